Background: an optimization exercise with open tools, aiming at small area and a short achievable clock period. Do not read the settings as production practice.
RTL that was checked went through simulation tests only; none was proved equivalent to the original.
Runs are listed by start time; runs that overlapped did not see each other's results, and the first one shown may already differ from the original design.
Some runs may be left out. An edit can pass the tests and still lose a function that they never use.
For run 3, only the layout was checked, not whether the RTL still works.
Power and IR drop assume default switching activity.

**flow/config.mk**
```make
export PLATFORM = sky130hd
export DESIGN_NAME = pipeline
export DESIGN_NICKNAME = pipeline
export VERILOG_FILES = /design/flow/design.v
export SDC_FILE = /design/flow/constraint.sdc
export NUM_CORES = 4
export LEC_CHECK = 0
export CAP_MARGIN = 20
export CELL_PAD_IN_SITES_DETAIL_PLACEMENT = 2
export CELL_PAD_IN_SITES_GLOBAL_PLACEMENT = 2
export CORE_MARGIN = 2
export CORE_UTILIZATION = 30
export PLACE_DENSITY = 0.35
export SLEW_MARGIN = 20
```
**flow/constraint.sdc**
```tcl
create_clock -name core_clock -period 12.0 [get_ports {clk}]
set_input_delay 2.4000 -clock core_clock [delete_from_list [all_inputs] [get_ports {clk}]]
set_output_delay 2.4000 -clock core_clock [all_outputs]
set_load 0.01 [all_outputs]
```
**flow/design.v**
```verilog
module func_unit(
  input [3:0]  FS,
  input [4:0]  SH,
  input [31:0] A,
  input [31:0] B,
  output reg V,
  output reg C,
  output reg N,
  output reg Z,
  output reg [31:0] F
);
  parameter T_A    = 4'b0000,
            A_A1   = 4'b0001,
            A_AB   = 4'b0010,
            A_AB1  = 4'b0011,
            A_ANB  = 4'b0100,
            A_ANB1 = 4'b0101,
            S_A1   = 4'b0110,
            T_A2   = 4'b0111,
            LAND   = 4'b1000,
            LOR    = 4'b1001,
            LXOR   = 4'b1010,
            T_NA   = 4'b1011,
            T_B    = 4'b1100,
            LSR    = 4'b1101,
            LSL    = 4'b1110,
            ONE    = 32'h0000_0001,
            NONE   = 32'hFFFF_FFFF;
  reg [31:0] NA;
  reg [31:0] NB;
  function overflow;
    input M_A, M_B, M_F;
    begin
      overflow = (M_A != M_B) | (M_A == M_F) ? 1'b0 : 1'b1; 
    end
  endfunction
  always @(*) begin
    V = 0;
    C = 0;
    F = 0;
    NA = ~A;  
    NB = ~B;
    case(FS)
      T_A    : begin
                 F = A;
               end
      A_A1   : begin
                 {C, F} = A + ONE; 
                 V = overflow(A[31], 1'b0, F[31]);
               end
      A_AB   : begin 
                 {C, F} = A + B;
                 V = overflow(A[31], B[31], F[31]);
               end
      A_AB1  : begin
                 {C, F} = A + B + ONE;
                 V = overflow(A[31], (B + ONE) >> 31, F[31]);
               end
      A_ANB  : begin
                 {C, F} = A + NB;
                 V = overflow(A[31], NB[31], F[31]);
               end
      A_ANB1 : begin
                 {C, F} = A + NB + 1;
                 V = overflow(A[31], (NB + ONE) >> 31, F[31]);
               end
      S_A1   : begin
                 {C, F} = A + NONE;
                 V = overflow(A[31], 1'b1, F[31]);
               end
      T_A2   : begin 
                 F = A;
               end
      LAND   : begin
                 F = A & B;
               end
      LOR    : begin
                 F = A | B;
               end
      LXOR   : begin
                 F = A ^ B;
               end
      T_NA   : begin
                 F = NA;
               end
      T_B    : begin
                 F = B;
               end
      LSR    : begin
                 F = B >> SH;
               end
      LSL    : begin
                 F = B << SH;
               end
    endcase
    Z = F ? 0 : 1;
    N = F[31];
  end
endmodule
module instruction_decoder (
    input  wire flush,
    input  wire [31:0] IR,
    output reg  [4:0]  DA,
    output reg  [4:0]  AA,
    output reg  [4:0]  BA,
    output reg         RW,
    output reg  [1:0]  MD,
    output reg  [1:0]  BS,
    output reg         PS,
    output reg         MW,
    output reg  [3:0]  FS,
    output reg         MB,
    output reg         MA,
    output reg         CS
    );
reg [6:0] opcode;
parameter NOP  = 7'b000_0000,
          MOVA = 7'b100_0000,
          ADD  = 7'b000_0010,
          SUB  = 7'b000_0101,
          AND  = 7'b000_1000,
          OR   = 7'b000_1001,
          XOR  = 7'b000_1010,
          NOT  = 7'b000_1011,
          ADI  = 7'b010_0010,
          SBI  = 7'b010_0101,
          ANI  = 7'b010_1000,
          ORI  = 7'b010_1001,
          XRI  = 7'b010_1010,
          AIU  = 7'b100_0010,
          SIU  = 7'b100_0101,
          MOVB = 7'b000_1100,
          LSR  = 7'b000_1101,
          LSL  = 7'b000_1110,
          LD   = 7'b001_0000,
          ST   = 7'b010_0000,
          JMR  = 7'b111_0000,
          SLT  = 7'b110_0101,
          BZ   = 7'b110_0000,
          BNZ  = 7'b100_1000,
          JMP  = 7'b110_1000,
          JML  = 7'b011_0000;
  always @(*) begin
    RW = 0;
    MD = 0;
    BS = 0;
    PS = 0;
    MW = 0;
    MB = 0;
    MA = 0;
    CS = 0;
    FS = 0;
    DA = 0;
    AA = 0;
    BA = 0;
    opcode = 0;
    if(!flush) begin
      DA = IR[24:20];
      AA = IR[19:15];
      BA = IR[14:10];
      opcode = IR[31:25];
      FS = IR[28:25];
      case(opcode)
        MOVA,
        MOVB,
        ADD ,
        SUB ,
        AND , 
        OR  ,
        XOR ,
        LSR ,
        LSL ,
        NOT  : RW = 1'b1;
        ADI ,
        SBI  : {RW, MB, CS} = 3'b1_1_1;
        ANI ,
        ORI ,
        XRI ,
        AIU ,
        SIU  : {RW, MB}             = 2'b1_1;
        LD   : {RW, MD}             = 3'b1_01;
        ST   : MW                   = 1'b1;
        JMR  : BS                   = 2'b10;
        SLT  : {RW, MD}             = 3'b1_10;
        BZ   : {BS, MB, CS}         = 4'b01_1_1;
        BNZ  : {BS, PS, FS, MB, CS} = 9'b01_1_0000_1_1;
        JMP  : {BS, MB, CS}         = 4'b11_1_1;
        JML  : {RW, BS, MB, MA, CS} = 6'b1_11_1_1_1;
      endcase
    end
  end
endmodule
module register_file (
  input clk,
  input rst_n,
  input RW,
  input  [4:0]  DA,
  input  [4:0]  AA,
  input  [4:0]  BA,
  input  [31:0] BUS_D,
  output reg [31:0] REG_A,
  output reg [31:0] REG_B
);
  reg [31:0] R00, R01, R02, R03, R04, R05, R06, R07, R08, R09, R10, R11, R12, R13, R14, R15,
             R16, R17, R18, R19, R20, R21, R22, R23, R24, R25, R26, R27, R28, R29, R30, R31;
  always @(posedge clk) begin
    if(!rst_n) begin
      R00 <= 0;
      R01 <= 0;
      R02 <= 0;
      R03 <= 0;
      R04 <= 0;
      R05 <= 0;
      R06 <= 0;
      R07 <= 0;
      R08 <= 0;
      R09 <= 0;
      R10 <= 0;
      R11 <= 0;
      R12 <= 0;
      R13 <= 0;
      R14 <= 0;
      R15 <= 0;
      R16 <= 0;
      R17 <= 0;
      R18 <= 0;
      R19 <= 0;
      R20 <= 0;
      R21 <= 0;
      R22 <= 0;
      R23 <= 0;
      R24 <= 0;
      R25 <= 0;
      R26 <= 0;
      R27 <= 0;
      R28 <= 0;
      R29 <= 0;
      R30 <= 0;
      R31 <= 0;
    end else begin
      if(RW) begin
        case(DA)
          5'd01 : R01 <= BUS_D;
          5'd02 : R02 <= BUS_D;
          5'd03 : R03 <= BUS_D;
          5'd04 : R04 <= BUS_D;
          5'd05 : R05 <= BUS_D;
          5'd06 : R06 <= BUS_D;
          5'd07 : R07 <= BUS_D;
          5'd08 : R08 <= BUS_D;
          5'd09 : R09 <= BUS_D;
          5'd10 : R10 <= BUS_D;
          5'd11 : R11 <= BUS_D;
          5'd12 : R12 <= BUS_D;
          5'd13 : R13 <= BUS_D;
          5'd14 : R14 <= BUS_D;
          5'd15 : R15 <= BUS_D;
          5'd16 : R16 <= BUS_D;
          5'd17 : R17 <= BUS_D;
          5'd18 : R18 <= BUS_D;
          5'd19 : R19 <= BUS_D;
          5'd20 : R20 <= BUS_D;
          5'd21 : R21 <= BUS_D;
          5'd22 : R22 <= BUS_D;
          5'd23 : R23 <= BUS_D;
          5'd24 : R24 <= BUS_D;
          5'd25 : R25 <= BUS_D;
          5'd26 : R26 <= BUS_D;
          5'd27 : R27 <= BUS_D;
          5'd28 : R28 <= BUS_D;
          5'd29 : R29 <= BUS_D;
          5'd30 : R30 <= BUS_D;
          5'd31 : R31 <= BUS_D;
        endcase
      end
    end
  end
  always @(*) begin
    case(AA)
      5'd01 : REG_A = R01;
      5'd02 : REG_A = R02;
      5'd03 : REG_A = R03;
      5'd04 : REG_A = R04;
      5'd05 : REG_A = R05;
      5'd06 : REG_A = R06;
      5'd07 : REG_A = R07;
      5'd08 : REG_A = R08;
      5'd09 : REG_A = R09;
      5'd10 : REG_A = R10;
      5'd11 : REG_A = R11;
      5'd12 : REG_A = R12;
      5'd13 : REG_A = R13;
      5'd14 : REG_A = R14;
      5'd15 : REG_A = R15;
      5'd16 : REG_A = R16;
      5'd17 : REG_A = R17;
      5'd18 : REG_A = R18;
      5'd19 : REG_A = R19;
      5'd20 : REG_A = R20;
      5'd21 : REG_A = R21;
      5'd22 : REG_A = R22;
      5'd23 : REG_A = R23;
      5'd24 : REG_A = R24;
      5'd25 : REG_A = R25;
      5'd26 : REG_A = R26;
      5'd27 : REG_A = R27;
      5'd28 : REG_A = R28;
      5'd29 : REG_A = R29;
      5'd30 : REG_A = R30;
      5'd31 : REG_A = R31;
      default:REG_A = 0;
    endcase
    case(BA)
      5'd01 : REG_B = R01;
      5'd02 : REG_B = R02;
      5'd03 : REG_B = R03;
      5'd04 : REG_B = R04;
      5'd05 : REG_B = R05;
      5'd06 : REG_B = R06;
      5'd07 : REG_B = R07;
      5'd08 : REG_B = R08;
      5'd09 : REG_B = R09;
      5'd10 : REG_B = R10;
      5'd11 : REG_B = R11;
      5'd12 : REG_B = R12;
      5'd13 : REG_B = R13;
      5'd14 : REG_B = R14;
      5'd15 : REG_B = R15;
      5'd16 : REG_B = R16;
      5'd17 : REG_B = R17;
      5'd18 : REG_B = R18;
      5'd19 : REG_B = R19;
      5'd20 : REG_B = R20;
      5'd21 : REG_B = R21;
      5'd22 : REG_B = R22;
      5'd23 : REG_B = R23;
      5'd24 : REG_B = R24;
      5'd25 : REG_B = R25;
      5'd26 : REG_B = R26;
      5'd27 : REG_B = R27;
      5'd28 : REG_B = R28;
      5'd29 : REG_B = R29;
      5'd30 : REG_B = R30;
      5'd31 : REG_B = R31;
      default:REG_B = 0;
    endcase
  end
endmodule
module pipeline(
  input  clk, rst_n,
  input  [31:0] IR ,   
  input  [31:0] D_IN,   
  output reg [31:0] D_OUT,  
  output reg [10:0] I_ADDR,
  output reg [10:0] D_ADDR, 
  output reg im_oen,
  output reg dm_oen,
  output reg dm_wen,
  output reg halt
);
reg  [31:0] BrA, RAA;
reg  [31:0] MUX_C, PC_NEXT;
reg  [31:0] PC, PC_1, PC_2;       
reg  [1:0]  C_SELECT;
reg  [1:0]  C_SELECT_NEXT;
reg  HA, HB;                      
wire MA, MB;                      
wire CS;                          
wire ID_RW, ID_PS, ID_MW;         
wire [1:0]  ID_MD, ID_BS;         
wire [3:0]  ID_FS;                
wire [4:0]  ID_DA, ID_AA, ID_BA;  
wire [31:0] RA, RB;               
reg  [31:0] BUS_A, BUS_B;         
reg  [31:0] FWD;                  
reg  [31:0] IM;                   
reg  [4:0]  ID_SH;                
reg  flush_ID;                    
wire V, C, N, Z;                  
wire [31:0]   F;                  
reg  [31:0] EX_BUSA, EX_BUSB;     
reg  EX_RW, EX_PS, EX_MW;         
reg  [1:0]  EX_MD, EX_BS;         
reg  [4:0]  EX_DA, EX_AA, EX_BA;  
reg  [3:0]  EX_FS;                
reg  [4:0]  EX_SH;                
reg WB_RW;                        
reg [1:0]  WB_MD;                 
reg [4:0]  WB_DA;                 
reg [31:0] WB_F, WB_SLT, WB_DIN;  
reg [31:0] BUS_D;          
reg WHA, WHB;
reg dm_onext, dm_wnext;
reg halt_next;
reg [31:0] instrc, instrc_next;
  always @(posedge clk) begin
    if(!rst_n) begin
      PC     <= 0;
      PC_1   <= 0;
      PC_2   <= 0;
      I_ADDR <= 0;
      im_oen <= 1'b1;
      halt   <= 1'b0;
      WB_RW  <= 0;
      WB_MD  <= 0;
      WB_DA  <= 0;
      WB_F   <= 0;
      WB_SLT <= 0;
      WB_DIN <= 0;
      EX_FS    <= 0;
      EX_RW    <= 0;
      EX_DA    <= 0;
      EX_MD    <= 0;
      EX_BS    <= 0;
      EX_PS    <= 0;
      flush_ID <= 0;
  end else begin
      im_oen <= 1'b0;
      PC_2   <= PC_1;
      PC_1   <= PC;
      PC     <= PC_NEXT;
      I_ADDR <= PC_NEXT[10:0];  
      WB_RW   <= EX_RW;
      WB_MD   <= EX_MD;
      WB_DA   <= EX_DA;
      WB_F    <= F;
      WB_SLT  <= {31'b0, N ^ V};
      WB_DIN  <= D_IN;
      EX_RW    <= ID_RW;
      EX_DA    <= ID_DA;
      EX_MD    <= ID_MD;
      EX_BS    <= ID_BS;
      EX_PS    <= ID_PS;
      EX_MW    <= ID_MW;
      EX_FS    <= ID_FS;
      EX_BUSA  <= BUS_A;
      EX_BUSB  <= BUS_B;
      EX_SH    <= ID_SH;
      flush_ID <= C_SELECT;        
      D_OUT    <= BUS_B;
      halt     <= halt_next;
    end
  end
  always @(posedge clk) begin
    if(!rst_n) begin
      instrc <= 0;
    end else begin
      instrc <= instrc_next;
    end
  end
  always @(*) begin
    instrc_next = ((C_SELECT != 2'b00) | flush_ID | !rst_n) ? 32'b0 : IR;
    halt_next = 0;
    if(&instrc_next | halt) begin 
      halt_next = 1'b1;
    end
  end
register_file       REGF (.clk(clk), .rst_n(rst_n), .RW(WB_RW),
                          .DA(WB_DA), .AA(ID_AA)   , .BA(ID_BA), .BUS_D(BUS_D),
                          .REG_A(RA), .REG_B(RB));
instruction_decoder INSDE(.flush(|C_SELECT),
                          .IR(instrc), .DA(ID_DA), .AA(ID_AA), .BA(ID_BA),
                          .RW(ID_RW) , .MD(ID_MD), .BS(ID_BS), .PS(ID_PS), 
                          .MW(ID_MW) , .FS(ID_FS), .MB(MB)   , .MA(MA)   , .CS(CS));
  always @(*) begin
    IM      = {17'h0_0000 ,instrc[14:0]};
    ID_SH   = instrc[4:0];
    if(CS & instrc[14]) begin
      IM = {17'h1_ffff, instrc[14:0]};
    end
  end
  always @(*) begin
    case({WHA, HA, MA})
      3'b000 : BUS_A = RA;
      3'b001 : BUS_A = PC_1;  
      3'b010,
      3'b110 : BUS_A = FWD;
      3'b100 : BUS_A = BUS_D;
      default: BUS_A = 0;
    endcase
  end
  always @(*) begin
    case({WHB, HB, MB})
      3'b000 : BUS_B = RB;
      3'b001 : BUS_B = IM;  
      3'b010 : BUS_B = FWD;
      3'b100 : BUS_B = BUS_D;
      default: BUS_B = 0;
    endcase
  end
  always @(posedge clk) begin
    if(!rst_n) begin
      dm_oen <= 1'b1;
      dm_wen <= 1'b1;
    end else begin
      dm_oen <= dm_onext;
      dm_wen <= dm_wnext;
    end
  end
  always @(*) begin
    dm_onext = 1'b1;
    dm_wnext = 1'b1;
    if(ID_MW)
      dm_wnext = 1'b0;
    if(ID_MD[0])
      dm_onext = 1'b0;
    if(dm_wen) begin
      D_ADDR = BUS_A;
    end else begin
      D_ADDR = EX_BUSA;
    end
  end
func_unit FUNCUNIT(.FS(EX_FS), .SH(EX_SH), .A(EX_BUSA), .B(EX_BUSB), 
                    .V(V), .C(C), .N(N), .Z(Z), .F(F));
  always @(*) begin
    HA = (EX_RW) & (|EX_DA) & ~(MA) & (EX_DA == ID_AA);
    HB = (EX_RW) & (|EX_DA) & ~(MB) & (EX_DA == ID_BA);
    WHA= (WB_RW) & (|WB_DA) & ~(MA) & (WB_DA == ID_AA);
    WHB= (WB_RW) & (|WB_DA) & ~(MB) & (WB_DA == ID_BA);
  end
  always @(*) begin
    FWD = 0;
    case(EX_MD)
      2'b00 : FWD = F;
      2'b01 : FWD = D_IN;
      2'b10 : FWD = {31'b0, N ^ V};
    endcase
  end
  always @(*) begin
    BrA = PC_2 + EX_BUSB;
    RAA = EX_BUSA;
  end
  always @(*) begin
    case(WB_MD)
      2'b00 : BUS_D = WB_F;
      2'b01 : BUS_D = WB_DIN;
      2'b10 : BUS_D = WB_SLT;
      default:BUS_D = 0;
    endcase
  end
  always @(*) begin
      PC_NEXT = PC + 1;
    case(C_SELECT)
      2'b01 : PC_NEXT = BrA;
      2'b10 : PC_NEXT = RAA;
      2'b11 : PC_NEXT = BrA;
    endcase
  end
  always @(*) begin
    if(!flush_ID)
      C_SELECT = {EX_BS[1], (((EX_PS ^ Z) | EX_BS[1]) & EX_BS[0])};
    else
      C_SELECT = 0;
  end
endmodule
```
**flow/run.sh**
```bash
#!/bin/bash
# synth_recipe.tcl (not shown) runs the flow's synth.tcl, then flattens the netlist and writes it again
# the make line also repeats each setting of config.mk as NAME=value (left out here)
make -C /OpenROAD-flow-scripts/flow DESIGN_CONFIG=/design/flow/config.mk WORK_HOME=/design/flow/orfs CLKGATE_MAP_FILE= SYNTH_SCRIPT=/design/flow/synth_recipe.tcl finish
```
==> reports/metrics.yaml, run 1 <==
synth_top_cell_by_area: "dfxtp_1"
globalRouteTotalUtil_pct: 46.7
rsz0062_at_grt: "true"
hp-start: "PC_1[16]"
cp.required_ns: 9.60
max_stage_delay_ns: 0.66
period_minus_slack_ns: 11.90
start_util_pct: 30.1
synth_seq_cells: 1282
clockBufferDepth: 3
maxCapViolCount: 0
synth_area_leaders: "dfxtp_1 32%, nand2_1 11%, a21oi_1 8.1%"
ant_nets: 0
grt_pass1_wl_mm: 811
postCtsHoldBufs: 0
nets: 10073
post-dp-hpwl_mm: 419
vias: 90893
crit_family: "simple AND/OR/NAND/NOR gates"
relSlewSlack_pct: 11.8
clkPwrFrac_pct: 45.8
firstDrtPassIters: 10
fmax_ghz: 0.0841
synth_area_um2: 74800
worst_slew_pin_slew_ns: 1.32
drc: 0
peakVddDrop_mv: 0.134
holdPathStages: 1
ioPinCount: 124
synth_edf_count: 69
skew_ns: 0.0469
grt_max_degree: 188
worstSetupPathDepth: 30
post_dp_cell_area_um2: 82900
overflow: 0
synth.avg_cell_area_um2: 7.61
finalMaxSlewViolations: 0
reg2reg_from: "EX_BUSB[2]"
antenna_found_initial: 66
slowest_stage: "nor4_4"
pwr-share-comb_pct: 14.9
area.growth.synth_to_final_pct: 18.9
worstSetupStartpointType: "register"
grt_pass1_vias: 89448
crit_buf_inv: 10
die_h_um: 503
min_path_type: "register to register"
wl_mm: 612
cp_max_fo: 15
path_clk_slew_ns: 0.06
rows: 183
swShare_pct: 31.1
power_density_nw_per_um2: 126
worst_setup_path_end_kind: "output pin"
layout-drive-gt1-share_pct: 13.5
async_reset_ff_share_pct: 0
crit_top_cell: "buf_4"
hold_violations: 0
cts_max_level: 4
vias_per_cell: 6.80
drt_iter0_drc: 12755
postSynthCellCount: 9837
p_sw_uw: 3470
setup_viol: 0
post-place-ws_ns: -0.431
crit_path_start: "EX_BUSB[2]"
run_status: "complete, no violations"
sequentialPowerShare_pct: 39.3
cp.arrival_ns: 9.50
period_share_pct: 99.1
dieArea_um2: 253000
finalInstanceArea_um2: 89000
setup_slack_ns: 0.104
ys_types: 107
r2r_cells: 28
core-area_um2: 248000
clockRootBuffer: "clkbuf_16"
wire_per_inst_um: 45.8
crit_type: "register to output pin"
fin_tns_setup_ns: 0
synth_top_area_share_pct: 32.4
clk_latency_ns: 0.87
portBuffers: 123
gp_congestion: 1.05
cts_buffers: 158
die_x_um: 503
p_leak_uw: 0.0301
ys.warnings.count: 4
synth-main-ff-cell: "dfxtp_1"
internal-power_uw: 7700
ys_seq_area_share_pct: 35.2
cts_sinks: 1282
cts_tree: "yes"
## through the flow
| stage | power [uW] | util, % | hold slack, ns | instances |
|---|---|---|---|---|
| 2_1_floorplan | 5240 | - | 0.408 | 9837 |
| 3_3_place_gp | 6040 | 33.3 | 0.444 | 13011 |
| 3_5_place_dp | 6050 | 33.4 | 0.446 | 13014 |
| 4_1_cts | 11100 | 35.7 | 0.461 | 13308 |
| 5_1_grt | 11400 | 35.8 | 0.492 | 13331 |
| 6_report | 11200 | 35.8 | 0.463 | 13357 |
## worst register-to-register path, delay by kind of cell (launching register included)
family / cells / cell delay (ns)
simple gates: 11 / 4.08
buf+inv: 9 / 2.35
compound gates: 6 / 1.75
fa+ha+maj: 1 / 0.49
flops: 1 / 0.32
xor+xnor: 1 / 0.23
## repair_timing
item	4_1_cts	5_1_grt
endpoints found under the setup margin	11	11
pin swaps	4	6
setup buffers	10	16
resized for setup	51	29
## metal layers
layer / vias up / GRT usage [%] / routed length [um]
li1: 35696 / - / -
met4: 24 / 39.5 / 62100
met1: 46608 / 54.7 / 226000
met3: 2358 / 12.4 / 61100
met5: - / 0 / 148
met2: 6207 / 70.9 / 262000
## final timing paths
| kind | end | slack (ns) |
|---|---|---|
| hold reg to reg | PC_2[16] | 0.46 |
| setup / recovery | D_ADDR[5] | 0.10 |
| setup reg to reg | EX_BUSB[15] | 2.42 |
| hold / removal | PC_2[16] | 0.46 |
## area by class of cell
type                    instances  area, um^2
diodes                         32        80.1
fillers                     28204      159000
inverters                     144         549
clock inverters                48         657
clock buffers                 236        4740
multi-input cells            7495       45600
repair buffers                790        6840
well taps                    3330        4170
flip-flops and latches       1282       26400
## placed cells by master (no fill, tap or decap), drive strengths merged, types with 133 or more instances in the layout
master	Yosys	final
nor3	199	199
nand3	195	195
dfxtp	1213	1213
inv	138	147
clkbuf	761	236
a22o	232	232
nand2	2240	2240
o21ai	204	204
nor2	525	525
and2	175	175
a221oi	217	217
buf	155	668
a21oi	1209	1209
nand4	159	159
ha	133	133
a22oi	442	442
## power by group through the flow
stage | clock [uW] | sequential [uW] | combinational (uW)
after floorplan | 0 | 4450 | 783
after global placement | 0 | 4490 | 1550
after detailed placement | 0 | 4490 | 1560
after CTS | 5130 | 4400 | 1580
after global routing | 5320 | 4400 | 1680
final | 5120 | 4400 | 1660
## Yosys cell counts, types with 119 or more instances
library cell / instances
nand2_1: 2240
dfxtp_1: 1213
a21oi_1: 1208
clkbuf_1: 761
nor2_1: 524
a22oi_1: 442
a22o_1: 232
a221oi_1: 216
o21ai_0: 202
nand3_1: 195
nor3_1: 191
and2_1: 175
nand4_1: 159
inv_1: 134
ha_1: 133
mux2i_1: 132
xnor2_1: 119
## cells by family (layout without fill, tap and decap cells)
kind of cell	Yosys count	after routing	share of synthesized area (%)
other	0	32	0
AO/OA/AOI/OAI	2994	2994	26.9
multiplexers	252	252	4.31
AND/OR/NAND/NOR	3933	3933	23.5
XOR/XNOR	180	180	2.12
buffers and inverters	1060	1218	5.66
flip-flops	1282	1282	35.2
adder cells (fa/ha/maj)	136	136	2.30
==> inputs of run 2 (changes only) <==
==> flow/design.v (replaced) <==
module func_unit(
  input  [3:0]  FS,
  input         SLT,
  input  [4:0]  SH,
  input  [31:0] A,
  input  [31:0] B,
  output [31:0] F
);
  wire [31:0] bx  = ({32{FS[1]}} & B) | ({32{FS[0]}} & ~B);
  wire [31:0] sum = A + bx + {31'b0, FS[0]};
  wire nb1 = ~B[31] ^ ~(|B[30:0]);
  wire v   = (A[31] == nb1) & (A[31] != sum[31]);
  wire lt  = sum[31] ^ v;
  reg [3:0] tt;
  always @(*) begin
    case (FS[2:0])
      3'b000:  tt = 4'b1000;  
      3'b001:  tt = 4'b1110;  
      3'b010:  tt = 4'b0110;  
      3'b011:  tt = 4'b0011;  
      default: tt = 4'b1010;  
    endcase
  end
  wire [31:0] lu = ({32{tt[3]}} &  A &  B) | ({32{tt[2]}} &  A & ~B) |
                   ({32{tt[1]}} & ~A &  B) | ({32{tt[0]}} & ~A & ~B);
  wire lsl = FS[1];
  reg  [31:0] brev, srev;
  wire [31:0] sin = lsl ? brev : B;
  wire [31:0] sr  = sin >> SH;
  integer k;
  always @(*)
    for (k = 0; k < 32; k = k + 1) begin
      brev[k] = B[31-k];
      srev[k] = sr[31-k];
    end
  wire [31:0] sh = lsl ? srev : sr;
  wire shift = FS[3] & FS[2] & (FS[1] ^ FS[0]);
  assign F = SLT      ? {31'b0, lt} :
             ~FS[3]   ? sum :
             shift    ? sh  : lu;
endmodule
module instruction_decoder (
  input  [31:0] IR,
  output        RW,     
  output        LD,     
  output        SLT,    
  output        ST,     
  output        MA,     
  output        MB,     
  output        CS,     
  output        BR,     
  output        BZ,
  output        BNZ,
  output        JMP,    
  output        JMR
);
  wire [6:0] op = IR[31:25];
  localparam NOP  = 7'b000_0000,
             MOVA = 7'b100_0000,
             ADD  = 7'b000_0010,
             SUB  = 7'b000_0101,
             AND  = 7'b000_1000,
             OR   = 7'b000_1001,
             XOR  = 7'b000_1010,
             NOT  = 7'b000_1011,
             ADI  = 7'b010_0010,
             SBI  = 7'b010_0101,
             ANI  = 7'b010_1000,
             ORI  = 7'b010_1001,
             XRI  = 7'b010_1010,
             AIU  = 7'b100_0010,
             SIU  = 7'b100_0101,
             MOVB = 7'b000_1100,
             LSR  = 7'b000_1101,
             LSL  = 7'b000_1110,
             LDO  = 7'b001_0000,
             STO  = 7'b010_0000,
             JMRO = 7'b111_0000,
             SLTO = 7'b110_0101,
             BZO  = 7'b110_0000,
             BNZO = 7'b100_1000,
             JMPO = 7'b110_1000,
             JML  = 7'b011_0000;
  assign LD  = op == LDO;
  assign SLT = op == SLTO;
  assign ST  = op == STO;
  assign MA  = op == JML;
  assign BZ  = op == BZO;
  assign BNZ = op == BNZO;
  assign JMP = op == JMPO || op == JML;
  assign JMR = op == JMRO;
  assign BR  = BZ | BNZ | JMP;
  assign CS  = op == ADI || op == SBI || BR;
  assign MB  = CS || op == ANI || op == ORI || op == XRI || op == AIU || op == SIU;
  assign RW  = op == MOVA || op == MOVB || op == ADD || op == SUB || op == AND ||
               op == OR   || op == XOR  || op == LSR || op == LSL || op == NOT ||
               op == ADI  || op == SBI  || op == ANI || op == ORI || op == XRI ||
               op == AIU  || op == SIU  || LD || SLT || MA;
endmodule
module register_file (
  input         clk,
  input         rst_n,
  input         we,       
  input  [4:0]  wa,
  input  [31:0] wd,
  input  [4:0]  AA,
  input  [4:0]  BA,
  output [31:0] REG_A,
  output [31:0] REG_B
);
  reg  [31:1] valid;
  wire [31:0] rdata [0:31];
  assign rdata[0] = 32'b0;
  genvar i;
  generate
    for (i = 1; i < 32; i = i + 1) begin : r
      reg [31:0] q;
      always @(posedge clk)
        if (we && wa == i) q <= wd;
      always @(posedge clk)
        if (!rst_n)              valid[i] <= 1'b0;
        else if (we && wa == i)  valid[i] <= 1'b1;
      assign rdata[i] = q;
    end
  endgenerate
  wire [31:0] asel, bsel;
  assign asel[0] = 1'b0;
  assign bsel[0] = 1'b0;
  generate
    for (i = 1; i < 32; i = i + 1) begin : s
      assign asel[i] = valid[i] & (AA == i);
      assign bsel[i] = valid[i] & (BA == i);
    end
  endgenerate
  reg [31:0] ra, rb;
  integer k;
  always @(*) begin
    ra = 32'b0;
    rb = 32'b0;
    for (k = 1; k < 32; k = k + 1) begin
      ra = ra | ({32{asel[k]}} & rdata[k]);
      rb = rb | ({32{bsel[k]}} & rdata[k]);
    end
  end
  assign REG_A = ra;
  assign REG_B = rb;
endmodule
module pipeline(
  input  clk, rst_n,
  input  [31:0] IR ,   
  input  [31:0] D_IN,   
  output [31:0] D_OUT,  
  output [10:0] I_ADDR,
  output [10:0] D_ADDR, 
  output reg im_oen,
  output reg dm_oen,
  output reg dm_wen,
  output reg halt
);
  reg  [31:0] PC, PC_1;
  reg  [31:0] ins;                  
  reg         iv;                   
  reg         flush_ID;             
  reg  [31:0] EX_BUSA, EX_BUSB;
  reg  [4:0]  EX_DA;
  reg  [4:0]  EX_SH;
  reg  [3:0]  EX_FS;
  reg         EX_RW;                
  reg         EX_LD, EX_SLT;
  reg         EX_BZ, EX_BNZ, EX_JMP, EX_JMR;
  reg  [4:0]  WB_DA;                
  reg         WB_RW;
  wire [31:0] F;
  func_unit FUNCUNIT(.FS(EX_FS), .SLT(EX_SLT), .SH(EX_SH), .A(EX_BUSA),
                     .B(EX_BUSB), .F(F));
  wire [31:0] WD = EX_LD ? D_IN : F;
  wire Z        = ~|EX_BUSA;        
  wire take_bra = EX_JMP | (EX_BZ & Z) | (EX_BNZ & ~Z);
  wire take_raa = EX_JMR;
  wire take     = take_bra | take_raa;
  wire [31:0] PC_NEXT = take_raa ? EX_BUSA :
                        take_bra ? EX_BUSB : PC + 32'd1;
  wire ID_RW, ID_LD, ID_SLT, ID_ST, MA, MB, CS, ID_BR, ID_BZ, ID_BNZ,
       ID_JMP, ID_JMR;
  instruction_decoder INSDE(.IR(ins), .RW(ID_RW), .LD(ID_LD), .SLT(ID_SLT),
                            .ST(ID_ST), .MA(MA), .MB(MB), .CS(CS), .BR(ID_BR),
                            .BZ(ID_BZ), .BNZ(ID_BNZ), .JMP(ID_JMP),
                            .JMR(ID_JMR));
  wire [4:0] ID_DA = ins[24:20];
  wire [4:0] ID_AA = ins[19:15];
  wire [4:0] ID_BA = ins[14:10];
  wire       id_v  = iv & ~take;
  wire [31:0] RA, RB;
  register_file REGF (.clk(clk), .rst_n(rst_n), .we(EX_RW), .wa(EX_DA),
                      .wd(WD), .AA(ID_AA), .BA(ID_BA), .REG_A(RA), .REG_B(RB));
  wire [31:0] IM  = {{17{CS & ins[14]}}, ins[14:0]};
  wire [31:0] BRA = PC_1 + IM;
  wire HA = EX_RW & (EX_DA == ID_AA);
  wire HB = EX_RW & (EX_DA == ID_BA);
  wire [31:0] BUS_A = MA ? PC_1 : HA ? WD : RA;
  wire WHB = WB_RW & (WB_DA == ID_BA);
  wire [31:0] BUS_B = MB ? (ID_BR ? BRA : IM) :
                      HB ? (WHB ? 32'b0 : WD) : RB;
  wire sel_din = dm_wen & HA & EX_LD;
  assign D_ADDR = sel_din ? D_IN[10:0] :
                  ~dm_wen ? EX_BUSA[10:0] :
                  HA      ? F[10:0] : RA[10:0];
  assign D_OUT  = EX_BUSB;
  assign I_ADDR = PC[10:0];
  wire squash_if = take | flush_ID;
  always @(posedge clk) begin
    ins      <= IR;
    EX_BUSA  <= BUS_A;
    EX_BUSB  <= BUS_B;
    EX_DA    <= ID_DA;
    EX_SH    <= ins[4:0];
    EX_FS    <= ins[28:25];
    EX_LD    <= ID_LD;
    EX_SLT   <= ID_SLT;
    WB_DA    <= EX_DA;
  end
  always @(posedge clk) begin
    if (!rst_n) begin
      PC       <= 0;
      PC_1     <= 0;
      im_oen   <= 1'b1;
      halt     <= 1'b0;
      iv       <= 1'b0;
      flush_ID <= 1'b0;
      dm_oen   <= 1'b1;
      dm_wen   <= 1'b1;
      EX_RW    <= 1'b0;
      WB_RW    <= 1'b0;
      EX_BZ    <= 1'b0;
      EX_BNZ   <= 1'b0;
      EX_JMP   <= 1'b0;
      EX_JMR   <= 1'b0;
    end else begin
      PC       <= PC_NEXT;
      PC_1     <= PC;
      im_oen   <= 1'b0;
      halt     <= halt | (~squash_if & (&IR));
      iv       <= ~squash_if;
      flush_ID <= take_bra;
      dm_oen   <= ~(id_v & ID_LD);
      dm_wen   <= ~(id_v & ID_ST);
      EX_RW    <= id_v & ID_RW & (|ID_DA);
      WB_RW    <= EX_RW;
      EX_BZ    <= id_v & ID_BZ;
      EX_BNZ   <= id_v & ID_BNZ;
      EX_JMP   <= id_v & ID_JMP;
      EX_JMR   <= id_v & ID_JMR;
    end
  end
endmodule
==> reports/metrics.yaml, run 2 <==
run_status: "complete, no violations"
ys.warnings.count: 3  # -1
synth_compound_area_share_pct: 21.3  # -5.6 points
drc: 0  # unchanged
fin_tns_setup_ns: 0  # unchanged
wl_mm: 388  # -37%
final_util_pct: 35.2  # -0.58 points
cts_max_level: 4  # unchanged
dieArea_um2: 198000  # -22%
synth_adder_area_share_pct: 1.52  # -0.79 points
largest_reg_flops: 992
whs_ns: 0.351  # -0.112 ns
cts_buffers: 150  # -5.1%
firstDrtPassIters: 13  # +3
postSynthCellCount: 4835  # -51%
mostFrequentLayoutCell: "edfxtp_1"
whs_endpoint: "EX_DA[2]"
cts_sinks: 1216  # -5.1%
synth_edf_count: 992  # +1300%
relSlewSlack_pct: 9.87  # -1.9 points
grt_max_degree: 62  # -67%
hp-start: "ins[22]"
synth_common_cells: "992 x edfxtp_1, 418 x a22oi_1, 372 x clkbuf_1"
clockBufferDepth: 3  # unchanged
r2r_cells: 13  # -54%
min_path_type: "register to register"
die_x_um: 445  # -12%
start_util_pct: 30.1  # about the same
synthSimpleGateAreaFrac_pct: 9.98  # -14 points
die_h_um: 445  # -12%
crit_type: "register to output pin"
ys_seq_area_share_pct: 58.6  # +23 points
portBuffers: 123  # unchanged
area.growth.synth_to_final_pct: 17.1
core-area_um2: 194000  # -22%
layout_common_cells: "992 x edfxtp_1, 418 x a22oi_1, 291 x nor2_1"
layout-drive-gt1-share_pct: 14.2  # +0.76 points
setup_viol: 0  # unchanged
worstSetupStartpointType: "register"
globalRouteTotalUtil_pct: 38.3  # -8.4 points
synth-xor-area-share_pct: 1.30  # -0.81 points
timing.rr.end: "REGF.r[6].q[28]"
largest-register: "REGF.r.q"
drt_iter0_drc: 7328  # -43%
grt_pass1_vias: 51702  # -42%
holdPathStages: 0  # -1
clk_latency_ns: 0.84  # -0.03 ns
period_minus_slack_ns: 8.90  # -3.00 ns
worst_setup_path_end_kind: "output pin"
cp.required_ns: 9.60  # about the same
synth_area_um2: 58500  # -22%
synth-main-ff-cell: "edfxtp_1"
cp.arrival_ns: 6.50  # -3.00 ns
postCtsHoldBufs: 0  # unchanged
maxCapViolCount: 0  # unchanged
slowest_stage: "o311ai_0"
vias: 52226  # -43%
n_fill_cell: 20144  # -29%
overflow: 0  # unchanged
skew_ns: 0.0582  # +0.0113 ns
p_leak_uw: 0.0230  # -24%
ioPinCount: 124  # unchanged
max_stage_delay_ns: 0.75  # +0.09 ns
power_density_nw_per_um2: 148  # +18%
rsz0062_at_grt: "false"
synth_seq_cells: 1216  # -5.1%
reg2reg_from: "EX_BUSB[0]"
peakVddDrop_mv: 0.120  # -10%
finalMaxSlewViolations: 0  # unchanged
ctsResizeCount: 0  # -100%
wire_per_inst_um: 51.2  # +12%
r2r_slack_ns: 5.86  # +3.44 ns
synthMuxAreaShare_pct: 3.85  # -0.45 points
hold_violations: 0  # unchanged
post-dp-hpwl_mm: 242  # -42%
clockRootBuffer: "clkbuf_16"
synth_top_area_share_pct: 51.0  # +19 points
ant_nets: 0  # unchanged
synth_most_common_cell: "edfxtp_1"
synth_top_cell_by_area: "edfxtp_1"
grt_pass1_wl_mm: 508  # -37%
cts_tree: "yes"
worst_slew_pin_slew_ns: 1.34  # +0.0185 ns
crit_chain: "inv_1 > buf_4 > o21ai_0 > ha_1 > nand3_1 > nor4_1 > o211ai_1 > o211ai_1 > a31oi_1 > mux2i_1 > o311ai_0 > a31oi_1 > a21o_1 > clkdlybuf4s50_1"
crit_path_start: "EX_FS[0]"
async_reset_ff_share_pct: 0  # unchanged
path_clk_slew_ns: 0.06  # about the same
cp_max_fo: 26  # +11
nets: 5044  # -50%
ys_types: 83  # -22%
rows: 162  # -11%
synth_top_family_by_area: "compound AO/OA/AOI/OAI gates"
synth.avg_cell_area_um2: 12.1  # +59%
period_share_pct: 74.1  # -25 points
antenna_found_initial: 32  # -52%
vias_per_cell: 6.88  # +1.2%
fmax_ghz: 0.112  # +34%
synth_area_leaders: "edfxtp_1 51%, dfxtp_1 7.7%, a22oi_1 5.4%"
gp_congestion: 0.907  # -13%
post-cts-setup-buffers: 0  # -10
==> run 2: worst max-delay path by stage <==
stage	end	slack, ns	depth (start not counted)
3_5_place_dp	D_ADDR[0]	3.97	14
5_1_grt	D_ADDR[0]	2.97	14
3_3_place_gp	D_ADDR[0]	3.95	14
4_1_cts	D_ADDR[0]	3.09	14
6_report	D_ADDR[0]	3.10	14
2_1_floorplan	D_ADDR[10]	4.42	20
==> run 2: layer usage <==
layer  track usage (%)  wire length, um
met5                 0              105
met4              20.7            25200
met3              8.26            33900
met2              60.6           176000
met1              48.7           153000
==> run 2: cell families (layout without fill, tap and decap cells) <==
family          after synthesis  count (layout)
compound gates             1649            1649
flops                      1216            1216
simple gates               1175            1175
buf+inv                     504             703
mux                         135             135
xor+xnor                     87              87
fa+ha+maj                    69              69
other cells                   0              10
==> run 2: final cells by class <==
class                   instances  area (um^2)  share of cell area [%]
multi-input cells            3115        22600                    33.1
inverters                      54          203                   0.296
clock inverters                93          930                    1.36
repair buffers                372         3160                    4.61
diodes                         10         25.0                  0.0366
well taps                    2542         3180                    4.65
clock buffers                 184         4010                    5.86
flip-flops and latches       1216        34300                    50.1
==> run 2: metrics by stage <==
stage               total power, uW  setup WS, ns  std cells  instance area [um^2]
global placement               5470          3.95       7295                 63400
finish                        10100          3.10       7586                 68400
CTS                           10100          3.09       7575                 68400
global route                  10300          2.97       7577                 68400
detailed placement             5480          3.97       7298                 63400
floorplan                      5120          4.42       4835                 58500
==> run 2: critical path, delay by kind of cell, from the launching register on <==
| kind | cells | cell delay, ns |
|---|---|---|
| flip-flops | 1 | 0.35 |
| AND/OR/NAND/NOR | 2 | 0.90 |
| multiplexers | 1 | 0.24 |
| AO/OA/AOI/OAI | 7 | 2.59 |
| buffers and inverters | 3 | 1.12 |
| adder cells (fa/ha/maj) | 1 | 0.43 |
==> run 2: power by group <==
group	switching (uW)	leakage, uW	internal, uW
registers	49.0	0.0108	4680
logic	487	0.00976	187
clock network	2050	0.00239	2650
==> inputs of run 3 (changes only) <==
==> flow/design.v (replaced) <==
module func_unit(
  input  [3:0]  FS,
  input         SLT,
  input  [4:0]  SH,
  input  [31:0] A,
  input  [31:0] B,
  output [31:0] F
);
  wire [31:0] bx  = ({32{FS[1]}} & B) | ({32{FS[0]}} & ~B);
  wire        cin = FS[0];
  wire [32:0] sum1 = {A, 1'b1} + {bx, cin};
  wire [31:0] sum = sum1[32:1];
  wire nb1 = ~B[31] ^ ~(|B[30:0]);
  wire v   = (A[31] == nb1) & (A[31] != sum[31]);
  wire lt  = sum[31] ^ v;
  reg [3:0] tt;
  always @(*) begin
    case (FS[2:0])
      3'b000:  tt = 4'b1000;  
      3'b001:  tt = 4'b1110;  
      3'b010:  tt = 4'b0110;  
      3'b011:  tt = 4'b0011;  
      default: tt = 4'b1010;  
    endcase
  end
  wire [31:0] lu = ({32{tt[3]}} &  A &  B) | ({32{tt[2]}} &  A & ~B) |
                   ({32{tt[1]}} & ~A &  B) | ({32{tt[0]}} & ~A & ~B);
  wire lsl = FS[1];
  wire [4:0] amt = lsl ? (5'd0 - SH) : SH;
  wire [63:0] bb = {B, B};
  wire [31:0] rot = bb >> amt;
  reg  [31:0] mask;
  integer k;
  always @(*)
    for (k = 0; k < 32; k = k + 1)
      mask[k] = lsl ? (k >= SH) : (k <= 31 - SH);
  wire [31:0] sh = rot & mask;
  wire shift = FS[3] & FS[2] & (FS[1] ^ FS[0]);
  assign F = SLT      ? {31'b0, lt} :
             ~FS[3]   ? sum :
             shift    ? sh  : lu;
endmodule
module instruction_decoder (
  input  [31:0] IR,
  output        RW,     
  output        LD,     
  output        SLT,    
  output        ST,     
  output        MA,     
  output        MB,     
  output        CS,     
  output        BR,     
  output        BZ,
  output        BNZ,
  output        JMP,    
  output        JMR
);
  wire [6:0] op = IR[31:25];
  localparam NOP  = 7'b000_0000,
             MOVA = 7'b100_0000,
             ADD  = 7'b000_0010,
             SUB  = 7'b000_0101,
             AND  = 7'b000_1000,
             OR   = 7'b000_1001,
             XOR  = 7'b000_1010,
             NOT  = 7'b000_1011,
             ADI  = 7'b010_0010,
             SBI  = 7'b010_0101,
             ANI  = 7'b010_1000,
             ORI  = 7'b010_1001,
             XRI  = 7'b010_1010,
             AIU  = 7'b100_0010,
             SIU  = 7'b100_0101,
             MOVB = 7'b000_1100,
             LSR  = 7'b000_1101,
             LSL  = 7'b000_1110,
             LDO  = 7'b001_0000,
             STO  = 7'b010_0000,
             JMRO = 7'b111_0000,
             SLTO = 7'b110_0101,
             BZO  = 7'b110_0000,
             BNZO = 7'b100_1000,
             JMPO = 7'b110_1000,
             JML  = 7'b011_0000;
  assign LD  = op == LDO;
  assign SLT = op == SLTO;
  assign ST  = op == STO;
  assign MA  = op == JML;
  assign BZ  = op == BZO;
  assign BNZ = op == BNZO;
  assign JMP = op == JMPO || op == JML;
  assign JMR = op == JMRO;
  assign BR  = BZ | BNZ | JMP;
  assign CS  = op == ADI || op == SBI || BR;
  assign MB  = CS || op == ANI || op == ORI || op == XRI || op == AIU || op == SIU;
  assign RW  = op == MOVA || op == MOVB || op == ADD || op == SUB || op == AND ||
               op == OR   || op == XOR  || op == LSR || op == LSL || op == NOT ||
               op == ADI  || op == SBI  || op == ANI || op == ORI || op == XRI ||
               op == AIU  || op == SIU  || LD || SLT || MA;
endmodule
module daddr_mux (
  input         sel,
  input  [10:0] din,
  input  [10:0] other,
  output [10:0] q
);
  assign q = sel ? din : other;
endmodule
module reg_next (
  input  l,
  input  h,
  input  d,
  input  q,
  output o
);
  assign o = (l & d) | (h & q);
endmodule
module rd3 (
  input  [2:0] s,
  input  [2:0] d,
  output       n
);
  assign n = ~|(s & d);
endmodule
module pipeline(
  input  clk, rst_n,
  input  [31:0] IR ,   
  input  [31:0] D_IN,   
  output [31:0] D_OUT,  
  output [10:0] I_ADDR,
  output [10:0] D_ADDR, 
  output reg im_oen,
  output reg dm_oen,
  output reg dm_wen,
  output reg halt
);
  reg  [31:0] PC, PC_1;
  reg  [31:0] ins;                  
  reg         iv;                   
  reg         flush_ID;             
  reg  [31:1] asel, bsel;           
  reg         HA, HB;               
  reg         WHB;                  
  reg  [31:0] EX_R;                 
  reg  [31:0] EX_T;                 
  reg  [4:0]  EX_DA;
  reg         EX_RW;                
  reg         EX_LD;                
  reg         EX_TAKE;              
  reg         EX_FL;                
  wire [31:0] RES     = EX_LD ? D_IN : EX_R;    
  wire [31:0] PC_NEXT = EX_TAKE ? EX_T : PC + 32'd1;
  reg  [31:0] rf [1:31];
  wire [31:0] rf_nxt [1:31];
  integer k;
  genvar gi, gb;
  generate
    for (gi = 1; gi < 32; gi = gi + 1) begin : w
      wire we = EX_RW && EX_DA == gi;
      wire l = rst_n & we, h = rst_n & ~we;
      for (gb = 0; gb < 32; gb = gb + 1) begin : b
        reg_next RN(.l(l), .h(h), .d(RES[gb]), .q(rf[gi][gb]),
                    .o(rf_nxt[gi][gb]));
      end
    end
  endgenerate
  always @(posedge clk)
    for (k = 1; k < 32; k = k + 1)
      rf[k] <= rf_nxt[k];
  wire ID_RW, ID_LD, ID_SLT, ID_ST, MA, MB, CS, ID_BR, ID_BZ, ID_BNZ,
       ID_JMP, ID_JMR;
  instruction_decoder INSDE(.IR(ins), .RW(ID_RW), .LD(ID_LD), .SLT(ID_SLT),
                            .ST(ID_ST), .MA(MA), .MB(MB), .CS(CS), .BR(ID_BR),
                            .BZ(ID_BZ), .BNZ(ID_BNZ), .JMP(ID_JMP),
                            .JMR(ID_JMR));
  wire [4:0] ID_DA = ins[24:20];
  wire       id_v  = iv & ~EX_TAKE;
  wire       rw_next = id_v & ID_RW & (|ID_DA);   
  wire [31:0] RA, RB;
  generate
    for (gb = 0; gb < 32; gb = gb + 1) begin : rd
      wire [10:0] ga, gbb;
      for (gi = 0; gi < 10; gi = gi + 1) begin : g
        rd3 RDA(.s(asel[3*gi+3:3*gi+1]),
                .d({rf[3*gi+3][gb], rf[3*gi+2][gb], rf[3*gi+1][gb]}),
                .n(ga[gi]));
        rd3 RDB(.s(bsel[3*gi+3:3*gi+1]),
                .d({rf[3*gi+3][gb], rf[3*gi+2][gb], rf[3*gi+1][gb]}),
                .n(gbb[gi]));
      end
      assign ga[10]  = ~(asel[31] & rf[31][gb]);
      assign gbb[10] = ~(bsel[31] & rf[31][gb]);
      assign RA[gb] = ~&ga;
      assign RB[gb] = ~&gbb;
    end
  endgenerate
  wire [31:0] IM  = {{17{CS & ins[14]}}, ins[14:0]};
  wire [31:0] BRA = PC_1 + IM;
  wire [31:0] BUS_A = MA ? PC_1 : HA ? RES : RA;
  wire [31:0] BUS_B = MB ? IM : HB ? (WHB ? 32'b0 : RES) : RB;
  wire [31:0] F;
  func_unit FUNCUNIT(.FS(ID_ST ? 4'b1100 : ins[28:25]), .SLT(ID_SLT),
                     .SH(ins[4:0]), .A(BUS_A), .B(BUS_B), .F(F));
  wire Z    = ~|BUS_A;
  wire take = ID_JMP | ID_JMR | (ID_BZ & Z) | (ID_BNZ & ~Z);
  daddr_mux DMUX(.sel(dm_wen & HA & EX_LD), .din(D_IN[10:0]),
                 .other(~dm_wen ? EX_T[10:0] : HA ? EX_R[10:0] : RA[10:0]),
                 .q(D_ADDR));
  assign D_OUT  = EX_R;
  assign I_ADDR = PC[10:0];
  wire squash_if = EX_TAKE | flush_ID;
  always @(posedge clk) begin
    ins      <= IR;
    for (k = 1; k < 32; k = k + 1) begin
      asel[k] <= IR[19:15] == k;
      bsel[k] <= IR[14:10] == k;
    end
    EX_R     <= F;
    EX_T     <= ID_BR ? BRA : BUS_A;
    EX_DA    <= ID_DA;
    EX_LD    <= ID_LD;
  end
  always @(posedge clk) begin
    if (!rst_n) begin
      PC       <= 0;
      PC_1     <= 0;
      im_oen   <= 1'b1;
      halt     <= 1'b0;
      iv       <= 1'b0;
      flush_ID <= 1'b0;
      dm_oen   <= 1'b1;
      dm_wen   <= 1'b1;
      EX_RW    <= 1'b0;
      EX_TAKE  <= 1'b0;
      EX_FL    <= 1'b0;
      HA       <= 1'b0;
      HB       <= 1'b0;
      WHB      <= 1'b0;
    end else begin
      PC       <= PC_NEXT;
      PC_1     <= PC;
      im_oen   <= 1'b0;
      halt     <= halt | (~squash_if & (&IR));
      iv       <= ~squash_if;
      flush_ID <= EX_FL;
      dm_oen   <= ~(id_v & ID_LD);
      dm_wen   <= ~(id_v & ID_ST);
      EX_RW    <= rw_next;
      EX_TAKE  <= id_v & take;
      EX_FL    <= id_v & take & ~ID_JMR;
      HA       <= rw_next & (IR[19:15] == ID_DA);
      HB       <= rw_next & (IR[14:10] == ID_DA);
      WHB      <= EX_RW & (IR[14:10] == EX_DA);
    end
  end
endmodule
==> flow/flow/run.sh (new file) <==
#!/bin/bash
set -euo pipefail
bash standard.sh \
  SETUP_SLACK_MARGIN=6.6 \
  "BUFFER_PORTS_ARGS=-buffer_cell sky130_fd_sc_hd__buf_4" \
  "CTS_ARGS=-sink_clustering_enable -repair_clock_nets -sink_clustering_size 30 -sink_clustering_max_diameter 60 -dont_use_dummy_load" \
  finish > standard_flow.log 2>&1
==> flow/standard.sh (new file) <==
#!/bin/bash
# synth_recipe.tcl (not shown) runs the flow's synth.tcl, then flattens the netlist and writes it again
# the make line also repeats each setting of config.mk as NAME=value (left out here)
make -C /OpenROAD-flow-scripts/flow DESIGN_CONFIG=/design/flow/config.mk WORK_HOME=/design/flow/orfs CLKGATE_MAP_FILE= SYNTH_SCRIPT=/design/flow/synth_recipe.tcl "${@:-finish}"
--- a/flow/config.mk
+++ b/flow/config.mk
@@ -8,7 +8,11 @@
 export CAP_MARGIN = 20
-export CELL_PAD_IN_SITES_DETAIL_PLACEMENT = 2
-export CELL_PAD_IN_SITES_GLOBAL_PLACEMENT = 2
 export CORE_MARGIN = 2
-export CORE_UTILIZATION = 30
-export PLACE_DENSITY = 0.35
+export CORE_UTILIZATION = 35
+export CTS_CLUSTER_DIAMETER = 60
+export CTS_CLUSTER_SIZE = 30
+export GPL_ROUTABILITY_DRIVEN = 1
+export PLACE_DENSITY = 0.45
+export SETUP_SLACK_MARGIN = 5
 export SLEW_MARGIN = 20
+export SYNTH_HIERARCHICAL = 1
+export SYNTH_MINIMUM_KEEP_SIZE = 1
removed: flow/run.sh
==> reports/metrics.yaml, run 3 <==
run_status: "complete, no violations"
post-dp-hpwl_mm: 207  # -15%
postSynthCellCount: 5177  # +7.1%
nets: 5778  # +15%
path_clk_slew_ns: 0.08  # +0.02 ns
rows: 145  # -10%
worst_setup_path_end_kind: "output pin"
grt_max_degree: 66  # +6.5%
period_minus_slack_ns: 6.86  # -2.04 ns
clockRootBuffer: "clkbuf_16"
largest-register: "rf"
clk_latency_ns: 0.79  # -0.05 ns
timing.rr.end: "EX_R[0]"
fin_tns_setup_ns: 0  # unchanged
start_util_pct: 35.2  # +5.1 points
cts_buffers: 117  # -22%
core-area_um2: 156000  # -20%
cp.required_ns: 9.60  # about the same
drc: 0  # unchanged
grt_pass1_wl_mm: 440  # -13%
wire_per_inst_um: 42.7  # -17%
wl_mm: 329  # -15%
maxCapViolCount: 0  # unchanged
globalRouteTotalUtil_pct: 38.6  # +0.39 points
peakVddDrop_mv: 0.120  # about the same
layout-drive-gt1-share_pct: 18.8  # +4.5 points
antenna_found_initial: 13  # -59%
power_density_nw_per_um2: 126  # -14%
period_share_pct: 57.2  # -17 points
skew_ns: 0.107  # +0.0483 ns
portBuffers: 123  # unchanged
ys.warnings.count: 10  # +7
dp.cells: 7421  # +1.7%
cp.arrival_ns: 4.46  # -2.04 ns
finalMaxSlewViolations: 0  # unchanged
hold_violations: 0  # unchanged
clockBufferDepth: 3  # unchanged
dieArea_um2: 160000  # -19%
cp_max_fo: 32  # +23%
r2r_slack_ns: 6.38  # +0.52 ns
overflow: 0  # unchanged
fmax_ghz: 0.146  # +30%
min_path_type: "register to register"
area.growth.synth_to_final_pct: 21.2
cts_sinks: 1227  # +0.90%
ioPinCount: 124  # unchanged
crit_path_start: "asel[8]"
ant_nets: 0  # unchanged
cts_max_level: 3  # -1
synth_area_um2: 55000  # -5.8%
vias: 55910  # +7.1%
synth.avg_cell_area_um2: 10.6  # -12%
r2r_cells: 16  # +3
stdcell_count: 7705  # +1.6%
die_h_um: 401  # -10%
cp-endpoint: "D_ADDR[5]"
grt_pass1_vias: 50926  # -1.5%
drt_iter0_drc: 12473  # +70%
setup_viol: 0  # unchanged
relSlewSlack_pct: 8.21  # -1.7 points
postCtsHoldBufs: 0  # unchanged
die_x_um: 401  # -10%
largest_reg_flops: 992  # unchanged
worstSetupStartpointType: "register"
p_leak_uw: 0.0247  # +7.7%
mostFrequentLayoutCell: "dfxtp_1"
layout_common_cells: "1,197 x dfxtp_1, 993 x a22o_1, 640 x a222oi_1"
final_util_pct: 42.7  # +7.5 points
crit_type: "register to output pin"
firstDrtPassIters: 11  # -2
vias_per_cell: 7.26  # +5.4%
cts_tree: "yes"
worst_slew_pin_slew_ns: 1.38  # +0.0353 ns
rsz0062_at_grt: "true"
reg2reg_from: "asel[7]"
gp_congestion: 0.969  # +6.8%
[run 3: cell count changes in the layout (fill, tap and decap cells not counted), moves of 90 or more]
cell and delta:
dfxtp_1 +978, buf_4 +191, nand3_1 -90, a22oi_1 -417, a222oi_1 +589, clkdlybuf4s50_1 -122
a22o_1 +737, edfxtp_1 -992, a221oi_1 -254
[run 3: how the worst min path moves through the flow]
stage / cells after the start / to / from
after CTS: 0 / EX_DA[0] / ins[20]
after detailed placement: 0 / EX_DA[2] / ins[22]
final: 0 / EX_DA[0] / ins[20]
after global routing: 1 / flush_ID / EX_FL
after floorplan: 0 / EX_DA[1] / ins[21]
after global placement: 0 / EX_DA[3] / ins[23]
[run 3: report_power, final]
part	internal [uW]	switching [uW]
combinational	243	712
sequential	4100	43.3
clock	1690	1630
[run 3: what timing repair did]
item / 4_1_cts / 5_1_grt
gates resized for setup: 274 / 128
setup endpoints to repair: 50 / 39
buffers inserted: 94 / 39
cloned: 17 / 2
pin swaps: 146 / 145
[run 3: cell type report]
type                       instances  area [um^2]
fill                           14873        89500
sequential                      1227        24600
clock buffer                     117         2930
timing repair buffer             528         4950
antenna                           11         27.5
inverter                          77          298
multi-input combinational       3687        31300
tap                             2058         2570
[run 3: worst max-delay path: stages, from the launching register on]
cell and delay (ns):
dfxtp_1 0.30, buf_6 0.20, a222oi_1 0.86, nand4b_1 0.84
a2111oi_2 0.48, buf_4 0.25, a21oi_1 0.06, mux2_2 0.29
mux2_4 0.27, buf_4 0.14
[run 3: stage by stage]
step / total power, uW / setup WS, ns / area (um^2) / hold WS, ns
finish: 8420 / 5.14 / 66700 / 0.431
global route: 8570 / 5.33 / 66700 / 0.459
CTS: 8380 / 5.65 / 65700 / 0.437
detailed placement: 5090 / 5.44 / 60200 / 0.413
global placement: 5100 / 5.44 / 60200 / 0.414
floorplan: 4630 / 6.61 / 55000 / 0.380
[run 3: per-layer routing]
| metal | vias up | GRT usage, % | part of all wire (%) |
|---|---|---|---|
| met4 | 6 | 26.0 | 8.5 |
| met1 | 27855 | 47.7 | 37 |
| met3 | 843 | 10.6 | 12 |
| met5 | - | 0.833 | 0.061 |
| met2 | 4229 | 58.6 | 43 |
| li1 | 22977 | - | - |
==> inputs of run 4 (changes only) <==
--- a/flow/design.v
+++ b/flow/design.v
@@ -124,2 +124,20 @@
 endmodule
+module rd_nand4 (
+  input  [3:0] a,
+  output       y
+);
+  assign y = ~&a;
+endmodule
+module rd_nand3 (
+  input  [2:0] a,
+  output       y
+);
+  assign y = ~&a;
+endmodule
+module rd_nor3 (
+  input  [2:0] a,
+  output       y
+);
+  assign y = ~|a;
+endmodule
 module pipeline(
@@ -178,3 +196,4 @@
   wire       rw_next = id_v & ID_RW & (|ID_DA);   
-  wire [31:0] RA, RB;
+  wire [31:0] RAn, RBn;
+  wire [31:0] RA = ~RAn, RB = ~RBn;
   generate
@@ -182,2 +201,3 @@
       wire [10:0] ga, gbb;
+      wire [2:0]  ha, hb;
       for (gi = 0; gi < 10; gi = gi + 1) begin : g
@@ -192,4 +212,10 @@
       assign gbb[10] = ~(bsel[31] & rf[31][gb]);
-      assign RA[gb] = ~&ga;
-      assign RB[gb] = ~&gbb;
+      rd_nand4 A0(.a(ga[3:0]),  .y(ha[0]));
+      rd_nand4 A1(.a(ga[7:4]),  .y(ha[1]));
+      rd_nand3 A2(.a(ga[10:8]), .y(ha[2]));
+      rd_nand4 B0(.a(gbb[3:0]),  .y(hb[0]));
+      rd_nand4 B1(.a(gbb[7:4]),  .y(hb[1]));
+      rd_nand3 B2(.a(gbb[10:8]), .y(hb[2]));
+      rd_nor3 AN(.a(ha), .y(RAn[gb]));
+      rd_nor3 BN(.a(hb), .y(RBn[gb]));
     end
==> reports/metrics.yaml, run 4 <==
overflow: 0  # unchanged
synth.avg_cell_area_um2: 10.4  # -2.1%
die_x_um: 402  # +0.38%
vias_per_cell: 7.19  # -0.94%
cts_buffers: 113  # -3.4%
wire_per_inst_um: 39.1  # -8.4%
path_clk_slew_ns: 0.07  # about the same
clk_latency_ns: 0.77  # -0.02 ns
power_density_nw_per_um2: 129  # +1.9%
grt_max_degree: 63  # -4.5%
final_util_pct: 40.7  # -2.0 points
maxCapViolCount: 0  # unchanged
p_leak_uw: 0.0231  # -6.5%
max_stage_delay_ns: 0.78  # -0.08 ns
nets: 5719  # -1.0%
vias: 55174  # -1.3%
drc: 0  # unchanged
worstSetupStartpointType: "register"
worst_setup_path_end_kind: "output pin"
slowest_stage: "nand4_1"
crit_chain: "a222oi_1 > nand4_1 > nor3_4 > buf_6 > nor2_1 > a21oi_2 > a21oi_2 > mux2_4 > buf_6"
finalMaxSlewViolations: 0  # unchanged
firstDrtPassIters: 14  # +3
cp.required_ns: 9.60  # about the same
skew_ns: 0.107  # +0.000277 ns
start_util_pct: 35.1  # -0.093 points
rows: 146  # +0.69%
largest-register: "rf"
cts_sinks: 1227  # unchanged
cts_tree: "yes"
synth_area_um2: 55500  # +0.78%
relSlewSlack_pct: 19.3  # +11 points
post-place-ws_ns: 5.55  # +0.109 ns
pwr-share-comb_pct: 10.7  # -0.6 points
hold_violations: 0  # unchanged
internal-power_uw: 5970  # -1.1%
crit_buf_inv: 2  # -1
period_minus_slack_ns: 6.12  # -0.739 ns
dieArea_um2: 162000  # +0.77%
min_path_type: "register to register"
setup_slack_ns: 5.88  # +0.739 ns
postSynthCellCount: 5330  # +3.0%
mostFrequentLayoutCell: "dfxtp_1"
crit_family: "simple AND/OR/NAND/NOR gates"
ys.warnings.count: 10  # unchanged
swShare_pct: 27.9  # -0.47 points
drt_iter0_drc: 11656  # -6.6%
grt_pass1_wl_mm: 407  # -7.5%
ant_nets: 0  # unchanged
clockRootBuffer: "clkbuf_16"
cp_max_fo: 6  # -81%
post-dp-hpwl_mm: 183  # -11%
p_sw_uw: 2310  # -3.4%
portBuffers: 123  # unchanged
antenna_found_initial: 14  # +1
area.growth.synth_to_final_pct: 15.9
cts_max_level: 3  # unchanged
sequentialPowerShare_pct: 50.3  # +1.1 points
largest_reg_flops: 992  # unchanged
fin_tns_setup_ns: 0  # unchanged
globalRouteTotalUtil_pct: 34.9  # -3.8 points
clkPwrFrac_pct: 39.0  # -0.5 points
rsz0062_at_grt: "true"
core-area_um2: 158000  # +1.0%
die_h_um: 402  # +0.38%
period_share_pct: 51.0  # -6.2 points
wl_mm: 300  # -8.7%
ioPinCount: 124  # unchanged
clockBufferDepth: 3  # unchanged
crit_type: "register to output pin"
fmax_ghz: 0.163  # +12%
layout-drive-gt1-share_pct: 15.2  # -3.5 points
gp_congestion: 0.967  # -0.15%
grt_pass1_vias: 50997  # +0.14%
layout_common_cells: "1,157 x dfxtp_1, 995 x a22o_1, 640 x a222oi_1"
worst_slew_pin_slew_ns: 1.21  # -0.169 ns
setup_viol: 0  # unchanged
peakVddDrop_mv: 0.119  # -0.50%
cp.arrival_ns: 3.72  # -0.74 ns
run_status: "complete, no violations"
==> run 4: layer usage <==
| layer | part of all wire [%] | wire (um) | up-vias | global-route usage [%] |
|---|---|---|---|---|
| li1 | - | - | 23008 | - |
| met1 | 40 | 121000 | 27582 | 46.0 |
| met2 | 43 | 128000 | 3844 | 52.0 |
| met3 | 11 | 32400 | 734 | 8.77 |
| met4 | 6.4 | 19300 | 6 | 19.3 |
| met5 | 0.089 | 268 | - | 0 |
==> run 4: worst paths after layout <==
path | startpoint | endpoint | slack [ns] | depth (start not counted)
hold reg to reg | EX_T[26] | PC[26] | 0.42 | 2
hold / removal | EX_T[26] | PC[26] | 0.42 | 2
setup reg to reg | bsel[15] | EX_R[0] | 6.52 | 13
setup / recovery | asel[24] | D_ADDR[5] | 5.88 | 9
==> run 4: repair_timing <==
| action | in CTS | in global routing |
|---|---|---|
| resized for setup | 73 | 113 |
| pin swaps | 43 | 75 |
| setup buffers | 10 | 22 |
| hold buffers | 0 | 0 |
| gates cloned | 2 | 7 |
| setup endpoints to repair | 24 | 33 |
| endpoints found under the hold margin | 0 | 0 |
==> run 4: cell type report <==
| type | count | area, um^2 |
|---|---|---|
| antenna | 11 | 27.5 |
| clock buffer | 113 | 2830 |
| fill | 15402 | 93500 |
| inverter | 69 | 269 |
| multi-input combinational | 3830 | 30600 |
| sequential | 1227 | 24700 |
| tap | 2072 | 2590 |
| timing repair buffer | 354 | 3250 |
==> run 4: power groups by stage <==
stage               registers (uW)  clock network, uW  logic [uW]
CTS                           4160               3260         846
global route                  4160               3390         910
detailed placement            4250                  0         837
global placement              4250                  0         841
finish                        4160               3230         887
floorplan                     4240                  0         418
==> run 4: through the flow <==
step | hold WS (ns) | cell area, um^2 | power [uW] | cells
after floorplan | 0.380 | 55500 | 4660 | 5330
after global placement | 0.423 | 60100 | 5090 | 7506
after detailed placement | 0.429 | 60100 | 5090 | 7508
after CTS | 0.425 | 63400 | 8260 | 7633
after global routing | 0.449 | 64300 | 8460 | 7669
final | 0.420 | 64300 | 8270 | 7676
==> run 4: worst reg2reg max path, cell delays in order, from the launching register on <==
cell and delay (ns):
dfxtp_2 0.45, buf_4 0.37, a222oi_1 0.48, nand4_1 0.60, nor3_2 0.76, o22ai_1 0.17, o21a_1 0.41, mux4_1 0.71
mux2i_1 0.23, mux2i_1 0.12, mux2i_1 0.15, nor3_1 0.07, a2111oi_0 0.67, a21oi_1 0.08
==> inputs of run 5 (changes only) <==
--- a/flow/design.v
+++ b/flow/design.v
@@ -100,9 +100,7 @@
 endmodule
-module daddr_mux (
-  input         sel,
-  input  [10:0] din,
-  input  [10:0] other,
-  output [10:0] q
-);
-  assign q = sel ? din : other;
+module ao221 (
+  input  a1, a2, b1, b2, c,
+  output x
+);
+  assign x = (a1 & a2) | (b1 & b2) | c;
 endmodule
@@ -117,10 +115,10 @@
 endmodule
-module rd3 (
-  input  [2:0] s,
-  input  [2:0] d,
-  output       n
-);
-  assign n = ~|(s & d);
-endmodule
-module rd_nand4 (
+module rd4 (
+  input  [3:0] s,
+  input  [3:0] d,
+  output       y
+);
+  assign y = |(s & d);
+endmodule
+module rd_nor4 (
   input  [3:0] a,
@@ -128,15 +126,9 @@
 );
+  assign y = ~|a;
+endmodule
+module rd_nand2 (
+  input  [1:0] a,
+  output       y
+);
   assign y = ~&a;
-endmodule
-module rd_nand3 (
-  input  [2:0] a,
-  output       y
-);
-  assign y = ~&a;
-endmodule
-module rd_nor3 (
-  input  [2:0] a,
-  output       y
-);
-  assign y = ~|a;
 endmodule
@@ -196,26 +188,24 @@
   wire       rw_next = id_v & ID_RW & (|ID_DA);   
-  wire [31:0] RAn, RBn;
-  wire [31:0] RA = ~RAn, RB = ~RBn;
+  wire [31:0] RA, RB;
+  wire [31:0] sa = {asel, 1'b0};
+  wire [31:0] sb = {bsel, 1'b0};
   generate
     for (gb = 0; gb < 32; gb = gb + 1) begin : rd
-      wire [10:0] ga, gbb;
-      wire [2:0]  ha, hb;
-      for (gi = 0; gi < 10; gi = gi + 1) begin : g
-        rd3 RDA(.s(asel[3*gi+3:3*gi+1]),
-                .d({rf[3*gi+3][gb], rf[3*gi+2][gb], rf[3*gi+1][gb]}),
-                .n(ga[gi]));
-        rd3 RDB(.s(bsel[3*gi+3:3*gi+1]),
-                .d({rf[3*gi+3][gb], rf[3*gi+2][gb], rf[3*gi+1][gb]}),
-                .n(gbb[gi]));
+      wire [31:0] d;
+      assign d[0] = 1'b0;
+      for (gi = 1; gi < 32; gi = gi + 1) begin : c
+        assign d[gi] = rf[gi][gb];
       end
-      assign ga[10]  = ~(asel[31] & rf[31][gb]);
-      assign gbb[10] = ~(bsel[31] & rf[31][gb]);
-      rd_nand4 A0(.a(ga[3:0]),  .y(ha[0]));
-      rd_nand4 A1(.a(ga[7:4]),  .y(ha[1]));
-      rd_nand3 A2(.a(ga[10:8]), .y(ha[2]));
-      rd_nand4 B0(.a(gbb[3:0]),  .y(hb[0]));
-      rd_nand4 B1(.a(gbb[7:4]),  .y(hb[1]));
-      rd_nand3 B2(.a(gbb[10:8]), .y(hb[2]));
-      rd_nor3 AN(.a(ha), .y(RAn[gb]));
-      rd_nor3 BN(.a(hb), .y(RBn[gb]));
+      wire [7:0] ga, gbb;
+      wire [1:0] ha, hb;
+      for (gi = 0; gi < 8; gi = gi + 1) begin : g
+        rd4 RDA(.s(sa[4*gi+3:4*gi]), .d(d[4*gi+3:4*gi]), .y(ga[gi]));
+        rd4 RDB(.s(sb[4*gi+3:4*gi]), .d(d[4*gi+3:4*gi]), .y(gbb[gi]));
+      end
+      rd_nor4 A0(.a(ga[3:0]), .y(ha[0]));
+      rd_nor4 A1(.a(ga[7:4]), .y(ha[1]));
+      rd_nor4 B0(.a(gbb[3:0]), .y(hb[0]));
+      rd_nor4 B1(.a(gbb[7:4]), .y(hb[1]));
+      rd_nand2 AN(.a(ha), .y(RA[gb]));
+      rd_nand2 BN(.a(hb), .y(RB[gb]));
     end
@@ -224,4 +214,14 @@
   wire [31:0] BRA = PC_1 + IM;
-  wire [31:0] BUS_A = MA ? PC_1 : HA ? RES : RA;
-  wire [31:0] BUS_B = MB ? IM : HB ? (WHB ? 32'b0 : RES) : RB;
+  wire aPC = MA,  aR = ~MA & HA & ~EX_LD, aD = ~MA & HA & EX_LD, aF = ~MA & ~HA;
+  wire bIM = MB,  bR = ~MB & HB & ~WHB & ~EX_LD, bD = ~MB & HB & ~WHB & EX_LD,
+       bF = ~MB & ~HB;
+  wire [31:0] BUS_A, BUS_B;
+  generate
+    for (gb = 0; gb < 32; gb = gb + 1) begin : opm
+      ao221 MXA(.a1(aF), .a2(RA[gb]), .b1(aD), .b2(D_IN[gb]),
+                .c((aPC & PC_1[gb]) | (aR & EX_R[gb])), .x(BUS_A[gb]));
+      ao221 MXB(.a1(bF), .a2(RB[gb]), .b1(bD), .b2(D_IN[gb]),
+                .c((bIM & IM[gb]) | (bR & EX_R[gb])), .x(BUS_B[gb]));
+    end
+  endgenerate
   wire [31:0] F;
@@ -231,5 +231,9 @@
   wire take = ID_JMP | ID_JMR | (ID_BZ & Z) | (ID_BNZ & ~Z);
-  daddr_mux DMUX(.sel(dm_wen & HA & EX_LD), .din(D_IN[10:0]),
-                 .other(~dm_wen ? EX_T[10:0] : HA ? EX_R[10:0] : RA[10:0]),
-                 .q(D_ADDR));
+  wire dD = dm_wen & HA & EX_LD, dR = dm_wen & HA & ~EX_LD, dF = dm_wen & ~HA;
+  generate
+    for (gb = 0; gb < 11; gb = gb + 1) begin : dam
+      ao221 MXD(.a1(dF), .a2(RA[gb]), .b1(dD), .b2(D_IN[gb]),
+                .c((~dm_wen & EX_T[gb]) | (dR & EX_R[gb])), .x(D_ADDR[gb]));
+    end
+  endgenerate
   assign D_OUT  = EX_R;
==> flow/flow/run.sh (replaced) <==
#!/bin/bash
set -euo pipefail
bash standard.sh \
  SETUP_SLACK_MARGIN=6.8 \
  "BUFFER_PORTS_ARGS=-buffer_cell sky130_fd_sc_hd__buf_4" \
  "CTS_ARGS=-sink_clustering_enable -repair_clock_nets -sink_clustering_size 30 -sink_clustering_max_diameter 75 -dont_use_dummy_load" \
  finish > standard_flow.log 2>&1
--- a/flow/config.mk
+++ b/flow/config.mk
@@ -10,3 +10,3 @@
 export CORE_UTILIZATION = 35
-export CTS_CLUSTER_DIAMETER = 60
+export CTS_CLUSTER_DIAMETER = 75
 export CTS_CLUSTER_SIZE = 30
==> reports/metrics.yaml, run 5 <==
run_status: "complete, no violations"
worst_slew_pin_slew_ns: 1.26  # +0.0514 ns
timing.rr.end: "EX_R[0]"
rsz0062_at_grt: "true"
post_dp_cell_area_um2: 63300  # +5.3%
post-dp-hpwl_mm: 202  # +10%
path_clk_slew_ns: 0.11  # +0.04 ns
holdPathStages: 2  # unchanged
finalMaxSlewViolations: 0  # unchanged
wire_per_inst_um: 37.9  # -3.1%
dieArea_um2: 169000  # +4.7%
portBuffers: 123  # unchanged
crit_type: "register to output pin"
crit_buf_inv: 3  # +1
finalInstanceArea_um2: 68800  # +7.0%
skew_ns: 0.112  # +0.00518 ns
antenna_found_initial: 18  # +4
r2r_slack_ns: 6.63  # +0.11 ns
sequentialPowerShare_pct: 49.3  # -1.0 points
area.growth.synth_to_final_pct: 18.4
postSynthCellCount: 5945  # +12%
period_minus_slack_ns: 5.44  # -0.679 ns
firstDrtPassIters: 6  # -8
cp.arrival_ns: 3.04  # -0.68 ns
peakVddDrop_mv: 0.101  # -15%
grt_max_degree: 61  # -3.2%
synth.avg_cell_area_um2: 9.78  # -6.1%
largest-register: "rf"
ant_nets: 0  # unchanged
clk_latency_ns: 0.80  # +0.03 ns
synth_area_um2: 58100  # +4.8%
overflow: 0  # unchanged
final_util_pct: 41.7  # +0.97 points
nets: 6517  # +14%
worst_setup_path_end_kind: "output pin"
crit_chain: "buf_12 > buf_12 > a22oi_2 > nand2_2 > nor4_4 > nand2_1 > a221o_1 > buf_6"
pwr-share-comb_pct: 16.0  # +5.3 points
gp_congestion: 0.963  # -0.41%
slowest_stage: "nor4_4"
die_h_um: 412  # +2.3%
n_fill_cell: 16143  # +4.8%
fin_tns_setup_ns: 0  # unchanged
internal-power_uw: 5870  # -1.5%
worstSetupStartpointType: "register"
hold_violations: 0  # unchanged
start_util_pct: 35.2  # +0.084 points
relSlewSlack_pct: 15.9  # -3.4 points
p_leak_uw: 0.0272  # +17%
globalRouteTotalUtil_pct: 36.3  # +1.4 points
grt_pass1_vias: 52948  # +3.8%
die_x_um: 412  # +2.3%
drt_iter0_drc: 8600  # -26%
period_share_pct: 45.3  # -5.7 points
cts_max_level: 3  # unchanged
vias: 58015  # +5.1%
max_stage_delay_ns: 0.62  # -0.16 ns
core-area_um2: 165000  # +4.5%
setup_viol: 0  # unchanged
clkPwrFrac_pct: 34.7  # -4.3 points
hp-start: "EX_T[17]"
whs_endpoint: "PC[17]"
power_density_nw_per_um2: 124  # -3.5%
swShare_pct: 31.2  # +3.4 points
wl_mm: 325  # +8.3%
mostFrequentLayoutCell: "dfxtp_1"
clockRootBuffer: "clkbuf_16"
maxCapViolCount: 0  # unchanged
ys.warnings.count: 10  # unchanged
cp.required_ns: 9.60  # about the same
min_path_type: "register to register"
p_sw_uw: 2670  # +16%
ioPinCount: 124  # unchanged
cts_tree: "yes"
vias_per_cell: 6.76  # -6.0%
grt_pass1_wl_mm: 435  # +6.9%
cp_max_fo: 8  # +2
fmax_ghz: 0.184  # +12%
power_uw: 8540  # +3.3%
largest_reg_flops: 992  # unchanged
layout-drive-gt1-share_pct: 15.5  # +0.26 points
layout_common_cells: "1,200 x dfxtp_1, 1,040 x a22o_1, 977 x a22oi_1"
drc: 0  # unchanged
r2r_cells: 16  # +3
rows: 149  # +2.1%
reg2reg_from: "asel[2]"
crit_top_cell: "buf_12"
crit_family: "simple AND/OR/NAND/NOR gates"
cts_sinks: 1227  # unchanged
cts_buffers: 96  # -15%
whs_ns: 0.431  # +0.0109 ns
clockBufferDepth: 3  # unchanged
-- run 5: timing repair --
| action | in CTS | in global routing |
|---|---|---|
| hold endpoints to repair | 0 | 0 |
| resized for setup | 249 | 152 |
| gates cloned | 15 | 9 |
| buffers inserted | 45 | 30 |
| pin swaps | 60 | 71 |
| hold buffers | 0 | 0 |
| setup endpoints to repair | 43 | 32 |
-- run 5: layout make-up --
class	count	area, um^2	share of cell area [%]
multi-input combinational	4631	34700	50.4
sequential	1227	24600	35.8
timing repair buffer	401	4160	6.05
tap	2189	2740	3.98
clock buffer	96	2400	3.49
inverter	36	140	0.204
antenna	5	12.5	0.0182
-- run 5: power groups by stage --
stage          Combinational [uW]  Clock [uW]  Sequential (uW)
2_1_floorplan                 629           0             4270
3_3_place_gp                 1270           0             4300
3_5_place_dp                 1260           0             4300
4_1_cts                      1300        3000             4210
5_1_grt                      1400        3140             4210
6_report                     1370        2960             4210
-- run 5: tightest hold or removal path, cell delays in order (launching register included) --
cell,delay (ns)
dfxtp_1,0.31
a21oi_1,0.06
nor2_1,0.07
-- run 5: stage by stage --
stage	worst slack (ns)	instances
after floorplan	6.81	6072
after global placement	5.30	8384
after detailed placement	5.19	8385
after CTS	6.53	8541
after global routing	6.55	8580
final	6.56	8585
-- run 5: layer usage --
| layer | GRT usage [%] | share of wire (%) | wire length (um) | vias up |
|---|---|---|---|---|
| li1 | - | - | - | 24564 |
| met1 | 47.8 | 40 | 132000 | 28993 |
| met2 | 53.5 | 42 | 137000 | 3690 |
| met3 | 10.0 | 11 | 35200 | 748 |
| met4 | 19.6 | 6.4 | 20900 | 20 |
| met5 | 0 | 0.039 | 128 | - |
-- run 5: how the worst max path moves through the flow --
stage | startpoint | cells past startpoint | to
final | asel[20] | 8 | D_ADDR[9]
after global routing | asel[20] | 8 | D_ADDR[9]
after CTS | asel[30] | 9 | D_ADDR[3]
after detailed placement | ins[31] | 20 | EX_R[23]
after global placement | ins[31] | 20 | EX_R[23]
after floorplan | D_IN[0] | 12 | EX_R[23]
==> inputs of run 6 (changes only) <==
--- a/flow/design.v
+++ b/flow/design.v
@@ -189,8 +189,7 @@
   wire [31:0] RA, RB;
-  wire [31:0] sa = {asel, 1'b0};
-  wire [31:0] sb = {bsel, 1'b0};
+  wire [31:1] sa = asel;
+  wire [31:1] sb = bsel;
   generate
     for (gb = 0; gb < 32; gb = gb + 1) begin : rd
-      wire [31:0] d;
-      assign d[0] = 1'b0;
+      wire [31:1] d;
       for (gi = 1; gi < 32; gi = gi + 1) begin : c
@@ -200,3 +199,5 @@
       wire [1:0] ha, hb;
-      for (gi = 0; gi < 8; gi = gi + 1) begin : g
+      rd4 RDA0(.s({sa[3:1], sa[1]}), .d({d[3:1], d[1]}), .y(ga[0]));
+      rd4 RDB0(.s({sb[3:1], sb[1]}), .d({d[3:1], d[1]}), .y(gbb[0]));
+      for (gi = 1; gi < 8; gi = gi + 1) begin : g
         rd4 RDA(.s(sa[4*gi+3:4*gi]), .d(d[4*gi+3:4*gi]), .y(ga[gi]));
--- a/flow/flow/run.sh
+++ b/flow/flow/run.sh
@@ -3,3 +3,3 @@
 bash standard.sh \
-  SETUP_SLACK_MARGIN=6.8 \
+  SETUP_SLACK_MARGIN=6.6 \
   "BUFFER_PORTS_ARGS=-buffer_cell sky130_fd_sc_hd__buf_4" \
==> reports/metrics.yaml, run 6 <==
vias_per_cell: 6.84  # +1.2%
dieArea_um2: 169000  # about the same
r2r_slack_ns: 6.59  # -0.04 ns
cts_tree: "yes"
nets: 6385  # -2.0%
rows: 149  # unchanged
slowest_stage: "nor4_4"
setup_viol: 0  # unchanged
grt_max_degree: 60  # -1.6%
skew_ns: 0.149  # +0.0371 ns
ioPinCount: 124  # unchanged
run_status: "complete, no violations"
finalMaxSlewViolations: 0  # unchanged
period_share_pct: 45.4  # +0.088 points
overflow: 0  # unchanged
start_util_pct: 35.2  # about the same
rsz0062_at_grt: "true"
layout_common_cells: "1,199 x dfxtp_1, 1,040 x a22o_1, 996 x a22oi_1"
drt-met1-wl_mm: 135  # +2.2%
crit_type: "register to output pin"
worstSetupStartpointType: "register"
clockRootBuffer: "clkbuf_16"
firstDrtPassIters: 6  # unchanged
wl_met2_mm: 136  # -1.3%
globalRouteTotalUtil_pct: 36.3  # +0.049 points
crit_chain: "buf_12 > a22oi_2 > nand2_2 > nor4_4 > nand2_1 > a221o_1 > buf_6"
power_uw: 7990  # -6.5%
maxCapViolCount: 0  # unchanged
worst_setup_path_end_kind: "output pin"
core-area_um2: 165000  # unchanged
area.growth.synth_to_final_pct: 16.7
power_density_nw_per_um2: 118  # -5.2%
path_clk_slew_ns: 0.10  # about the same
post-dp-hpwl_mm: 203  # +0.63%
relSlewSlack_pct: 14.2  # -1.7 points
min_path_type: "register to register"
drc: 0  # unchanged
drt_iter0_drc: 8532  # -0.79%
cp.arrival_ns: 3.05  # about the same
portBuffers: 123  # unchanged
die_h_um: 412  # about the same
vias: 57826  # -0.33%
grt_pass1_vias: 52620  # -0.62%
gp_congestion: 0.982  # +1.9%
ys.warnings.count: 10  # unchanged
p_leak_uw: 0.0269  # -1.0%
fmax_ghz: 0.183  # -0.19%
mostFrequentLayoutCell: "dfxtp_1"
cts_max_level: 3  # unchanged
synth_area_um2: 58100  # about the same
largest_reg_flops: 992  # unchanged
postCtsHoldBufs: 0  # unchanged
wire_per_inst_um: 38.4  # +1.4%
ant_nets: 0  # unchanged
postSynthCellCount: 5944  # -0.017%
synth.avg_cell_area_um2: 9.78  # about the same
clk_latency_ns: 0.80  # about the same
topRoutingLayerUsed: "met5"
cp_max_fo: 16  # +8
largest-register: "rf"
antenna_found_initial: 8  # -10
hold_violations: 0  # unchanged
cts_buffers: 100  # +4.2%
clockBufferDepth: 3  # unchanged
fin_tns_setup_ns: 0  # unchanged
wl_met3_mm: 33.5  # -4.8%
peakVddDrop_mv: 0.123  # +22%
worst_slew_pin_slew_ns: 1.28  # +0.0172 ns
cts_sinks: 1227  # unchanged
max_stage_delay_ns: 0.76  # +0.14 ns
die_x_um: 412  # about the same
grt_pass1_wl_mm: 436  # +0.22%
layout-drive-gt1-share_pct: 15.0  # -0.46 points
cp.required_ns: 9.60  # about the same
period_minus_slack_ns: 5.45  # +0.0106 ns
wl_mm: 325  # about the same
run 6: where the power goes:
| group | leakage, uW | internal, uW | total, uW | switching [uW] |
|---|---|---|---|---|
| Clock | 0.00123 | 1460 | 3030 | 1570 |
| Sequential | 0.00992 | 4090 | 4160 | 61.3 |
| Combinational | 0.0157 | 190 | 802 | 611 |
| Total | 0.0269 | 5740 | 7990 | 2250 |
run 6: final cells by class:
type / count / area, um^2
Antenna cell: 8 / 20.0
Clock buffer: 100 / 2500
Sequential cell: 1227 / 24600
Inverter: 36 / 140
Multi-Input combinational cell: 4503 / 33900
Fill cell: 16048 / 97100
Tap cell: 2189 / 2740
Timing Repair Buffer: 393 / 3930
run 6: final timing paths:
kind	startpoint	cells past startpoint	end
max	asel[26]	7	D_ADDR[8]
min	EX_T[5]	2	PC[5]
max reg2reg	bsel[1]	14	EX_R[7]
min reg2reg	EX_T[5]	2	PC[5]
run 6: metal layers:
metal / vias up / GRT usage [%]
li1: 24425 / -
met1: 29004 / 49.0
met2: 3691 / 52.5
met3: 704 / 9.33
met4: 2 / 20.3
met5: - / 0
run 6: timing repair:
item,in CTS,in global routing
gates cloned,12,11
gates resized for setup,161,142
endpoints found under the setup margin,42,29
setup buffers,32,32
pin swaps,33,53
run 6: worst max-delay path, delay by kind of cell, from the launching register on:
family	cells	cell delay (ns)
AO/OA/AOI/OAI	2	0.61
buffers and inverters	2	0.29
flip-flops	1	0.35
AND/OR/NAND/NOR	3	1.06
run 6: per-stage QoR:
step                utilization (%)  setup WS (ns)  hold slack (ns)  std cells  cell area [um^2]
finish                         41.1           6.55            0.436       8456             67900
CTS                            40.4           6.56            0.427       8403             66600
global placement               38.1           5.35            0.421       8259             62800
detailed placement             38.1           5.36            0.427       8259             62800
floorplan                         -           6.63            0.380       5944             58100
global route                   41.1           6.52            0.442       8448             67800
==> inputs of run 7 (changes only) <==
--- a/flow/design.v
+++ b/flow/design.v
@@ -146,2 +146,3 @@
 );
+  integer k;
   reg  [31:0] PC, PC_1;
@@ -161,6 +162,17 @@
   wire [31:0] RES     = EX_LD ? D_IN : EX_R;    
-  wire [31:0] PC_NEXT = EX_TAKE ? EX_T : PC + 32'd1;
+  reg  [31:0] PC_INC, ia;
+  integer d;
+  always @(*) begin
+    ia = PC;
+    for (d = 1; d < 32; d = d * 2)
+      for (k = 2*d - 1; k < 32; k = k + 2*d)
+        ia[k] = ia[k] & ia[k-d];
+    for (d = 8; d >= 1; d = d / 2)
+      for (k = 3*d - 1; k < 32; k = k + 2*d)
+        ia[k] = ia[k] & ia[k-d];
+    PC_INC = PC ^ {ia[30:0], 1'b1};
+  end
+  wire [31:0] PC_NEXT = EX_TAKE ? EX_T : PC_INC;
   reg  [31:0] rf [1:31];
   wire [31:0] rf_nxt [1:31];
-  integer k;
   genvar gi, gb;
@@ -214,3 +226,20 @@
   wire [31:0] IM  = {{17{CS & ins[14]}}, ins[14:0]};
-  wire [31:0] BRA = PC_1 + IM;
+  reg  [31:0] BRA, bg, bp, BG, BP;
+  always @(*) begin
+    bg = PC_1 & IM;
+    bp = PC_1 ^ IM;
+    BG = bg;
+    BP = bp;
+    for (d = 1; d < 32; d = d * 2)
+      for (k = 2*d - 1; k < 32; k = k + 2*d) begin
+        BG[k] = BG[k] | (BP[k] & BG[k-d]);
+        BP[k] = BP[k] & BP[k-d];
+      end
+    for (d = 8; d >= 1; d = d / 2)
+      for (k = 3*d - 1; k < 32; k = k + 2*d) begin
+        BG[k] = BG[k] | (BP[k] & BG[k-d]);
+        BP[k] = BP[k] & BP[k-d];
+      end
+    BRA = bp ^ {BG[30:0], 1'b0};
+  end
   wire aPC = MA,  aR = ~MA & HA & ~EX_LD, aD = ~MA & HA & EX_LD, aF = ~MA & ~HA;
==> flow/flow/run.sh (replaced) <==
#!/bin/bash
set -euo pipefail
bash standard.sh \
  SETUP_SLACK_MARGIN=6.6 \
  "BUFFER_PORTS_ARGS=-buffer_cell sky130_fd_sc_hd__buf_4" \
  "CTS_ARGS=-sink_clustering_enable -repair_clock_nets -sink_clustering_size 25 -sink_clustering_max_diameter 90 -dont_use_dummy_load" \
  finish > standard_flow.log 2>&1
--- a/flow/config.mk
+++ b/flow/config.mk
@@ -10,4 +10,4 @@
 export CORE_UTILIZATION = 35
-export CTS_CLUSTER_DIAMETER = 75
-export CTS_CLUSTER_SIZE = 30
+export CTS_CLUSTER_DIAMETER = 90
+export CTS_CLUSTER_SIZE = 25
 export GPL_ROUTABILITY_DRIVEN = 1
==> reports/metrics.yaml, run 7 <==
post-dp-hpwl_mm: 192  # -5.4%
postCtsHoldBufs: 0  # unchanged
cts_tree: "yes"
skew_ns: 0.0989  # -0.0502 ns
period_minus_slack_ns: 5.54  # +0.0921 ns
layout_common_cells: "1,188 x dfxtp_1, 1,040 x a22o_1, 997 x a22oi_1"
run_status: "complete, no violations"
ant_nets: 0  # unchanged
clockRootBuffer: "clkbuf_16"
worstSetupStartpointType: "register"
p_sw_uw: 2160  # -3.9%
cts_buffers: 73  # -27%
layout-drive-gt1-share_pct: 14.9  # -0.18 points
cp_max_fo: 22  # +6
cp.required_ns: 12.51  # +2.91 ns
n_fill_cell: 15952  # -0.60%
portBuffers: 123  # unchanged
reg2reg_from: "bsel[14]"
dp.cells: 8120  # -1.7%
vias_per_cell: 6.87  # +0.40%
stdcell_count: 8301  # -1.8%
nets: 6282  # -1.6%
relSlewSlack_pct: 23.0  # +8.7 points
pwr-share-comb_pct: 10.3  # +0.3 points
wl_mm: 318  # -2.1%
drt_iter0_drc: 8700  # +2.0%
cts_max_level: 3  # unchanged
internal-power_uw: 5360  # -6.6%
setup_viol: 0  # unchanged
period_share_pct: 46.2  # +0.77 points
synth_area_um2: 57600  # -0.85%
peakVddDrop_mv: 0.108  # -12%
fin_tns_setup_ns: 0  # unchanged
clockBufferDepth: 3  # unchanged
hold_violations: 0  # unchanged
maxCapViolCount: 0  # unchanged
min_path_type: "register to register"
finalMaxSlewViolations: 0  # unchanged
r2r_slack_ns: 6.46  # -0.13 ns
grt_pass1_wl_mm: 428  # -2.0%
globalRouteTotalUtil_pct: 35.7  # -0.65 points
swShare_pct: 28.7  # +0.59 points
crit_type: "register to register"
ioPinCount: 124  # unchanged
vias: 56995  # -1.4%
crit_path_start: "bsel[14]"
largest_reg_flops: 992  # unchanged
core-area_um2: 163000  # -1.1%
die_x_um: 410  # -0.42%
area.growth.synth_to_final_pct: 15.8
die_h_um: 410  # -0.42%
start_util_pct: 35.3  # +0.097 points
cts_sinks: 1227  # unchanged
sequentialPowerShare_pct: 55.3  # +3.3 points
cp.arrival_ns: 6.05  # +3.00 ns
mostFrequentLayoutCell: "dfxtp_1"
antenna_found_initial: 24  # +16
clkPwrFrac_pct: 34.4  # -3.6 points
hp-start: "ins[22]"
dieArea_um2: 168000  # -0.84%
p_leak_uw: 0.0266  # -1.1%
gp_congestion: 0.968  # -1.4%
post-place-ws_ns: 5.45  # +0.0869 ns
drc: 0  # unchanged
wire_per_inst_um: 38.3  # -0.23%
grt_max_degree: 65  # +8.3%
clk_latency_ns: 0.73  # -0.07 ns
synth.avg_cell_area_um2: 9.92  # +1.5%
path_clk_slew_ns: 0.10  # about the same
postSynthCellCount: 5809  # -2.3%
worst_slew_pin_slew_ns: 1.15  # -0.130 ns
overflow: 0  # unchanged
grt_pass1_vias: 52236  # -0.73%
fmax_ghz: 0.180  # -1.7%
rsz0062_at_grt: "true"
rows: 148  # -0.67%
worst_setup_path_end_kind: "register"
power_density_nw_per_um2: 113  # -4.3%
setup_slack_ns: 6.46  # -0.0921 ns
largest-register: "rf"
firstDrtPassIters: 8  # +2
ys.warnings.count: 10  # unchanged
run 7: through the flow:
step / hold WS, ns / utilization, % / area (um^2) / power, uW
floorplan: 0.380 / - / 57600 / 4570
global placement: 0.402 / 38.3 / 62500 / 4980
detailed placement: 0.402 / 38.3 / 62500 / 4980
CTS: 0.397 / 40.2 / 65600 / 7500
global route: 0.405 / 40.9 / 66700 / 7690
finish: 0.387 / 40.9 / 66700 / 7520
run 7: repair_timing:
| action | CTS | global route |
|---|---|---|
| resized for setup | 169 | 126 |
| setup buffers | 46 | 30 |
| gates cloned | 7 | 11 |
| endpoints found under the setup margin | 57 | 28 |
| pin swaps | 37 | 45 |
run 7: power groups by stage:
stage	Clock [uW]	Sequential, uW	Combinational [uW]
floorplan	0	4230	338
global placement	0	4250	727
CTS	2600	4160	742
detailed placement	0	4250	723
finish	2590	4160	779
global route	2740	4160	789
run 7: worst max-delay path: stages (launching register included):
cell and delay (ns):
dfxtp_1 0.49, buf_4 0.39, a22oi_1 0.24, nand2_1 0.16, nor4_2 0.73, nand2_1 0.44
a221o_1 0.64, mux4_1 0.66, mux2i_1 0.24, mux2i_1 0.13, mux2i_1 0.15, nor3_1 0.13
a2111oi_0 0.83, a21oi_1 0.07
run 7: routing by layer:
layer	global-route usage [%]	vias to the layer above	wire, um
met2	51.3	3749	133000
li1	-	23848	-
met1	48.9	28635	133000
met5	0	-	101
met3	9.11	747	34400
met4	18.4	16	18100
run 7: final cells by class:
class / count / area [um^2] / share of cell area (%)
diodes: 14 / 35.0 / 0.0525
clock buffers: 73 / 1830 / 2.74
inverters: 51 / 200 / 0.300
multi-input cells: 4370 / 33400 / 50.1
flip-flops and latches: 1227 / 24700 / 37.0
well taps: 2175 / 2720 / 4.08
repair buffers: 390 / 3860 / 5.79
repair inverters: 1 / 5.00 / 0.00750
run 7: path summary, 6_finish.rpt:
check | cells past startpoint | to
setup / recovery | 13 | EX_R[0]
hold / removal | 0 | EX_DA[2]
setup reg to reg | 13 | EX_R[0]
hold reg to reg | 0 | EX_DA[2]
==> inputs of run 8 (changes only) <==
--- a/flow/config.mk
+++ b/flow/config.mk
@@ -9,3 +9,3 @@
 export CORE_MARGIN = 2
-export CORE_UTILIZATION = 35
+export CORE_UTILIZATION = 42
 export CTS_CLUSTER_DIAMETER = 90
@@ -13,3 +13,3 @@
 export GPL_ROUTABILITY_DRIVEN = 1
-export PLACE_DENSITY = 0.45
+export PLACE_DENSITY = 0.52
 export SETUP_SLACK_MARGIN = 5
==> reports/metrics.yaml, run 8 <==
run_status: "complete, no violations"
maxCapViolCount: 0  # unchanged
ant_nets: 0  # unchanged
area.growth.synth_to_final_pct: 14.6
dp.cells: 7741  # -4.7%
crit_buf_inv: 3  # +2
fin_tns_setup_ns: 0  # unchanged
worstSetupStartpointType: "register"
p_sw_uw: 2080  # -3.6%
gr-usage-met1_pct: 54.2  # +5.3 points
reg2reg_from: "bsel[10]"
fmax_ghz: 0.182  # +1.0%
slowest_stage: "nor4_4"
finalInstanceArea_um2: 66000  # -1.1%
finalMaxSlewViolations: 0  # unchanged
layout-drive-gt1-share_pct: 14.7  # -0.13 points
ioPinCount: 124  # unchanged
largest_reg_flops: 992  # unchanged
busiest_layer: "met2"
clockBufferDepth: 3  # unchanged
crit_family: "simple AND/OR/NAND/NOR gates"
nets: 6267  # -0.24%
overflow: 0  # unchanged
die_h_um: 374  # -8.6%
cp_max_fo: 10  # -55%
worst_setup_path_end_kind: "output pin"
post-dp-hpwl_mm: 186  # -3.3%
synth_area_um2: 57600  # unchanged
use_met2_pct: 59.4  # +8.0 points
wl_mm: 305  # -4.2%
grt_pass1_wl_mm: 416  # -2.7%
period_minus_slack_ns: 5.49  # -0.0548 ns
path_clk_slew_ns: 0.11  # about the same
clockRootBuffer: "clkbuf_16"
hold_violations: 0  # unchanged
cts_max_level: 2  # -1
grt.met3_usage_pct: 12.8  # +3.7 points
start_util_pct: 42.4  # +7.1 points
peakVddDrop_mv: 0.120  # +11%
crit_path_start: "asel[18]"
cts_buffers: 60  # -18%
synth.avg_cell_area_um2: 9.92  # unchanged
postSynthCellCount: 5809  # unchanged
n_fill_cell: 12694  # -20%
rsz0062_at_grt: "true"
gp_congestion: 0.991  # +2.4%
power_uw: 7250  # -3.6%
period_share_pct: 45.7  # -0.46 points
dieArea_um2: 140000  # -17%
final_util_pct: 48.6  # +7.7 points
wire_per_inst_um: 38.7  # +0.85%
crit_chain: "buf_12 > buf_16 > a22oi_1 > nand2_1 > nor4_4 > nand2_2 > a221o_1 > buf_6"
worst_slew_pin_slew_ns: 1.16  # +0.0118 ns
clk_latency_ns: 0.80  # +0.07 ns
firstDrtPassIters: 10  # +2
hp-start: "EX_T[15]"
post_dp_cell_area_um2: 62000  # -0.81%
antenna_found_initial: 20  # -17%
layout_common_cells: "1,197 x dfxtp_1, 1,040 x a22o_1, 999 x a22oi_1"
largest-register: "rf"
cts_sinks: 1227  # unchanged
mostFrequentLayoutCell: "dfxtp_1"
internal-power_uw: 5170  # -3.6%
setup_viol: 0  # unchanged
min_path_type: "register to register"
drc: 0  # unchanged
cp.arrival_ns: 3.09  # -2.96 ns
grt_pass1_vias: 52183  # -0.10%
stdcell_count: 7886  # -5.0%
p_leak_uw: 0.0266  # about the same
clkPwrFrac_pct: 32.0  # -2.4 points
cp.required_ns: 9.60  # -2.91 ns
drt_iter0_drc: 9335  # +7.3%
vias_per_cell: 7.21  # +5.0%
die_x_um: 374  # -8.6%
power_density_nw_per_um2: 110  # -2.6%
ys.warnings.count: 10  # unchanged
vias: 56833  # -0.28%
cts_tree: "yes"
crit_type: "register to output pin"
max_stage_delay_ns: 0.57  # -0.26 ns
relSlewSlack_pct: 22.2  # -0.79 points
portBuffers: 123  # unchanged
postCtsHoldBufs: 0  # unchanged
grt_max_degree: 66  # +1.5%
swShare_pct: 28.7  # about the same
core-area_um2: 136000  # -17%
skew_ns: 0.168  # +0.0696 ns
sequentialPowerShare_pct: 57.3  # +2.0 points
rows: 135  # -8.8%
pwr-share-comb_pct: 10.7  # +0.4 points
globalRouteTotalUtil_pct: 41.4  # +5.7 points
-- run 8: per-layer routing --
metal  part of all wire, %  vias up
met5                 0.068        -
met4                   7.1       14
met3                    12      877
met2                    41     4056
met1                    39    28067
li1                      -    23819
-- run 8: timing repair --
| item | 4_1_cts | 5_1_grt |
|---|---|---|
| resized for setup | 189 | 133 |
| endpoints found under the setup margin | 52 | 29 |
| pin swaps | 40 | 51 |
| cloned | 17 | 6 |
| buffers inserted | 45 | 9 |
-- run 8: power groups by stage --
stage                     registers [uW]  clock network [uW]  logic (uW)
final                               4160                2320         775
after CTS                           4150                2330         735
after global placement              4250                   0         718
after global routing                4160                2460         782
after floorplan                     4230                   0         338
after detailed placement            4250                   0         714
-- run 8: final timing paths --
path / endpoint / slack (ns) / cells after the start
worst max register to register: EX_R[0] / 6.72 / 13
worst min register to register: PC[15] / 0.37 / 2
worst max-delay path: D_ADDR[10] / 6.51 / 8
worst min-delay path: PC[15] / 0.37 / 2
-- run 8: final cells by class --
cell class                      count  area (um^2)  share of cell area [%]
Clock buffer                       60         1500                    2.27
Timing Repair Buffer              388         3940                    5.97
Tap cell                         1781         2230                    3.38
Sequential cell                  1227        24600                    37.3
Inverter                           51          200                   0.303
Multi-Input combinational cell   4370        33500                    50.7
Timing Repair inverter              1         5.00                 0.00758
Antenna cell                        8         20.0                  0.0303
-- run 8: worst register-to-register path: cells and delay by family (launching register included) --
| kind | cells | cell delay, ns |
|---|---|---|
| AND/OR/NAND/NOR | 4 | 1.54 |
| multiplexers | 4 | 1.14 |
| AO/OA/AOI/OAI | 4 | 1.50 |
| flip-flops | 1 | 0.50 |
| buffers and inverters | 1 | 0.33 |
-- run 8: through the flow --
step	hold WS (ns)	worst slack [ns]
2_1_floorplan	0.380	6.63
3_3_place_gp	0.403	5.32
3_5_place_dp	0.406	5.22
4_1_cts	0.366	6.56
5_1_grt	0.395	6.53
6_report	0.370	6.51
==> inputs of run 9 (changes only) <==
--- a/flow/design.v
+++ b/flow/design.v
@@ -13,4 +13,3 @@
   wire nb1 = ~B[31] ^ ~(|B[30:0]);
-  wire v   = (A[31] == nb1) & (A[31] != sum[31]);
-  wire lt  = sum[31] ^ v;
+  wire eq  = A[31] == nb1;
   reg [3:0] tt;
@@ -38,5 +37,6 @@
   wire shift = FS[3] & FS[2] & (FS[1] ^ FS[0]);
-  assign F = SLT      ? {31'b0, lt} :
-             ~FS[3]   ? sum :
-             shift    ? sh  : lu;
+  wire [31:0] f = ~FS[3] ? sum : shift ? sh : lu;
+  wire f0_s1 = SLT ? (eq ? A[31] : 1'b1) : f[0];    
+  wire f0_s0 = SLT ? (eq ? A[31] : 1'b0) : f[0];    
+  assign F = {f[31:1] & {31{~SLT}}, sum[31] ? f0_s1 : f0_s0};
 endmodule
@@ -115,5 +115,5 @@
 endmodule
-module rd4 (
-  input  [3:0] s,
-  input  [3:0] d,
+module rd6 (
+  input  [5:0] s,
+  input  [5:0] d,
   output       y
@@ -122,4 +122,10 @@
 endmodule
-module rd_nor4 (
-  input  [3:0] a,
+module rd_and2 (
+  input  [1:0] a,
+  output       y
+);
+  assign y = &a;
+endmodule
+module rd_nor3 (
+  input  [2:0] a,
   output       y
@@ -201,4 +207,2 @@
   wire [31:0] RA, RB;
-  wire [31:1] sa = asel;
-  wire [31:1] sb = bsel;
   generate
@@ -209,14 +213,14 @@
       end
-      wire [7:0] ga, gbb;
+      wire [5:0] ga, gbb;
       wire [1:0] ha, hb;
-      rd4 RDA0(.s({sa[3:1], sa[1]}), .d({d[3:1], d[1]}), .y(ga[0]));
-      rd4 RDB0(.s({sb[3:1], sb[1]}), .d({d[3:1], d[1]}), .y(gbb[0]));
-      for (gi = 1; gi < 8; gi = gi + 1) begin : g
-        rd4 RDA(.s(sa[4*gi+3:4*gi]), .d(d[4*gi+3:4*gi]), .y(ga[gi]));
-        rd4 RDB(.s(sb[4*gi+3:4*gi]), .d(d[4*gi+3:4*gi]), .y(gbb[gi]));
+      for (gi = 0; gi < 5; gi = gi + 1) begin : g
+        rd6 RDA(.s(asel[6*gi+6:6*gi+1]), .d(d[6*gi+6:6*gi+1]), .y(ga[gi]));
+        rd6 RDB(.s(bsel[6*gi+6:6*gi+1]), .d(d[6*gi+6:6*gi+1]), .y(gbb[gi]));
       end
-      rd_nor4 A0(.a(ga[3:0]), .y(ha[0]));
-      rd_nor4 A1(.a(ga[7:4]), .y(ha[1]));
-      rd_nor4 B0(.a(gbb[3:0]), .y(hb[0]));
-      rd_nor4 B1(.a(gbb[7:4]), .y(hb[1]));
+      rd_and2 RDA31(.a({asel[31], d[31]}), .y(ga[5]));
+      rd_and2 RDB31(.a({bsel[31], d[31]}), .y(gbb[5]));
+      rd_nor3 A0(.a(ga[2:0]), .y(ha[0]));
+      rd_nor3 A1(.a(ga[5:3]), .y(ha[1]));
+      rd_nor3 B0(.a(gbb[2:0]), .y(hb[0]));
+      rd_nor3 B1(.a(gbb[5:3]), .y(hb[1]));
       rd_nand2 AN(.a(ha), .y(RA[gb]));
--- a/flow/config.mk
+++ b/flow/config.mk
@@ -9,3 +9,3 @@
 export CORE_MARGIN = 2
-export CORE_UTILIZATION = 42
+export CORE_UTILIZATION = 35
 export CTS_CLUSTER_DIAMETER = 90
@@ -13,3 +13,3 @@
 export GPL_ROUTABILITY_DRIVEN = 1
-export PLACE_DENSITY = 0.52
+export PLACE_DENSITY = 0.45
 export SETUP_SLACK_MARGIN = 5
==> reports/metrics.yaml, run 9 <==
ant_nets: 0  # unchanged
ioPinCount: 124  # unchanged
p_leak_uw: 0.0245  # -7.7%
largest_reg_flops: 992  # unchanged
rows: 147  # +8.9%
period_minus_slack_ns: 5.47  # -0.0216 ns
grt_pass1_vias: 49176  # -5.8%
start_util_pct: 35.3  # -7.1 points
cp.arrival_ns: 3.07  # -0.02 ns
clockRootBuffer: "clkbuf_16"
rsz0062_at_grt: "true"
ys.warnings.count: 10  # unchanged
postSynthCellCount: 5622  # -3.2%
largest-register: "rf"
layout_common_cells: "1,211 x dfxtp_1, 1,039 x a22o_1, 949 x a22oi_1"
vias_per_cell: 6.83  # -5.2%
hold_violations: 0  # unchanged
core-area_um2: 161000  # +19%
run_status: "complete, no violations"
layout-drive-gt1-share_pct: 13.7  # -1.0 points
setup_viol: 0  # unchanged
grt_max_degree: 52  # -21%
cts_sinks: 1227  # unchanged
postCtsHoldBufs: 0  # unchanged
mostFrequentLayoutCell: "dfxtp_1"
die_x_um: 407  # +8.7%
cts_tree: "yes"
swShare_pct: 28.4  # -0.32 points
min_path_type: "register to register"
globalRouteTotalUtil_pct: 33.6  # -7.8 points
peakVddDrop_mv: 0.105  # -13%
internal-power_uw: 5340  # +3.3%
path_clk_slew_ns: 0.11  # about the same
relSlewSlack_pct: 15.8  # -6.3 points
power_uw: 7460  # +2.8%
maxCapViolCount: 0  # unchanged
synth_area_um2: 56900  # -1.3%
fin_tns_setup_ns: 0  # unchanged
fmax_ghz: 0.183  # +0.40%
nets: 6030  # -3.8%
grt_pass1_wl_mm: 404  # -3.0%
pwr-share-comb_pct: 10.1  # -0.6 points
clockBufferDepth: 3  # unchanged
wl_mm: 296  # -3.0%
dieArea_um2: 166000  # +18%
portBuffers: 123  # unchanged
clkPwrFrac_pct: 34.3  # +2.3 points
firstDrtPassIters: 6  # -4
antenna_found_initial: 5  # -75%
crit_type: "register to output pin"
worst_setup_path_end_kind: "output pin"
wire_per_inst_um: 36.9  # -4.6%
synth.avg_cell_area_um2: 10.1  # +2.0%
drt_iter0_drc: 8052  # -14%
n_fill_cell: 15740  # +24%
die_h_um: 407  # +8.7%
multi_input_area_um2: 32600  # -2.7%
clk_latency_ns: 0.74  # -0.06 ns
finalMaxSlewViolations: 0  # unchanged
sequentialPowerShare_pct: 55.6  # -1.7 points
cp.required_ns: 9.60  # about the same
area.growth.synth_to_final_pct: 13.7
gp_congestion: 0.969  # -2.2%
worstSetupStartpointType: "register"
seqCellArea_um2: 24600  # -0.15%
post-dp-hpwl_mm: 181  # -2.6%
cts_buffers: 72  # +20%
skew_ns: 0.0776  # -0.0909 ns
overflow: 0  # unchanged
r2r_slack_ns: 6.64  # -0.08 ns
cts_max_level: 3  # +1
vias: 54767  # -3.6%
cp_max_fo: 32  # +22
drc: 0  # unchanged
worst_slew_pin_slew_ns: 1.26  # +0.104 ns
p_sw_uw: 2120  # +1.7%
period_share_pct: 45.6  # -0.18 points
power_density_nw_per_um2: 115  # +5.0%
[run 9: what timing repair did]
item,4_1_cts,5_1_grt
buffers inserted,10,13
pin swaps,23,37
resized for setup,100,70
gates cloned,1,4
endpoints found under the setup margin,50,38
[run 9: power groups by stage]
stage                     Clock, uW  Sequential (uW)  Combinational, uW
after floorplan                   0             4230                323
after global placement            0             4240                720
after detailed placement          0             4240                718
after CTS                      2590             4140                725
after global routing           2720             4150                770
final                          2560             4150                754
[run 9: metrics by stage]
stage | instance area (um^2) | hold WS (ns) | setup slack, ns | cells | utilization [%]
floorplan | 56900 | 0.380 | 6.76 | 5622 | -
global placement | 61600 | 0.411 | 5.51 | 7908 | 38.3
detailed placement | 61700 | 0.428 | 5.40 | 7912 | 38.3
CTS | 64000 | 0.421 | 6.53 | 7995 | 39.8
global route | 64700 | 0.424 | 6.54 | 8018 | 40.2
finish | 64700 | 0.416 | 6.53 | 8020 | 40.2
[run 9: area by class of cell]
class | instances | area share, %
Clock buffer | 72 | 2.79
Sequential cell | 1227 | 38.0
Multi-Input combinational cell | 4187 | 50.4
Antenna cell | 2 | 0.00774
Timing Repair Buffer | 316 | 4.28
Inverter | 56 | 0.329
Tap cell | 2160 | 4.18
[run 9: worst max-delay path, cell delays in order, from the launching register on]
cell	delay (ns)
dfxtp_2	0.33
buf_6	0.21
a22oi_1	0.29
nand3_2	0.23
nor3_4	0.44
nand2_2	0.20
a221o_1	0.43
buf_6	0.15
[run 9: metal layers]
| metal | vias to the layer above | track usage (%) | share of wire (%) |
|---|---|---|---|
| li1 | 23199 | - | - |
| met1 | 27722 | 49.1 | 44 |
| met2 | 3412 | 46.6 | 40 |
| met3 | 428 | 8.59 | 11 |
| met4 | 6 | 13.4 | 4.6 |
| met5 | - | 0 | 0.014 |
[run 9: final timing paths]
| path | start | to | depth (start not counted) |
|---|---|---|---|
| hold / removal | EX_T[7] | PC[7] | 2 |
| setup / recovery | asel[17] | D_ADDR[7] | 7 |
| setup reg to reg | bsel[9] | EX_R[29] | 17 |
| hold reg to reg | EX_T[7] | PC[7] | 2 |
==> inputs of run 10 (changes only) <==
--- a/flow/config.mk
+++ b/flow/config.mk
@@ -9,3 +9,3 @@
 export CORE_MARGIN = 2
-export CORE_UTILIZATION = 35
+export CORE_UTILIZATION = 48
 export CTS_CLUSTER_DIAMETER = 90
@@ -13,3 +13,3 @@
 export GPL_ROUTABILITY_DRIVEN = 1
-export PLACE_DENSITY = 0.45
+export PLACE_DENSITY = 0.6
 export SETUP_SLACK_MARGIN = 5
==> reports/metrics.yaml, run 10 <==
synth_area_um2: 56900  # unchanged
grt_max_degree: 56  # +7.7%
wl_mm: 268  # -9.5%
p_leak_uw: 0.0240  # -2.0%
topRoutingLayerUsed: "met5"
path_clk_slew_ns: 0.10  # about the same
globalRouteTotalUtil_pct: 41.8  # +8.2 points
clkPwrFrac_pct: 31.5  # -2.8 points
pwr-share-comb_pct: 10.2  # about the same
whs_endpoint: "iv"
cts_max_level: 2  # -1
fmax_ghz: 0.182  # -0.31%
vias_per_cell: 7.50  # +9.8%
cts_buffers: 58  # -19%
r2r_cells: 11  # -6
ant_nets: 0  # unchanged
core-area_um2: 118000  # -27%
cts_sinks: 1227  # unchanged
drc: 0  # unchanged
max_stage_delay_ns: 0.43  # about the same
finalInstanceArea_um2: 63000  # -2.6%
crit_top_cell: "buf_4"
mostFrequentLayoutCell: "dfxtp_1"
postCtsHoldBufs: 0  # unchanged
overflow: 0  # unchanged
wl_met2_mm: 104  # -12%
crit_type: "register to output pin"
clk_latency_ns: 0.75  # about the same
wire_per_inst_um: 36.4  # -1.3%
period_share_pct: 45.7  # +0.14 points
antenna_found_initial: 7  # +2
clockBufferDepth: 3  # unchanged
layout_common_cells: "1,219 x dfxtp_1, 1,039 x a22o_1, 957 x a22oi_1"
crit_path_start: "asel[13]"
rsz0062_at_grt: "true"
grt_pass1_vias: 49435  # +0.53%
drt-met1-wl_mm: 106  # -19%
hold_violations: 0  # unchanged
drt_iter0_drc: 9713  # +21%
run_status: "complete, no violations"
ioPinCount: 124  # unchanged
postSynthCellCount: 5622  # unchanged
firstDrtPassIters: 7  # +1
reg2reg_from: "ins[27]"
cp.required_ns: 9.60  # about the same
die_h_um: 348  # -14%
finalMaxSlewViolations: 0  # unchanged
min_path_type: "register to register"
maxCapViolCount: 0  # unchanged
stdcell_count: 7353  # -8.3%
ys.warnings.count: 10  # unchanged
cp.arrival_ns: 3.08  # about the same
relSlewSlack_pct: 16.2  # +0.33 points
area.growth.synth_to_final_pct: 10.7
dp.cells: 7268  # -8.1%
setup_viol: 0  # unchanged
post_dp_cell_area_um2: 60800  # -1.6%
hp-start: "flush_ID"
slowest_stage: "nor3_4"
rows: 126  # -14%
clockRootBuffer: "clkbuf_16"
internal-power_uw: 5120  # -4.1%
period_minus_slack_ns: 5.48  # +0.0169 ns
post-dp-hpwl_mm: 163  # -10%
skew_ns: 0.0906  # +0.0130 ns
peakVddDrop_mv: 0.131  # +25%
wl_met3_mm: 40.4  # +26%
largest-register: "rf"
worst_slew_pin_slew_ns: 1.25  # -0.00797 ns
worst_setup_path_end_kind: "output pin"
start_util_pct: 48.3  # +13 points
worstSetupStartpointType: "register"
die_x_um: 348  # -14%
sequentialPowerShare_pct: 58.3  # +2.7 points
grt_pass1_wl_mm: 371  # -8.0%
cp_max_fo: 32  # unchanged
worstSetupPathDepth: 7  # unchanged
nets: 5986  # -0.73%
r2r_slack_ns: 6.63  # about the same
vias: 55118  # +0.64%
crit_buf_inv: 2  # unchanged
power_density_nw_per_um2: 113  # -2.1%
fin_tns_setup_ns: 0  # unchanged
cts_tree: "yes"
layout-drive-gt1-share_pct: 12.6  # -1.1 points
dieArea_um2: 121000  # -27%
gp_congestion: 0.998  # +3.0%
largest_reg_flops: 992  # unchanged
power_uw: 7110  # -4.7%
portBuffers: 123  # unchanged
holdPathStages: 1  # -1
timing.rr.end: "EX_R[9]"
crit_family: "simple AND/OR/NAND/NOR gates"
p_sw_uw: 1980  # -6.3%
crit_chain: "buf_4 > a22oi_1 > nand3_2 > nor3_4 > nand2_2 > a221o_1 > buf_4"
swShare_pct: 27.9  # -0.48 points
synth.avg_cell_area_um2: 10.1  # unchanged
==> run 10: layout make-up <==
type                            instances  area, um^2
Antenna cell                            3        7.51
Clock buffer                           58        1450
Fill cell                           10625       54800
Inverter                               56         213
Multi-Input combinational cell       4185       32400
Sequential cell                      1227       24600
Tap cell                             1536        1920
Timing Repair Buffer                  288        2430
==> run 10: layer usage <==
layer / up-vias / track usage, %
li1: 23081 / -
met1: 27180 / 57.0
met2: 4225 / 56.3
met3: 620 / 16.4
met4: 12 / 22.0
met5: - / 0.240
==> run 10: per-stage QoR <==
stage	util, %	hold WS [ns]	worst slack, ns
finish	53.5	0.414	6.52
global route	53.5	0.448	6.57
CTS	53.1	0.416	6.58
detailed placement	51.6	0.404	5.66
global placement	51.5	0.400	5.78
floorplan	-	0.380	6.76
==> run 10: what timing repair did <==
item	4_1_cts	5_1_grt
pin swaps	15	29
buffers inserted	3	14
setup endpoints to repair	41	29
gates cloned	2	1
resized for setup	58	58
==> run 10: how the worst max path moves through the flow <==
stage | endpoint
floorplan | EX_R[0]
global placement | EX_R[30]
detailed placement | EX_R[30]
CTS | EX_R[30]
global route | D_ADDR[5]
finish | D_ADDR[7]
==> run 10: power by group through the flow <==
stage	clock network (uW)	registers, uW	logic, uW
global placement	0	4230	677
CTS	2240	4140	684
floorplan	0	4230	323
global route	2370	4140	734
detailed placement	0	4230	681
finish	2240	4140	728
==> inputs of run 11 (changes only) <==
==> flow/flow/run.sh (replaced) <==
#!/bin/bash
set -euo pipefail
bash standard.sh \
  SETUP_SLACK_MARGIN=6.5 \
  "BUFFER_PORTS_ARGS=-buffer_cell sky130_fd_sc_hd__buf_2" \
  "CTS_ARGS=-sink_clustering_enable -repair_clock_nets -sink_clustering_size 25 -sink_clustering_max_diameter 90 -dont_use_dummy_load" \
  finish > standard_flow.log 2>&1
--- a/flow/config.mk
+++ b/flow/config.mk
@@ -7,5 +7,5 @@
 export LEC_CHECK = 0
-export CAP_MARGIN = 20
+export CAP_MARGIN = 10
 export CORE_MARGIN = 2
-export CORE_UTILIZATION = 48
+export CORE_UTILIZATION = 42
 export CTS_CLUSTER_DIAMETER = 90
@@ -13,5 +13,5 @@
 export GPL_ROUTABILITY_DRIVEN = 1
-export PLACE_DENSITY = 0.6
+export PLACE_DENSITY = 0.52
 export SETUP_SLACK_MARGIN = 5
-export SLEW_MARGIN = 20
+export SLEW_MARGIN = 10
 export SYNTH_HIERARCHICAL = 1
==> reports/metrics.yaml, run 11 <==
ys.warnings.count: 10  # unchanged
gp_congestion: 0.977  # -2.1%
grt_pass1_vias: 48638  # -1.6%
crit_chain: "buf_4 > a22oi_1 > nand3_2 > nor3_4 > nand2_2 > a221o_1 > buf_2"
largest_reg_flops: 992  # unchanged
start_util_pct: 42.1  # -6.2 points
run_status: "complete, no violations"
setup_viol: 0  # unchanged
cp.arrival_ns: 3.14  # +0.06 ns
cts_tree: "yes"
wire_per_inst_um: 36.4  # about the same
crit_type: "register to output pin"
post-dp-hpwl_mm: 170  # +4.0%
rsz0062_at_grt: "false"
p_leak_uw: 0.0237  # -1.4%
vias: 54259  # -1.6%
overflow: 0  # unchanged
crit_path_start: "asel[9]"
cts_max_level: 2  # unchanged
cts_buffers: 60  # +3.4%
fmax_ghz: 0.181  # -0.99%
die_x_um: 372  # +6.8%
die_h_um: 372  # +6.8%
post-place-ws_ns: 5.71  # +0.0446 ns
nets: 5955  # -0.52%
slowest_stage: "nor3_4"
n_fill_cell: 12713  # +20%
hold_violations: 0  # unchanged
maxCapViolCount: 0  # unchanged
finalInstanceArea_um2: 62500  # -0.70%
reg2reg_from: "bsel[9]"
mostFrequentLayoutCell: "dfxtp_1"
ant_nets: 0  # unchanged
clockRootBuffer: "clkbuf_16"
max_stage_delay_ns: 0.43  # about the same
grt_max_degree: 52  # -7.1%
power_density_nw_per_um2: 114  # +1.3%
area.growth.synth_to_final_pct: 9.93
dieArea_um2: 138000  # +14%
whs_endpoint: "PC[29]"
r2r_slack_ns: 6.47  # -0.16 ns
fin_tns_setup_ns: 0  # unchanged
multi_input_area_um2: 32300  # -0.21%
dp.cells: 7497  # +3.2%
cp.required_ns: 9.60  # about the same
finalMaxSlewViolations: 0  # unchanged
drc: 0  # unchanged
stdcell_count: 7569  # +2.9%
drt_iter0_drc: 8547  # -12%
core-area_um2: 135000  # +15%
relSlewSlack_pct: 7.18  # -9.0 points
postSynthCellCount: 5622  # unchanged
timing.rr.end: "EX_R[0]"
holdPathStages: 2  # +1
worst_slew_pin_slew_ns: 1.39  # +0.135 ns
largest-register: "rf"
peakVddDrop_mv: 0.134  # +2.4%
setup_slack_ns: 6.46  # -0.0547 ns
synth.avg_cell_area_um2: 10.1  # unchanged
layout_common_cells: "1,220 x dfxtp_1, 1,039 x a22o_1, 960 x a22oi_1"
grt_pass1_wl_mm: 382  # +2.9%
final_util_pct: 46.3  # -7.1 points
globalRouteTotalUtil_pct: 38.1  # -3.7 points
clockBufferDepth: 3  # unchanged
wl_mm: 276  # +3.0%
vias_per_cell: 7.17  # -4.4%
synth_area_um2: 56900  # unchanged
skew_ns: 0.101  # +0.0103 ns
antenna_found_initial: 12  # +5
period_share_pct: 46.2  # +0.46 points
min_path_type: "register to register"
path_clk_slew_ns: 0.11  # about the same
ioPinCount: 124  # unchanged
post_dp_cell_area_um2: 60600  # -0.29%
cp_max_fo: 32  # unchanged
firstDrtPassIters: 6  # -1
worstSetupStartpointType: "register"
r2r_cells: 16  # +5
seqCellArea_um2: 24600  # about the same
hp-start: "EX_T[29]"
cts_sinks: 1227  # unchanged
period_minus_slack_ns: 5.54  # +0.0547 ns
portBuffers: 123  # unchanged
rows: 135  # +7.1%
clk_latency_ns: 0.76  # about the same
worst_setup_path_end_kind: "output pin"
layout-drive-gt1-share_pct: 11.7  # -0.90 points
## run 11: cell count changes in the layout (fill, tap and decap cells not counted), moves of 4 or more
| cell | before | now |
|---|---|---|
| buf_6 | 13 | 5 |
| nor2_2 | 10 | 6 |
| nor2_4 | 42 | 46 |
| buf_12 | 7 | 1 |
| nand3_1 | 336 | 343 |
| a221o_1 | 66 | 77 |
| buf_4 | 260 | 121 |
| buf_16 | 4 | 0 |
| a221o_2 | 12 | 1 |
| buf_2 | 1 | 123 |
| nand3_2 | 25 | 18 |
## run 11: layout make-up
type,instances,share of cell area [%]
Timing Repair Buffer,255,2.71
Tap cell,1781,3.56
Clock buffer,60,2.40
Multi-Input combinational cell,4185,51.7
Sequential cell,1227,39.3
Inverter,56,0.340
Antenna cell,5,0.0200
## run 11: how the worst max path moves through the flow
stage | to | cells after the start
floorplan | EX_R[0] | 21
global placement | EX_R[24] | 21
detailed placement | EX_R[24] | 21
CTS | D_ADDR[0] | 7
global route | D_ADDR[1] | 7
finish | D_ADDR[9] | 7
## run 11: per-layer routing
metal | share of wire [%] | up-vias | global-route usage [%]
li1 | - | 23036 | -
met1 | 43 | 27234 | 55.5
met2 | 39 | 3561 | 51.8
met3 | 13 | 426 | 11.1
met4 | 5.0 | 2 | 15.7
met5 | 0.0058 | - | 0
## run 11: timing repair
item,4_1_cts,5_1_grt
cloned,1,2
setup endpoints to repair,41,29
pin swaps,8,12
hold buffers,0,0
gates resized for setup,33,40
hold endpoints to repair,0,0
setup buffers,2,2
## run 11: power breakdown
part	total, uW	switching (uW)	internal [uW]
Combinational	714	569	145
Clock	2290	1400	888
Sequential	4140	46.8	4100
Total	7140	2020	5130
## run 11: critical path, delay by kind of cell, from the launching register on
| kind | cells | cell delay [ns] |
|---|---|---|
| AOI/OAI and AO/OA | 2 | 0.71 |
| buffers and inverters | 2 | 0.44 |
| DFF | 1 | 0.33 |
| and+or+nand+nor | 3 | 0.91 |
## run 11: metrics by stage
step / power [uW] / hold slack (ns)
2_1_floorplan: 4560 / 0.380
3_3_place_gp: 4920 / 0.436
3_5_place_dp: 4910 / 0.430
4_1_cts: 7140 / 0.389
5_1_grt: 7310 / 0.405
6_report: 7140 / 0.406
==> inputs of run 12 (changes only) <==
--- a/flow/design.v
+++ b/flow/design.v
@@ -128,13 +128,7 @@
 endmodule
-module rd_nor3 (
-  input  [2:0] a,
+module rd_or6 (
+  input  [5:0] a,
   output       y
 );
-  assign y = ~|a;
-endmodule
-module rd_nand2 (
-  input  [1:0] a,
-  output       y
-);
-  assign y = ~&a;
+  assign y = |a;
 endmodule
@@ -214,3 +208,2 @@
       wire [5:0] ga, gbb;
-      wire [1:0] ha, hb;
       for (gi = 0; gi < 5; gi = gi + 1) begin : g
@@ -221,8 +214,4 @@
       rd_and2 RDB31(.a({bsel[31], d[31]}), .y(gbb[5]));
-      rd_nor3 A0(.a(ga[2:0]), .y(ha[0]));
-      rd_nor3 A1(.a(ga[5:3]), .y(ha[1]));
-      rd_nor3 B0(.a(gbb[2:0]), .y(hb[0]));
-      rd_nor3 B1(.a(gbb[5:3]), .y(hb[1]));
-      rd_nand2 AN(.a(ha), .y(RA[gb]));
-      rd_nand2 BN(.a(hb), .y(RB[gb]));
+      rd_or6 AN(.a(ga), .y(RA[gb]));
+      rd_or6 BN(.a(gbb), .y(RB[gb]));
     end
==> flow/flow/run.sh (replaced) <==
#!/bin/bash
set -euo pipefail
bash standard.sh \
  SETUP_SLACK_MARGIN=6.6 \
  "BUFFER_PORTS_ARGS=-buffer_cell sky130_fd_sc_hd__buf_4" \
  "CTS_ARGS=-sink_clustering_enable -repair_clock_nets -sink_clustering_size 25 -sink_clustering_max_diameter 90 -dont_use_dummy_load" \
  finish > standard_flow.log 2>&1
--- a/flow/config.mk
+++ b/flow/config.mk
@@ -7,3 +7,3 @@
 export LEC_CHECK = 0
-export CAP_MARGIN = 10
+export CAP_MARGIN = 20
 export CORE_MARGIN = 2
@@ -15,3 +15,3 @@
 export SETUP_SLACK_MARGIN = 5
-export SLEW_MARGIN = 10
+export SLEW_MARGIN = 20
 export SYNTH_HIERARCHICAL = 1
==> reports/metrics.yaml, run 12 <==
largest-register: "rf"
p_sw_uw: 2030  # +0.82%
relSlewSlack_pct: 16.1  # +8.9 points
die_x_um: 370  # -0.56%
p_leak_uw: 0.0243  # +2.4%
period_share_pct: 45.4  # -0.80 points
mostFrequentLayoutCell: "dfxtp_1"
drc: 0  # unchanged
sequentialPowerShare_pct: 57.6  # -0.4 points
overflow: 0  # unchanged
path_clk_slew_ns: 0.10  # about the same
r2r_cells: 16  # unchanged
die_h_um: 370  # -0.56%
internal-power_uw: 5170  # +0.69%
cp_max_fo: 32  # unchanged
min_path_type: "register to register"
finalInstanceArea_um2: 63400  # +1.4%
period_minus_slack_ns: 5.44  # -0.0962 ns
postCtsHoldBufs: 0  # unchanged
layout-drive-gt1-share_pct: 12.1  # +0.41 points
cts_buffers: 61  # +1.7%
ant_nets: 0  # unchanged
cts_max_level: 2  # unchanged
cp.arrival_ns: 3.04  # -0.10 ns
worst_slew_pin_slew_ns: 1.25  # -0.142 ns
finalMaxSlewViolations: 0  # unchanged
dieArea_um2: 137000  # -1.1%
clk_latency_ns: 0.76  # about the same
cts_sinks: 1227  # unchanged
rows: 134  # -0.74%
core-area_um2: 133000  # -1.4%
area.growth.synth_to_final_pct: 12.8
run_status: "complete, no violations"
post_dp_cell_area_um2: 60800  # +0.38%
grt_pass1_vias: 51153  # +5.2%
ys.warnings.count: 10  # unchanged
swShare_pct: 28.2  # about the same
portBuffers: 123  # unchanged
holdPathStages: 2  # unchanged
clockBufferDepth: 3  # unchanged
firstDrtPassIters: 8  # +2
fmax_ghz: 0.184  # +1.8%
drt_iter0_drc: 8802  # +3.0%
largest_reg_flops: 992  # unchanged
wl_mm: 288  # +4.4%
nets: 6058  # +1.7%
maxCapViolCount: 0  # unchanged
synth.avg_cell_area_um2: 10.0  # -1.1%
start_util_pct: 42.2  # +0.10 points
pwr-share-comb_pct: 10.4  # +0.4 points
ioPinCount: 124  # unchanged
vias: 55470  # +2.2%
power_density_nw_per_um2: 113  # -0.70%
cts_tree: "yes"
globalRouteTotalUtil_pct: 40.1  # +2.0 points
final_util_pct: 47.6  # +1.3 points
synth_area_um2: 56200  # -1.1%
layout_common_cells: "1,221 x dfxtp_1, 1,039 x a22o_1, 945 x a22oi_1"
fin_tns_setup_ns: 0  # unchanged
whs_ns: 0.359  # -0.0470 ns
hold_violations: 0  # unchanged
post-dp-hpwl_mm: 174  # +2.5%
antenna_found_initial: 8  # -4
clkPwrFrac_pct: 32.1  # about the same
clockRootBuffer: "clkbuf_16"
cp.required_ns: 9.60  # about the same
grt_pass1_wl_mm: 397  # +3.9%
grt_max_degree: 52  # unchanged
vias_per_cell: 7.24  # +1.0%
peakVddDrop_mv: 0.117  # -13%
worst_setup_path_end_kind: "output pin"
skew_ns: 0.127  # +0.0263 ns
wire_per_inst_um: 37.6  # +3.2%
crit_type: "register to output pin"
n_fill_cell: 12657  # -0.44%
gp_congestion: 0.973  # -0.41%
postSynthCellCount: 5622  # unchanged
setup_viol: 0  # unchanged
rsz0062_at_grt: "true"
worstSetupStartpointType: "register"
[run 12: power by group through the flow]
stage                     combinational (uW)  clock, uW  sequential [uW]
after floorplan                          323          0             4230
after global placement                   705          0             4240
after detailed placement                 701          0             4240
after CTS                                708       2330             4140
after global routing                     755       2470             4150
final                                    746       2310             4140
[run 12: area by class of cell]
| type | count | area, um^2 | share of cell area [%] |
|---|---|---|---|
| Sequential cell | 1227 | 24600 | 38.8 |
| Multi-Input combinational cell | 4185 | 32000 | 50.5 |
| Antenna cell | 4 | 10.0 | 0.0158 |
| Inverter | 56 | 213 | 0.335 |
| Tap cell | 1768 | 2210 | 3.49 |
| Timing Repair Buffer | 357 | 2850 | 4.50 |
| Clock buffer | 61 | 1530 | 2.41 |
[run 12: critical path, stage by stage, from the launching register on]
cell     delay, ns
dfxtp_1       0.31
buf_4         0.32
a22oi_1       0.27
nand3_1       0.16
nor2_1        0.48
nand2_1       0.20
a221o_1       0.40
buf_6         0.14
[run 12: stage by stage]
step / std cells / power [uW] / setup WS (ns)
floorplan: 5622 / 4560 / 6.76
global placement: 7557 / 4940 / 5.25
detailed placement: 7559 / 4940 / 5.29
CTS: 7633 / 7180 / 6.55
global route: 7654 / 7370 / 6.55
finish: 7658 / 7200 / 6.56
[run 12: what timing repair did]
action | in CTS | in global routing
buffers inserted | 12 | 18
pin swaps | 19 | 23
cloned | 1 | 3
endpoints found under the setup margin | 50 | 27
gates resized for setup | 94 | 79
[run 12: final timing paths]
kind / from / end / slack (ns)
setup / recovery: asel[12] / D_ADDR[9] / 6.56
hold / removal: EX_T[23] / PC[23] / 0.36
setup reg to reg: bsel[30] / EX_R[30] / 6.58
hold reg to reg: EX_T[23] / PC[23] / 0.36
[run 12: per-layer routing]
| metal | routed length (um) | up-vias | track usage (%) |
|---|---|---|---|
| met5 | 24 | - | 0 |
| met4 | 19500 | 4 | 23.1 |
| met3 | 38000 | 729 | 14.1 |
| met2 | 115000 | 3983 | 55.2 |
| met1 | 116000 | 27522 | 53.8 |
| li1 | - | 23232 | - |
==> inputs of run 13 (changes only) <==
==> flow/flow/run.sh (replaced) <==
#!/bin/bash
set -euo pipefail
bash standard.sh \
  SETUP_SLACK_MARGIN=6.5 \
  "BUFFER_PORTS_ARGS=-buffer_cell sky130_fd_sc_hd__buf_2" \
  "CTS_ARGS=-sink_clustering_enable -repair_clock_nets -sink_clustering_size 25 -sink_clustering_max_diameter 90 -dont_use_dummy_load" \
  finish > standard_flow.log 2>&1
--- a/flow/config.mk
+++ b/flow/config.mk
@@ -7,3 +7,3 @@
 export LEC_CHECK = 0
-export CAP_MARGIN = 20
+export CAP_MARGIN = 10
 export CORE_MARGIN = 2
@@ -15,3 +15,3 @@
 export SETUP_SLACK_MARGIN = 5
-export SLEW_MARGIN = 20
+export SLEW_MARGIN = 10
 export SYNTH_HIERARCHICAL = 1
==> reports/metrics.yaml, run 13 <==
run_status: "complete, no violations"
relSlewSlack_pct: 8.17  # -8.0 points
largest-register: "rf"
clk_latency_ns: 0.77  # about the same
largest_reg_flops: 992  # unchanged
drt-met1-wl_mm: 115  # -0.88%
n_fill_cell: 12638  # -0.15%
period_minus_slack_ns: 5.62  # +0.180 ns
hold_violations: 0  # unchanged
globalRouteTotalUtil_pct: 39.6  # -0.52 points
nets: 6042  # -0.26%
cts_sinks: 1227  # unchanged
ioPinCount: 124  # unchanged
worst_slew_pin_slew_ns: 1.36  # +0.118 ns
topRoutingLayerUsed: "met5"
clockBufferDepth: 3  # unchanged
min_path_type: "register to register"
layout-drive-gt1-share_pct: 11.7  # -0.41 points
rsz0062_at_grt: "true"
whs_ns: 0.390  # +0.0308 ns
dp.cells: 7539  # -0.26%
clockRootBuffer: "clkbuf_16"
ys.warnings.count: 10  # unchanged
layout_common_cells: "1,218 x dfxtp_1, 1,039 x a22o_1, 948 x a22oi_1"
firstDrtPassIters: 7  # -1
crit_chain: "buf_6 > a22oi_1 > nand3_2 > nor4_4 > nand2_1 > a221o_1 > buf_2"
worstSetupStartpointType: "register"
maxCapViolCount: 0  # unchanged
p_leak_uw: 0.0241  # -0.75%
skew_ns: 0.121  # -0.00605 ns
die_h_um: 370  # unchanged
wl_mm: 284  # -1.6%
fmax_ghz: 0.178  # -3.2%
power_density_nw_per_um2: 114  # +0.38%
overflow: 0  # unchanged
path_clk_slew_ns: 0.11  # about the same
vias_per_cell: 7.17  # -0.97%
crit_buf_inv: 2  # unchanged
die_x_um: 370  # unchanged
start_util_pct: 42.2  # unchanged
wl_met3_mm: 35.7  # -6.2%
final_util_pct: 47.3  # -0.33 points
mostFrequentLayoutCell: "dfxtp_1"
period_share_pct: 46.8  # +1.5 points
grt_max_degree: 52  # unchanged
drt_iter0_drc: 8613  # -2.1%
gp_congestion: 0.986  # +1.3%
ant_nets: 0  # unchanged
postSynthCellCount: 5622  # unchanged
post-dp-hpwl_mm: 174  # about the same
power_uw: 7170  # -0.31%
crit_family: "simple AND/OR/NAND/NOR gates"
synth_area_um2: 56200  # unchanged
synth.avg_cell_area_um2: 10.0  # unchanged
max_stage_delay_ns: 0.59  # +0.11 ns
wl_met2_mm: 115  # +0.73%
cp.arrival_ns: 3.22  # +0.18 ns
cts_tree: "yes"
finalMaxSlewViolations: 0  # unchanged
peakVddDrop_mv: 0.127  # +8.7%
grt_pass1_vias: 49971  # -2.3%
cp_max_fo: 32  # unchanged
drc: 0  # unchanged
wire_per_inst_um: 37.1  # -1.4%
core-area_um2: 133000  # unchanged
stdcell_count: 7645  # -0.17%
cts_buffers: 61  # unchanged
cp.required_ns: 9.60  # about the same
grt_pass1_wl_mm: 391  # -1.5%
antenna_found_initial: 16  # +8
cts_max_level: 2  # unchanged
area.growth.synth_to_final_pct: 12.0
fin_tns_setup_ns: 0  # unchanged
crit_type: "register to output pin"
portBuffers: 123  # unchanged
rows: 134  # unchanged
dieArea_um2: 137000  # unchanged
setup_viol: 0  # unchanged
vias: 54839  # -1.1%
worst_setup_path_end_kind: "output pin"
slowest_stage: "nor4_4"
==> run 13: final timing paths <==
kind | start | endpoint | slack (ns) | depth (start not counted)
hold reg to reg | EX_T[30] | PC[30] | 0.39 | 2
setup reg to reg | bsel[27] | EX_R[30] | 6.53 | 16
hold / removal | EX_T[30] | PC[30] | 0.39 | 2
setup / recovery | asel[29] | D_ADDR[7] | 6.38 | 7
==> run 13: routing by layer <==
metal / track usage, % / vias up
met4: 21.6 / 14
met1: 53.4 / 27236
met5: 1.12 / -
met3: 13.1 / 645
met2: 55.3 / 3719
li1: - / 23225
==> run 13: what timing repair did <==
item                                    4_1_cts  5_1_grt
setup buffers                                15       19
cloned                                        3        1
pin swaps                                    20       21
hold buffers                                  0        0
endpoints found under the hold margin         0        0
endpoints found under the setup margin       46       28
gates resized for setup                     101       55
==> run 13: cell type report <==
class,instances,area (um^2),share of cell area [%]
multi-input cells,4185,32000,50.7
flip-flops and latches,1227,24600,39.0
repair buffers,341,2490,3.95
well taps,1768,2210,3.51
clock buffers,61,1530,2.42
inverters,56,213,0.338
diodes,7,17.5,0.0278
==> run 13: worst register-to-register path: cells and delay by family (launching register included) <==
family / cells / cell delay (ns)
DFF: 1 / 0.31
adders and majority gates: 1 / 0.40
buffers and inverters: 1 / 0.27
muxes: 1 / 0.36
and+or+nand+nor: 5 / 1.91
AOI/OAI and AO/OA: 8 / 2.12
==> run 13: metrics by stage <==
step           worst slack, ns  cell area, um^2
4_1_cts                   6.50            62600
5_1_grt                   6.47            63000
2_1_floorplan             6.59            56300
3_3_place_gp              5.32            60400
3_5_place_dp              5.34            60400
6_report                  6.38            63000
==> run 13: report_power, final <==
part / internal, uW / switching (uW) / total [uW]
Combinational: 152 / 567 / 719
Clock: 902 / 1410 / 2310
Sequential: 4100 / 46.8 / 4140
==> inputs of run 14 (changes only) <==
--- a/flow/config.mk
+++ b/flow/config.mk
@@ -9,3 +9,3 @@
 export CORE_MARGIN = 2
-export CORE_UTILIZATION = 42
+export CORE_UTILIZATION = 48
 export CTS_CLUSTER_DIAMETER = 90
@@ -13,3 +13,3 @@
 export GPL_ROUTABILITY_DRIVEN = 1
-export PLACE_DENSITY = 0.52
+export PLACE_DENSITY = 0.6
 export SETUP_SLACK_MARGIN = 5
==> reports/metrics.yaml, run 14 <==
path_clk_slew_ns: 0.11  # about the same
portBuffers: 123  # unchanged
ioPinCount: 124  # unchanged
grt_max_degree: 49  # -5.8%
maxCapViolCount: 0  # unchanged
hold_violations: 0  # unchanged
setup_viol: 0  # unchanged
crit_type: "register to output pin"
final_util_pct: 53.4  # +6.1 points
post-dp-hpwl_mm: 162  # -6.9%
gp_congestion: 1.07  # +8.3%
dp.cells: 7290  # -3.3%
antenna_found_initial: 11  # -5
stdcell_count: 7360  # -3.7%
nets: 6004  # -0.63%
fin_tns_setup_ns: 0  # unchanged
overflow: 0  # unchanged
rsz0062_at_grt: "true"
die_h_um: 346  # -6.4%
vias_per_cell: 7.48  # +4.3%
clk_latency_ns: 0.74  # -0.03 ns
grt_pass1_vias: 51012  # +2.1%
ys.warnings.count: 10  # unchanged
max_stage_delay_ns: 0.54  # -0.05 ns
mostFrequentLayoutCell: "dfxtp_1"
postCtsHoldBufs: 0  # unchanged
ant_nets: 0  # unchanged
dieArea_um2: 120000  # -12%
crit_chain: "buf_4 > a22oi_1 > nand3_4 > nor4_4 > nand2_1 > a221o_1 > buf_2"
largest_reg_flops: 992  # unchanged
worst_setup_path_end_kind: "output pin"
rows: 125  # -6.7%
peakVddDrop_mv: 0.124  # -2.3%
layout_common_cells: "1,220 x dfxtp_1, 1,039 x a22o_1, 948 x a22oi_1"
cp.required_ns: 9.60  # about the same
drt_iter0_drc: 9867  # +15%
synth.avg_cell_area_um2: 10.0  # unchanged
clockRootBuffer: "clkbuf_16"
period_minus_slack_ns: 5.55  # -0.0698 ns
core-area_um2: 116000  # -13%
clockBufferDepth: 3  # unchanged
cp.arrival_ns: 3.15  # -0.07 ns
start_util_pct: 48.4  # +6.2 points
synth_area_um2: 56200  # unchanged
cts_sinks: 1227  # unchanged
worstSetupStartpointType: "register"
run_status: "complete, no violations"
area.growth.synth_to_final_pct: 10.3
wire_per_inst_um: 36.9  # -0.62%
finalInstanceArea_um2: 62000  # -1.5%
cts_buffers: 58  # -4.9%
skew_ns: 0.0885  # -0.0326 ns
cts_tree: "yes"
min_path_type: "register to register"
fmax_ghz: 0.180  # +1.3%
crit_family: "simple AND/OR/NAND/NOR gates"
layout-drive-gt1-share_pct: 10.9  # -0.80 points
slowest_stage: "nor4_4"
wl_mm: 271  # -4.3%
cts_max_level: 2  # unchanged
postSynthCellCount: 5622  # unchanged
power_density_nw_per_um2: 114  # +0.14%
grt_pass1_wl_mm: 378  # -3.2%
r2r_slack_ns: 6.50  # -0.03 ns
vias: 55060  # +0.40%
die_x_um: 346  # -6.4%
worst_slew_pin_slew_ns: 1.41  # +0.0438 ns
period_share_pct: 46.3  # -0.58 points
cp_max_fo: 32  # unchanged
firstDrtPassIters: 9  # +2
relSlewSlack_pct: 5.86  # -2.3 points
globalRouteTotalUtil_pct: 43.1  # +3.5 points
drc: 0  # unchanged
p_leak_uw: 0.0237  # -1.4%
largest-register: "rf"
finalMaxSlewViolations: 0  # unchanged
crit_buf_inv: 2  # unchanged
post_dp_cell_area_um2: 60000  # -0.65%
[run 14: what timing repair did]
item / CTS / global route
setup buffers: 5 / 1
endpoints found under the setup margin: 48 / 28
gates cloned: 2 / 0
pin swaps: 8 / 9
resized for setup: 43 / 67
[run 14: worst min-delay path, stage by stage (launching register included)]
cell and delay, ns:
dfxtp_1 0.31, a21oi_1 0.06, nor2_1 0.09
[run 14: final cells by class]
class | instances | area [um^2]
fill | 10561 | 54200
multi-input combinational | 4185 | 31900
sequential | 1227 | 24600
timing repair buffer | 305 | 2030
tap | 1524 | 1910
clock buffer | 58 | 1450
inverter | 56 | 216
antenna | 4 | 10.0
timing repair inverter | 1 | 5.00
[run 14: worst paths after layout]
kind                            cells after the start     start         to
worst max-delay path                                7  asel[26]  D_ADDR[7]
worst min-delay path                                2  EX_T[31]     PC[31]
worst max register to register                     12   ins[27]   EX_R[23]
worst min register to register                      2  EX_T[31]     PC[31]
[run 14: metal layers]
metal	track usage, %	vias up	wire [um]
met5	0	-	34
met2	59.1	4222	108000
li1	-	23148	-
met1	56.9	27008	105000
met4	25.6	6	18100
met3	16.6	676	40600
[run 14: report_power, final]
group	internal (uW)	switching, uW
clock	861	1370
combinational	145	556
sequential	4100	47.9
[run 14: metrics by stage]
step | power (uW) | hold slack [ns] | setup slack, ns
after global placement | 4900 | 0.411 | 5.29
after global routing | 7210 | 0.429 | 6.42
final | 7080 | 0.416 | 6.45
after floorplan | 4560 | 0.380 | 6.59
after detailed placement | 4900 | 0.418 | 5.28
after CTS | 7040 | 0.403 | 6.49
==> inputs of run 15 (changes only) <==
--- a/flow/design.v
+++ b/flow/design.v
@@ -128,7 +128,13 @@
 endmodule
-module rd_or6 (
-  input  [5:0] a,
+module rd_nor3 (
+  input  [2:0] a,
   output       y
 );
-  assign y = |a;
+  assign y = ~|a;
+endmodule
+module rd_nand2 (
+  input  [1:0] a,
+  output       y
+);
+  assign y = ~&a;
 endmodule
@@ -208,2 +214,3 @@
       wire [5:0] ga, gbb;
+      wire [1:0] ha, hb;
       for (gi = 0; gi < 5; gi = gi + 1) begin : g
@@ -214,4 +221,8 @@
       rd_and2 RDB31(.a({bsel[31], d[31]}), .y(gbb[5]));
-      rd_or6 AN(.a(ga), .y(RA[gb]));
-      rd_or6 BN(.a(gbb), .y(RB[gb]));
+      rd_nor3 A0(.a(ga[2:0]), .y(ha[0]));
+      rd_nor3 A1(.a(ga[5:3]), .y(ha[1]));
+      rd_nor3 B0(.a(gbb[2:0]), .y(hb[0]));
+      rd_nor3 B1(.a(gbb[5:3]), .y(hb[1]));
+      rd_nand2 AN(.a(ha), .y(RA[gb]));
+      rd_nand2 BN(.a(hb), .y(RB[gb]));
     end
==> reports/metrics.yaml, run 15 <==
vias: 54875  # -0.34%
run_status: "complete, no violations"
firstDrtPassIters: 8  # -1
power_uw: 7090  # +0.13%
cts_buffers: 58  # unchanged
ys.warnings.count: 10  # unchanged
clockRootBuffer: "clkbuf_16"
layout_common_cells: "1,219 x dfxtp_1, 1,039 x a22o_1, 960 x a22oi_1"
wire_per_inst_um: 36.3  # -1.5%
wl_mm: 266  # -1.9%
cp.arrival_ns: 3.14  # about the same
worst_setup_path_end_kind: "output pin"
rows: 126  # +0.80%
layout-drive-gt1-share_pct: 11.9  # +1.0 points
drc: 0  # unchanged
postSynthCellCount: 5622  # unchanged
gp_congestion: 1.01  # -5.8%
cp.required_ns: 9.60  # about the same
path_clk_slew_ns: 0.11  # about the same
grt_pass1_wl_mm: 370  # -2.2%
fin_tns_setup_ns: 0  # unchanged
setup_slack_ns: 6.46  # +0.00936 ns
period_minus_slack_ns: 5.54  # -0.00936 ns
dp.cells: 7258  # -0.44%
synth_area_um2: 56900  # +1.1%
maxCapViolCount: 0  # unchanged
cts_tree: "yes"
min_path_type: "register to register"
vias_per_cell: 7.48  # about the same
die_x_um: 348  # +0.56%
ant_nets: 0  # unchanged
portBuffers: 123  # unchanged
core-area_um2: 118000  # +1.3%
die_h_um: 348  # +0.56%
rsz0062_at_grt: "false"
setup_viol: 0  # unchanged
grt_pass1_vias: 49429  # -3.1%
worst_slew_pin_slew_ns: 1.28  # -0.124 ns
overflow: 0  # unchanged
grt_max_degree: 60  # +22%
peakVddDrop_mv: 0.122  # -1.2%
stdcell_count: 7332  # -0.38%
post-place-ws_ns: 5.73  # +0.446 ns
hold_violations: 0  # unchanged
globalRouteTotalUtil_pct: 41.6  # -1.5 points
cts_max_level: 2  # unchanged
cp_max_fo: 32  # unchanged
mostFrequentLayoutCell: "dfxtp_1"
antenna_found_initial: 6  # -5
largest-register: "rf"
start_util_pct: 48.3  # -0.097 points
period_share_pct: 46.2  # -0.078 points
dieArea_um2: 121000  # +1.1%
synth.avg_cell_area_um2: 10.1  # +1.1%
drt_iter0_drc: 9302  # -5.7%
ioPinCount: 124  # unchanged
worstSetupStartpointType: "register"
fmax_ghz: 0.180  # +0.17%
clk_latency_ns: 0.75  # about the same
post-dp-hpwl_mm: 161  # -0.44%
power_density_nw_per_um2: 114  # -0.13%
crit_type: "register to output pin"
cts_sinks: 1227  # unchanged
r2r_slack_ns: 6.55  # +0.05 ns
largest_reg_flops: 992  # unchanged
p_leak_uw: 0.0237  # -0.33%
skew_ns: 0.0834  # -0.00510 ns
whs_ns: 0.395  # -0.0213 ns
n_fill_cell: 10570  # +0.085%
nets: 5966  # -0.63%
finalMaxSlewViolations: 0  # unchanged
relSlewSlack_pct: 14.1  # +8.3 points
area.growth.synth_to_final_pct: 9.36
clockBufferDepth: 3  # unchanged
==> run 15: changes by cell type in the layout (fill, tap and decap cells not counted), moves of 9 or more <==
cell and change:
buf_4 -37, nor2_2 -9, a22oi_2 -12, nor4_2 -14, nor2_1 -60, nor3_4 +15, nor4_4 -11, nor3_2 +113
a22oi_1 +12, nor4_1 -39
==> run 15: path summary, 6_finish.rpt <==
check / start / endpoint / cells after the start
min: EX_T[21] / PC[21] / 2
max reg2reg: bsel[17] / EX_R[0] / 16
min reg2reg: EX_T[21] / PC[21] / 2
max: asel[13] / D_ADDR[7] / 7
==> run 15: critical path, stage by stage (launching register included) <==
cell and delay, ns:
dfxtp_1 0.32, buf_4 0.27, a22oi_1 0.27, nand3_1 0.29, nor3_4 0.38, nand2_1 0.28
a221o_1 0.38, buf_2 0.14
==> run 15: final cells by class <==
cell class	count	area, um^2	share of cell area, %
Antenna cell	2	5.00	0.00805
Clock buffer	58	1450	2.33
Inverter	56	216	0.348
Multi-Input combinational cell	4185	32300	51.8
Sequential cell	1227	24600	39.5
Tap cell	1536	1920	3.09
Timing Repair Buffer	267	1770	2.85
Timing Repair inverter	1	5.00	0.00805
==> run 15: per-stage QoR <==
step                      area, um^2  util [%]
after detailed placement       60300      51.2
final                          62200      52.8
after global placement         60300      51.2
after global routing           62200      52.8
after CTS                      61900      52.6
after floorplan                56900         -
==> run 15: repair_timing <==
action / CTS / global route
cloned: 1 / 3
setup endpoints to repair: 34 / 28
gates resized for setup: 25 / 47
setup buffers: 2 / 8
pin swaps: 5 / 8
hold buffers: 0 / 0
==> run 15: routing by layer <==
| layer | vias up | wire (um) | track usage, % |
|---|---|---|---|
| met4 | 10 | 16200 | 21.0 |
| met1 | 27016 | 106000 | 57.4 |
| met3 | 554 | 40600 | 15.7 |
| met5 | - | 165 | 0.840 |
| li1 | 23071 | - | - |
| met2 | 4224 | 103000 | 55.8 |
==> run 15: where the power goes <==
group	switching (uW)	internal, uW	leakage [uW]	total [uW]
Clock	1380	861	0.000715	2240
Sequential	44.8	4100	0.00991	4140
Combinational	560	146	0.0130	705
==> inputs of run 16 (changes only) <==
--- a/flow/design.v
+++ b/flow/design.v
@@ -100,7 +100,13 @@
 endmodule
-module ao221 (
-  input  a1, a2, b1, b2, c,
+module m_a21o (
+  input  a, b, c,
   output x
 );
-  assign x = (a1 & a2) | (b1 & b2) | c;
+  assign x = (a & b) | c;
+endmodule
+module m_a21oi (
+  input  a, b, c,
+  output y
+);
+  assign y = ~((a & b) | c);
 endmodule
@@ -206,3 +212,3 @@
   wire       rw_next = id_v & ID_RW & (|ID_DA);   
-  wire [31:0] RA, RB;
+  wire [31:0] RA0, RA1, RB0, RB1;
   generate
@@ -214,3 +220,2 @@
       wire [5:0] ga, gbb;
-      wire [1:0] ha, hb;
       for (gi = 0; gi < 5; gi = gi + 1) begin : g
@@ -221,8 +226,6 @@
       rd_and2 RDB31(.a({bsel[31], d[31]}), .y(gbb[5]));
-      rd_nor3 A0(.a(ga[2:0]), .y(ha[0]));
-      rd_nor3 A1(.a(ga[5:3]), .y(ha[1]));
-      rd_nor3 B0(.a(gbb[2:0]), .y(hb[0]));
-      rd_nor3 B1(.a(gbb[5:3]), .y(hb[1]));
-      rd_nand2 AN(.a(ha), .y(RA[gb]));
-      rd_nand2 BN(.a(hb), .y(RB[gb]));
+      rd_nor3 A0(.a(ga[2:0]), .y(RA0[gb]));
+      rd_nor3 A1(.a(ga[5:3]), .y(RA1[gb]));
+      rd_nor3 B0(.a(gbb[2:0]), .y(RB0[gb]));
+      rd_nor3 B1(.a(gbb[5:3]), .y(RB1[gb]));
     end
@@ -254,6 +257,11 @@
     for (gb = 0; gb < 32; gb = gb + 1) begin : opm
-      ao221 MXA(.a1(aF), .a2(RA[gb]), .b1(aD), .b2(D_IN[gb]),
-                .c((aPC & PC_1[gb]) | (aR & EX_R[gb])), .x(BUS_A[gb]));
-      ao221 MXB(.a1(bF), .a2(RB[gb]), .b1(bD), .b2(D_IN[gb]),
-                .c((bIM & IM[gb]) | (bR & EX_R[gb])), .x(BUS_B[gb]));
+      wire xa, ya, xb, yb;
+      m_a21o  XA(.a(RA0[gb]), .b(RA1[gb]), .c(~aF), .x(xa));
+      m_a21oi YA(.a(aD), .b(D_IN[gb]),
+                 .c((aPC & PC_1[gb]) | (aR & EX_R[gb])), .y(ya));
+      rd_nand2 ZA(.a({xa, ya}), .y(BUS_A[gb]));
+      m_a21o  XB(.a(RB0[gb]), .b(RB1[gb]), .c(~bF), .x(xb));
+      m_a21oi YB(.a(bD), .b(D_IN[gb]),
+                 .c((bIM & IM[gb]) | (bR & EX_R[gb])), .y(yb));
+      rd_nand2 ZB(.a({xb, yb}), .y(BUS_B[gb]));
     end
@@ -268,4 +276,7 @@
     for (gb = 0; gb < 11; gb = gb + 1) begin : dam
-      ao221 MXD(.a1(dF), .a2(RA[gb]), .b1(dD), .b2(D_IN[gb]),
-                .c((~dm_wen & EX_T[gb]) | (dR & EX_R[gb])), .x(D_ADDR[gb]));
+      wire xd, yd;
+      m_a21o  XD(.a(RA0[gb]), .b(RA1[gb]), .c(~dF), .x(xd));
+      m_a21oi YD(.a(dD), .b(D_IN[gb]),
+                 .c((~dm_wen & EX_T[gb]) | (dR & EX_R[gb])), .y(yd));
+      rd_nand2 ZD(.a({xd, yd}), .y(D_ADDR[gb]));
     end
--- a/flow/config.mk
+++ b/flow/config.mk
@@ -9,3 +9,3 @@
 export CORE_MARGIN = 2
-export CORE_UTILIZATION = 48
+export CORE_UTILIZATION = 42
 export CTS_CLUSTER_DIAMETER = 90
@@ -13,3 +13,3 @@
 export GPL_ROUTABILITY_DRIVEN = 1
-export PLACE_DENSITY = 0.6
+export PLACE_DENSITY = 0.52
 export SETUP_SLACK_MARGIN = 5
==> reports/metrics.yaml, run 16 <==
postCtsHoldBufs: 0  # unchanged
clk_latency_ns: 0.76  # about the same
post-dp-hpwl_mm: 178  # +11%
holdPathStages: 2  # unchanged
worst_setup_path_end_kind: "output pin"
sequentialPowerShare_pct: 57.8  # -0.6 points
peakVddDrop_mv: 0.128  # +4.4%
fmax_ghz: 0.178  # -1.3%
skew_ns: 0.106  # +0.0224 ns
setup_slack_ns: 6.39  # -0.0723 ns
layout_common_cells: "1,219 x dfxtp_1, 1,039 x a22o_1, 960 x a22oi_1"
cp.arrival_ns: 3.21  # +0.07 ns
grt_pass1_wl_mm: 398  # +7.6%
power_density_nw_per_um2: 114  # about the same
ant_nets: 0  # unchanged
relSlewSlack_pct: 11.8  # -2.3 points
synth_area_um2: 57300  # +0.71%
synth.avg_cell_area_um2: 10.0  # -0.69%
die_h_um: 373  # +7.2%
die_x_um: 373  # +7.2%
dieArea_um2: 139000  # +15%
largest_reg_flops: 992  # unchanged
postSynthCellCount: 5701  # +1.4%
vias: 54941  # +0.12%
antenna_found_initial: 6  # unchanged
p_leak_uw: 0.0237  # +0.13%
internal-power_uw: 5120  # +0.41%
ys.warnings.count: 10  # unchanged
whs_ns: 0.397  # +0.00277 ns
hp-start: "EX_T[11]"
wl_mm: 288  # +8.3%
power_uw: 7170  # +1.2%
cts_max_level: 2  # unchanged
worst_slew_pin_slew_ns: 1.32  # +0.0347 ns
grt.met3_usage_pct: 13.1  # -2.6 points
maxCapViolCount: 0  # unchanged
wire_per_inst_um: 37.6  # +3.5%
busiest_layer: "met1"
cp_max_fo: 32  # unchanged
post-place-ws_ns: 5.76  # +0.0290 ns
pwr-share-comb_pct: 10.4  # +0.4 points
largest-register: "rf"
grt_pass1_vias: 49478  # +0.099%
use_met2_pct: 52.8  # -3.0 points
grt_max_degree: 52  # -13%
run_status: "complete, no violations"
core-area_um2: 135000  # +15%
cts_sinks: 1227  # unchanged
r2r_slack_ns: 6.63  # +0.08 ns
crit_type: "register to output pin"
firstDrtPassIters: 6  # -2
hold_violations: 0  # unchanged
vias_per_cell: 7.16  # -4.4%
whs_endpoint: "PC[11]"
p_sw_uw: 2050  # +3.3%
period_minus_slack_ns: 5.61  # +0.0723 ns
finalMaxSlewViolations: 0  # unchanged
cts_tree: "yes"
period_share_pct: 46.8  # +0.60 points
clkPwrFrac_pct: 31.9  # +0.3 points
rsz0062_at_grt: "false"
path_clk_slew_ns: 0.10  # about the same
clockRootBuffer: "clkbuf_16"
drt_iter0_drc: 8487  # -8.8%
overflow: 0  # unchanged
reg2reg_from: "ins[26]"
rows: 135  # +7.1%
swShare_pct: 28.6  # +0.58 points
clockBufferDepth: 3  # unchanged
drc: 0  # unchanged
r2r_cells: 20  # +4
gr-usage-met1_pct: 56.3  # -1.1 points
mostFrequentLayoutCell: "dfxtp_1"
globalRouteTotalUtil_pct: 39.3  # -2.3 points
final_util_pct: 46.5  # -6.3 points
ioPinCount: 124  # unchanged
gp_congestion: 0.968  # -3.7%
layout-drive-gt1-share_pct: 13.3  # +1.4 points
cts_buffers: 59  # +1.7%
portBuffers: 123  # unchanged
worstSetupStartpointType: "register"
setup_viol: 0  # unchanged
fin_tns_setup_ns: 0  # unchanged
area.growth.synth_to_final_pct: 9.96
min_path_type: "register to register"
start_util_pct: 42.3  # -6.0 points
cp.required_ns: 9.60  # about the same
nets: 6063  # +1.6%
timing.rr.end: "EX_R[31]"
run 16: power by group through the flow:
stage / clock network [uW] / logic, uW / registers [uW]
floorplan: 0 / 329 / 4230
global placement: 0 / 707 / 4230
detailed placement: 0 / 703 / 4230
CTS: 2310 / 707 / 4140
global route: 2430 / 754 / 4150
finish: 2280 / 744 / 4140
run 16: stage by stage:
step | instances | instance area, um^2
floorplan | 5701 | 57300
global placement | 7596 | 61100
detailed placement | 7596 | 61100
CTS | 7659 | 62700
global route | 7673 | 63000
finish | 7675 | 63000
run 16: area by class of cell:
class                           instances  area [um^2]
Antenna cell                            3         7.51
Clock buffer                           59         1480
Fill cell                           12863        72500
Inverter                               52          201
Multi-Input combinational cell       4266        32500
Sequential cell                      1227        24600
Tap cell                             1781         2230
Timing Repair Buffer                  286         1950
Timing Repair inverter                  1         5.00
run 16: worst max-delay path, cell delays in order (launching register included):
cell,delay (ns)
dfxtp_1,0.31
buf_4,0.30
a22oi_1,0.26
nand3_1,0.44
nor3_2,0.63
a21o_1,0.30
nand2_1,0.08
buf_2,0.15
run 16: metal layers:
layer / up-vias / part of all wire [%]
met4: 6 / 5.2
met1: 27550 / 42
li1: 23238 / -
met3: 464 / 13
met2: 3683 / 39
met5: - / 0.014
run 16: worst max path at each step:
stage | startpoint | endpoint | cells after the start | slack (ns)
CTS | EX_LD | D_ADDR[10] | 5 | 6.50
global route | ins[27] | EX_R[31] | 20 | 6.49
detailed placement | ins[31] | EX_T[31] | 18 | 5.76
finish | asel[17] | D_ADDR[6] | 7 | 6.39
global placement | ins[31] | EX_R[0] | 20 | 5.90
floorplan | ins[31] | EX_R[0] | 19 | 6.50
run 16: timing repair:
action                                  4_1_cts  5_1_grt
buffers inserted                              2       11
cloned                                        2        2
pin swaps                                     2        7
endpoints found under the setup margin       44       25
gates resized for setup                      26       37
==> inputs of run 17 (changes only) <==
--- a/flow/flow/run.sh
+++ b/flow/flow/run.sh
@@ -3,3 +3,3 @@
 bash standard.sh \
-  SETUP_SLACK_MARGIN=6.5 \
+  SETUP_SLACK_MARGIN=6.7 \
   "BUFFER_PORTS_ARGS=-buffer_cell sky130_fd_sc_hd__buf_2" \
==> reports/metrics.yaml, run 17 <==
run_status: "complete, no violations"
rsz0062_at_grt: "true"
firstDrtPassIters: 6  # unchanged
cp_max_fo: 26  # -19%
setup_viol: 0  # unchanged
p_leak_uw: 0.0239  # +0.80%
dieArea_um2: 139000  # unchanged
skew_ns: 0.117  # +0.0114 ns
worstSetupStartpointType: "register"
cts_max_level: 2  # unchanged
worst_slew_pin_slew_ns: 1.37  # +0.0481 ns
r2r_slack_ns: 6.75  # +0.12 ns
rows: 135  # unchanged
vias_per_cell: 7.23  # +0.94%
synth_area_um2: 57300  # unchanged
r2r_cells: 22  # +10%
drc: 0  # unchanged
globalRouteTotalUtil_pct: 39.3  # +0.068 points
cts_tree: "yes"
hold_violations: 0  # unchanged
cts_buffers: 59  # unchanged
ant_nets: 0  # unchanged
power_density_nw_per_um2: 113  # -0.64%
wire_per_inst_um: 37.7  # +0.47%
reg2reg_from: "ins[30]"
wl_mm: 290  # +0.61%
hp-start: "flush_ID"
die_x_um: 373  # unchanged
portBuffers: 123  # unchanged
layout-drive-gt1-share_pct: 14.1  # +0.84 points
drt_iter0_drc: 9339  # +10%
mostFrequentLayoutCell: "dfxtp_1"
clockBufferDepth: 3  # unchanged
cp.arrival_ns: 2.91  # -0.30 ns
whs_endpoint: "iv"
worst_setup_path_end_kind: "output pin"
ioPinCount: 124  # unchanged
power_uw: 7190  # +0.18%
nets: 6072  # +0.15%
timing.rr.end: "EX_R[31]"
fin_tns_setup_ns: 0  # unchanged
antenna_found_initial: 20  # +14
clk_latency_ns: 0.77  # about the same
grt_max_degree: 51  # -1.9%
maxCapViolCount: 0  # unchanged
path_clk_slew_ns: 0.11  # about the same
fmax_ghz: 0.188  # +5.7%
holdPathStages: 1  # -1
overflow: 0  # unchanged
cts_sinks: 1227  # unchanged
synth.avg_cell_area_um2: 10.0  # unchanged
relSlewSlack_pct: 8.82  # -3.0 points
period_share_pct: 44.3  # -2.5 points
ys.warnings.count: 10  # unchanged
period_minus_slack_ns: 5.31  # -0.300 ns
vias: 55536  # +1.1%
min_path_type: "register to register"
core-area_um2: 135000  # unchanged
layout_common_cells: "1,220 x dfxtp_1, 1,039 x a22o_1, 960 x a22oi_1"
grt_pass1_vias: 49391  # -0.18%
cp.required_ns: 9.60  # about the same
post-dp-hpwl_mm: 177  # -0.49%
start_util_pct: 42.3  # unchanged
die_h_um: 373  # unchanged
crit_type: "register to output pin"
postSynthCellCount: 5701  # unchanged
gp_congestion: 0.999  # +3.2%
finalMaxSlewViolations: 0  # unchanged
peakVddDrop_mv: 0.132  # +3.0%
area.growth.synth_to_final_pct: 10.9
clockRootBuffer: "clkbuf_16"
largest-register: "rf"
grt_pass1_wl_mm: 398  # about the same
largest_reg_flops: 992  # unchanged
[run 17: worst max-delay path: stages (launching register included)]
cell,delay [ns]
dfxtp_1,0.46
buf_6,0.27
a22oi_1,0.22
nand3_2,0.24
nor3_4,0.26
buf_12,0.15
a21o_1,0.25
nand2_1,0.12
buf_2,0.15
[run 17: where the power goes]
group	leakage (uW)	internal [uW]	switching, uW
clock network	0.000727	875	1410
registers	0.00991	4100	49.6
logic	0.0132	156	599
[run 17: per-stage QoR]
| stage | hold WS (ns) | worst slack [ns] | instance area, um^2 | std cells | utilization (%) |
|---|---|---|---|---|---|
| CTS | 0.430 | 6.69 | 63000 | 7657 | 46.5 |
| global route | 0.438 | 6.67 | 63500 | 7682 | 46.9 |
| detailed placement | 0.411 | 5.99 | 61100 | 7589 | 45.1 |
| floorplan | 0.380 | 6.64 | 57400 | 5701 | - |
| global placement | 0.407 | 6.08 | 61100 | 7589 | 45.1 |
| finish | 0.432 | 6.69 | 63500 | 7686 | 46.9 |
[run 17: how the worst max path moves through the flow]
stage	start	to	slack, ns
5_1_grt	ins[29]	EX_R[0]	6.67
3_5_place_dp	ins[31]	EX_R[0]	5.99
3_3_place_gp	ins[31]	EX_R[30]	6.08
2_1_floorplan	ins[31]	EX_R[0]	6.64
4_1_cts	ins[26]	EX_R[0]	6.69
6_report	asel[16]	D_ADDR[8]	6.69
[run 17: layer usage]
metal  wire, um  share of wire [%]  global-route usage [%]  up-vias
li1           -                  -                       -    23259
met1     122000                 42                    56.9    27833
met2     112000                 39                    52.4     3944
met3      41900                 14                    14.3      488
met4      13500                4.7                    14.7       12
met5         79              0.027                       0        -
[run 17: timing repair]
action / in CTS / in global routing
cloned: 5 / 3
setup endpoints to repair: 48 / 33
resized for setup: 68 / 70
pin swaps: 6 / 29
hold buffers: 0 / 0
setup buffers: 4 / 21
[run 17: final cells by class]
type                            instances  area (um^2)
Fill cell                           12908        72000
Multi-Input combinational cell       4267        32900
Sequential cell                      1227        24600
Tap cell                             1781         2230
Timing Repair Buffer                  292         2110
Clock buffer                           59         1480
Inverter                               52          209
Timing Repair inverter                  3         17.5
Antenna cell                            5         12.5
==> inputs of run 18 (changes only) <==
--- a/flow/design.v
+++ b/flow/design.v
@@ -100,13 +100,7 @@
 endmodule
-module m_a21o (
-  input  a, b, c,
+module ao221 (
+  input  a1, a2, b1, b2, c,
   output x
 );
-  assign x = (a & b) | c;
-endmodule
-module m_a21oi (
-  input  a, b, c,
-  output y
-);
-  assign y = ~((a & b) | c);
+  assign x = (a1 & a2) | (b1 & b2) | c;
 endmodule
@@ -212,3 +206,3 @@
   wire       rw_next = id_v & ID_RW & (|ID_DA);   
-  wire [31:0] RA0, RA1, RB0, RB1;
+  wire [31:0] RA, RB;
   generate
@@ -220,2 +214,3 @@
       wire [5:0] ga, gbb;
+      wire [1:0] ha, hb;
       for (gi = 0; gi < 5; gi = gi + 1) begin : g
@@ -226,6 +221,8 @@
       rd_and2 RDB31(.a({bsel[31], d[31]}), .y(gbb[5]));
-      rd_nor3 A0(.a(ga[2:0]), .y(RA0[gb]));
-      rd_nor3 A1(.a(ga[5:3]), .y(RA1[gb]));
-      rd_nor3 B0(.a(gbb[2:0]), .y(RB0[gb]));
-      rd_nor3 B1(.a(gbb[5:3]), .y(RB1[gb]));
+      rd_nor3 A0(.a(ga[2:0]), .y(ha[0]));
+      rd_nor3 A1(.a(ga[5:3]), .y(ha[1]));
+      rd_nor3 B0(.a(gbb[2:0]), .y(hb[0]));
+      rd_nor3 B1(.a(gbb[5:3]), .y(hb[1]));
+      rd_nand2 AN(.a(ha), .y(RA[gb]));
+      rd_nand2 BN(.a(hb), .y(RB[gb]));
     end
@@ -257,11 +254,6 @@
     for (gb = 0; gb < 32; gb = gb + 1) begin : opm
-      wire xa, ya, xb, yb;
-      m_a21o  XA(.a(RA0[gb]), .b(RA1[gb]), .c(~aF), .x(xa));
-      m_a21oi YA(.a(aD), .b(D_IN[gb]),
-                 .c((aPC & PC_1[gb]) | (aR & EX_R[gb])), .y(ya));
-      rd_nand2 ZA(.a({xa, ya}), .y(BUS_A[gb]));
-      m_a21o  XB(.a(RB0[gb]), .b(RB1[gb]), .c(~bF), .x(xb));
-      m_a21oi YB(.a(bD), .b(D_IN[gb]),
-                 .c((bIM & IM[gb]) | (bR & EX_R[gb])), .y(yb));
-      rd_nand2 ZB(.a({xb, yb}), .y(BUS_B[gb]));
+      ao221 MXA(.a1(aF), .a2(RA[gb]), .b1(aD), .b2(D_IN[gb]),
+                .c((aPC & PC_1[gb]) | (aR & EX_R[gb])), .x(BUS_A[gb]));
+      ao221 MXB(.a1(bF), .a2(RB[gb]), .b1(bD), .b2(D_IN[gb]),
+                .c((bIM & IM[gb]) | (bR & EX_R[gb])), .x(BUS_B[gb]));
     end
@@ -276,7 +268,4 @@
     for (gb = 0; gb < 11; gb = gb + 1) begin : dam
-      wire xd, yd;
-      m_a21o  XD(.a(RA0[gb]), .b(RA1[gb]), .c(~dF), .x(xd));
-      m_a21oi YD(.a(dD), .b(D_IN[gb]),
-                 .c((~dm_wen & EX_T[gb]) | (dR & EX_R[gb])), .y(yd));
-      rd_nand2 ZD(.a({xd, yd}), .y(D_ADDR[gb]));
+      ao221 MXD(.a1(dF), .a2(RA[gb]), .b1(dD), .b2(D_IN[gb]),
+                .c((~dm_wen & EX_T[gb]) | (dR & EX_R[gb])), .x(D_ADDR[gb]));
     end
--- a/flow/flow/run.sh
+++ b/flow/flow/run.sh
@@ -3,3 +3,3 @@
 bash standard.sh \
-  SETUP_SLACK_MARGIN=6.7 \
+  SETUP_SLACK_MARGIN=6.6 \
   "BUFFER_PORTS_ARGS=-buffer_cell sky130_fd_sc_hd__buf_2" \
==> reports/metrics.yaml, run 18 <==
internal-power_uw: 5140  # +0.16%
worstSetupStartpointType: "register"
peakVddDrop_mv: 0.108  # -18%
cp.required_ns: 9.60  # about the same
wire_per_inst_um: 36.7  # -2.9%
vias: 54381  # -2.1%
post-place-ws_ns: 5.69  # -0.301 ns
hold_violations: 0  # unchanged
crit_buf_inv: 2  # -1
worstSetupPathDepth: 7  # -1
cp.arrival_ns: 3.05  # +0.14 ns
cts_sinks: 1227  # unchanged
crit_type: "register to output pin"
synth_area_um2: 56900  # -0.70%
globalRouteTotalUtil_pct: 38.3  # -1.0 points
swShare_pct: 28.3  # -0.33 points
mostFrequentLayoutCell: "dfxtp_1"
power_uw: 7160  # -0.29%
die_x_um: 372  # -0.35%
p_sw_uw: 2030  # -1.4%
overflow: 0  # unchanged
period_minus_slack_ns: 5.45  # +0.133 ns
core-area_um2: 135000  # -0.37%
maxCapViolCount: 0  # unchanged
crit_chain: "buf_4 > a22oi_1 > nand3_2 > nor3_4 > nand2_2 > a221o_1 > buf_2"
ant_nets: 0  # unchanged
pwr-share-comb_pct: 10.1  # -0.4 points
firstDrtPassIters: 7  # +1
grt_max_degree: 52  # +2.0%
grt_pass1_vias: 48708  # -1.4%
fmax_ghz: 0.184  # -2.4%
cp-endpoint: "D_ADDR[8]"
synth.avg_cell_area_um2: 10.1  # +0.69%
largest_reg_flops: 992  # unchanged
period_share_pct: 45.4  # +1.1 points
die_h_um: 372  # -0.35%
relSlewSlack_pct: 12.4  # +3.6 points
grt_pass1_wl_mm: 383  # -3.8%
ioPinCount: 124  # unchanged
drt_iter0_drc: 8716  # -6.7%
sequentialPowerShare_pct: 57.8  # about the same
vias_per_cell: 7.17  # -0.83%
worst_slew_pin_slew_ns: 1.31  # -0.0569 ns
layout_common_cells: "1,219 x dfxtp_1, 1,039 x a22o_1, 947 x a22oi_1"
drc: 0  # unchanged
postSynthCellCount: 5622  # -1.4%
area.growth.synth_to_final_pct: 10.5
run_status: "complete, no violations"
max_stage_delay_ns: 0.38  # -0.08 ns
cp_max_fo: 32  # +23%
dieArea_um2: 138000  # -0.70%
rows: 135  # unchanged
rsz0062_at_grt: "false"
antenna_found_initial: 6  # -70%
post-dp-hpwl_mm: 170  # -4.1%
setup_slack_ns: 6.55  # -0.133 ns
nets: 5977  # -1.6%
skew_ns: 0.108  # -0.00935 ns
wl_mm: 278  # -4.1%
ys.warnings.count: 10  # unchanged
portBuffers: 123  # unchanged
largest-register: "rf"
r2r_slack_ns: 6.66  # -0.09 ns
start_util_pct: 42.1  # -0.14 points
timing.rr.end: "EX_R[30]"
power_density_nw_per_um2: 114  # +0.72%
r2r_cells: 17  # -23%
min_path_type: "register to register"
crit_path_start: "asel[15]"
clockBufferDepth: 3  # unchanged
clk_latency_ns: 0.75  # -0.02 ns
finalMaxSlewViolations: 0  # unchanged
cts_tree: "yes"
cts_buffers: 60  # +1.7%
reg2reg_from: "bsel[18]"
clkPwrFrac_pct: 32.1  # +0.3 points
worst_setup_path_end_kind: "output pin"
crit_family: "simple AND/OR/NAND/NOR gates"
clockRootBuffer: "clkbuf_16"
cts_max_level: 2  # unchanged
path_clk_slew_ns: 0.10  # about the same
setup_viol: 0  # unchanged
fin_tns_setup_ns: 0  # unchanged
gp_congestion: 0.979  # -2.1%
slowest_stage: "nor3_4"
final_util_pct: 46.6  # -0.30 points
p_leak_uw: 0.0239  # about the same
layout-drive-gt1-share_pct: 12.6  # -1.6 points
run 18: cell count changes in the layout (fill, tap and decap cells not counted), moves of 13 or more:
cell and delta:
a21oi_2 -74, a21o_1 -73, a221o_1 +66, buf_4 -17
nand2_2 -17, nor2_1 -17, nand2_1 +14, a22oi_1 -13
a22oi_2 +13, nand3_2 +13
run 18: layer usage:
metal	up-vias	GRT usage (%)	part of all wire, %
li1	23072	-	-
met1	27376	55.2	43
met2	3546	52.8	40
met3	383	11.8	13
met4	4	14.7	4.5
met5	-	0	0.0097
run 18: worst reg2reg max path, cell delays in order (launching register included):
cell,delay [ns]
dfxtp_1,0.33
buf_4,0.28
a22oi_1,0.31
nand3_1,0.34
nor3_2,0.56
nand2_1,0.26
a221o_2,0.49
nand2_1,0.09
o21ai_0,0.09
ha_1,0.40
and3_1,0.24
and4_1,0.25
a211oi_2,0.10
o31a_1,0.34
a211o_1,0.34
o221ai_4,0.29
mux2_1,0.35
a21oi_1,0.15
run 18: repair_timing:
item	in CTS	in global routing
gates cloned	2	1
hold endpoints to repair	0	0
setup endpoints to repair	39	28
setup buffers	3	10
resized for setup	59	68
hold buffers	0	0
pin swaps	18	30
run 18: power groups by stage:
stage	combinational (uW)	clock (uW)	sequential [uW]
floorplan	323	0	4230
detailed placement	683	0	4230
global route	731	2450	4140
finish	721	2300	4140
CTS	687	2320	4140
global placement	684	0	4230
run 18: area by class of cell:
type / count / area (um^2)
fillers: 12709 / 72100
multi-input cells: 4185 / 32400
flip-flops and latches: 1227 / 24600
well taps: 1781 / 2230
repair buffers: 277 / 1910
clock buffers: 60 / 1500
inverters: 56 / 213
diodes: 3 / 7.51
run 18: worst min-delay path by stage:
| stage | slack [ns] | cells after the start | end | from |
|---|---|---|---|---|
| global route | 0.44 | 2 | PC[19] | EX_T[19] |
| CTS | 0.42 | 2 | PC[19] | EX_T[19] |
| finish | 0.41 | 2 | PC[19] | EX_T[19] |
| detailed placement | 0.43 | 0 | EX_DA[0] | ins[20] |
| global placement | 0.43 | 0 | EX_DA[1] | ins[21] |
| floorplan | 0.38 | 0 | EX_DA[1] | ins[21] |
run 18: per-stage QoR:
step                      std cells  instance area [um^2]  hold WS [ns]
after floorplan                5622                 56900         0.380
after global placement         7510                 60700         0.429
after detailed placement       7510                 60700         0.432
after CTS                      7575                 62500         0.417
after global routing           7586                 62900         0.438
final                          7589                 62900         0.415
==> inputs of run 19 (changes only) <==
--- a/flow/flow/run.sh
+++ b/flow/flow/run.sh
@@ -3,3 +3,3 @@
 bash standard.sh \
-  SETUP_SLACK_MARGIN=6.6 \
+  SETUP_SLACK_MARGIN=6.8 \
   "BUFFER_PORTS_ARGS=-buffer_cell sky130_fd_sc_hd__buf_2" \
==> reports/metrics.yaml, run 19 <==
drt_iter0_drc: 7972  # -8.5%
ioPinCount: 124  # unchanged
layout_common_cells: "1,217 x dfxtp_1, 1,039 x a22o_1, 947 x a22oi_1"
nets: 6012  # +0.59%
rows: 135  # unchanged
reg2reg_from: "bsel[9]"
worst_setup_path_end_kind: "output pin"
postCtsHoldBufs: 0  # unchanged
clk_latency_ns: 0.78  # +0.03 ns
relSlewSlack_pct: 14.0  # +1.6 points
finalMaxSlewViolations: 0  # unchanged
grt_pass1_vias: 49121  # +0.85%
start_util_pct: 42.1  # unchanged
hold_violations: 0  # unchanged
overflow: 0  # unchanged
ys.warnings.count: 10  # unchanged
period_minus_slack_ns: 5.41  # -0.0366 ns
fmax_ghz: 0.185  # +0.68%
peakVddDrop_mv: 0.126  # +17%
whs_ns: 0.383  # -0.0319 ns
largest_reg_flops: 992  # unchanged
synth_area_um2: 56900  # unchanged
drc: 0  # unchanged
whs_endpoint: "PC[16]"
synth.avg_cell_area_um2: 10.1  # unchanged
crit_type: "register to output pin"
layout-drive-gt1-share_pct: 13.9  # +1.3 points
r2r_cells: 17  # unchanged
setup_slack_ns: 6.59  # +0.0366 ns
clockRootBuffer: "clkbuf_16"
wire_per_inst_um: 36.0  # -1.9%
holdPathStages: 2  # unchanged
final_util_pct: 47.1  # +0.54 points
cts_tree: "yes"
cts_sinks: 1227  # unchanged
ant_nets: 0  # unchanged
area.growth.synth_to_final_pct: 11.8
vias: 54176  # -0.38%
portBuffers: 123  # unchanged
wl_mm: 274  # -1.5%
worstSetupStartpointType: "register"
cts_max_level: 2  # unchanged
skew_ns: 0.145  # +0.0375 ns
setup_viol: 0  # unchanged
dp.cells: 7503  # -0.093%
postSynthCellCount: 5622  # unchanged
r2r_slack_ns: 6.76  # +0.10 ns
largest-register: "rf"
path_clk_slew_ns: 0.11  # about the same
grt_max_degree: 73  # +40%
timing.rr.end: "EX_R[26]"
post-place-ws_ns: 5.83  # +0.140 ns
globalRouteTotalUtil_pct: 37.8  # -0.53 points
fin_tns_setup_ns: 0  # unchanged
gp_congestion: 0.957  # -2.2%
hp-start: "EX_T[16]"
cp_max_fo: 32  # unchanged
mostFrequentLayoutCell: "dfxtp_1"
p_leak_uw: 0.0243  # +1.6%
power_density_nw_per_um2: 113  # -0.77%
run_status: "complete, no violations"
die_x_um: 372  # unchanged
worst_slew_pin_slew_ns: 1.29  # -0.0204 ns
die_h_um: 372  # unchanged
clockBufferDepth: 3  # unchanged
cp.required_ns: 9.60  # about the same
cts_buffers: 61  # +1.7%
vias_per_cell: 7.11  # -0.82%
min_path_type: "register to register"
antenna_found_initial: 13  # +7
stdcell_count: 7623  # +0.45%
post-dp-hpwl_mm: 169  # -0.68%
cp.arrival_ns: 3.01  # -0.04 ns
maxCapViolCount: 0  # unchanged
grt_pass1_wl_mm: 379  # -1.0%
core-area_um2: 135000  # unchanged
firstDrtPassIters: 6  # -1
dieArea_um2: 138000  # unchanged
period_share_pct: 45.1  # -0.31 points
rsz0062_at_grt: "true"
## run 19: cell type report
| type | count | area (um^2) |
|---|---|---|
| multi-input combinational | 4185 | 32700 |
| clock buffer | 61 | 1530 |
| inverter | 56 | 213 |
| tap | 1781 | 2230 |
| fill | 12630 | 71400 |
| sequential | 1227 | 24600 |
| timing repair buffer | 311 | 2330 |
| antenna | 2 | 5.00 |
## run 19: repair_timing
action | 4_1_cts | 5_1_grt
pin swaps | 26 | 62
setup endpoints to repair | 50 | 32
buffers inserted | 15 | 38
gates resized for setup | 110 | 127
gates cloned | 2 | 2
## run 19: worst max-delay path by stage
stage	from	end	slack, ns	depth (start not counted)
2_1_floorplan	D_IN[6]	EX_R[0]	6.80	13
3_3_place_gp	ins[31]	EX_R[24]	5.82	21
3_5_place_dp	ins[31]	EX_R[24]	5.83	21
4_1_cts	D_IN[4]	D_ADDR[4]	6.64	3
5_1_grt	D_IN[0]	D_ADDR[0]	6.64	3
6_report	asel[11]	D_ADDR[2]	6.59	7
## run 19: power by group
group	leakage, uW	switching, uW	internal, uW	total, uW
clock	0.000752	1420	902	2320
sequential	0.00991	45.9	4100	4140
combinational	0.0136	569	160	729
total	0.0243	2030	5160	7190
## run 19: per-layer routing
layer  routed length, um  global-route usage (%)  part of all wire [%]
met2              108000                    51.5                    40
met5                  57                       0                 0.021
met4               13200                    16.1                   4.8
met1              118000                    54.9                    43
met3               34200                    10.7                    12
## run 19: worst max-delay path, cell delays in order, from the launching register on
cell,delay [ns]
dfxtp_1,0.34
buf_8,0.20
a22oi_1,0.25
nand3_2,0.24
nor3_4,0.49
nand2_4,0.19
a221o_1,0.35
buf_2,0.14
## run 19: metrics by stage
stage | power (uW) | instance area (um^2)
floorplan | 4560 | 56900
global placement | 4910 | 60600
detailed placement | 4910 | 60600
CTS | 7160 | 62700
global route | 7350 | 63600
finish | 7190 | 63600
==> inputs of run 20 (changes only) <==
--- a/flow/design.v
+++ b/flow/design.v
@@ -100,7 +100,13 @@
 endmodule
-module ao221 (
-  input  a1, a2, b1, b2, c,
+module m_a21o (
+  input  a, b, c,
   output x
 );
-  assign x = (a1 & a2) | (b1 & b2) | c;
+  assign x = (a & b) | c;
+endmodule
+module m_a21oi (
+  input  a, b, c,
+  output y
+);
+  assign y = ~((a & b) | c);
 endmodule
@@ -206,3 +212,3 @@
   wire       rw_next = id_v & ID_RW & (|ID_DA);   
-  wire [31:0] RA, RB;
+  wire [31:0] RA0, RA1, RB0, RB1;
   generate
@@ -214,3 +220,2 @@
       wire [5:0] ga, gbb;
-      wire [1:0] ha, hb;
       for (gi = 0; gi < 5; gi = gi + 1) begin : g
@@ -221,8 +226,6 @@
       rd_and2 RDB31(.a({bsel[31], d[31]}), .y(gbb[5]));
-      rd_nor3 A0(.a(ga[2:0]), .y(ha[0]));
-      rd_nor3 A1(.a(ga[5:3]), .y(ha[1]));
-      rd_nor3 B0(.a(gbb[2:0]), .y(hb[0]));
-      rd_nor3 B1(.a(gbb[5:3]), .y(hb[1]));
-      rd_nand2 AN(.a(ha), .y(RA[gb]));
-      rd_nand2 BN(.a(hb), .y(RB[gb]));
+      rd_nor3 A0(.a(ga[2:0]), .y(RA0[gb]));
+      rd_nor3 A1(.a(ga[5:3]), .y(RA1[gb]));
+      rd_nor3 B0(.a(gbb[2:0]), .y(RB0[gb]));
+      rd_nor3 B1(.a(gbb[5:3]), .y(RB1[gb]));
     end
@@ -254,6 +257,11 @@
     for (gb = 0; gb < 32; gb = gb + 1) begin : opm
-      ao221 MXA(.a1(aF), .a2(RA[gb]), .b1(aD), .b2(D_IN[gb]),
-                .c((aPC & PC_1[gb]) | (aR & EX_R[gb])), .x(BUS_A[gb]));
-      ao221 MXB(.a1(bF), .a2(RB[gb]), .b1(bD), .b2(D_IN[gb]),
-                .c((bIM & IM[gb]) | (bR & EX_R[gb])), .x(BUS_B[gb]));
+      wire xa, ya, xb, yb;
+      m_a21o  XA(.a(RA0[gb]), .b(RA1[gb]), .c(~aF), .x(xa));
+      m_a21oi YA(.a(aD), .b(D_IN[gb]),
+                 .c((aPC & PC_1[gb]) | (aR & EX_R[gb])), .y(ya));
+      rd_nand2 ZA(.a({xa, ya}), .y(BUS_A[gb]));
+      m_a21o  XB(.a(RB0[gb]), .b(RB1[gb]), .c(~bF), .x(xb));
+      m_a21oi YB(.a(bD), .b(D_IN[gb]),
+                 .c((bIM & IM[gb]) | (bR & EX_R[gb])), .y(yb));
+      rd_nand2 ZB(.a({xb, yb}), .y(BUS_B[gb]));
     end
@@ -268,4 +276,7 @@
     for (gb = 0; gb < 11; gb = gb + 1) begin : dam
-      ao221 MXD(.a1(dF), .a2(RA[gb]), .b1(dD), .b2(D_IN[gb]),
-                .c((~dm_wen & EX_T[gb]) | (dR & EX_R[gb])), .x(D_ADDR[gb]));
+      wire xd, yd;
+      m_a21o  XD(.a(RA0[gb]), .b(RA1[gb]), .c(~dF), .x(xd));
+      m_a21oi YD(.a(dD), .b(D_IN[gb]),
+                 .c((~dm_wen & EX_T[gb]) | (dR & EX_R[gb])), .y(yd));
+      rd_nand2 ZD(.a({xd, yd}), .y(D_ADDR[gb]));
     end
--- a/flow/flow/run.sh
+++ b/flow/flow/run.sh
@@ -3,3 +3,3 @@
 bash standard.sh \
-  SETUP_SLACK_MARGIN=6.8 \
+  SETUP_SLACK_MARGIN=6.9 \
   "BUFFER_PORTS_ARGS=-buffer_cell sky130_fd_sc_hd__buf_2" \
==> reports/metrics.yaml, run 20 <==
firstDrtPassIters: 8  # +2
drc: 0  # unchanged
clockBufferDepth: 3  # unchanged
fmax_ghz: 0.189  # +2.2%
cts_tree: "yes"
power_density_nw_per_um2: 113  # -0.41%
drt-met1-wl_mm: 120  # +1.6%
vias: 55151  # +1.8%
run_status: "complete, no violations"
gp_congestion: 0.977  # +2.1%
topRoutingLayerUsed: "met5"
vias_per_cell: 7.16  # +0.76%
grt_pass1_wl_mm: 392  # +3.5%
grt_max_degree: 56  # -23%
n_fill_cell: 12813  # +1.4%
finalInstanceArea_um2: 64000  # +0.55%
maxCapViolCount: 0  # unchanged
post_dp_cell_area_um2: 61000  # +0.67%
stdcell_count: 7702  # +1.0%
area.growth.synth_to_final_pct: 11.6
wl_met2_mm: 111  # +2.4%
mostFrequentLayoutCell: "dfxtp_1"
fin_tns_setup_ns: 0  # unchanged
clk_latency_ns: 0.75  # -0.03 ns
internal-power_uw: 5150  # -0.15%
wire_per_inst_um: 37.0  # +2.8%
finalMaxSlewViolations: 0  # unchanged
power_uw: 7200  # +0.14%
layout-drive-gt1-share_pct: 14.7  # +0.87 points
cp.required_ns: 9.60  # about the same
cts_sinks: 1227  # unchanged
path_clk_slew_ns: 0.10  # about the same
slowest_stage: "nand3_1"
crit_buf_inv: 3  # +1
synth_area_um2: 57300  # +0.71%
crit_top_cell: "buf_4"
period_share_pct: 44.1  # -0.96 points
max_stage_delay_ns: 0.35  # -0.14 ns
skew_ns: 0.109  # -0.0365 ns
min_path_type: "register to register"
crit_type: "register to output pin"
ioPinCount: 124  # unchanged
antenna_found_initial: 12  # -1
portBuffers: 123  # unchanged
crit_chain: "buf_4 > a22oi_1 > nand3_1 > nor3_4 > buf_4 > a21o_1 > nand2_1 > buf_6"
p_sw_uw: 2050  # +0.88%
worstSetupStartpointType: "register"
peakVddDrop_mv: 0.109  # -14%
clockRootBuffer: "clkbuf_16"
grt_pass1_vias: 49385  # +0.54%
sequentialPowerShare_pct: 57.5  # about the same
core-area_um2: 135000  # +0.37%
cts_buffers: 60  # -1.6%
relSlewSlack_pct: 12.2  # -1.7 points
overflow: 0  # unchanged
pwr-share-comb_pct: 10.5  # +0.4 points
ys.warnings.count: 10  # unchanged
globalRouteTotalUtil_pct: 38.6  # +0.85 points
rsz0062_at_grt: "true"
swShare_pct: 28.5  # +0.21 points
dieArea_um2: 139000  # +0.70%
post-dp-hpwl_mm: 174  # +2.7%
hold_violations: 0  # unchanged
largest-register: "rf"
worst_setup_path_end_kind: "output pin"
setup_viol: 0  # unchanged
largest_reg_flops: 992  # unchanged
wl_mm: 285  # +3.9%
cp_max_fo: 32  # unchanged
period_minus_slack_ns: 5.29  # -0.116 ns
cp.arrival_ns: 2.89  # -0.12 ns
layout_common_cells: "1,216 x dfxtp_1, 1,039 x a22o_1, 958 x a22oi_1"
die_h_um: 373  # +0.35%
p_leak_uw: 0.0242  # -0.42%
dp.cells: 7576  # +0.97%
wl_met3_mm: 39.7  # +16%
nets: 6088  # +1.3%
postSynthCellCount: 5701  # +1.4%
clkPwrFrac_pct: 31.9  # -0.4 points
cts_max_level: 2  # unchanged
rows: 135  # unchanged
synth.avg_cell_area_um2: 10.0  # -0.69%
drt_iter0_drc: 8763  # +9.9%
start_util_pct: 42.3  # +0.14 points
crit_family: "simple AND/OR/NAND/NOR gates"
ant_nets: 0  # unchanged
worst_slew_pin_slew_ns: 1.31  # +0.0230 ns
die_x_um: 373  # +0.35%
==> run 20: timing repair <==
item | CTS | global route
pin swaps | 27 | 32
setup buffers | 27 | 27
cloned | 5 | 2
hold buffers | 0 | 0
gates resized for setup | 111 | 79
setup endpoints to repair | 56 | 39
endpoints found under the hold margin | 0 | 0
==> run 20: area by class of cell <==
class                           count  area [um^2]  area share [%]
Timing Repair inverter              1         7.51          0.0117
Inverter                           52          201           0.315
Timing Repair Buffer              309         2360            3.70
Clock buffer                       60         1500            2.35
Tap cell                         1781         2230            3.48
Multi-Input combinational cell   4267        33000            51.7
Antenna cell                        5         12.5          0.0196
Sequential cell                  1227        24600            38.5
==> run 20: power by group through the flow <==
stage	Combinational, uW	Sequential (uW)	Clock [uW]
after floorplan	331	4230	0
after global placement	699	4240	0
after detailed placement	696	4230	0
after CTS	713	4140	2320
after global routing	766	4150	2450
final	758	4140	2300
==> run 20: routing by layer <==
layer,global-route usage (%),vias up
li1,-,23305
met1,55.1,27730
met4,15.3,12
met5,0,-
met2,52.1,3665
met3,14.1,439
==> run 20: final timing paths <==
| path | from | to | slack, ns | cells after the start |
|---|---|---|---|---|
| worst max-delay path | asel[17] | D_ADDR[9] | 6.71 | 8 |
| worst max register to register | bsel[11] | EX_R[0] | 6.91 | 18 |
| worst min register to register | ins[21] | EX_DA[1] | 0.42 | 0 |
| worst min-delay path | ins[21] | EX_DA[1] | 0.42 | 0 |
==> run 20: through the flow <==
| stage | util (%) | hold WS (ns) | setup slack [ns] |
|---|---|---|---|
| global route | 47.2 | 0.443 | 6.74 |
| floorplan | - | 0.380 | 6.64 |
| finish | 47.2 | 0.424 | 6.71 |
| detailed placement | 45.0 | 0.410 | 6.03 |
| CTS | 46.8 | 0.421 | 6.76 |
| global placement | 45.0 | 0.404 | 6.08 |
==> inputs of run 21 (changes only) <==
--- a/flow/flow/run.sh
+++ b/flow/flow/run.sh
@@ -3,3 +3,3 @@
 bash standard.sh \
-  SETUP_SLACK_MARGIN=6.9 \
+  SETUP_SLACK_MARGIN=7.1 \
   "BUFFER_PORTS_ARGS=-buffer_cell sky130_fd_sc_hd__buf_2" \
==> reports/metrics.yaml, run 21 <==
run_status: "complete, no violations"
largest_reg_flops: 992  # unchanged
clk_latency_ns: 0.76  # about the same
worst_slew_pin_slew_ns: 1.33  # +0.0163 ns
crit_type: "register to output pin"
min_path_type: "register to register"
postSynthCellCount: 5701  # unchanged
largest-register: "rf"
vias_per_cell: 7.21  # +0.71%
synth.avg_cell_area_um2: 10.0  # unchanged
crit_family: "simple AND/OR/NAND/NOR gates"
ioPinCount: 124  # unchanged
start_util_pct: 42.3  # unchanged
hold_violations: 0  # unchanged
overflow: 0  # unchanged
firstDrtPassIters: 9  # +1
worst_setup_path_end_kind: "output pin"
die_x_um: 373  # unchanged
power_density_nw_per_um2: 111  # -1.1%
setup_slack_ns: 6.72  # +0.0122 ns
grt_max_degree: 74  # +32%
core-area_um2: 135000  # unchanged
path_clk_slew_ns: 0.11  # about the same
area.growth.synth_to_final_pct: 13.0
crit_chain: "buf_4 > a22oi_1 > nand3_2 > nor3_4 > buf_12 > a21o_1 > nand2_1 > buf_2"
maxCapViolCount: 0  # unchanged
p_sw_uw: 2060  # +0.68%
clkPwrFrac_pct: 31.7  # -0.2 points
fmax_ghz: 0.189  # +0.23%
cp_max_fo: 32  # unchanged
portBuffers: 123  # unchanged
drt_iter0_drc: 9579  # +9.3%
layout-drive-gt1-share_pct: 16.1  # +1.4 points
period_minus_slack_ns: 5.28  # -0.0122 ns
cp.required_ns: 9.60  # about the same
globalRouteTotalUtil_pct: 39.2  # +0.59 points
cts_sinks: 1227  # unchanged
post-dp-hpwl_mm: 177  # +1.9%
antenna_found_initial: 18  # +6
period_share_pct: 44.0  # -0.10 points
dp.cells: 7589  # +0.17%
ys.warnings.count: 10  # unchanged
stdcell_count: 7761  # +0.77%
setup_viol: 0  # unchanged
synth_area_um2: 57300  # unchanged
clockRootBuffer: "clkbuf_16"
p_leak_uw: 0.0245  # +1.3%
swShare_pct: 28.6  # +0.16 points
wire_per_inst_um: 37.4  # +1.1%
cp-endpoint: "D_ADDR[10]"
sequentialPowerShare_pct: 57.5  # about the same
pwr-share-comb_pct: 10.8  # +0.3 points
worstSetupStartpointType: "register"
reg2reg_from: "bsel[11]"
r2r_slack_ns: 6.96  # +0.05 ns
cp.arrival_ns: 2.88  # about the same
die_h_um: 373  # unchanged
internal-power_uw: 5140  # -0.11%
crit_buf_inv: 3  # unchanged
skew_ns: 0.105  # -0.00367 ns
layout_common_cells: "1,216 x dfxtp_1, 1,039 x a22o_1, 955 x a22oi_1"
rsz0062_at_grt: "true"
dieArea_um2: 139000  # unchanged
mostFrequentLayoutCell: "dfxtp_1"
cts_max_level: 2  # unchanged
rows: 135  # unchanged
cts_tree: "yes"
fin_tns_setup_ns: 0  # unchanged
max_stage_delay_ns: 0.32  # -0.03 ns
cts_buffers: 59  # -1.7%
post-place-ws_ns: 5.86  # -0.167 ns
ant_nets: 0  # unchanged
vias: 55967  # +1.5%
grt_pass1_vias: 49692  # +0.62%
grt_pass1_wl_mm: 398  # +1.3%
peakVddDrop_mv: 0.129  # +19%
relSlewSlack_pct: 11.4  # -0.88 points
timing.rr.end: "EX_R[0]"
crit_path_start: "asel[12]"
slowest_stage: "dfxtp_1"
r2r_cells: 18  # unchanged
clockBufferDepth: 3  # unchanged
post_dp_cell_area_um2: 61100  # +0.19%
nets: 6143  # +0.90%
postCtsHoldBufs: 0  # unchanged
wl_mm: 290  # +1.9%
finalMaxSlewViolations: 0  # unchanged
finalInstanceArea_um2: 64700  # +1.2%
gp_congestion: 1.00  # +2.6%
worstSetupPathDepth: 8  # unchanged
drc: 0  # unchanged
-- run 21: layout make-up --
type | instances | area, um^2
antenna | 9 | 22.5
timing repair buffer | 366 | 2870
fill | 12710 | 70700
inverter | 52 | 208
multi-input combinational | 4266 | 33300
clock buffer | 59 | 1480
sequential | 1227 | 24600
tap | 1781 | 2230
timing repair inverter | 1 | 7.51
-- run 21: worst min-delay path by stage --
| stage | start | endpoint | slack (ns) | cells past startpoint |
|---|---|---|---|---|
| floorplan | ins[21] | EX_DA[1] | 0.38 | 0 |
| global placement | ins[21] | EX_DA[1] | 0.41 | 0 |
| detailed placement | flush_ID | iv | 0.40 | 1 |
| CTS | flush_ID | iv | 0.42 | 1 |
| global route | flush_ID | iv | 0.43 | 1 |
| finish | flush_ID | iv | 0.42 | 1 |
-- run 21: what timing repair did --
item | in CTS | in global routing
setup buffers | 37 | 59
pin swaps | 47 | 75
resized for setup | 135 | 123
cloned | 6 | 2
endpoints found under the setup margin | 61 | 34
-- run 21: power groups by stage --
stage / clock (uW) / combinational (uW) / sequential [uW]
floorplan: 0 / 331 / 4230
global placement: 0 / 705 / 4240
detailed placement: 0 / 701 / 4230
CTS: 2310 / 721 / 4140
global route: 2430 / 781 / 4150
finish: 2290 / 777 / 4150
-- run 21: per-layer routing --
metal / part of all wire [%] / wire, um / GRT usage [%]
met3: 15 / 43100 / 15.1
met2: 38 / 111000 / 51.7
met4: 5.6 / 16100 / 18.3
met5: 0.044 / 127 / 0
met1: 41 / 120000 / 55.4
-- run 21: stage by stage --
| stage | hold WS, ns | util (%) | power, uW |
|---|---|---|---|
| 6_report | 0.423 | 47.8 | 7210 |
| 3_5_place_dp | 0.404 | 45.1 | 4940 |
| 5_1_grt | 0.430 | 47.8 | 7360 |
| 2_1_floorplan | 0.380 | - | 4560 |
| 3_3_place_gp | 0.411 | 45.1 | 4940 |
| 4_1_cts | 0.419 | 47.0 | 7170 |
==> inputs of run 22 (changes only) <==
--- a/flow/flow/run.sh
+++ b/flow/flow/run.sh
@@ -3,3 +3,3 @@
 bash standard.sh \
-  SETUP_SLACK_MARGIN=7.1 \
+  SETUP_SLACK_MARGIN=7.3 \
   "BUFFER_PORTS_ARGS=-buffer_cell sky130_fd_sc_hd__buf_2" \
==> reports/metrics.yaml, run 22 <==
period_share_pct: 43.6  # -0.40 points
rows: 135  # unchanged
vias_per_cell: 7.17  # -0.62%
gr-usage-met1_pct: 55.1  # -0.25 points
gp_congestion: 1.02  # +1.6%
cts_sinks: 1227  # unchanged
clockBufferDepth: 3  # unchanged
final_util_pct: 48.2  # +0.43 points
slowest_stage: "buf_2"
setup_viol: 0  # unchanged
cts_max_level: 2  # unchanged
wl_mm: 291  # +0.19%
die_x_um: 373  # unchanged
area.growth.synth_to_final_pct: 14.0
portBuffers: 123  # unchanged
crit_type: "input port to output pin"
maxCapViolCount: 0  # unchanged
grt_max_degree: 51  # -31%
busiest_layer: "met1"
worstSetupStartpointType: "input port"
reg2reg_from: "ins[30]"
synth.avg_cell_area_um2: 10.0  # unchanged
firstDrtPassIters: 7  # -2
wire_per_inst_um: 37.3  # -0.34%
cp-endpoint: "D_ADDR[10]"
p_leak_uw: 0.0247  # +1.2%
peakVddDrop_mv: 0.133  # +3.0%
postCtsHoldBufs: 0  # unchanged
dieArea_um2: 139000  # unchanged
grt.met3_usage_pct: 14.4  # -0.68 points
worstSetupPathDepth: 4  # -4
crit_path_start: "D_IN[10]"
worst_setup_path_end_kind: "output pin"
cp.arrival_ns: 2.83  # -0.05 ns
r2r_slack_ns: 7.02  # +0.06 ns
worst_slew_pin_slew_ns: 1.33  # -0.000365 ns
period_minus_slack_ns: 5.23  # -0.0477 ns
nets: 6187  # +0.72%
fmax_ghz: 0.191  # +0.91%
path_clk_slew_ns: 0.11  # about the same
start_util_pct: 42.3  # unchanged
cp_max_fo: 2  # -94%
min_path_type: "register to register"
use_met2_pct: 53.9  # +2.1 points
internal-power_uw: 5160  # +0.39%
largest-register: "rf"
crit_buf_inv: 2  # -1
mostFrequentLayoutCell: "dfxtp_1"
cp.required_ns: 9.60  # about the same
finalMaxSlewViolations: 0  # unchanged
clkPwrFrac_pct: 31.8  # about the same
globalRouteTotalUtil_pct: 39.3  # +0.10 points
core-area_um2: 135000  # unchanged
post-place-ws_ns: 6.00  # +0.137 ns
ant_nets: 0  # unchanged
setup_slack_ns: 6.77  # +0.0477 ns
timing.rr.end: "EX_R[0]"
overflow: 0  # unchanged
hold_violations: 0  # unchanged
postSynthCellCount: 5701  # unchanged
drc: 0  # unchanged
pwr-share-comb_pct: 10.8  # about the same
max_stage_delay_ns: 0.15  # -0.17 ns
ioPinCount: 124  # unchanged
layout_common_cells: "1,216 x dfxtp_1, 1,039 x a22o_1, 956 x a22oi_1"
sequentialPowerShare_pct: 57.4  # about the same
grt_pass1_vias: 49902  # +0.42%
vias: 55914  # -0.095%
whs_ns: 0.441  # +0.0179 ns
cts_buffers: 60  # +1.7%
die_h_um: 373  # unchanged
r2r_cells: 23  # +5
drt_iter0_drc: 9304  # -2.9%
layout-drive-gt1-share_pct: 17.3  # +1.2 points
power_density_nw_per_um2: 111  # -0.65%
crit_chain: "buf_12 > a21oi_2 > nand2_1 > buf_2"
relSlewSlack_pct: 11.4  # +0.024 points
fin_tns_setup_ns: 0  # unchanged
post-dp-hpwl_mm: 177  # -0.15%
synth_area_um2: 57300  # unchanged
ys.warnings.count: 10  # unchanged
p_sw_uw: 2060  # about the same
cts_tree: "yes"
swShare_pct: 28.5  # -0.096 points
grt_pass1_wl_mm: 398  # +0.16%
run_status: "complete, no violations"
clockRootBuffer: "clkbuf_16"
rsz0062_at_grt: "true"
antenna_found_initial: 13  # -5
crit_family: "buffers and inverters"
largest_reg_flops: 992  # unchanged
skew_ns: 0.127  # +0.0220 ns
clk_latency_ns: 0.78  # +0.02 ns
## run 22: timing repair
action / CTS / global route
cloned: 7 / 4
setup endpoints to repair: 61 / 76
buffers inserted: 77 / 61
gates resized for setup: 171 / 141
pin swaps: 75 / 78
## run 22: layer usage
| layer | vias up | share of wire, % |
|---|---|---|
| li1 | 23488 | - |
| met1 | 28000 | 41 |
| met2 | 3874 | 39 |
| met3 | 542 | 14 |
| met4 | 10 | 5.2 |
| met5 | - | 0.067 |
## run 22: how the worst min path moves through the flow
stage                     startpoint       end  slack, ns  depth (start not counted)
after floorplan              ins[21]  EX_DA[1]       0.38                          0
after global placement       ins[21]  EX_DA[1]       0.41                          0
after detailed placement    flush_ID        iv       0.42                          1
after CTS                   flush_ID        iv       0.43                          1
after global routing        flush_ID        iv       0.46                          1
final                       flush_ID        iv       0.44                          1
## run 22: power groups by stage
stage               Clock (uW)  Combinational (uW)  Sequential, uW
detailed placement           0                 697            4240
CTS                       2320                 727            4140
finish                    2300                 783            4150
global route              2450                 790            4150
global placement             0                 700            4240
floorplan                    0                 331            4230
## run 22: area by class of cell
| cell class | count | area [um^2] |
|---|---|---|
| multi-input combinational | 4268 | 33500 |
| fill | 12757 | 70100 |
| timing repair buffer | 408 | 3300 |
| antenna | 6 | 15.0 |
| inverter | 52 | 204 |
| clock buffer | 60 | 1500 |
| sequential | 1227 | 24600 |
| tap | 1781 | 2230 |
## run 22: through the flow
| stage | power, uW | instances | cell area [um^2] |
|---|---|---|---|
| 2_1_floorplan | 4560 | 5701 | 57400 |
| 3_3_place_gp | 4940 | 7587 | 61100 |
| 3_5_place_dp | 4930 | 7587 | 61100 |
| 4_1_cts | 7190 | 7731 | 64200 |
| 5_1_grt | 7390 | 7799 | 65300 |
| 6_report | 7230 | 7802 | 65300 |

port drivers added, routing unchanged:
In the flow no input, the clock included, has a driving cell. The finished layouts below were timed again as built, in two steps. Step 1 sets driving cells, clkbuf_16 on the clock port and buf_2 on the other inputs (assumed; they add their load-dependent delay and slew). Step 2 also shifts input and output timing later by t, the mid clock arrival at the registers, as if the neighbouring blocks saw the same clock. Slacks: ideal ports / drivers / drivers and shift; pairs: ideal ports / drivers.
run	t, ns	setup slack, ns	pins driven straight from the clock port
run 1	0.949	0.104 / 0.004 / 0.953	1
run 2	0.899	3.104 / 3.017 / 3.916	1
run 3	0.825	5.141 / 5.055 / 5.819	1
run 4	0.801	5.880 / 5.798 / 5.908	1
run 5	0.830	6.559 / 6.478 / 6.277	1
run 6	0.801	6.549 / 6.469 / 6.290	1
run 7	0.767	6.457 / 6.457 / 6.366	1
run 8	0.800	6.512 / 6.430 / 6.313	1
run 9	0.790	6.533 / 6.445 / 6.043	1
run 10	0.791	6.516 / 6.435 / 6.197	1
run 11	0.785	6.462 / 6.379 / 6.206	1
run 12	0.786	6.558 / 6.473 / 6.042	1
run 13	0.792	6.378 / 6.293 / 6.198	1
run 14	0.777	6.448 / 6.368 / 6.059	1
run 15	0.792	6.457 / 6.370 / 6.132	1
run 16	0.800	6.385 / 6.297 / 6.342	1
run 17	0.796	6.686 / 6.601 / 6.381	1
run 18	0.790	6.553 / 6.463 / 6.228	1
run 19	0.798	6.590 / 6.502 / 6.081	1
run 20	0.785	6.705 / 6.619 / 6.385	1
run 21	0.794	6.718 / 6.628 / 6.438	1
run 22	0.798	6.765 / 6.683 / 6.337	1
After both steps setup and hold are still met in every run listed. For run 12, which loses most, drivers alone change the setup slack by -0.085 ns; drivers and shift together by -0.516 ns.
